What follows belongs to an exercise in optimizing a design on an open flow for small area; a production flow would make more cautious choices. The RTL was checked by simulation tests, not by an equivalence proof against the original design. The runs stand in the order in which they began. Some may have run side by side, so a run need not build on the results above it, and the first need not be the original design. Some runs may be left out. An edit can pass the tests and still lose a function that they never use. No activity file was given, so power comes from the tool's default toggle rates.

[design/flow/config.mk]
export PLATFORM = sky130hd
export DESIGN_NAME = slave_apb
export DESIGN_NICKNAME = slave_apb
export VERILOG_FILES = /design/flow/design.v
export SDC_FILE = /design/flow/constraint.sdc
export NUM_CORES = 4
export LEC_CHECK = 0
export CAP_MARGIN = 20
export CORE_MARGIN = 2
export CORE_UTILIZATION = 45
export PLACE_DENSITY = 0.6
export SLEW_MARGIN = 20
[design/flow/constraint.sdc]
create_clock -name core_clock -period 10.0 [get_ports {pclk}]
set_input_delay 2.0000 -clock core_clock [delete_from_list [all_inputs] [get_ports {pclk}]]
set_output_delay 2.0000 -clock core_clock [all_outputs]
set_load 0.01 [all_outputs]
[design/flow/design.v]
module slave_apb (
                   output     [ 7 : 0 ]   prdata,
                   output                 pready,
                   output                 pslverr,
                   input                  penable,
                   input                  pwrite,
                   input                  psel,
                   input                  pclk,
                   input                  presetn,
                   input      [ 7 : 0 ]   paddr,
                   input      [ 7 : 0 ]   pwdata
                   );
  reg   [ 3 : 0 ]   cnt16;
  reg   [ 3 : 0 ]   cnt9;
  always @ ( posedge pclk ) begin
    cnt16 <= cnt16 + 4'd1;
    cnt9  <= cnt9[3] ? 4'd0 : cnt9 + 4'd1;
  end
  wire        err  = paddr > 8'd200;
  wire        hi   = paddr[7:4] == 4'd12;
  wire        hit  = hi ? ( paddr[3:0] == cnt9 ) : ( paddr[3:0] == cnt16 );
  assign pslverr = err;
  assign pready  = presetn & ( err | hit );
  wire        wr   = psel & penable & pwrite & presetn & ~err & hit;
  wire  [ 7 : 0 ]   head [ 0 : 12 ];
  genvar r;
  generate
    for ( r = 0; r < 12; r = r + 1 ) begin : g_ring
      reg   [ 127 : 0 ]   ring;
      wire                we = wr & ( paddr[7:4] == r );
      always @ ( posedge pclk )
        ring <= { ( we ? pwdata : ring[7:0] ), ring[127:8] };
      assign head[r] = ring[7:0];
    end
  endgenerate
  reg   [ 71 : 0 ]   ring12;
  always @ ( posedge pclk )
    ring12 <= { ( ( wr & hi ) ? pwdata : ring12[7:0] ), ring12[71:8] };
  assign head[12] = ring12[7:0];
  assign prdata = ( paddr[7:4] > 4'd12 ) ? head[12] : head[paddr[7:4]];
endmodule
[design/flow/run.sh]
#!/bin/bash
# synth_recipe.tcl (not shown) runs the flow's synth.tcl, then flattens the netlist and writes it again
# the make line also repeats each setting of config.mk as NAME=value (left out here)
make -C /OpenROAD-flow-scripts/flow DESIGN_CONFIG=/design/flow/config.mk WORK_HOME=/design/flow/orfs CLKGATE_MAP_FILE= SYNTH_SCRIPT=/design/flow/synth_recipe.tcl finish
==> results of run 1 <==
routing by layer:
| layer | share of wire | vias up |
|---|---|---|
| met4 | 0.045 | 2 |
| li1 | - | 6699 |
| met2 | 0.42 | 334 |
| met3 | 0.044 | 151 |
| met1 | 0.49 | 6483 |
| met5 | 0.00025 | - |
placed cells by master (no fill, tap or decap), types with 3 or more instances in the layout:
cell type                            n
sky130_fd_sc_hd__clkbuf_1           33
sky130_fd_sc_hd__a31oi_1             3
sky130_fd_sc_hd__o2111ai_4           8
sky130_fd_sc_hd__a2111oi_0           3
sky130_fd_sc_hd__nor2b_1            13
sky130_fd_sc_hd__o32ai_1             6
sky130_fd_sc_hd__clkbuf_16         145
sky130_fd_sc_hd__a221oi_1            4
sky130_fd_sc_hd__xnor2_1             5
sky130_fd_sc_hd__o2111ai_2           4
sky130_fd_sc_hd__o21ai_0             8
sky130_fd_sc_hd__clkinv_16           3
sky130_fd_sc_hd__nand3_1             9
sky130_fd_sc_hd__a21oi_1            11
sky130_fd_sc_hd__a22oi_1            14
sky130_fd_sc_hd__clkdlybuf4s50_1    28
sky130_fd_sc_hd__nor2_1             26
sky130_fd_sc_hd__and3b_1             3
sky130_fd_sc_hd__clkinvlp_4          5
sky130_fd_sc_hd__nand2_1            12
sky130_fd_sc_hd__clkinv_8            3
sky130_fd_sc_hd__o22ai_1             5
sky130_fd_sc_hd__inv_6               3
sky130_fd_sc_hd__o211ai_1            3
sky130_fd_sc_hd__o21a_1              4
sky130_fd_sc_hd__clkinv_2           20
sky130_fd_sc_hd__bufinv_16           8
sky130_fd_sc_hd__clkbuf_8           25
sky130_fd_sc_hd__dfxtp_1          1616
sky130_fd_sc_hd__mux2_2            106
sky130_fd_sc_hd__mux2i_1             8
sky130_fd_sc_hd__inv_1              10
sky130_fd_sc_hd__nand2b_1            6
sky130_fd_sc_hd__nor3_1             12
synthesized netlist by cell type (4+ instances only):
| master | count | area, sq um |
|---|---|---|
| sky130_fd_sc_hd__clkbuf_1 | 22 | 82.6 |
| sky130_fd_sc_hd__o32ai_1 | 6 | 52.6 |
| sky130_fd_sc_hd__o2111ai_2 | 4 | 60.1 |
| sky130_fd_sc_hd__mux2_2 | 106 | 1190 |
| sky130_fd_sc_hd__nand2b_1 | 6 | 37.5 |
| sky130_fd_sc_hd__a21oi_1 | 11 | 55.1 |
| sky130_fd_sc_hd__nor3_1 | 12 | 60.1 |
| sky130_fd_sc_hd__nor2b_1 | 13 | 81.3 |
| sky130_fd_sc_hd__nand3_1 | 9 | 45.0 |
| sky130_fd_sc_hd__a221oi_1 | 4 | 35.0 |
| sky130_fd_sc_hd__dfxtp_1 | 1616 | 32400 |
| sky130_fd_sc_hd__o22ai_1 | 5 | 31.3 |
| sky130_fd_sc_hd__nand2_1 | 12 | 45.0 |
| sky130_fd_sc_hd__inv_1 | 10 | 37.5 |
| sky130_fd_sc_hd__o21ai_0 | 8 | 40.0 |
| sky130_fd_sc_hd__o2111ai_4 | 8 | 210 |
| sky130_fd_sc_hd__nor2_1 | 27 | 101 |
| sky130_fd_sc_hd__mux2i_1 | 8 | 80.1 |
| sky130_fd_sc_hd__a22oi_1 | 14 | 105 |
| sky130_fd_sc_hd__xnor2_1 | 5 | 43.8 |
| sky130_fd_sc_hd__o21a_1 | 4 | 30.0 |
area by class of cell:
cell class              count  share of cell area
clock buffers             203              0.0987
flip-flops and latches   1616               0.779
clock inverters            43              0.0136
multi-input cells         315              0.0684
inverters                  10            0.000904
repair buffers             33             0.00763
diodes                      2            0.000121
well taps                1040              0.0313
metrics by stage:
step | utilization | total power [mW] | hold slack [ns] | setup WS (ns)
6_report | 0.535 | 11.8 | 0.299 | 2.72
5_1_grt | 0.535 | 12.2 | 0.314 | 2.61
4_1_cts | 0.535 | 11.9 | 0.307 | 2.72
3_5_place_dp | 0.475 | 6.65 | 0.312 | 2.73
3_3_place_gp | 0.475 | 6.65 | 0.310 | 2.79
2_1_floorplan | - | 6.62 | 0.310 | 4.33
power groups by stage:
stage / registers [mW] / logic (mW) / clock network [mW]
after CTS: 6.44 / 0.0716 / 5.42
final: 6.44 / 0.0727 / 5.29
after detailed placement: 6.58 / 0.0711 / 0
after floorplan: 6.58 / 0.0386 / 0
after global placement: 6.58 / 0.0689 / 0
after global routing: 6.43 / 0.0767 / 5.70
cell families after synthesis:
group           share of synthesized area
flops                               0.915
mux                                0.0379
simple gates                       0.0143
compound gates                     0.0254
buf+inv                           0.00541
xor+xnor                          0.00149
fa+ha+maj                        0.000707
registers in the layout, summed over array words and instances (netlist names):
| name | count |
|---|---|
| cnt9 | 4 |
| ring12 | 72 |
| cnt16 | 4 |
| g_ring.ring | 1536 |
critical path: stages:
cell,delay (ns)
sky130_fd_sc_hd__clkdlybuf4s50_1,0.40
sky130_fd_sc_hd__buf_4,0.25
sky130_fd_sc_hd__nand4bb_4,0.36
sky130_fd_sc_hd__or4_4,0.64
sky130_fd_sc_hd__o21ai_4,0.65
sky130_fd_sc_hd__o21a_1,0.28
sky130_fd_sc_hd__o21a_1,0.13
sky130_fd_sc_hd__clkdlybuf4s50_1,0.53
worst max-delay path by stage:
stage / startpoint / to
2_1_floorplan: paddr[4] / pready
3_3_place_gp: paddr[5] / pready
3_5_place_dp: paddr[5] / pready
4_1_cts: paddr[5] / pready
5_1_grt: paddr[5] / pready
6_report: paddr[5] / pready
==> run notes, run 1 <==
----------------------------------------------------
[Power]
  Clock power frac ... 0.448
  Leak pwr ... 16.5 nW
  Worst vdd rail ir drop ... 152 uV
  Net Sw Frac ... 0.192
  Internal Dissipation ... 9.54 mW
  PD cells ... 284 nW/um^2
  Switching Power ... 2.27 mW
  Logic gate share of total power ... 0.006
  Flop pwr share ... 0.545

[Min path]
  Type of the tightest min-delay check ... reg2reg
  Hold Path Origin ... ring12[32]
  Cells on Worst Hold Path ... 0
  Sink of the worst hold path ... ring12[24]

[Worst setup path]
  Setup crit end kind ... output port
  CP Class ... in2out
  Flop-to-flop setup slack ... 7.00 ns
  Capture point of the worst reg-to-reg path ... g_ring[2].ring[127]
  Worst path arrival time ... 5.28 ns
  Critical path data required time ... 8.00 ns
  Length in cells of the worst reg-to-reg path ... 5
  Setup crit start kind ... primary input
  Largest driver fanout on the critical path ... 35
  FF-to-FF Start ... cnt9[3]

[Clock tree]
  CTS clk-pin slew, worst paths ... 0.07 ns
  CTS hold repair buffers ... 0
  Root Buffer ... sky130_fd_sc_hd__clkbuf_16
  Max Root-Sink Buffers ... 3
  Maximum level of the CTS H-tree ... 4
  Cts bufs inserted ... 142
  Post-cts resize count ... 0
  Total number of clock tree sinks ... 1616
  Skew-Pair Late Insertion Delay ... 0.71 ns
  Setup Fix Bufs, Post-CTS ... 0
  TritonCTS clock tree ... yes

[Timing]
  Tightest Pin Transition ... 1.06 ns
  Final critical path time including I/O delays and setup ... 7.28 ns
  Setup repair after global routing missed its margin ... false
  Hold Fails Final Rpt ... 0
  Worst clock skew on the final layout ... 0.0260 ns
  Headroom to the max-slew limit ... 0.294
  Setup total negative slack ... 0 ns
  Setup-failing EPs final ... 0
  Final number of max-transition violations ... 0
  F_max ... 137 MHz
  Final clock period utilization by the worst path ... 0.728

[Layout]
  Nets ... 2141
  Finished Layout Cells ... 3262
  Layout overhead on the synthesized area ... 17.4%
  Area occupied by multi-input gates ... 2840 sq um
  FILL cells ... 6132
  Seq. cell area ... 32400 sq um
  Fraction of final layout cells sized beyond drive strength 1 ... 0.156
  Finished layout cell area ... 41500 sq um

[Floorplanning]
  Vertical die dimension ... 284 um
  Die Wd ... 284 um
  Core area ... 77600 sq um
  Row count ... 102
  Initial standard-cell utilization of the core ... 0.456
  IO Pins ... 31
  Area of the die ... 80800 sq um

[GRT]
  Busiest metal layer after global routing ... met2
  Global routing usage on met3 ... 0.0357
  Met2 routing resource usage after global routing ... 0.189
  Global-route met1 utilization ... 0.180
  Total global routing overflow ... 0
  First-pass GRT wire length ... 79500 um
  Overall track demand over capacity in global routing ... 0.132
  Maximum number of pins on one net before global-route repair ... 50
  Number of antenna violations at the first check in global routing ... 4
  Number of global-route vias before repair ... 13600

[Synth]
  Ys Warns ... 1
  Post-synthesis cell count ... 1972
  Synthesized area ... 35400 sq um
  Total of flip-flops plus latches after synthesis ... 1616
  Post-synth ARST share ... 0
  Proportion of synthesized chip area in sequential cells ... 0.915
  Dominant register cell in the synthesized netlist ... sky130_fd_sc_hd__dfxtp_1
  Number of enable-type register cells in the synthesized netlist ... 0
  Number of unique standard cell types used by synthesis ... 59
  Mean area per synthesized cell ... 17.9 sq um
  Number of nets in the synthesized netlist ... 1995

[Place]
  Placed inst area ... 36800 sq um
  Routability congestion estimate from global placement ... 0.910
  Number of I/O port buffers ... 30
  Placed Instances ... 3014
  Sum of net half-perimeters after detailed placement ... 31500 um

[Route]
  Count of routing violations after the opening detailed-route iteration ... 740
  DRT Pass-1 Iters ... 5
  Remaining number of nets flagged by the antenna check after routing ... 0
  Post-detailed-route via-to-cell ratio ... 4.19
  Wirelength per Cell ... 16.0 um
  Total vias in the final route ... 13700
  Total Wirelength ... 52100 um
  DRC ... 0

[Job]
  Max-capacitance violation count ... 0

[Run status]
  Status ... timing/DRC/antenna clean

----------------------------------------------------
==> run 2, diff against run 1 <==
--- a/design/flow/config.mk
+++ b/design/flow/config.mk
@@ -7,6 +7,8 @@
 export LEC_CHECK = 0
 export CAP_MARGIN = 20
 export CORE_MARGIN = 2
-export CORE_UTILIZATION = 45
-export PLACE_DENSITY = 0.6
+export CORE_UTILIZATION = 60
+export CTS_BUF_LIST = sky130_fd_sc_hd__clkbuf_4
+export CTS_CLUSTER_SIZE = 30
+export PLACE_DENSITY = 0.75
 export SLEW_MARGIN = 20
==> run 2 against run 1 <==
  * Synthesized cell count is the same
  * Sequential share of layout area grew 1.1 points
  * Die area shrank 25%
  * Final cell count grew 2.7%
  * Synthesized area is the same
  * Via count grew 11%
  * Clock skew grew 0.069 ns
  * Worst hold slack lost 0.039 ns
  * Critical path type unchanged
  * Still clean on timing, DRC and antenna
  * Clock power shrank 9.1%
  * Largest power group unchanged
==> run notes, run 2 <==
----------------------------------------------------
[Timing]
  Final number of max-transition violations ... 0
  Worst clock skew on the final layout ... 0.0948 ns
  Setup repair after global routing missed its margin ... false
  Final critical path time including I/O delays and setup ... 7.24 ns
  Setup-failing EPs final ... 0
  Tightest Pin Transition ... 1.08 ns
  Headroom to the max-slew limit ... 0.277
  Setup total negative slack ... 0 ns
  Hold Fails Final Rpt ... 0
  Final clock period utilization by the worst path ... 0.724
  F_max ... 138 MHz

[Route]
  Count of routing violations after the opening detailed-route iteration ... 882
  Post-detailed-route via-to-cell ratio ... 4.54
  Wirelength per Cell ... 16.4 um
  DRT Pass-1 Iters ... 6
  Total Wirelength ... 55000 um
  Remaining number of nets flagged by the antenna check after routing ... 0
  Total vias in the final route ... 15200
  DRC ... 0

[Worst setup path]
  Worst path arrival time ... 5.24 ns
  Setup crit start kind ... primary input
  Setup crit end kind ... output port
  CP Class ... in2out
  Largest driver fanout on the critical path ... 35
  Critical path data required time ... 8.00 ns

[Place]
  Sum of net half-perimeters after detailed placement ... 31600 um
  Placed inst area ... 36500 sq um
  Placed Instances ... 2738
  Number of I/O port buffers ... 30
  Routability congestion estimate from global placement ... 0.921

[Synth]
  Leading post-synthesis cells by instance count ... sky130_fd_sc_hd__dfxtp_1 (1616), sky130_fd_sc_hd__mux2_2 (106), sky130_fd_sc_hd__nor2_1 (27), sky130_fd_sc_hd__clkbuf_1 (22), sky130_fd_sc_hd__a22oi_1 (14)
  Synthesized area ... 35400 sq um
  Total of flip-flops plus latches after synthesis ... 1616
  Largest cells by area after synthesis ... sky130_fd_sc_hd__dfxtp_1 (91%), sky130_fd_sc_hd__mux2_2 (3.4%), sky130_fd_sc_hd__o2111ai_4 (0.59%)
  Share of Yosys cell area claimed by the top area cell type ... 0.915
  Dominant register cell in the synthesized netlist ... sky130_fd_sc_hd__dfxtp_1
  Proportion of synthesized chip area in sequential cells ... 0.915
  Cell taking the most area after synthesis ... sky130_fd_sc_hd__dfxtp_1
  Post-synthesis cell count ... 1972
  Mean area per synthesized cell ... 17.9 sq um
  Most numerous cell in the Yosys netlist ... sky130_fd_sc_hd__dfxtp_1
  Number of enable-type register cells in the synthesized netlist ... 0
  Number of unique standard cell types used by synthesis ... 59
  Ys Warns ... 1
  Post-synth ARST share ... 0
  Number of nets in the synthesized netlist ... 1995

[Layout]
  Most common cell after layout, fill and taps aside ... sky130_fd_sc_hd__dfxtp_1
  Fraction of final layout cells sized beyond drive strength 1 ... 0.272
  Area occupied by multi-input gates ... 2850 sq um
  Max reg flops ... 1536
  Finished Layout Cells ... 3350
  Finished layout cell area ... 41000 sq um
  Nets ... 2362
  Layout overhead on the synthesized area ... 15.8%
  FILL cells ... 3446
  Most frequent cells in the layout ... sky130_fd_sc_hd__dfxtp_1 (1616), sky130_fd_sc_hd__clkbuf_4 (553), sky130_fd_sc_hd__mux2_2 (106), sky130_fd_sc_hd__clkinv_1 (34), sky130_fd_sc_hd__clkdlybuf4s50_1 (28)
  Regs by FF count ... g_ring.ring x1536, ring12 x72
  Register with the most flip-flops ... g_ring.ring
  Seq. cell area ... 32400 sq um

[Clock tree]
  Maximum level of the CTS H-tree ... 5
  Skew-Pair Late Insertion Delay ... 1.15 ns
  TritonCTS clock tree ... yes
  CTS hold repair buffers ... 0
  Cts bufs inserted ... 363
  CTS clk-pin slew, worst paths ... 0.07 ns
  Root Buffer ... sky130_fd_sc_hd__clkbuf_4
  Max Root-Sink Buffers ... 4
  Post-cts resize count ... 0
  Setup Fix Bufs, Post-CTS ... 0
  Total number of clock tree sinks ... 1616

[Min path]
  Type of the tightest min-delay check ... reg2reg

[Power]
  PD cells ... 276 nW/um^2
  Worst vdd rail ir drop ... 172 uV
  Leak pwr ... 16.9 nW

[GRT]
  Number of antenna violations at the first check in global routing ... 5
  Maximum number of pins on one net before global-route repair ... 50
  Total global routing overflow ... 0
  Overall track demand over capacity in global routing ... 0.187
  Number of global-route vias before repair ... 15900
  First-pass GRT wire length ... 84000 um

[Run status]
  Status ... timing/DRC/antenna clean

[Floorplanning]
  Row count ... 88
  Vertical die dimension ... 247 um
  Area of the die ... 60900 sq um
  IO Pins ... 31
  Die Wd ... 247 um
  Core area ... 58000 sq um
  Initial standard-cell utilization of the core ... 0.609

[Job]
  Max-capacitance violation count ... 0

----------------------------------------------------
run 2: kinds of logic (layout without fill, tap and decap cells):
group	after synthesis	in the layout	synth area share
AO/OA/AOI/OAI	94	94	0.0254
XOR/XNOR	6	6	0.00149
adder cells (fa/ha/maj)	2	2	0.000707
buffers and inverters	41	645	0.00541
flip-flops	1616	1616	0.915
multiplexers	118	118	0.0379
other	0	9	0
AND/OR/NAND/NOR	95	95	0.0143
run 2: area by class of cell:
type	count	area share
well taps	765	0.0234
clock inverters	49	0.00663
clock buffers	553	0.101
diodes	9	0.000550
inverters	10	0.000916
flip-flops and latches	1616	0.790
repair buffers	33	0.00782
multi-input cells	315	0.0695
run 2: routing by layer:
layer	vias up	global-route usage	wire, um
met2	451	0.282	25000
met3	163	0.0612	2920
met5	-	0	13
li1	7369	-	-
met1	7214	0.236	25000
met4	2	0.113	2000
run 2: critical path, stage by stage:
cell and delay [ns]:
sky130_fd_sc_hd__clkdlybuf4s50_1 0.40, sky130_fd_sc_hd__buf_4 0.26, sky130_fd_sc_hd__nand4bb_4 0.36, sky130_fd_sc_hd__or4_4 0.64, sky130_fd_sc_hd__o21ai_4 0.64, sky130_fd_sc_hd__o21a_1 0.26, sky130_fd_sc_hd__o21a_1 0.12, sky130_fd_sc_hd__clkdlybuf4s50_1 0.53
run 2: stage by stage:
step	hold WS, ns	utilization	worst slack, ns	power, mW
2_1_floorplan	0.310	-	4.33	6.62
3_3_place_gp	0.310	0.629	2.85	6.65
3_5_place_dp	0.312	0.629	2.79	6.65
4_1_cts	0.249	0.705	2.77	11.5
5_1_grt	0.258	0.706	2.65	11.8
6_report	0.260	0.706	2.76	11.3
run 2: path summary, 6_finish.rpt:
check                           cells past startpoint             endpoint               start  slack (ns)
worst max-delay path                                8               pready            paddr[5]        2.76
worst min-delay path                                0   g_ring[5].ring[38]  g_ring[5].ring[46]        0.26
worst max register to register                      5  g_ring[1].ring[125]             cnt9[3]        6.84
worst min register to register                      0   g_ring[5].ring[38]  g_ring[5].ring[46]        0.26
run 2: power by group:
part	switching (mW)	internal, mW	total [mW]	leakage [nW]
Clock	2.23	2.58	4.81	2.69
Combinational	0.0464	0.0248	0.0712	1.22
Sequential	0.0000963	6.43	6.43	13.0
Total	2.28	9.04	11.3	16.9
==> run 3, diff against run 2 <==
==> design/flow/config.mk (replaced) <==
export PLATFORM = sky130hd
export DESIGN_NAME = slave_apb
export DESIGN_NICKNAME = slave_apb
export VERILOG_FILES = /design/flow/design.v
export SDC_FILE = /design/flow/constraint.sdc
export NUM_CORES = 4
export LEC_CHECK = 0
export CAP_MARGIN = 20
export CORE_MARGIN = 2
export CORE_UTILIZATION = 45
export CTS_BUF_LIST = sky130_fd_sc_hd__clkbuf_8
export PLACE_DENSITY = 0.6
export SLEW_MARGIN = 20
==> run 3 against run 2 <==
  * Cell area up 0.69%
  * Die area up 33%
  * Synthesized cell count unchanged
  * Flip-flop and latch count unchanged
  * Power down 0.70%
  * Clock power down 2%
  * Sequential power about the same
  * Core utilization down 17 points
  * Routed wire length down 6.5%
  * Global-route usage down 5.7 points
==> run notes, run 3 <==
----------------------------------------------------
[GRT]
  Overall track demand over capacity in global routing ... 0.131
  Total global routing overflow ... 0
  Maximum number of pins on one net before global-route repair ... 50
  First-pass GRT wire length ... 78900 um
  Number of antenna violations at the first check in global routing ... 3
  Number of global-route vias before repair ... 14000

[Place]
  Routability congestion estimate from global placement ... 0.910
  Number of I/O port buffers ... 30
  Worst-case setup slack after placement ... 2.73 ns
  Placed inst area ... 36800 sq um
  Sum of net half-perimeters after detailed placement ... 31500 um

[Min path]
  Type of the tightest min-delay check ... reg2reg

[Layout]
  Register with the most flip-flops ... g_ring.ring
  Most frequent cells in the layout ... sky130_fd_sc_hd__dfxtp_1 (1616), sky130_fd_sc_hd__clkbuf_8 (273), sky130_fd_sc_hd__mux2_2 (106), sky130_fd_sc_hd__inv_1 (86), sky130_fd_sc_hd__clkdlybuf4s50_1 (28)
  Most common cell after layout, fill and taps aside ... sky130_fd_sc_hd__dfxtp_1
  Regs by FF count ... g_ring.ring x1536, ring12 x72
  Finished layout cell area ... 41200 sq um
  Nets ... 2217
  Fraction of final layout cells sized beyond drive strength 1 ... 0.185
  Max reg flops ... 1536
  Layout overhead on the synthesized area ... 16.6%

[Synth]
  Proportion of synthesized chip area in sequential cells ... 0.915
  Dominant register cell in the synthesized netlist ... sky130_fd_sc_hd__dfxtp_1
  Cell taking the most area after synthesis ... sky130_fd_sc_hd__dfxtp_1
  Total of flip-flops plus latches after synthesis ... 1616
  Number of enable-type register cells in the synthesized netlist ... 0
  Number of unique standard cell types used by synthesis ... 59
  Mean area per synthesized cell ... 17.9 sq um
  Most numerous cell in the Yosys netlist ... sky130_fd_sc_hd__dfxtp_1
  Largest cells by area after synthesis ... sky130_fd_sc_hd__dfxtp_1 (91%), sky130_fd_sc_hd__mux2_2 (3.4%), sky130_fd_sc_hd__o2111ai_4 (0.59%)
  Share of Yosys cell area claimed by the top area cell type ... 0.915
  Ys Warns ... 1
  Number of nets in the synthesized netlist ... 1995
  Leading post-synthesis cells by instance count ... sky130_fd_sc_hd__dfxtp_1 (1616), sky130_fd_sc_hd__mux2_2 (106), sky130_fd_sc_hd__nor2_1 (27), sky130_fd_sc_hd__clkbuf_1 (22), sky130_fd_sc_hd__a22oi_1 (14)
  Synthesized area ... 35400 sq um
  Post-synthesis cell count ... 1972
  Post-synth ARST share ... 0

[Timing]
  Headroom to the max-slew limit ... 0.290
  Final number of max-transition violations ... 0
  Tightest Pin Transition ... 1.06 ns
  Final critical path time including I/O delays and setup ... 7.28 ns
  Minimum hold slack ... 0.289 ns
  Final Worst Setup Slack ... 2.72 ns
  Setup repair after global routing missed its margin ... false
  Worst clock skew on the final layout ... 0.0488 ns
  Setup-failing EPs final ... 0
  Final clock period utilization by the worst path ... 0.728
  F_max ... 137 MHz
  Setup total negative slack ... 0 ns
  Hold Fails Final Rpt ... 0

[Route]
  DRC ... 0
  Routed met3 length ... 2360 um
  Wirelength per Cell ... 15.2 um
  Total vias in the final route ... 14000
  Met2 wire length ... 22300 um
  Total Wirelength ... 51400 um
  Remaining number of nets flagged by the antenna check after routing ... 0
  Met1 wire length ... 25300 um
  DRT Pass-1 Iters ... 5
  Count of routing violations after the opening detailed-route iteration ... 602
  Post-detailed-route via-to-cell ratio ... 4.12
  Highest layer used for signal routing ... met5

[Worst setup path]
  Slowest stage cell on the critical path ... sky130_fd_sc_hd__o21ai_4
  Crit-path leading delay family ... buffers and inverters
  Crit path buf inv count ... 3
  Crit path cell chain ... clkdlybuf4s50_1 > buf_4 > nand4bb_4 > or4_4 > o21ai_4 > o21a_1 > o21a_1 > clkdlybuf4s50_1
  Setup crit start kind ... primary input
  CP Class ... in2out
  Worst path arrival time ... 5.28 ns
  Critical path data required time ... 8.00 ns
  Setup crit end kind ... output port
  Largest stage delay, worst path ... 0.65 ns
  Largest driver fanout on the critical path ... 35

[Clock tree]
  Setup Fix Bufs, Post-CTS ... 0
  Max Root-Sink Buffers ... 3
  Maximum level of the CTS H-tree ... 4
  Root Buffer ... sky130_fd_sc_hd__clkbuf_8
  CTS hold repair buffers ... 0
  Post-cts resize count ... 0
  CTS clk-pin slew, worst paths ... 0.06 ns
  Total number of clock tree sinks ... 1616
  TritonCTS clock tree ... yes
  Cts bufs inserted ... 218
  Skew-Pair Late Insertion Delay ... 0.82 ns

[Power]
  Worst vdd rail ir drop ... 115 uV
  Leak pwr ... 16.8 nW
  PD cells ... 272 nW/um^2

[Floorplanning]
  IO Pins ... 31
  Initial standard-cell utilization of the core ... 0.456
  Core area ... 77600 sq um
  Vertical die dimension ... 284 um
  Area of the die ... 80800 sq um
  Row count ... 102
  Die Wd ... 284 um

[Job]
  Max-capacitance violation count ... 0

[Run status]
  Status ... timing/DRC/antenna clean

----------------------------------------------------
-- run 3: cell types whose count changed in the layout (fill, tap and decap cells not counted), sizes merged --
cell      delta
clkinv      -23
buf          -1
clkbuf     -279
clkinvlp     +2
diode        -7
inv         +78
-- run 3: kinds of logic (layout without fill, tap and decap cells) --
group,Yosys count,in the layout,share of synthesized area
AOI/OAI and AO/OA,94,94,0.0254
xor gates and xnor gates,6,6,0.00149
adders and majority gates,2,2,0.000707
buffers and inverters,41,422,0.00541
DFF,1616,1616,0.915
muxes,118,118,0.0379
other,0,2,0
and+or+nand+nor,95,95,0.0143
-- run 3: final cells by class --
class	count	area, sq um
multi-input cells	315	2840
fillers	6226	36400
clock buffers	273	3760
repair buffers	33	317
diodes	2	5.00
inverters	10	37.5
well taps	1040	1300
clock inverters	106	631
flip-flops and latches	1616	32400
-- run 3: layer usage --
| metal | track usage | vias up |
|---|---|---|
| li1 | - | 6890 |
| met1 | 0.175 | 6668 |
| met2 | 0.190 | 332 |
| met3 | 0.0437 | 90 |
| met4 | 0.0621 | 2 |
| met5 | 0 | - |
-- run 3: stage by stage --
step                 util  std cells  power (mW)
floorplan               -       1972        6.62
global placement    0.475       3013        6.65
detailed placement  0.475       3014        6.65
CTS                 0.531       3393        11.4
global route        0.531       3394        11.7
finish              0.531       3395        11.2
-- run 3: final timing paths --
kind | startpoint | end | slack, ns | cells past startpoint
worst max-delay path | paddr[5] | pready | 2.72 | 8
worst min-delay path | g_ring[10].ring[56] | g_ring[10].ring[48] | 0.29 | 0
worst max register to register | cnt9[3] | g_ring[2].ring[127] | 6.96 | 5
worst min register to register | g_ring[10].ring[56] | g_ring[10].ring[48] | 0.29 | 0
-- run 3: power breakdown --
| part | switching [mW] | leakage (nW) | internal [mW] |
|---|---|---|---|
| Combinational | 0.0482 | 1.22 | 0.0244 |
| Sequential | 0.0000920 | 13.0 | 6.44 |
| Clock | 2.18 | 2.54 | 2.54 |
| Total | 2.23 | 16.8 | 9.01 |
==> run 4, diff against run 3 <==
--- a/design/flow/design.v
+++ b/design/flow/design.v
@@ -23,19 +23,21 @@
   assign pready  = presetn & ( err | hit );
   wire        wr   = psel & penable & pwrite & presetn & ~err & hit;
   wire  [ 7 : 0 ]   head [ 0 : 12 ];
+  wire  [ 7 : 0 ]   rd   [ 0 : 12 ];
   genvar r;
   generate
-    for ( r = 0; r < 12; r = r + 1 ) begin : g_ring
-      reg   [ 127 : 0 ]   ring;
-      wire                we = wr & ( paddr[7:4] == r );
+    for ( r = 0; r < 13; r = r + 1 ) begin : g_ring
+      localparam N = ( r < 12 ) ? 16 : 9;           
+      reg   [ 8*N-1 : 0 ]   ring;
+      wire                  sel  = paddr[7:4] == r;
+      wire                  we   = wr & sel;
+      wire                  keep = ~we;
       always @ ( posedge pclk )
-        ring <= { ( we ? pwdata : ring[7:0] ), ring[127:8] };
+        ring <= { ( ( {8{we}} & pwdata ) | ( {8{keep}} & ring[7:0] ) ), ring[8*N-1:8] };
       assign head[r] = ring[7:0];
+      assign rd[r]   = {8{sel}} & ring[7:0];
     end
   endgenerate
-  reg   [ 71 : 0 ]   ring12;
-  always @ ( posedge pclk )
-    ring12 <= { ( ( wr & hi ) ? pwdata : ring12[7:0] ), ring12[71:8] };
-  assign head[12] = ring12[7:0];
-  assign prdata = ( paddr[7:4] > 4'd12 ) ? head[12] : head[paddr[7:4]];
+  assign prdata = rd[0] | rd[1] | rd[2]  | rd[3]  | rd[4]  | rd[5] | rd[6] |
+                  rd[7] | rd[8] | rd[9]  | rd[10] | rd[11] | rd[12];
 endmodule
==> design/flow/flow/run.sh (new file) <==
#!/bin/bash
set -euo pipefail
export CTS_ARGS="-sink_clustering_enable -repair_clock_nets -dont_use_dummy_load -buf_list sky130_fd_sc_hd__clkbuf_8 -sink_clustering_size 20 -sink_clustering_max_diameter 100"
bash standard.sh finish > standard_make.log 2>&1
==> design/flow/standard.sh (new file) <==
#!/bin/bash
# synth_recipe.tcl (not shown) runs the flow's synth.tcl, then flattens the netlist and writes it again
# the make line also repeats each setting of config.mk as NAME=value (left out here)
make -C /OpenROAD-flow-scripts/flow DESIGN_CONFIG=/design/flow/config.mk WORK_HOME=/design/flow/orfs CLKGATE_MAP_FILE= SYNTH_SCRIPT=/design/flow/synth_recipe.tcl "${@:-finish}"
--- a/design/flow/config.mk
+++ b/design/flow/config.mk
@@ -8,6 +8,5 @@
 export CAP_MARGIN = 20
 export CORE_MARGIN = 2
 export CORE_UTILIZATION = 45
-export CTS_BUF_LIST = sky130_fd_sc_hd__clkbuf_8
 export PLACE_DENSITY = 0.6
 export SLEW_MARGIN = 20
removed: design/flow/run.sh
==> run 4 against run 3 <==
  * Worst setup slack worse by 0.44 ns
  * Global-route usage down 0.83 points
  * Flip-flop and latch count unchanged
  * Register-to-register slack improved by 0.09 ns
  * Clock power is 47% lower
  * Critical path depth stayed put
  * Critical path type unchanged
  * Final cell count fell by 11%
  * Largest cell class unchanged
  * Worst hold slack got worse by 0.0093 ns
  * Critical endpoint unchanged
  * Highest routed layer unchanged
  * Via count shrank 10%
==> run notes, run 4 <==
----------------------------------------------------
[Run status]
  Status ... timing/DRC/antenna clean

[Power]
  PD cells ... 238 nW/um^2
  Leak pwr ... 14.7 nW
  Worst vdd rail ir drop ... 126 uV

[Route]
  Total Wirelength ... 47800 um
  Remaining number of nets flagged by the antenna check after routing ... 0
  Post-detailed-route via-to-cell ratio ... 4.16
  DRC ... 0
  DRT Pass-1 Iters ... 7
  Total vias in the final route ... 12600
  Count of routing violations after the opening detailed-route iteration ... 902
  Wirelength per Cell ... 15.8 um

[Timing]
  Final number of max-transition violations ... 0
  Worst clock skew on the final layout ... 0.0691 ns
  Hold Fails Final Rpt ... 0
  Final Worst Setup Slack ... 2.28 ns
  Final critical path time including I/O delays and setup ... 7.72 ns
  Tightest Pin Transition ... 1.16 ns
  Setup total negative slack ... 0 ns
  F_max ... 130 MHz
  Headroom to the max-slew limit ... 0.223
  Final clock period utilization by the worst path ... 0.772
  Setup-failing EPs final ... 0
  Minimum hold slack ... 0.280 ns
  Setup repair after global routing missed its margin ... false

[Floorplanning]
  Core area ... 77100 sq um
  Initial standard-cell utilization of the core ... 0.452
  IO Pins ... 31
  Area of the die ... 79700 sq um
  Row count ... 102
  Vertical die dimension ... 282 um
  Die Wd ... 282 um

[Place]
  Sum of net half-perimeters after detailed placement ... 29100 um
  Number of I/O port buffers ... 30
  Routability congestion estimate from global placement ... 0.775
  Worst-case setup slack after placement ... 2.32 ns
  Placed Instances ... 2934

[Layout]
  Finished Layout Cells ... 3027
  Layout overhead on the synthesized area ... 7.97%
  Most common cell after layout, fill and taps aside ... sky130_fd_sc_hd__dfxtp_1
  Most frequent cells in the layout ... sky130_fd_sc_hd__dfxtp_1 (1616), sky130_fd_sc_hd__mux2_2 (100), sky130_fd_sc_hd__clkbuf_8 (90), sky130_fd_sc_hd__a22oi_1 (40), sky130_fd_sc_hd__clkdlybuf4s50_1 (30)
  Regs by FF count ... g_ring.ring x1608, cnt16 x4, cnt9 x4
  Max reg flops ... 1608
  Fraction of final layout cells sized beyond drive strength 1 ... 0.110
  Register with the most flip-flops ... g_ring.ring
  Nets ... 2010
  FILL cells ... 6407

[Worst setup path]
  Setup crit end kind ... output port
  CP Class ... in2out
  FF-to-FF Start ... cnt16[1]
  Length in cells of the worst reg-to-reg path ... 4
  Setup crit start kind ... primary input
  Largest driver fanout on the critical path ... 14
  Critical path data required time ... 8.00 ns
  Capture point of the worst reg-to-reg path ... g_ring[2].ring[123]
  Flop-to-flop setup slack ... 7.05 ns
  Worst path arrival time ... 5.72 ns

[GRT]
  Maximum number of pins on one net before global-route repair ... 21
  First-pass GRT wire length ... 71800 um
  Number of global-route vias before repair ... 12200
  Total global routing overflow ... 0
  Overall track demand over capacity in global routing ... 0.122
  Number of antenna violations at the first check in global routing ... 8

[Synth]
  Largest cells by area after synthesis ... sky130_fd_sc_hd__dfxtp_1 (93%), sky130_fd_sc_hd__mux2_2 (3.2%), sky130_fd_sc_hd__a22oi_1 (0.86%)
  Number of enable-type register cells in the synthesized netlist ... 0
  Post-synth ARST share ... 0
  Dominant register cell in the synthesized netlist ... sky130_fd_sc_hd__dfxtp_1
  Number of nets in the synthesized netlist ... 1906
  Ys Warns ... 1
  Most numerous cell in the Yosys netlist ... sky130_fd_sc_hd__dfxtp_1
  Cell taking the most area after synthesis ... sky130_fd_sc_hd__dfxtp_1
  Proportion of synthesized chip area in sequential cells ... 0.928
  Synthesized area ... 34900 sq um
  Mean area per synthesized cell ... 18.5 sq um
  Share of Yosys cell area claimed by the top area cell type ... 0.928
  Number of unique standard cell types used by synthesis ... 38
  Leading post-synthesis cells by instance count ... sky130_fd_sc_hd__dfxtp_1 (1616), sky130_fd_sc_hd__mux2_2 (100), sky130_fd_sc_hd__a22oi_1 (40), sky130_fd_sc_hd__clkbuf_1 (13), sky130_fd_sc_hd__nor3_1 (11)
  Total of flip-flops plus latches after synthesis ... 1616
  Post-synthesis cell count ... 1883

[Clock tree]
  Setup Fix Bufs, Post-CTS ... 0
  Maximum level of the CTS H-tree ... 3
  Root Buffer ... sky130_fd_sc_hd__clkbuf_8
  CTS hold repair buffers ... 0
  Total number of clock tree sinks ... 1616
  Post-cts resize count ... 0
  Max Root-Sink Buffers ... 3
  CTS clk-pin slew, worst paths ... 0.11 ns
  Cts bufs inserted ... 90
  Skew-Pair Late Insertion Delay ... 0.73 ns
  TritonCTS clock tree ... yes

[Min path]
  Hold Path Origin ... g_ring[0].ring[75]
  Cells on Worst Hold Path ... 0
  Type of the tightest min-delay check ... reg2reg
  Sink of the worst hold path ... g_ring[0].ring[67]

[Job]
  Max-capacitance violation count ... 0

----------------------------------------------------
-- run 4: cell count changes after synthesis, moves of 8 or more --
cell                        change
sky130_fd_sc_hd__clkbuf_1       -9
sky130_fd_sc_hd__a22oi_1       +26
sky130_fd_sc_hd__nor2b_1        -8
sky130_fd_sc_hd__a222oi_1       +8
sky130_fd_sc_hd__nor2_1        -17
sky130_fd_sc_hd__o21ai_0        -8
sky130_fd_sc_hd__o2111ai_4      -8
sky130_fd_sc_hd__nand2_1        -9
sky130_fd_sc_hd__nand3_1        -8
sky130_fd_sc_hd__nand4_4        +9
sky130_fd_sc_hd__a21oi_1       -11
-- run 4: final cells by class --
type / count / area (sq um) / share of cell area
Sequential cell: 1616 / 32400 / 0.859
Multi-Input combinational cell: 244 / 2410 / 0.0641
Tap cell: 1040 / 1300 / 0.0346
Clock buffer: 90 / 1240 / 0.0329
Timing Repair Buffer: 32 / 319 / 0.00848
Inverter: 3 / 11.3 / 0.000299
Antenna cell: 2 / 5.00 / 0.000133
-- run 4: cell families after synthesis --
group           after synthesis  share of synthesized area
fa+ha+maj                     2                   0.000718
simple gates                 77                     0.0181
compound gates               56                     0.0137
buf+inv                      23                    0.00431
flops                      1616                      0.928
mux                         106                     0.0345
xor+xnor                      3                   0.000754
-- run 4: critical path: stages --
cell and delay, ns:
sky130_fd_sc_hd__clkdlybuf4s50_1 0.78, sky130_fd_sc_hd__nor4bb_4 0.69, sky130_fd_sc_hd__buf_4 0.33, sky130_fd_sc_hd__mux2i_1 0.14
sky130_fd_sc_hd__a22oi_4 0.68, sky130_fd_sc_hd__a31oi_1 0.35, sky130_fd_sc_hd__nor2b_1 0.20, sky130_fd_sc_hd__clkdlybuf4s50_1 0.55
-- run 4: layer usage --
metal,share of wire,vias to the layer above,GRT usage
met3,0.057,134,0.0344
li1,-,6204,-
met1,0.49,5953,0.170
met2,0.41,280,0.175
met5,0.00088,-,0
met4,0.046,8,0.0598
-- run 4: metrics by stage --
stage,power (mW),area [sq um],utilization
finish,8.97,37600,0.488
global placement,6.62,36300,0.471
detailed placement,6.63,36400,0.472
floorplan,6.61,34900,-
global route,9.33,37600,0.488
CTS,9.09,37600,0.488
-- run 4: how the worst max path moves through the flow --
stage | start | to | slack (ns)
floorplan | paddr[5] | pready | 4.50
global placement | paddr[7] | pready | 2.14
detailed placement | paddr[7] | pready | 2.32
CTS | paddr[7] | pready | 2.32
global route | paddr[7] | pready | 2.09
finish | paddr[7] | pready | 2.28
-- run 4: where the power goes --
part           internal (mW)  switching (mW)
combinational         0.0139          0.0304
sequential              6.43        0.000930
clock                  0.815            1.68
total                   7.26            1.71
==> run 5, diff against run 4 <==
==> design/flow/flow/run.sh (replaced) <==
#!/bin/bash
set -euo pipefail
here=$(pwd)
export BUFFER_PORTS_ARGS="-buffer_cell sky130_fd_sc_hd__buf_1"
export POST_FLOORPLAN_TCL="$here/flow/downsize.tcl"
export CTS_ARGS="-sink_clustering_enable -repair_clock_nets -dont_use_dummy_load -buf_list sky130_fd_sc_hd__clkbuf_8 -sink_clustering_size 16 -sink_clustering_max_diameter 100"
bash standard.sh finish > standard_make.log 2>&1
==> design/flow/flow/downsize.tcl (new file) <==
# Swap each combinational cell that synthesis upsized for its smallest drive
# strength of the same function; repair_design and repair_timing, which run
# later in the standard flow, size back up whatever then needs it.
set n_swapped 0
foreach inst [get_cells *] {
  set cell [get_property $inst ref_name]
  if {![regexp {^(sky130_fd_sc_hd__[a-z0-9]+)_([0-9]+)$} $cell -> base size]} { continue }
  if {[regexp {df|dl|sdf|edf|clk|tap|fill|decap|diode|conb} $base]} { continue }
  set best ""
  set best_area 1e9
  foreach s {0 1 2 4} {
    set lc [get_lib_cells -quiet */${base}_$s]
    if {$lc eq ""} { continue }
    if {[get_property $lc dont_use]} { continue }
    set a [get_property $lc area]
    if {$a < $best_area} { set best_area $a; set best ${base}_$s }
  }
  if {$best ne "" && $best ne $cell && $best_area < [get_property [get_lib_cells */$cell] area]} {
    replace_cell $inst $best
    incr n_swapped
  }
}
puts "downsize: swapped $n_swapped cells"
==> run 5 against run 4 <==
  * Largest cell class unchanged
  * Worst hold slack got worse by 0.0028 ns
  * Via count rose by 0.76%
  * Still clean on timing, DRC and antenna
  * Register-to-register slack got worse by 0.22 ns
  * Synthesized cell count did not move
==> run notes, run 5 <==
----------------------------------------------------
[Run status]
  Status ... timing/DRC/antenna clean

[Power]
  Leak pwr ... 14.7 nW
  Internal Dissipation ... 7.43 mW
  Switching Power ... 1.75 mW
  Worst vdd rail ir drop ... 143 uV
  Flop pwr share ... 0.701
  Logic gate share of total power ... 0.004
  Clock power frac ... 0.296
  Net Sw Frac ... 0.191
  PD cells ... 245 nW/um^2

[GRT]
  First-pass GRT wire length ... 72400 um
  Total global routing overflow ... 0
  Number of global-route vias before repair ... 12600
  Maximum number of pins on one net before global-route repair ... 18
  Number of antenna violations at the first check in global routing ... 10
  Overall track demand over capacity in global routing ... 0.122

[Synth]
  Post-synth ARST share ... 0
  Number of enable-type register cells in the synthesized netlist ... 0
  Total of flip-flops plus latches after synthesis ... 1616
  Mean area per synthesized cell ... 18.5 sq um
  Most numerous cell in the Yosys netlist ... sky130_fd_sc_hd__dfxtp_1
  Proportion of synthesized chip area in sequential cells ... 0.928
  Dominant register cell in the synthesized netlist ... sky130_fd_sc_hd__dfxtp_1
  Number of nets in the synthesized netlist ... 1906
  Largest cells by area after synthesis ... sky130_fd_sc_hd__dfxtp_1 (93%), sky130_fd_sc_hd__mux2_2 (3.2%), sky130_fd_sc_hd__a22oi_1 (0.86%)
  Share of Yosys cell area claimed by the top area cell type ... 0.928
  Number of unique standard cell types used by synthesis ... 38
  Leading post-synthesis cells by instance count ... sky130_fd_sc_hd__dfxtp_1 (1616), sky130_fd_sc_hd__mux2_2 (100), sky130_fd_sc_hd__a22oi_1 (40), sky130_fd_sc_hd__clkbuf_1 (13), sky130_fd_sc_hd__nor3_1 (11)
  Synthesized area ... 34900 sq um
  Ys Warns ... 1
  Post-synthesis cell count ... 1883
  Cell taking the most area after synthesis ... sky130_fd_sc_hd__dfxtp_1

[Clock tree]
  Cts bufs inserted ... 111
  Post-cts resize count ... 0
  Root Buffer ... sky130_fd_sc_hd__clkbuf_8
  Setup Fix Bufs, Post-CTS ... 0
  Maximum level of the CTS H-tree ... 3
  CTS clk-pin slew, worst paths ... 0.10 ns
  CTS hold repair buffers ... 0
  TritonCTS clock tree ... yes
  Total number of clock tree sinks ... 1616
  Max Root-Sink Buffers ... 3
  Skew-Pair Late Insertion Delay ... 0.74 ns

[Timing]
  Setup repair after global routing missed its margin ... false
  Final clock period utilization by the worst path ... 0.695
  Worst clock skew on the final layout ... 0.0655 ns
  Final critical path time including I/O delays and setup ... 6.95 ns
  Final number of max-transition violations ... 0
  Tightest Pin Transition ... 1.05 ns
  Setup-failing EPs final ... 0
  Headroom to the max-slew limit ... 0.295
  Setup total negative slack ... 0 ns
  Hold Fails Final Rpt ... 0
  F_max ... 144 MHz

[Worst setup path]
  CP Class ... in2out
  Crit path buf inv count ... 3
  Setup crit start kind ... primary input
  Critical path data required time ... 8.00 ns
  Crit path cell chain ... buf_1 > nor4bb_4 > buf_6 > mux2i_1 > a22oi_1 > a31oi_1 > nor2b_1 > buf_1
  Largest driver fanout on the critical path ... 14
  Crit-path leading delay family ... compound AO/OA/AOI/OAI gates
  Worst path arrival time ... 4.95 ns
  Top cell by count, worst path ... sky130_fd_sc_hd__buf_1
  Setup crit end kind ... output port
  Largest stage delay, worst path ... 0.80 ns
  Slowest stage cell on the critical path ... sky130_fd_sc_hd__a22oi_1

[Floorplanning]
  Initial standard-cell utilization of the core ... 0.452
  Core area ... 77100 sq um
  IO Pins ... 31
  Die Wd ... 282 um
  Area of the die ... 79700 sq um
  Vertical die dimension ... 282 um
  Row count ... 102

[Layout]
  Register with the most flip-flops ... g_ring.ring
  Fraction of final layout cells sized beyond drive strength 1 ... 0.110
  Most frequent cells in the layout ... sky130_fd_sc_hd__dfxtp_1 (1616), sky130_fd_sc_hd__clkbuf_8 (111), sky130_fd_sc_hd__mux2_2 (100), sky130_fd_sc_hd__a22oi_1 (41), sky130_fd_sc_hd__buf_1 (30)
  Regs by FF count ... g_ring.ring x1608, cnt16 x4, cnt9 x4
  Finished layout cell area ... 37500 sq um
  Max reg flops ... 1608
  Nets ... 2030
  Layout overhead on the synthesized area ... 7.66%
  Core occupancy in the finished layout ... 0.487
  Most common cell after layout, fill and taps aside ... sky130_fd_sc_hd__dfxtp_1

[Place]
  Sum of net half-perimeters after detailed placement ... 28800 um
  Placed inst area ... 36000 sq um
  Number of I/O port buffers ... 30
  Routability congestion estimate from global placement ... 0.770

[Route]
  Total vias in the final route ... 12700
  DRT Pass-1 Iters ... 5
  Count of routing violations after the opening detailed-route iteration ... 809
  Remaining number of nets flagged by the antenna check after routing ... 0
  Post-detailed-route via-to-cell ratio ... 4.16
  DRC ... 0
  Wirelength per Cell ... 15.5 um
  Total Wirelength ... 47200 um

[Min path]
  Type of the tightest min-delay check ... reg2reg

[Job]
  Max-capacitance violation count ... 0

----------------------------------------------------
## run 5: cell counts after synthesis
Identical to the previous run, type by type.
## run 5: cell type report
class                      instances  area, sq um
fill                            6451        39600
antenna                            4         10.0
multi-input combinational        244         2200
timing repair buffer              31          124
sequential                      1616        32400
inverter                           3         11.3
clock buffer                     111         1530
tap                             1040         1300
## run 5: logic make-up (layout without fill, tap and decap cells)
kind of cell	Yosys count	count (layout)	synth area share
AOI/OAI and AO/OA	56	56	0.0137
xor gates and xnor gates	3	3	0.000754
adders and majority gates	2	2	0.000718
buffers and inverters	23	145	0.00431
DFF	1616	1616	0.928
muxes	106	106	0.0345
other	0	4	0
and+or+nand+nor	77	77	0.0181
## run 5: metrics by stage
stage,hold WS (ns),instances,worst slack [ns],power (mW)
after global placement,0.309,2933,3.12,6.61
final,0.277,3049,3.05,9.18
after detailed placement,0.312,2933,2.84,6.62
after CTS,0.280,3044,2.80,9.30
after global routing,0.281,3048,2.82,9.56
after floorplan,0.310,1883,4.50,6.61
## run 5: routing by layer
layer  wire length [um]  track usage  part of all wire  up-vias
li1                   -            -                 -     6237
met2              19300        0.172              0.41      277
met1              23800        0.176              0.50     6052
met5                 43            0           0.00091        -
met3               2750       0.0344             0.058      102
met4               1300       0.0525             0.028        6
## run 5: power by group through the flow
stage,Combinational (mW),Clock (mW),Sequential [mW]
CTS,0.0310,2.84,6.43
finish,0.0325,2.72,6.43
global placement,0.0283,0,6.58
global route,0.0347,3.09,6.44
detailed placement,0.0310,0,6.58
floorplan,0.0249,0,6.58
## run 5: final timing paths
check / cells past startpoint / slack (ns) / startpoint / to
max reg2reg: 4 / 6.83 / cnt16[3] / g_ring[3].ring[122]
min reg2reg: 0 / 0.28 / g_ring[2].ring[11] / g_ring[2].ring[3]
max: 8 / 3.05 / paddr[7] / pready
min: 0 / 0.28 / g_ring[2].ring[11] / g_ring[2].ring[3]
==> run 6, diff against run 5 <==
--- a/design/flow/config.mk
+++ b/design/flow/config.mk
@@ -7,6 +7,6 @@
 export LEC_CHECK = 0
 export CAP_MARGIN = 20
 export CORE_MARGIN = 2
-export CORE_UTILIZATION = 45
-export PLACE_DENSITY = 0.6
+export CORE_UTILIZATION = 65
+export PLACE_DENSITY = 0.8
 export SLEW_MARGIN = 20
==> run 6 against run 5 <==
  * Still clean
  * Register-to-register slack improved by 0.05 ns
  * Via count rose by 1.7%
  * Sequential share of layout area rose by 1.1 points
  * Count of clock-buffer cells in the layout fell by 1
  * Synthesized area did not move
  * Clock power barely moved
  * Fmax fell by 0.81%
  * Cell area fell by 1.2%
  * Worst setup slack got worse by 0.057 ns
  * Clock skew fell by 0.021 ns
  * First-iteration DRC count rose by 4.0%
  * Critical path depth did not move
  * Largest cell class unchanged
==> run notes, run 6 <==
----------------------------------------------------
[Clock tree]
  CTS hold repair buffers ... 0
  Max Root-Sink Buffers ... 3
  Setup Fix Bufs, Post-CTS ... 0
  TritonCTS clock tree ... yes
  Post-cts resize count ... 0
  CTS clk-pin slew, worst paths ... 0.09 ns
  Total number of clock tree sinks ... 1616
  Skew-Pair Late Insertion Delay ... 0.71 ns
  Maximum level of the CTS H-tree ... 3
  Cts bufs inserted ... 110
  Root Buffer ... sky130_fd_sc_hd__clkbuf_8

[Layout]
  Fraction of final layout cells sized beyond drive strength 1 ... 0.110
  Nets ... 2031
  Layout overhead on the synthesized area ... 6.34%
  Core occupancy in the finished layout ... 0.703
  Max reg flops ... 1608
  Finished layout cell area ... 37100 sq um
  Most common cell after layout, fill and taps aside ... sky130_fd_sc_hd__dfxtp_1
  Most frequent cells in the layout ... sky130_fd_sc_hd__dfxtp_1 (1616), sky130_fd_sc_hd__clkbuf_8 (110), sky130_fd_sc_hd__mux2_2 (100), sky130_fd_sc_hd__a22oi_1 (41), sky130_fd_sc_hd__buf_1 (30)
  Regs by FF count ... g_ring.ring x1608, cnt16 x4, cnt9 x4
  Register with the most flip-flops ... g_ring.ring
  Finished Layout Cells ... 2696

[Worst setup path]
  Crit path buf inv count ... 3
  Setup crit end kind ... output port
  Worst path arrival time ... 5.01 ns
  Critical path data required time ... 8.00 ns
  Largest driver fanout on the critical path ... 14
  End of the critical path ... pready
  Top cell by count, worst path ... sky130_fd_sc_hd__buf_1
  Crit path cell chain ... buf_1 > nor4bb_4 > buf_6 > mux2i_1 > a22oi_1 > a31oi_1 > nor2b_1 > buf_1
  Slowest stage cell on the critical path ... sky130_fd_sc_hd__a22oi_1
  Largest stage delay, worst path ... 0.84 ns
  Setup crit start kind ... primary input
  CP Class ... in2out
  Flop-to-flop setup slack ... 6.88 ns
  Logic depth of the worst path, buffers included ... 8
  Capture point of the worst reg-to-reg path ... g_ring[3].ring[122]
  Startpoint of the most critical setup path ... paddr[7]
  Crit-path leading delay family ... compound AO/OA/AOI/OAI gates
  FF-to-FF Start ... cnt9[3]
  Length in cells of the worst reg-to-reg path ... 4

[Power]
  Switching Power ... 1.76 mW
  Logic gate share of total power ... 0.004
  Flop pwr share ... 0.700
  Worst vdd rail ir drop ... 133 uV
  Internal Dissipation ... 7.42 mW
  Clock power frac ... 0.296
  Net Sw Frac ... 0.192
  PD cells ... 248 nW/um^2
  Leak pwr ... 14.7 nW

[Timing]
  Worst clock skew on the final layout ... 0.0449 ns
  Setup repair after global routing missed its margin ... false
  Setup total negative slack ... 0 ns
  Setup-failing EPs final ... 0
  Headroom to the max-slew limit ... 0.185
  Final critical path time including I/O delays and setup ... 7.01 ns
  F_max ... 143 MHz
  Final clock period utilization by the worst path ... 0.701
  Hold Fails Final Rpt ... 0
  Tightest Pin Transition ... 1.22 ns
  Final number of max-transition violations ... 0

[Floorplanning]
  Core area ... 52800 sq um
  Row count ... 84
  Area of the die ... 55500 sq um
  IO Pins ... 31
  Vertical die dimension ... 236 um
  Die Wd ... 236 um
  Initial standard-cell utilization of the core ... 0.661

[Route]
  DRC ... 0
  Count of routing violations after the opening detailed-route iteration ... 841
  Remaining number of nets flagged by the antenna check after routing ... 0
  DRT Pass-1 Iters ... 7
  Total vias in the final route ... 12900
  Post-detailed-route via-to-cell ratio ... 4.78
  Wirelength per Cell ... 18.6 um
  Total Wirelength ... 50100 um

[Synth]
  Total of flip-flops plus latches after synthesis ... 1616
  Dominant register cell in the synthesized netlist ... sky130_fd_sc_hd__dfxtp_1
  Multiplexer area fraction after synthesis ... 0.0345
  Largest cells by area after synthesis ... sky130_fd_sc_hd__dfxtp_1 (93%), sky130_fd_sc_hd__mux2_2 (3.2%), sky130_fd_sc_hd__a22oi_1 (0.86%)
  Proportion of synthesized chip area in sequential cells ... 0.928
  Fraction of the mapped netlist area in compound gates ... 0.0137
  Post-synthesis cell count ... 1883
  Cell taking the most area after synthesis ... sky130_fd_sc_hd__dfxtp_1
  Number of unique standard cell types used by synthesis ... 38
  Adder-cell share of the synthesized area ... 0.000718
  Simple-gate share of the synthesized area ... 0.0181
  Most numerous cell in the Yosys netlist ... sky130_fd_sc_hd__dfxtp_1
  Mean area per synthesized cell ... 18.5 sq um
  Post-synth ARST share ... 0
  Number of enable-type register cells in the synthesized netlist ... 0
  Share of Yosys cell area claimed by the top area cell type ... 0.928
  Number of nets in the synthesized netlist ... 1906
  Main combinational cell family by area after synthesis ... multiplexers
  Ys Warns ... 1
  Leading post-synthesis cells by instance count ... sky130_fd_sc_hd__dfxtp_1 (1616), sky130_fd_sc_hd__mux2_2 (100), sky130_fd_sc_hd__a22oi_1 (40), sky130_fd_sc_hd__clkbuf_1 (13), sky130_fd_sc_hd__nor3_1 (11)
  Xor and xnor fraction of the mapped netlist area ... 0.000754
  Synthesized area ... 34900 sq um

[Min path]
  Type of the tightest min-delay check ... reg2reg
  Cells on Worst Hold Path ... 0

[GRT]
  First-pass GRT wire length ... 75900 um
  Maximum number of pins on one net before global-route repair ... 18
  Number of antenna violations at the first check in global routing ... 10
  Total global routing overflow ... 0
  Number of global-route vias before repair ... 13100
  Overall track demand over capacity in global routing ... 0.184

[Place]
  Sum of net half-perimeters after detailed placement ... 30300 um
  Placed Instances ... 2583
  Number of I/O port buffers ... 30
  Routability congestion estimate from global placement ... 0.796
  Placed inst area ... 35500 sq um

[Job]
  Max-capacitance violation count ... 0

[Run status]
  Status ... timing/DRC/antenna clean

----------------------------------------------------
-- run 6: changes by cell type in the layout (fill, tap and decap cells not counted) --
cell,delta
sky130_fd_sc_hd__buf_4,+2
sky130_fd_sc_hd__clkbuf_8,-1
sky130_fd_sc_hd__diode_2,-2
sky130_fd_sc_hd__nor3_1,+1
sky130_fd_sc_hd__nor3_2,-1
sky130_fd_sc_hd__nor4_2,+1
sky130_fd_sc_hd__nor4_4,-1
-- run 6: through the flow --
stage | power (mW) | setup WS (ns) | hold WS [ns]
3_3_place_gp | 6.61 | 3.00 | 0.310
4_1_cts | 9.25 | 2.80 | 0.291
5_1_grt | 9.47 | 2.81 | 0.300
2_1_floorplan | 6.61 | 4.50 | 0.310
3_5_place_dp | 6.62 | 2.79 | 0.312
6_report | 9.18 | 2.99 | 0.295
-- run 6: area by class of cell --
| class | instances | area, sq um |
|---|---|---|
| multi-input cells | 244 | 2190 |
| repair buffers | 33 | 139 |
| flip-flops and latches | 1616 | 32400 |
| fillers | 2992 | 15700 |
| diodes | 2 | 5.00 |
| clock buffers | 110 | 1510 |
| inverters | 3 | 11.3 |
| well taps | 688 | 861 |
-- run 6: layer usage --
layer / vias to the layer above / GRT usage / share of wire
li1: 6229 / - / -
met1: 6144 / 0.260 / 0.47
met2: 376 / 0.273 / 0.43
met3: 130 / 0.0475 / 0.069
met4: 6 / 0.0743 / 0.034
met5: - / 0 / 0.00080
-- run 6: cells by family (layout without fill, tap and decap cells) --
kind of cell / Yosys count / count (layout)
other: 0 / 2
buffers and inverters: 23 / 146
XOR/XNOR: 3 / 3
AO/OA/AOI/OAI: 56 / 56
flip-flops: 1616 / 1616
multiplexers: 106 / 106
AND/OR/NAND/NOR: 77 / 77
adder cells (fa/ha/maj): 2 / 2
-- run 6: power by group through the flow --
stage	Combinational [mW]	Sequential [mW]	Clock, mW
3_5_place_dp	0.0316	6.58	0
6_report	0.0332	6.43	2.72
2_1_floorplan	0.0249	6.58	0
5_1_grt	0.0349	6.44	3.00
4_1_cts	0.0317	6.43	2.79
3_3_place_gp	0.0291	6.58	0
-- run 6: how the worst min path moves through the flow --
stage | slack [ns] | startpoint | to
3_3_place_gp | 0.31 | g_ring[8].ring[105] | g_ring[8].ring[97]
6_report | 0.29 | g_ring[5].ring[61] | g_ring[5].ring[53]
4_1_cts | 0.29 | g_ring[5].ring[61] | g_ring[5].ring[53]
5_1_grt | 0.30 | g_ring[5].ring[61] | g_ring[5].ring[53]
3_5_place_dp | 0.31 | g_ring[11].ring[66] | g_ring[11].ring[58]
2_1_floorplan | 0.31 | g_ring[0].ring[8] | g_ring[0].ring[0]
==> run 7, diff against run 6 <==
--- a/design/flow/design.v
+++ b/design/flow/design.v
@@ -18,10 +18,11 @@
   end
   wire        err  = paddr > 8'd200;
   wire        hi   = paddr[7:4] == 4'd12;
-  wire        hit  = hi ? ( paddr[3:0] == cnt9 ) : ( paddr[3:0] == cnt16 );
+  wire        m16  = paddr[3:0] == cnt16;
+  wire        m9   = paddr[3:0] == cnt9;
+  wire        acc  = psel & penable & pwrite & presetn;
   assign pslverr = err;
-  assign pready  = presetn & ( err | hit );
-  wire        wr   = psel & penable & pwrite & presetn & ~err & hit;
+  assign pready  = presetn & ( err | ( hi ? m9 : m16 ) );
   wire  [ 7 : 0 ]   head [ 0 : 12 ];
   wire  [ 7 : 0 ]   rd   [ 0 : 12 ];
   genvar r;
@@ -30,14 +31,15 @@
       localparam N = ( r < 12 ) ? 16 : 9;           
       reg   [ 8*N-1 : 0 ]   ring;
       wire                  sel  = paddr[7:4] == r;
-      wire                  we   = wr & sel;
-      wire                  keep = ~we;
+      wire                  we   = acc & sel & ( ( r < 12 ) ? m16 : ( m9 & ~err ) );
       always @ ( posedge pclk )
-        ring <= { ( ( {8{we}} & pwdata ) | ( {8{keep}} & ring[7:0] ) ), ring[8*N-1:8] };
+        ring <= { ( we ? pwdata : ring[7:0] ), ring[8*N-1:8] };
       assign head[r] = ring[7:0];
       assign rd[r]   = {8{sel}} & ring[7:0];
     end
   endgenerate
-  assign prdata = rd[0] | rd[1] | rd[2]  | rd[3]  | rd[4]  | rd[5] | rd[6] |
-                  rd[7] | rd[8] | rd[9]  | rd[10] | rd[11] | rd[12];
+  wire  [ 7 : 0 ]   q0 = paddr[5] ? ( paddr[4] ? head[3]  : head[2]  ) : ( paddr[4] ? head[1] : head[0] );
+  wire  [ 7 : 0 ]   q1 = paddr[5] ? ( paddr[4] ? head[7]  : head[6]  ) : ( paddr[4] ? head[5] : head[4] );
+  wire  [ 7 : 0 ]   q2 = paddr[5] ? ( paddr[4] ? head[11] : head[10] ) : ( paddr[4] ? head[9] : head[8] );
+  assign prdata = paddr[7] ? ( paddr[6] ? head[12] : q2 ) : ( paddr[6] ? q1 : q0 );
 endmodule
==> design/flow/flow/run.sh (replaced) <==
#!/bin/bash
set -euo pipefail
here=$(pwd)
export BUFFER_PORTS_ARGS="-buffer_cell sky130_fd_sc_hd__buf_1"
export POST_FLOORPLAN_TCL="$here/flow/post_floorplan.tcl"
export CTS_ARGS="-sink_clustering_enable -repair_clock_nets -dont_use_dummy_load -buf_list sky130_fd_sc_hd__clkbuf_8 -sink_clustering_size 18 -sink_clustering_max_diameter 100"
bash standard.sh finish > standard_make.log 2>&1
==> design/flow/flow/post_floorplan.tcl (new file) <==
source [file join [file dirname [info script]] downsize.tcl]
source [file join [file dirname [info script]] remap.tcl]
==> design/flow/flow/remap.tcl (new file) <==
# Rebuild each 2:1 multiplexer that feeds a flip-flop as an AND-OR gate
# (a22o: X = S&A1 | ~S&A0) with one shared inverter per select net: the same
# function in less area.
set block [ord::get_db_block]
set db [ord::get_db]
set m_a22o [$db findMaster sky130_fd_sc_hd__a22o_1]
set m_inv  [$db findMaster sky130_fd_sc_hd__inv_1]
array set inv_of {}
set n 0
foreach inst [$block getInsts] {
  set mname [[$inst getMaster] getName]
  if {![string match "sky130_fd_sc_hd__mux2_*" $mname]} { continue }
  set x  [[$inst findITerm X] getNet]
  set s  [[$inst findITerm S] getNet]
  set a0 [[$inst findITerm A0] getNet]
  set a1 [[$inst findITerm A1] getNet]
  if {$x eq "NULL" || $s eq "NULL" || $a0 eq "NULL" || $a1 eq "NULL"} { continue }
  # only muxes whose output goes to flip-flop D pins
  set ok 1
  foreach it [$x getITerms] {
    if {[$it getInst] eq $inst} { continue }
    if {![string match "sky130_fd_sc_hd__df*" [[[$it getInst] getMaster] getName]]} { set ok 0 }
  }
  if {!$ok} { continue }
  set sname [$s getName]
  if {![info exists inv_of($sname)]} {
    set sn [odb::dbNet_create $block "${sname}_remap_n"]
    set iv [odb::dbInst_create $block $m_inv "remap_inv_[incr n]"]
    [$iv findITerm A] connect $s
    [$iv findITerm Y] connect $sn
    set inv_of($sname) $sn
  }
  set iname [$inst getName]
  foreach t {X S A0 A1} { [$inst findITerm $t] disconnect }
  odb::dbInst_destroy $inst
  set g [odb::dbInst_create $block $m_a22o $iname]
  [$g findITerm A1] connect $s
  [$g findITerm A2] connect $a1
  [$g findITerm B1] connect $inv_of($sname)
  [$g findITerm B2] connect $a0
  [$g findITerm X]  connect $x
  incr n
}
puts "remap: rebuilt [expr {$n - [array size inv_of]}] multiplexers with [array size inv_of] inverters"
==> run 7 against run 6 <==
  * Still clean on timing, DRC and antenna
  * Die area decreased by 0.28%
  * Count of clock-buffer cells in the layout decreased by 11
  * Register-to-register slack improved by 0.29 ns
  * Final cell count decreased by 1.6%
  * Worst hold slack got worse by 0.0018 ns
  * Critical path depth decreased by 2
  * Synthesized area decreased by 0.29%
  * Routed wire length increased by 1.1%
  * Critical endpoint unchanged
==> run notes, run 7 <==
----------------------------------------------------
[Run status]
  Status ... timing/DRC/antenna clean

[Timing]
  Final critical path time including I/O delays and setup ... 5.79 ns
  Tightest Pin Transition ... 0.995 ns
  Setup-failing EPs final ... 0
  F_max ... 173 MHz
  Hold Fails Final Rpt ... 0
  Worst clock skew on the final layout ... 0.0579 ns
  Final number of max-transition violations ... 0
  Setup repair after global routing missed its margin ... false
  Final clock period utilization by the worst path ... 0.579
  Setup total negative slack ... 0 ns
  Headroom to the max-slew limit ... 0.331

[Layout]
  Layout overhead on the synthesized area ... 5.64%
  Max reg flops ... 1608
  Most common cell after layout, fill and taps aside ... sky130_fd_sc_hd__dfxtp_1
  Nets ... 1988
  Finished layout cell area ... 36700 sq um
  Most frequent cells in the layout ... sky130_fd_sc_hd__dfxtp_1 (1616), sky130_fd_sc_hd__a22o_1 (104), sky130_fd_sc_hd__clkbuf_8 (99), sky130_fd_sc_hd__buf_1 (28), sky130_fd_sc_hd__mux4_2 (24)
  Fraction of final layout cells sized beyond drive strength 1 ... 0.0652
  Register with the most flip-flops ... g_ring.ring
  Regs by FF count ... g_ring.ring x1608, cnt16 x4, cnt9 x4

[Clock tree]
  Max Root-Sink Buffers ... 3
  Skew-Pair Late Insertion Delay ... 0.74 ns
  Total number of clock tree sinks ... 1616
  Maximum level of the CTS H-tree ... 3
  CTS clk-pin slew, worst paths ... 0.10 ns
  Cts bufs inserted ... 99
  TritonCTS clock tree ... yes
  CTS hold repair buffers ... 0
  Setup Fix Bufs, Post-CTS ... 0
  Post-cts resize count ... 0
  Root Buffer ... sky130_fd_sc_hd__clkbuf_8

[GRT]
  Global-route met1 utilization ... 0.260
  Number of global-route vias before repair ... 13000
  Busiest metal layer after global routing ... met2
  Met2 routing resource usage after global routing ... 0.279
  Maximum number of pins on one net before global-route repair ... 34
  Total global routing overflow ... 0
  First-pass GRT wire length ... 75600 um
  Global routing usage on met3 ... 0.0505
  Number of antenna violations at the first check in global routing ... 10
  Overall track demand over capacity in global routing ... 0.186

[Synth]
  Most numerous cell in the Yosys netlist ... sky130_fd_sc_hd__dfxtp_1
  Mean area per synthesized cell ... 18.9 sq um
  Number of enable-type register cells in the synthesized netlist ... 0
  Cell taking the most area after synthesis ... sky130_fd_sc_hd__dfxtp_1
  Number of unique standard cell types used by synthesis ... 31
  Post-synthesis cell count ... 1839
  Dominant register cell in the synthesized netlist ... sky130_fd_sc_hd__dfxtp_1
  Total of flip-flops plus latches after synthesis ... 1616
  Post-synth ARST share ... 0
  Share of Yosys cell area claimed by the top area cell type ... 0.931
  Largest cells by area after synthesis ... sky130_fd_sc_hd__dfxtp_1 (93%), sky130_fd_sc_hd__mux2_2 (3.4%), sky130_fd_sc_hd__mux4_2 (1.6%)
  Leading post-synthesis cells by instance count ... sky130_fd_sc_hd__dfxtp_1 (1616), sky130_fd_sc_hd__mux2_2 (104), sky130_fd_sc_hd__mux4_2 (24), sky130_fd_sc_hd__a22oi_1 (16), sky130_fd_sc_hd__clkbuf_1 (13)
  Proportion of synthesized chip area in sequential cells ... 0.931
  Number of nets in the synthesized netlist ... 1862
  Synthesized area ... 34800 sq um
  Ys Warns ... 1

[Route]
  DRC ... 0
  Total vias in the final route ... 12800
  Post-detailed-route via-to-cell ratio ... 4.82
  Count of routing violations after the opening detailed-route iteration ... 828
  Remaining number of nets flagged by the antenna check after routing ... 0
  Wirelength per Cell ... 19.1 um
  Total Wirelength ... 50700 um
  DRT Pass-1 Iters ... 6

[Worst setup path]
  CP Class ... in2out
  Setup crit start kind ... primary input
  Largest driver fanout on the critical path ... 33
  Setup crit end kind ... output port
  Worst path arrival time ... 3.79 ns
  Critical path data required time ... 8.00 ns

[Floorplanning]
  IO Pins ... 31
  Row count ... 84
  Vertical die dimension ... 235 um
  Initial standard-cell utilization of the core ... 0.659
  Area of the die ... 55300 sq um
  Core area ... 52800 sq um
  Die Wd ... 235 um

[Power]
  Leak pwr ... 14.6 nW
  PD cells ... 247 nW/um^2
  Worst vdd rail ir drop ... 187 uV

[Job]
  Max-capacitance violation count ... 0

[Place]
  Number of I/O port buffers ... 30
  Placed inst area ... 35300 sq um
  Routability congestion estimate from global placement ... 0.876
  Sum of net half-perimeters after detailed placement ... 32900 um

[Min path]
  Type of the tightest min-delay check ... reg2reg

----------------------------------------------------
## run 7: area by class of cell
cell class                 count  area, sq um
multi-input combinational    203         1960
fill                        3128        16000
antenna                        3         7.51
inverter                      14         52.6
clock buffer                  99         1360
timing repair buffer          31          123
sequential                  1616        32400
tap                          688          861
## run 7: through the flow
stage / utilization / setup slack [ns] / total power, mW / cells / hold slack (ns)
after CTS: 0.696 / 4.27 / 9.14 / 2651 / 0.289
final: 0.696 / 4.21 / 9.07 / 2654 / 0.293
after global placement: 0.670 / 4.28 / 6.62 / 2552 / 0.310
after global routing: 0.696 / 4.08 / 9.35 / 2652 / 0.299
after detailed placement: 0.670 / 4.27 / 6.62 / 2552 / 0.312
after floorplan: - / 4.70 / 6.60 / 1839 / 0.310
## run 7: path summary, 6_finish.rpt
| kind | from | end | slack (ns) | cells after the start |
|---|---|---|---|---|
| max | paddr[5] | pready | 4.21 | 6 |
| max reg2reg | cnt16[1] | g_ring[4].ring[124] | 7.17 | 5 |
| min reg2reg | g_ring[11].ring[110] | g_ring[11].ring[102] | 0.29 | 0 |
| min | g_ring[11].ring[110] | g_ring[11].ring[102] | 0.29 | 0 |
## run 7: critical path, cell delays in order
cell,delay (ns)
sky130_fd_sc_hd__clkbuf_2,0.45
sky130_fd_sc_hd__nor2_1,0.49
sky130_fd_sc_hd__nand4_1,0.22
sky130_fd_sc_hd__nor2_1,0.21
sky130_fd_sc_hd__o31a_1,0.23
sky130_fd_sc_hd__buf_1,0.17
## run 7: per-layer routing
metal  routed length (um)  up-vias  part of all wire
li1                     -     6130                 -
met1                23700     6096              0.47
met2                21700      408              0.43
met3                 3220      157             0.063
met4                 2030       12             0.040
met5                   78        -            0.0015
## run 7: kinds of logic (layout without fill, tap and decap cells)
family | Yosys count | after routing | share of synthesized area
flip-flops | 1616 | 1616 | 0.931
AO/OA/AOI/OAI | 20 | 124 | 0.00425
other | 0 | 3 | 0
buffers and inverters | 20 | 144 | 0.00252
adder cells (fa/ha/maj) | 2 | 2 | 0.000720
XOR/XNOR | 11 | 11 | 0.00277
multiplexers | 128 | 24 | 0.0492
AND/OR/NAND/NOR | 42 | 42 | 0.00983
## run 7: where the power goes
group / internal [mW] / switching (mW) / total [mW] / leakage (nW)
registers: 6.43 / 0.00112 / 6.43 / 13.0
clock network: 0.892 / 1.71 / 2.60 / 0.712
logic: 0.00858 / 0.0248 / 0.0334 / 0.846
total: 7.33 / 1.74 / 9.07 / 14.6
==> run 8, diff against run 7 <==
==> design/flow/flow/run.sh (replaced) <==
#!/bin/bash
set -euo pipefail
here=$(pwd)
export BUFFER_PORTS_ARGS="-buffer_cell sky130_fd_sc_hd__buf_1"
export POST_FLOORPLAN_TCL="$here/flow/post_floorplan.tcl"
export CTS_ARGS="-sink_clustering_enable -repair_clock_nets -dont_use_dummy_load -buf_list sky130_fd_sc_hd__clkbuf_8 -sink_clustering_size 20 -sink_clustering_max_diameter 50"
bash standard.sh finish > standard_make.log 2>&1
==> run 8 against run 7 <==
  * Still clean
  * Clock power is 3% lower
  * Synthesized area stayed put
  * Power is 0.82% lower
  * Largest cell class unchanged
  * Largest power group unchanged
==> run notes, run 8 <==
----------------------------------------------------
[Synth]
  Number of enable-type register cells in the synthesized netlist ... 0
  Share of Yosys cell area claimed by the top area cell type ... 0.931
  Fraction of the mapped netlist area in compound gates ... 0.00425
  Number of nets in the synthesized netlist ... 1862
  Dominant register cell in the synthesized netlist ... sky130_fd_sc_hd__dfxtp_1
  Total of flip-flops plus latches after synthesis ... 1616
  Proportion of synthesized chip area in sequential cells ... 0.931
  Cell taking the most area after synthesis ... sky130_fd_sc_hd__dfxtp_1
  Number of unique standard cell types used by synthesis ... 31
  Adder-cell share of the synthesized area ... 0.000720
  Simple-gate share of the synthesized area ... 0.00983
  Leading post-synthesis cells by instance count ... sky130_fd_sc_hd__dfxtp_1 (1616), sky130_fd_sc_hd__mux2_2 (104), sky130_fd_sc_hd__mux4_2 (24), sky130_fd_sc_hd__a22oi_1 (16), sky130_fd_sc_hd__clkbuf_1 (13)
  Post-synth ARST share ... 0
  Xor and xnor fraction of the mapped netlist area ... 0.00277
  Post-synthesis cell count ... 1839
  Multiplexer area fraction after synthesis ... 0.0492
  Mean area per synthesized cell ... 18.9 sq um
  Synthesized area ... 34800 sq um
  Largest cells by area after synthesis ... sky130_fd_sc_hd__dfxtp_1 (93%), sky130_fd_sc_hd__mux2_2 (3.4%), sky130_fd_sc_hd__mux4_2 (1.6%)
  Most numerous cell in the Yosys netlist ... sky130_fd_sc_hd__dfxtp_1
  Main combinational cell family by area after synthesis ... multiplexers
  Ys Warns ... 1

[Worst setup path]
  Length in cells of the worst reg-to-reg path ... 5
  Worst path arrival time ... 3.77 ns
  Capture point of the worst reg-to-reg path ... g_ring[4].ring[120]
  Flop-to-flop setup slack ... 7.17 ns
  Largest driver fanout on the critical path ... 33
  Setup crit end kind ... output port
  End of the critical path ... pready
  Critical path data required time ... 8.00 ns
  Setup crit start kind ... primary input
  Startpoint of the most critical setup path ... paddr[5]
  FF-to-FF Start ... cnt16[0]
  CP Class ... in2out

[Clock tree]
  Setup Fix Bufs, Post-CTS ... 0
  CTS hold repair buffers ... 0
  TritonCTS clock tree ... yes
  Post-cts resize count ... 0
  Maximum level of the CTS H-tree ... 3
  Max Root-Sink Buffers ... 3
  Root Buffer ... sky130_fd_sc_hd__clkbuf_8
  Skew-Pair Late Insertion Delay ... 0.70 ns
  Total number of clock tree sinks ... 1616
  CTS clk-pin slew, worst paths ... 0.10 ns
  Cts bufs inserted ... 93

[Timing]
  Hold Fails Final Rpt ... 0
  Headroom to the max-slew limit ... 0.356
  F_max ... 173 MHz
  Final number of max-transition violations ... 0
  Setup-failing EPs final ... 0
  Minimum hold slack ... 0.284 ns
  Final critical path time including I/O delays and setup ... 5.77 ns
  Final clock period utilization by the worst path ... 0.577
  Setup total negative slack ... 0 ns
  Worst clock skew on the final layout ... 0.0380 ns
  Tightest Pin Transition ... 0.958 ns
  Setup repair after global routing missed its margin ... false

[Power]
  Leak pwr ... 14.5 nW
  PD cells ... 246 nW/um^2
  Internal Dissipation ... 7.28 mW
  Worst vdd rail ir drop ... 192 uV
  Logic gate share of total power ... 0.004
  Net Sw Frac ... 0.190
  Flop pwr share ... 0.715
  Switching Power ... 1.71 mW
  Clock power frac ... 0.281

[Run status]
  Status ... timing/DRC/antenna clean

[Layout]
  Area occupied by multi-input gates ... 1960 sq um
  Regs by FF count ... g_ring.ring x1608, cnt16 x4, cnt9 x4
  Layout overhead on the synthesized area ... 5.40%
  Most common cell after layout, fill and taps aside ... sky130_fd_sc_hd__dfxtp_1
  Most frequent cells in the layout ... sky130_fd_sc_hd__dfxtp_1 (1616), sky130_fd_sc_hd__a22o_1 (104), sky130_fd_sc_hd__clkbuf_8 (93), sky130_fd_sc_hd__buf_1 (28), sky130_fd_sc_hd__mux4_2 (24)
  Fraction of final layout cells sized beyond drive strength 1 ... 0.0623
  Nets ... 1982
  FILL cells ... 3135
  Seq. cell area ... 32400 sq um
  Max reg flops ... 1608
  Finished layout cell area ... 36600 sq um
  Register with the most flip-flops ... g_ring.ring

[Floorplanning]
  Row count ... 84
  IO Pins ... 31
  Core area ... 52800 sq um
  Die Wd ... 235 um
  Initial standard-cell utilization of the core ... 0.659
  Area of the die ... 55300 sq um
  Vertical die dimension ... 235 um

[Route]
  Total Wirelength ... 50100 um
  DRT Pass-1 Iters ... 5
  Count of routing violations after the opening detailed-route iteration ... 845
  Remaining number of nets flagged by the antenna check after routing ... 0
  DRC ... 0
  Wirelength per Cell ... 18.9 um
  Total vias in the final route ... 12700
  Post-detailed-route via-to-cell ratio ... 4.79

[GRT]
  Number of antenna violations at the first check in global routing ... 14
  Total global routing overflow ... 0
  Overall track demand over capacity in global routing ... 0.183
  First-pass GRT wire length ... 74500 um
  Number of global-route vias before repair ... 12900
  Maximum number of pins on one net before global-route repair ... 34

[Place]
  Number of I/O port buffers ... 30
  Routability congestion estimate from global placement ... 0.876
  Placed inst area ... 35300 sq um
  Sum of net half-perimeters after detailed placement ... 32900 um

[Job]
  Max-capacitance violation count ... 0

[Min path]
  Type of the tightest min-delay check ... reg2reg

----------------------------------------------------
-- run 8: cell count changes in the layout (fill, tap and decap cells not counted), sizes merged --
cell,delta
clkbuf,-6
diode,-1
-- run 8: kinds of logic (layout without fill, tap and decap cells) --
| logic type | Yosys count | count (layout) |
|---|---|---|
| other | 0 | 2 |
| adder cells (fa/ha/maj) | 2 | 2 |
| multiplexers | 128 | 24 |
| XOR/XNOR | 11 | 11 |
| AND/OR/NAND/NOR | 42 | 42 |
| buffers and inverters | 20 | 138 |
| flip-flops | 1616 | 1616 |
| AO/OA/AOI/OAI | 20 | 124 |
-- run 8: how the worst min path moves through the flow --
stage	from	to	slack, ns	cells after the start
finish	g_ring[4].ring[53]	g_ring[4].ring[45]	0.28	0
global route	g_ring[5].ring[19]	g_ring[5].ring[11]	0.30	0
CTS	g_ring[4].ring[53]	g_ring[4].ring[45]	0.29	0
detailed placement	g_ring[8].ring[14]	g_ring[8].ring[6]	0.31	0
global placement	g_ring[11].ring[79]	g_ring[11].ring[71]	0.31	0
floorplan	g_ring[0].ring[8]	g_ring[0].ring[0]	0.31	0
-- run 8: power by group through the flow --
stage          combinational [mW]  clock, mW  sequential, mW
6_report                   0.0331       2.53            6.44
3_3_place_gp               0.0311          0            6.58
5_1_grt                    0.0349       2.79            6.44
4_1_cts                    0.0322       2.59            6.44
2_1_floorplan              0.0210          0            6.58
3_5_place_dp               0.0321          0            6.58
-- run 8: metrics by stage --
stage / power, mW / setup slack (ns) / cells / util
4_1_cts: 9.06 / 4.27 / 2645 / 0.694
5_1_grt: 9.27 / 4.09 / 2646 / 0.694
3_3_place_gp: 6.62 / 4.28 / 2552 / 0.670
6_report: 9.00 / 4.23 / 2647 / 0.694
3_5_place_dp: 6.62 / 4.27 / 2552 / 0.670
2_1_floorplan: 6.60 / 4.70 / 1839 / -
-- run 8: final cells by class --
type,count,area share
tap,688,0.0235
clock buffer,93,0.0349
inverter,14,0.00143
antenna,2,0.000137
sequential,1616,0.883
timing repair buffer,31,0.00335
multi-input combinational,203,0.0536
-- run 8: per-layer routing --
layer	global-route usage	part of all wire
met3	0.0475	0.064
met1	0.257	0.47
met4	0.0782	0.039
met5	0	0.0015
met2	0.274	0.43
-- run 8: critical path, stage by stage --
cell and delay [ns]:
sky130_fd_sc_hd__clkbuf_2 0.46, sky130_fd_sc_hd__nor2_1 0.49, sky130_fd_sc_hd__nand4_1 0.24, sky130_fd_sc_hd__nor2_1 0.19, sky130_fd_sc_hd__o31a_1 0.21, sky130_fd_sc_hd__buf_1 0.17
==> run 9, diff against run 8 <==
==> design/flow/flow/run.sh (replaced) <==
#!/bin/bash
set -euo pipefail
here=$(pwd)
python3 flow/filterlib.py "$FLOW_HOME/platforms/sky130hd/lib/sky130_fd_sc_hd__tt_025C_1v80.lib" \
  "$here/rmp.lib" 'lpflow|probe' > filterlib.log 2>&1
export RMP_LIB="$here/rmp.lib"
export RMP_DIR="$here/rmp"
export BUFFER_PORTS_ARGS="-buffer_cell sky130_fd_sc_hd__buf_1"
export POST_FLOORPLAN_TCL="$here/flow/post_floorplan.tcl"
export CTS_ARGS="-sink_clustering_enable -repair_clock_nets -dont_use_dummy_load -buf_list sky130_fd_sc_hd__clkbuf_8 -sink_clustering_size 18 -sink_clustering_max_diameter 100"
bash standard.sh finish > standard_make.log 2>&1
==> design/flow/flow/filterlib.py (new file) <==
import re, sys
# Copy a liberty file without the cells whose names match a pattern.
src, dst, pat = sys.argv[1], sys.argv[2], re.compile(sys.argv[3])
out, skip, depth = [], False, 0
for line in open(src):
    if not skip:
        m = re.match(r'\s*cell\s*\(\s*"?([A-Za-z0-9_]+)"?\s*\)', line)
        if m and pat.search(m.group(1)):
            skip, depth = True, 0
    if skip:
        depth += line.count('{') - line.count('}')
        if depth <= 0 and '}' in line:
            skip = False
        continue
    out.append(line)
open(dst, 'w').writelines(out)
==> design/flow/flow/post_floorplan.tcl (replaced) <==
source [file join [file dirname [info script]] downsize.tcl]
source [file join [file dirname [info script]] remap.tcl]
source [file join [file dirname [info script]] restructure.tcl]
==> design/flow/flow/restructure.tcl (new file) <==
# Re-map the combinational logic for area with OpenROAD's restructure (ABC),
# using a copy of the library without the platform's don't-use cells.
file mkdir $::env(RMP_DIR)
restructure -liberty_file $::env(RMP_LIB) -target area \
  -tielo_port sky130_fd_sc_hd__conb_1/LO -tiehi_port sky130_fd_sc_hd__conb_1/HI \
  -work_dir $::env(RMP_DIR)
==> run 9 against run 8 <==
  * Routed wire length rose by 3.4%
  * Non-clock buffer count shrank 1
  * Worst hold slack lost 0.0026 ns
  * Worst setup slack lost 1.2 ns
  * Fmax decreased by 17%
  * First-iteration DRC count rose by 18%
  * Still clean
  * Register-to-register slack gained 0.28 ns
  * Count of clock-buffer cells in the layout up 6
  * Die area unchanged
  * Final cell count is 1.9% higher
  * Largest cell class unchanged
==> run notes, run 9 <==
----------------------------------------------------
[Run status]
  Status ... timing/DRC/antenna clean

[Synth]
  Most numerous cell in the Yosys netlist ... sky130_fd_sc_hd__dfxtp_1
  Synthesized area ... 34800 sq um
  Number of nets in the synthesized netlist ... 1862
  Post-synth ARST share ... 0
  Dominant register cell in the synthesized netlist ... sky130_fd_sc_hd__dfxtp_1
  Proportion of synthesized chip area in sequential cells ... 0.931
  Leading post-synthesis cells by instance count ... sky130_fd_sc_hd__dfxtp_1 (1616), sky130_fd_sc_hd__mux2_2 (104), sky130_fd_sc_hd__mux4_2 (24), sky130_fd_sc_hd__a22oi_1 (16), sky130_fd_sc_hd__clkbuf_1 (13)
  Ys Warns ... 1
  Main combinational cell family by area after synthesis ... multiplexers
  Cell taking the most area after synthesis ... sky130_fd_sc_hd__dfxtp_1
  Mean area per synthesized cell ... 18.9 sq um
  Post-synthesis cell count ... 1839
  Share of Yosys cell area claimed by the top area cell type ... 0.931
  Adder-cell share of the synthesized area ... 0.000720
  Fraction of the mapped netlist area in compound gates ... 0.00425
  Xor and xnor fraction of the mapped netlist area ... 0.00277
  Number of enable-type register cells in the synthesized netlist ... 0
  Number of unique standard cell types used by synthesis ... 31
  Total of flip-flops plus latches after synthesis ... 1616
  Simple-gate share of the synthesized area ... 0.00983
  Largest cells by area after synthesis ... sky130_fd_sc_hd__dfxtp_1 (93%), sky130_fd_sc_hd__mux2_2 (3.4%), sky130_fd_sc_hd__mux4_2 (1.6%)
  Multiplexer area fraction after synthesis ... 0.0492

[Floorplanning]
  Vertical die dimension ... 235 um
  Core area ... 52800 sq um
  Area of the die ... 55300 sq um
  Die Wd ... 235 um
  Row count ... 84
  IO Pins ... 31
  Initial standard-cell utilization of the core ... 0.659

[GRT]
  Maximum number of pins on one net before global-route repair ... 52
  Number of global-route vias before repair ... 13700
  Overall track demand over capacity in global routing ... 0.190
  Total global routing overflow ... 0
  First-pass GRT wire length ... 78200 um
  Number of antenna violations at the first check in global routing ... 2

[Timing]
  Final number of max-transition violations ... 0
  Final critical path time including I/O delays and setup ... 6.99 ns
  F_max ... 143 MHz
  Setup total negative slack ... 0 ns
  Tightest Pin Transition ... 1.14 ns
  Headroom to the max-slew limit ... 0.238
  Setup-failing EPs final ... 0
  Hold Fails Final Rpt ... 0
  Setup repair after global routing missed its margin ... false
  Worst clock skew on the final layout ... 0.0729 ns
  Final clock period utilization by the worst path ... 0.699

[Worst setup path]
  Setup crit start kind ... primary input
  End of the critical path ... prdata[4]
  Flop-to-flop setup slack ... 7.45 ns
  Largest driver fanout on the critical path ... 51
  Setup crit end kind ... output port
  Length in cells of the worst reg-to-reg path ... 5
  CP Class ... in2out
  FF-to-FF Start ... cnt16[1]
  Capture point of the worst reg-to-reg path ... g_ring[4].ring[120]
  Worst path arrival time ... 4.99 ns
  Critical path data required time ... 8.00 ns
  Startpoint of the most critical setup path ... paddr[5]

[Route]
  DRC ... 0
  Count of routing violations after the opening detailed-route iteration ... 999
  DRT Pass-1 Iters ... 6
  Total Wirelength ... 51800 um
  Wirelength per Cell ... 19.2 um
  Post-detailed-route via-to-cell ratio ... 4.93
  Remaining number of nets flagged by the antenna check after routing ... 0
  Total vias in the final route ... 13300

[Clock tree]
  Maximum level of the CTS H-tree ... 3
  CTS clk-pin slew, worst paths ... 0.10 ns
  Post-cts resize count ... 0
  Cts bufs inserted ... 99
  Max Root-Sink Buffers ... 3
  Root Buffer ... sky130_fd_sc_hd__clkbuf_8
  Total number of clock tree sinks ... 1616
  Skew-Pair Late Insertion Delay ... 0.73 ns
  TritonCTS clock tree ... yes
  Setup Fix Bufs, Post-CTS ... 0
  CTS hold repair buffers ... 0

[Min path]
  Hold Path Origin ... g_ring[2].ring[68]
  Type of the tightest min-delay check ... reg2reg

[Power]
  Worst vdd rail ir drop ... 202 uV
  Switching Power ... 1.77 mW
  PD cells ... 249 nW/um^2
  Internal Dissipation ... 7.34 mW
  Net Sw Frac ... 0.194
  Leak pwr ... 14.1 nW
  Flop pwr share ... 0.706
  Logic gate share of total power ... 0.006
  Clock power frac ... 0.288

[Place]
  Routability congestion estimate from global placement ... 0.888
  Number of I/O port buffers ... 30
  Sum of net half-perimeters after detailed placement ... 32500 um

[Layout]
  Regs by FF count ... g_ring.ring x1608, cnt16 x4, cnt9 x4
  Most frequent cells in the layout ... sky130_fd_sc_hd__dfxtp_1 (1616), sky130_fd_sc_hd__o2bb2ai_1 (105), sky130_fd_sc_hd__clkbuf_8 (99), sky130_fd_sc_hd__o22ai_1 (68), sky130_fd_sc_hd__buf_1 (29)
  N_diodes ... 0
  Max reg flops ... 1608
  Fraction of final layout cells sized beyond drive strength 1 ... 0.0502
  Layout overhead on the synthesized area ... 5.22%
  Nets ... 2033
  Core occupancy in the finished layout ... 0.693
  Most common cell after layout, fill and taps aside ... sky130_fd_sc_hd__dfxtp_1
  Register with the most flip-flops ... g_ring.ring

[Job]
  Max-capacitance violation count ... 0

----------------------------------------------------
==> run 9: cell counts after synthesis <==
Identical to the previous run, type by type.
==> run 9: critical path: stages <==
cell and delay (ns):
sky130_fd_sc_hd__clkbuf_2 0.79, sky130_fd_sc_hd__inv_2 0.65, sky130_fd_sc_hd__o22ai_1 0.41, sky130_fd_sc_hd__o22ai_1 0.16, sky130_fd_sc_hd__a222oi_1 0.42, sky130_fd_sc_hd__o21ai_0 0.29
sky130_fd_sc_hd__buf_1 0.20
==> run 9: worst min-delay path by stage <==
stage,endpoint,slack [ns],cells after the start
6_report,g_ring[2].ring[60],0.28,0
5_1_grt,g_ring[8].ring[38],0.27,0
4_1_cts,g_ring[8].ring[38],0.27,0
3_5_place_dp,g_ring[12].ring[0],0.31,0
3_3_place_gp,g_ring[11].ring[111],0.31,0
2_1_floorplan,g_ring[0].ring[0],0.31,0
==> run 9: kinds of logic after synthesis <==
kind of cell,count (synthesis)
AOI/OAI and AO/OA,20
xor gates and xnor gates,11
adders and majority gates,2
buffers and inverters,20
DFF,1616
muxes,128
and+or+nand+nor,42
==> run 9: power groups by stage <==
stage | registers [mW] | clock network [mW] | logic [mW]
after CTS | 6.43 | 2.68 | 0.0528
after floorplan | 6.58 | 0 | 0.0210
after detailed placement | 6.58 | 0 | 0.0524
final | 6.43 | 2.62 | 0.0547
after global placement | 6.58 | 0 | 0.0486
after global routing | 6.44 | 2.90 | 0.0571
==> run 9: final cells by class <==
type	instances	area [sq um]
clock buffer	99	1360
fill	3072	16200
inverter	25	93.8
multi-input combinational	240	1790
sequential	1616	32400
tap	688	861
timing repair buffer	30	114
==> run 9: per-stage QoR <==
stage          std cells  instance area [sq um]  hold slack, ns  setup WS (ns)  total power, mW
6_report            2698                  36600           0.282           3.01             9.11
5_1_grt             2698                  36600           0.269           2.96             9.39
4_1_cts             2698                  36600           0.274           2.25             9.17
3_5_place_dp        2599                  35200           0.312           2.25             6.63
3_3_place_gp        2599                  35200           0.309           2.72             6.63
2_1_floorplan       1839                  34800           0.310           4.70             6.60
==> run 9: per-layer routing <==
| layer | global-route usage | up-vias | routed length [um] |
|---|---|---|---|
| li1 | - | 6406 | - |
| met1 | 0.272 | 6332 | 24900 |
| met2 | 0.288 | 406 | 22300 |
| met3 | 0.0373 | 153 | 2720 |
| met4 | 0.0793 | 2 | 1860 |
| met5 | 0 | - | 12 |
==> run 10, diff against run 9 <==
==> design/flow/flow/post_floorplan.tcl (replaced) <==
source [file join [file dirname [info script]] downsize.tcl]
source [file join [file dirname [info script]] restructure.tcl]
==> run 10 against run 9 <==
  * Routed wire length increased by 2.5%
  * Core utilization barely moved
  * Via count grew 0.42%
  * Critical path type unchanged
  * Sequential share of layout area barely moved
  * Sequential power about the same
  * Clock power is essentially flat
==> run notes, run 10 <==
----------------------------------------------------
[Clock tree]
  CTS clk-pin slew, worst paths ... 0.10 ns
  Total number of clock tree sinks ... 1616
  Cts bufs inserted ... 99
  Skew-Pair Late Insertion Delay ... 0.72 ns
  Post-cts resize count ... 0
  Maximum level of the CTS H-tree ... 3
  Max Root-Sink Buffers ... 3
  Root Buffer ... sky130_fd_sc_hd__clkbuf_8
  CTS hold repair buffers ... 0
  Setup Fix Bufs, Post-CTS ... 0
  TritonCTS clock tree ... yes

[Worst setup path]
  Setup crit start kind ... primary input
  Top cell by count, worst path ... sky130_fd_sc_hd__o22ai_1
  Worst path arrival time ... 5.15 ns
  Crit path buf inv count ... 3
  Largest stage delay, worst path ... 0.75 ns
  Slowest stage cell on the critical path ... sky130_fd_sc_hd__clkbuf_2
  Critical path data required time ... 8.00 ns
  Crit-path leading delay family ... buffers and inverters
  Largest driver fanout on the critical path ... 51
  CP Class ... in2out
  Setup crit end kind ... output port
  Crit path cell chain ... clkbuf_2 > inv_2 > o22ai_1 > o22ai_1 > a222oi_1 > o21ai_0 > buf_1

[Power]
  Clock power frac ... 0.286
  Logic gate share of total power ... 0.006
  Flop pwr share ... 0.708
  Net Sw Frac ... 0.192
  Worst vdd rail ir drop ... 201 uV
  Switching Power ... 1.75 mW
  Leak pwr ... 14.1 nW
  PnR Total Power ... 9.08 mW
  Internal Dissipation ... 7.34 mW
  PD cells ... 248 nW/um^2

[Timing]
  Setup total negative slack ... 0 ns
  Final number of max-transition violations ... 0
  Setup-failing EPs final ... 0
  Tightest Pin Transition ... 1.05 ns
  Hold Fails Final Rpt ... 0
  Final clock period utilization by the worst path ... 0.715
  Worst clock skew on the final layout ... 0.0783 ns
  Final Worst Setup Slack ... 2.85 ns
  Headroom to the max-slew limit ... 0.298
  Minimum hold slack ... 0.262 ns
  F_max ... 140 MHz
  Final critical path time including I/O delays and setup ... 7.15 ns
  Setup repair after global routing missed its margin ... false

[Run status]
  Status ... timing/DRC/antenna clean

[Synth]
  Largest cells by area after synthesis ... sky130_fd_sc_hd__dfxtp_1 (93%), sky130_fd_sc_hd__mux2_2 (3.4%), sky130_fd_sc_hd__mux4_2 (1.6%)
  Leading post-synthesis cells by instance count ... sky130_fd_sc_hd__dfxtp_1 (1616), sky130_fd_sc_hd__mux2_2 (104), sky130_fd_sc_hd__mux4_2 (24), sky130_fd_sc_hd__a22oi_1 (16), sky130_fd_sc_hd__clkbuf_1 (13)
  Post-synth ARST share ... 0
  Proportion of synthesized chip area in sequential cells ... 0.931
  Number of nets in the synthesized netlist ... 1862
  Post-synthesis cell count ... 1839
  Share of Yosys cell area claimed by the top area cell type ... 0.931
  Cell taking the most area after synthesis ... sky130_fd_sc_hd__dfxtp_1
  Most numerous cell in the Yosys netlist ... sky130_fd_sc_hd__dfxtp_1
  Total of flip-flops plus latches after synthesis ... 1616
  Dominant register cell in the synthesized netlist ... sky130_fd_sc_hd__dfxtp_1
  Number of unique standard cell types used by synthesis ... 31
  Synthesized area ... 34800 sq um
  Mean area per synthesized cell ... 18.9 sq um
  Number of enable-type register cells in the synthesized netlist ... 0
  Ys Warns ... 1

[Layout]
  Most common cell after layout, fill and taps aside ... sky130_fd_sc_hd__dfxtp_1
  Regs by FF count ... g_ring.ring x1608, cnt16 x4, cnt9 x4
  Layout overhead on the synthesized area ... 5.23%
  Fraction of final layout cells sized beyond drive strength 1 ... 0.0502
  Area occupied by multi-input gates ... 1790 sq um
  Finished Layout Cells ... 2700
  Core occupancy in the finished layout ... 0.693
  Max reg flops ... 1608
  Finished layout cell area ... 36600 sq um
  Register with the most flip-flops ... g_ring.ring
  Nets ... 2033
  Seq. cell area ... 32400 sq um
  FILL cells ... 3086
  Most frequent cells in the layout ... sky130_fd_sc_hd__dfxtp_1 (1616), sky130_fd_sc_hd__o2bb2ai_1 (105), sky130_fd_sc_hd__clkbuf_8 (99), sky130_fd_sc_hd__o22ai_1 (68), sky130_fd_sc_hd__buf_1 (29)

[Place]
  Routability congestion estimate from global placement ... 0.814
  Placed inst area ... 35200 sq um
  Sum of net half-perimeters after detailed placement ... 33800 um
  Placed Instances ... 2599
  Number of I/O port buffers ... 30
  Worst-case setup slack after placement ... 2.28 ns

[Route]
  DRT Pass-1 Iters ... 8
  Post-detailed-route via-to-cell ratio ... 4.95
  Remaining number of nets flagged by the antenna check after routing ... 0
  DRC ... 0
  Count of routing violations after the opening detailed-route iteration ... 961
  Wirelength per Cell ... 19.7 um
  Total Wirelength ... 53100 um
  Total vias in the final route ... 13400

[GRT]
  Maximum number of pins on one net before global-route repair ... 52
  Total global routing overflow ... 0
  Number of antenna violations at the first check in global routing ... 0
  Overall track demand over capacity in global routing ... 0.195
  Number of global-route vias before repair ... 13700
  First-pass GRT wire length ... 79600 um

[Job]
  Max-capacitance violation count ... 0

[Floorplanning]
  Initial standard-cell utilization of the core ... 0.659
  Core area ... 52800 sq um
  Vertical die dimension ... 235 um
  IO Pins ... 31
  Die Wd ... 235 um
  Row count ... 84
  Area of the die ... 55300 sq um

[Min path]
  Type of the tightest min-delay check ... reg2reg

----------------------------------------------------
## run 10: cell types whose count changed in the layout (fill, tap and decap cells not counted)
| cell | change |
|---|---|
| sky130_fd_sc_hd__diode_2 | +2 |
## run 10: final timing paths
kind | slack (ns) | endpoint | cells after the start | start
max | 2.85 | prdata[2] | 7 | paddr[5]
max reg2reg | 7.36 | g_ring[5].ring[124] | 6 | cnt16[2]
min reg2reg | 0.26 | g_ring[10].ring[16] | 0 | g_ring[10].ring[24]
min | 0.26 | g_ring[10].ring[16] | 0 | g_ring[10].ring[24]
## run 10: cell type report
cell class | count | area share
sequential | 1616 | 0.884
tap | 688 | 0.0235
antenna | 2 | 0.000137
inverter | 25 | 0.00257
timing repair buffer | 30 | 0.00311
clock buffer | 99 | 0.0372
multi-input combinational | 240 | 0.0490
## run 10: power groups by stage
stage	clock network, mW	registers [mW]	logic [mW]
3_3_place_gp	0	6.58	0.0483
4_1_cts	2.66	6.43	0.0544
5_1_grt	2.87	6.44	0.0591
2_1_floorplan	0	6.58	0.0210
6_report	2.60	6.43	0.0564
3_5_place_dp	0	6.58	0.0532
## run 10: cells by family (layout without fill, tap and decap cells)
logic type / Yosys count / count (layout) / share of synthesized area
AO/OA/AOI/OAI: 20 / 206 / 0.00425
XOR/XNOR: 11 / 0 / 0.00277
adder cells (fa/ha/maj): 2 / 0 / 0.000720
buffers and inverters: 20 / 154 / 0.00252
flip-flops: 1616 / 1616 / 0.931
multiplexers: 128 / 0 / 0.0492
other: 0 / 2 / 0
AND/OR/NAND/NOR: 42 / 34 / 0.00983
## run 10: per-layer routing
| metal | routed length, um | vias up | GRT usage |
|---|---|---|---|
| li1 | - | 6411 | - |
| met1 | 24600 | 6308 | 0.268 |
| met2 | 23300 | 466 | 0.302 |
| met3 | 3170 | 170 | 0.0483 |
| met4 | 1940 | 0 | 0.0784 |
| met5 | 0 | - | 0 |
## run 10: worst register-to-register path, delay by kind of cell (launching register included)
kind	cells	cell delay, ns
AO/OA/AOI/OAI	3	0.76
flip-flops	1	0.42
AND/OR/NAND/NOR	3	1.38
==> run 11, diff against run 10 <==
==> design/flow/flow/run.sh (replaced) <==
#!/bin/bash
set -euo pipefail
here=$(pwd)
python3 flow/filterlib.py "$FLOW_HOME/platforms/sky130hd/lib/sky130_fd_sc_hd__tt_025C_1v80.lib" \
  "$here/rmp.lib" 'lpflow|probe' > filterlib.log 2>&1
export RMP_LIB="$here/rmp.lib"
export RMP_DIR="$here/rmp"
export BUFFER_PORTS_ARGS="-buffer_cell sky130_fd_sc_hd__buf_1"
export POST_FLOORPLAN_TCL="$here/flow/post_floorplan.tcl"
export CTS_ARGS="-sink_clustering_enable -repair_clock_nets -dont_use_dummy_load -buf_list sky130_fd_sc_hd__clkbuf_8 -sink_clustering_size 19 -sink_clustering_max_diameter 100"
bash standard.sh finish > standard_make.log 2>&1
==> run 11 against run 10 <==
  * Via count increased by 0.47%
  * First-iteration DRC count increased by 2.9%
  * Critical path depth unchanged
  * Fmax increased by 6.2%
  * Clock skew decreased by 0.0021 ns
==> run notes, run 11 <==
----------------------------------------------------
[Route]
  Count of routing violations after the opening detailed-route iteration ... 989
  DRC ... 0
  Total Wirelength ... 55000 um
  Remaining number of nets flagged by the antenna check after routing ... 0
  Total vias in the final route ... 13400
  Wirelength per Cell ... 20.4 um
  Post-detailed-route via-to-cell ratio ... 4.98
  DRT Pass-1 Iters ... 9

[Clock tree]
  Total number of clock tree sinks ... 1616
  Max Root-Sink Buffers ... 3
  CTS clk-pin slew, worst paths ... 0.10 ns
  Maximum level of the CTS H-tree ... 3
  Cts bufs inserted ... 95
  CTS hold repair buffers ... 0
  TritonCTS clock tree ... yes
  Root Buffer ... sky130_fd_sc_hd__clkbuf_8
  Skew-Pair Late Insertion Delay ... 0.71 ns
  Setup Fix Bufs, Post-CTS ... 0
  Post-cts resize count ... 0

[GRT]
  Number of global-route vias before repair ... 13700
  Maximum number of pins on one net before global-route repair ... 52
  Overall track demand over capacity in global routing ... 0.201
  First-pass GRT wire length ... 81300 um
  Number of antenna violations at the first check in global routing ... 2
  Total global routing overflow ... 0

[Job]
  Max-capacitance violation count ... 0

[Synth]
  Number of nets in the synthesized netlist ... 1862
  Synthesized area ... 34800 sq um
  Largest cells by area after synthesis ... sky130_fd_sc_hd__dfxtp_1 (93%), sky130_fd_sc_hd__mux2_2 (3.4%), sky130_fd_sc_hd__mux4_2 (1.6%)
  Mean area per synthesized cell ... 18.9 sq um
  Number of enable-type register cells in the synthesized netlist ... 0
  Post-synthesis cell count ... 1839
  Proportion of synthesized chip area in sequential cells ... 0.931
  Dominant register cell in the synthesized netlist ... sky130_fd_sc_hd__dfxtp_1
  Most numerous cell in the Yosys netlist ... sky130_fd_sc_hd__dfxtp_1
  Leading post-synthesis cells by instance count ... sky130_fd_sc_hd__dfxtp_1 (1616), sky130_fd_sc_hd__mux2_2 (104), sky130_fd_sc_hd__mux4_2 (24), sky130_fd_sc_hd__a22oi_1 (16), sky130_fd_sc_hd__clkbuf_1 (13)
  Post-synth ARST share ... 0
  Cell taking the most area after synthesis ... sky130_fd_sc_hd__dfxtp_1
  Share of Yosys cell area claimed by the top area cell type ... 0.931
  Number of unique standard cell types used by synthesis ... 31
  Total of flip-flops plus latches after synthesis ... 1616
  Ys Warns ... 1

[Place]
  Sum of net half-perimeters after detailed placement ... 33800 um
  Routability congestion estimate from global placement ... 0.814
  Placed Instances ... 2599
  Worst-case setup slack after placement ... 2.28 ns
  Number of I/O port buffers ... 30
  Placed inst area ... 35200 sq um

[Layout]
  Seq. cell area ... 32400 sq um
  Max reg flops ... 1608
  Most frequent cells in the layout ... sky130_fd_sc_hd__dfxtp_1 (1616), sky130_fd_sc_hd__o2bb2ai_1 (105), sky130_fd_sc_hd__clkbuf_8 (95), sky130_fd_sc_hd__o22ai_1 (68), sky130_fd_sc_hd__buf_1 (29)
  Most common cell after layout, fill and taps aside ... sky130_fd_sc_hd__dfxtp_1
  Layout overhead on the synthesized area ... 5.11%
  Area occupied by multi-input gates ... 1790 sq um
  N_diodes ... 0
  FILL cells ... 3082
  Finished Layout Cells ... 2695
  Nets ... 2030
  Fraction of final layout cells sized beyond drive strength 1 ... 0.0488
  Regs by FF count ... g_ring.ring x1608, cnt16 x4, cnt9 x4
  Register with the most flip-flops ... g_ring.ring
  Finished layout cell area ... 36500 sq um
  Core occupancy in the finished layout ... 0.693

[Floorplanning]
  Initial standard-cell utilization of the core ... 0.659
  Core area ... 52800 sq um
  Row count ... 84
  Die Wd ... 235 um
  Area of the die ... 55300 sq um
  Vertical die dimension ... 235 um
  IO Pins ... 31

[Min path]
  Type of the tightest min-delay check ... reg2reg

[Timing]
  Final critical path time including I/O delays and setup ... 6.73 ns
  Tightest Pin Transition ... 1.06 ns
  F_max ... 149 MHz
  Headroom to the max-slew limit ... 0.295
  Hold Fails Final Rpt ... 0
  Setup repair after global routing missed its margin ... false
  Setup total negative slack ... 0 ns
  Final number of max-transition violations ... 0
  Final clock period utilization by the worst path ... 0.673
  Worst clock skew on the final layout ... 0.0762 ns
  Minimum hold slack ... 0.251 ns
  Setup-failing EPs final ... 0
  Final Worst Setup Slack ... 3.27 ns

[Worst setup path]
  Setup crit end kind ... output port
  CP Class ... in2out
  Worst path arrival time ... 4.73 ns
  Critical path data required time ... 8.00 ns
  Largest driver fanout on the critical path ... 19
  Setup crit start kind ... primary input

[Power]
  PnR Total Power ... 9.06 mW
  PD cells ... 248 nW/um^2
  Worst vdd rail ir drop ... 209 uV
  Leak pwr ... 14.1 nW

[Run status]
  Status ... timing/DRC/antenna clean

----------------------------------------------------
-- run 11: cell counts after synthesis --
Identical to the previous run, type by type.
-- run 11: worst max-delay path: stages --
cell and delay [ns]:
sky130_fd_sc_hd__buf_1 0.61, sky130_fd_sc_hd__clkinv_1 0.71, sky130_fd_sc_hd__nand2_1 0.44, sky130_fd_sc_hd__nor3_1 0.12, sky130_fd_sc_hd__or3_1 0.37, sky130_fd_sc_hd__a31oi_1 0.27, sky130_fd_sc_hd__buf_1 0.20
-- run 11: area by class of cell --
| type | instances | area share |
|---|---|---|
| inverters | 25 | 0.00257 |
| multi-input cells | 240 | 0.0490 |
| clock buffers | 95 | 0.0358 |
| well taps | 688 | 0.0236 |
| flip-flops and latches | 1616 | 0.885 |
| repair buffers | 31 | 0.00366 |
-- run 11: where the power goes --
group          total, mW  switching [mW]  internal (mW)
Combinational     0.0585          0.0439         0.0147
Clock               2.57            1.71          0.859
Sequential          6.43        0.000580           6.43
Total               9.06            1.76           7.31
-- run 11: cell families after synthesis --
| group | Yosys count | synth area share |
|---|---|---|
| buffers and inverters | 20 | 0.00252 |
| adder cells (fa/ha/maj) | 2 | 0.000720 |
| AND/OR/NAND/NOR | 42 | 0.00983 |
| XOR/XNOR | 11 | 0.00277 |
| flip-flops | 1616 | 0.931 |
| multiplexers | 128 | 0.0492 |
| AO/OA/AOI/OAI | 20 | 0.00425 |
-- run 11: worst paths after layout --
| kind | to | cells after the start | from | slack, ns |
|---|---|---|---|---|
| worst min-delay path | g_ring[6].ring[87] | 0 | g_ring[6].ring[95] | 0.25 |
| worst min register to register | g_ring[6].ring[87] | 0 | g_ring[6].ring[95] | 0.25 |
| worst max-delay path | pready | 7 | paddr[4] | 3.27 |
| worst max register to register | g_ring[5].ring[125] | 6 | cnt16[2] | 7.26 |
-- run 11: routing by layer --
metal / global-route usage / wire length (um)
met3: 0.0455 / 3180
met4: 0.0799 / 2160
met5: 0 / 11
met1: 0.276 / 25100
met2: 0.314 / 24500
==> run 12, diff against run 11 <==
==> design/flow/flow/run.sh (replaced) <==
#!/bin/bash
set -euo pipefail
here=$(pwd)
python3 flow/filterlib.py "$FLOW_HOME/platforms/sky130hd/lib/sky130_fd_sc_hd__tt_025C_1v80.lib" \
  "$here/rmp.lib" 'lpflow|probe' > filterlib.log 2>&1
export RMP_LIB="$here/rmp.lib"
export RMP_DIR="$here/rmp"
export BUFFER_PORTS_ARGS="-buffer_cell sky130_fd_sc_hd__buf_1"
export POST_FLOORPLAN_TCL="$here/flow/post_floorplan.tcl"
export CTS_ARGS="-sink_clustering_enable -repair_clock_nets -dont_use_dummy_load -buf_list sky130_fd_sc_hd__clkbuf_8 -sink_clustering_size 18 -sink_clustering_max_diameter 100"
bash standard.sh finish > standard_make.log 2>&1
--- a/design/flow/config.mk
+++ b/design/flow/config.mk
@@ -7,6 +7,6 @@
 export LEC_CHECK = 0
 export CAP_MARGIN = 20
 export CORE_MARGIN = 2
-export CORE_UTILIZATION = 65
-export PLACE_DENSITY = 0.8
+export CORE_UTILIZATION = 55
+export PLACE_DENSITY = 0.7
 export SLEW_MARGIN = 20
==> run 12 against run 11 <==
  * Still clean
  * First-iteration DRC count down 7.3%
  * Core utilization down 11 points
  * Die area up 18%
  * Synthesized area unchanged
  * Fmax down 10%
  * Flip-flop and latch count unchanged
  * Clock power about the same
  * Sequential power about the same
  * Final cell count up 6.1%
  * Critical path depth up 1
  * Power up 0.11%
  * Worst setup slack worse by 0.78 ns
  * Critical endpoint is now prdata[5]
==> run notes, run 12 <==
----------------------------------------------------
[Layout]
  Core occupancy in the finished layout ... 0.587
  Register with the most flip-flops ... g_ring.ring
  Max reg flops ... 1608
  Most common cell after layout, fill and taps aside ... sky130_fd_sc_hd__dfxtp_1
  Finished Layout Cells ... 2860
  Most frequent cells in the layout ... sky130_fd_sc_hd__dfxtp_1 (1616), sky130_fd_sc_hd__o2bb2ai_1 (105), sky130_fd_sc_hd__clkbuf_8 (99), sky130_fd_sc_hd__o22ai_1 (68), sky130_fd_sc_hd__buf_1 (29)
  Finished layout cell area ... 36800 sq um
  Layout overhead on the synthesized area ... 5.91%
  Fraction of final layout cells sized beyond drive strength 1 ... 0.0512
  Regs by FF count ... g_ring.ring x1608, cnt16 x4, cnt9 x4
  Nets ... 2036

[Timing]
  Setup total negative slack ... 0 ns
  F_max ... 133 MHz
  Hold Fails Final Rpt ... 0
  Final critical path time including I/O delays and setup ... 7.51 ns
  Tightest Pin Transition ... 1.14 ns
  Setup repair after global routing missed its margin ... false
  Headroom to the max-slew limit ... 0.238
  Final number of max-transition violations ... 0
  Final clock period utilization by the worst path ... 0.751
  Setup-failing EPs final ... 0
  Worst clock skew on the final layout ... 0.0619 ns

[Synth]
  Post-synth ARST share ... 0
  Simple-gate share of the synthesized area ... 0.00983
  Most numerous cell in the Yosys netlist ... sky130_fd_sc_hd__dfxtp_1
  Synthesized area ... 34800 sq um
  Number of nets in the synthesized netlist ... 1862
  Fraction of the mapped netlist area in compound gates ... 0.00425
  Cell taking the most area after synthesis ... sky130_fd_sc_hd__dfxtp_1
  Largest cells by area after synthesis ... sky130_fd_sc_hd__dfxtp_1 (93%), sky130_fd_sc_hd__mux2_2 (3.4%), sky130_fd_sc_hd__mux4_2 (1.6%)
  Post-synthesis cell count ... 1839
  Mean area per synthesized cell ... 18.9 sq um
  Main combinational cell family by area after synthesis ... multiplexers
  Xor and xnor fraction of the mapped netlist area ... 0.00277
  Adder-cell share of the synthesized area ... 0.000720
  Number of enable-type register cells in the synthesized netlist ... 0
  Share of Yosys cell area claimed by the top area cell type ... 0.931
  Total of flip-flops plus latches after synthesis ... 1616
  Ys Warns ... 1
  Multiplexer area fraction after synthesis ... 0.0492
  Dominant register cell in the synthesized netlist ... sky130_fd_sc_hd__dfxtp_1
  Proportion of synthesized chip area in sequential cells ... 0.931
  Leading post-synthesis cells by instance count ... sky130_fd_sc_hd__dfxtp_1 (1616), sky130_fd_sc_hd__mux2_2 (104), sky130_fd_sc_hd__mux4_2 (24), sky130_fd_sc_hd__a22oi_1 (16), sky130_fd_sc_hd__clkbuf_1 (13)
  Number of unique standard cell types used by synthesis ... 31

[Worst setup path]
  Capture point of the worst reg-to-reg path ... g_ring[5].ring[120]
  Slowest stage cell on the critical path ... sky130_fd_sc_hd__clkinv_1
  Critical path data required time ... 8.00 ns
  Top cell by count, worst path ... sky130_fd_sc_hd__o22ai_1
  Length in cells of the worst reg-to-reg path ... 6
  Largest stage delay, worst path ... 0.98 ns
  FF-to-FF Start ... cnt16[2]
  Startpoint of the most critical setup path ... paddr[5]
  Logic depth of the worst path, buffers included ... 8
  Largest driver fanout on the critical path ... 50
  Crit path cell chain ... clkbuf_2 > clkinv_1 > buf_16 > o22ai_1 > o22ai_1 > a222oi_1 > o21ai_0 > buf_1
  Crit path buf inv count ... 4
  Setup crit end kind ... output port
  Worst path arrival time ... 5.51 ns
  End of the critical path ... prdata[5]
  CP Class ... in2out
  Crit-path leading delay family ... buffers and inverters
  Setup crit start kind ... primary input
  Flop-to-flop setup slack ... 7.26 ns

[Power]
  Logic gate share of total power ... 0.007
  Flop pwr share ... 0.709
  Leak pwr ... 14.1 nW
  Switching Power ... 1.73 mW
  PD cells ... 246 nW/um^2
  Net Sw Frac ... 0.191
  Worst vdd rail ir drop ... 162 uV
  PnR Total Power ... 9.07 mW
  Internal Dissipation ... 7.34 mW
  Clock power frac ... 0.284

[Clock tree]
  Max Root-Sink Buffers ... 3
  Cts bufs inserted ... 99
  TritonCTS clock tree ... yes
  Post-cts resize count ... 0
  Setup Fix Bufs, Post-CTS ... 0
  Skew-Pair Late Insertion Delay ... 0.72 ns
  Maximum level of the CTS H-tree ... 3
  CTS hold repair buffers ... 0
  Total number of clock tree sinks ... 1616
  CTS clk-pin slew, worst paths ... 0.10 ns
  Root Buffer ... sky130_fd_sc_hd__clkbuf_8

[Min path]
  Cells on Worst Hold Path ... 0
  Type of the tightest min-delay check ... reg2reg

[Route]
  Total vias in the final route ... 13000
  Wirelength per Cell ... 16.6 um
  Post-detailed-route via-to-cell ratio ... 4.55
  DRC ... 0
  Count of routing violations after the opening detailed-route iteration ... 917
  Remaining number of nets flagged by the antenna check after routing ... 0
  DRT Pass-1 Iters ... 7
  Total Wirelength ... 47500 um

[Place]
  Sum of net half-perimeters after detailed placement ... 29700 um
  Routability congestion estimate from global placement ... 0.828
  Placed Instances ... 2760
  Number of I/O port buffers ... 30
  Placed inst area ... 35500 sq um

[GRT]
  Number of global-route vias before repair ... 12700
  Number of antenna violations at the first check in global routing ... 3
  First-pass GRT wire length ... 72000 um
  Total global routing overflow ... 0
  Overall track demand over capacity in global routing ... 0.147
  Maximum number of pins on one net before global-route repair ... 51

[Floorplanning]
  IO Pins ... 31
  Die Wd ... 255 um
  Vertical die dimension ... 255 um
  Area of the die ... 65200 sq um
  Row count ... 92
  Core area ... 62700 sq um
  Initial standard-cell utilization of the core ... 0.554

[Job]
  Max-capacitance violation count ... 0

[Run status]
  Status ... timing/DRC/antenna clean

----------------------------------------------------
## run 12: power groups by stage
| stage | Sequential [mW] | Clock, mW | Combinational [mW] |
|---|---|---|---|
| 6_report | 6.43 | 2.58 | 0.0593 |
| 2_1_floorplan | 6.58 | 0 | 0.0210 |
| 4_1_cts | 6.43 | 2.68 | 0.0571 |
| 3_5_place_dp | 6.58 | 0 | 0.0570 |
| 5_1_grt | 6.44 | 2.91 | 0.0620 |
| 3_3_place_gp | 6.58 | 0 | 0.0537 |
## run 12: kinds of logic (layout without fill, tap and decap cells)
logic type,count (synthesis),in the layout
AOI/OAI and AO/OA,20,206
buffers and inverters,20,157
xor gates and xnor gates,11,0
and+or+nand+nor,42,34
adders and majority gates,2,0
other,0,1
DFF,1616,1616
muxes,128,0
## run 12: how the worst min path moves through the flow
stage,startpoint,end
floorplan,g_ring[0].ring[8],g_ring[0].ring[0]
detailed placement,g_ring[12].ring[59],g_ring[12].ring[51]
finish,g_ring[0].ring[19],g_ring[0].ring[11]
CTS,g_ring[0].ring[115],g_ring[0].ring[107]
global route,g_ring[8].ring[28],g_ring[8].ring[20]
global placement,g_ring[0].ring[70],g_ring[0].ring[62]
## run 12: cell type report
type	instances	area, sq um
flip-flops and latches	1616	32400
fillers	4553	25900
multi-input cells	240	1790
clock buffers	99	1360
well taps	846	1060
repair buffers	33	156
inverters	25	93.8
diodes	1	2.50
## run 12: worst register-to-register path: cells and delay by family (launching register included)
| family | cells | cell delay [ns] |
|---|---|---|
| DFF | 1 | 0.40 |
| AOI/OAI and AO/OA | 3 | 0.84 |
| and+or+nand+nor | 3 | 1.35 |
## run 12: stage by stage
stage | hold slack (ns) | setup WS, ns
global route | 0.271 | 2.35
detailed placement | 0.312 | 2.69
floorplan | 0.310 | 4.70
global placement | 0.309 | 2.53
finish | 0.271 | 2.49
CTS | 0.262 | 2.69
## run 12: per-layer routing
| layer | track usage | share of wire |
|---|---|---|
| met5 | 0 | 0.00044 |
| met4 | 0.0757 | 0.043 |
| met1 | 0.213 | 0.50 |
| met3 | 0.0383 | 0.063 |
| met2 | 0.204 | 0.40 |
==> run 13, diff against run 12 <==
--- a/design/flow/config.mk
+++ b/design/flow/config.mk
@@ -7,6 +7,8 @@
 export LEC_CHECK = 0
 export CAP_MARGIN = 20
 export CORE_MARGIN = 2
-export CORE_UTILIZATION = 55
-export PLACE_DENSITY = 0.7
+export CORE_UTILIZATION = 65
+export GPL_ROUTABILITY_DRIVEN = 0
+export GPL_TIMING_DRIVEN = 0
+export PLACE_DENSITY = 0.8
 export SLEW_MARGIN = 20
==> run 13 against run 12 <==
  * Fmax is 9.3% higher
  * Die area decreased by 15%
  * Cell area decreased by 0.42%
  * Core utilization increased by 11 points
  * Synthesized cell count is the same
  * Still clean
==> run notes, run 13 <==
----------------------------------------------------
[Run status]
  Status ... timing/DRC/antenna clean

[Synth]
  Ys Warns ... 1
  Dominant register cell in the synthesized netlist ... sky130_fd_sc_hd__dfxtp_1
  Number of unique standard cell types used by synthesis ... 31
  Share of Yosys cell area claimed by the top area cell type ... 0.931
  Cell taking the most area after synthesis ... sky130_fd_sc_hd__dfxtp_1
  Mean area per synthesized cell ... 18.9 sq um
  Synthesized area ... 34800 sq um
  Total of flip-flops plus latches after synthesis ... 1616
  Post-synthesis cell count ... 1839
  Post-synth ARST share ... 0
  Largest cells by area after synthesis ... sky130_fd_sc_hd__dfxtp_1 (93%), sky130_fd_sc_hd__mux2_2 (3.4%), sky130_fd_sc_hd__mux4_2 (1.6%)
  Most numerous cell in the Yosys netlist ... sky130_fd_sc_hd__dfxtp_1
  Leading post-synthesis cells by instance count ... sky130_fd_sc_hd__dfxtp_1 (1616), sky130_fd_sc_hd__mux2_2 (104), sky130_fd_sc_hd__mux4_2 (24), sky130_fd_sc_hd__a22oi_1 (16), sky130_fd_sc_hd__clkbuf_1 (13)
  Number of nets in the synthesized netlist ... 1862
  Number of enable-type register cells in the synthesized netlist ... 0
  Proportion of synthesized chip area in sequential cells ... 0.931

[Timing]
  Setup-failing EPs final ... 0
  F_max ... 145 MHz
  Tightest Pin Transition ... 1.15 ns
  Hold Fails Final Rpt ... 0
  Setup repair after global routing missed its margin ... false
  Final critical path time including I/O delays and setup ... 6.87 ns
  Headroom to the max-slew limit ... 0.231
  Setup total negative slack ... 0 ns
  Worst clock skew on the final layout ... 0.0467 ns
  Final number of max-transition violations ... 0
  Final clock period utilization by the worst path ... 0.687
  Final Worst Setup Slack ... 3.13 ns
  Minimum hold slack ... 0.308 ns

[Worst setup path]
  Largest driver fanout on the critical path ... 36
  CP Class ... in2out
  Setup crit start kind ... primary input
  Critical path data required time ... 8.00 ns
  Setup crit end kind ... output port
  Worst path arrival time ... 4.87 ns

[Layout]
  Finished layout cell area ... 36700 sq um
  Finished Layout Cells ... 2702
  Most common cell after layout, fill and taps aside ... sky130_fd_sc_hd__dfxtp_1
  Register with the most flip-flops ... g_ring.ring
  Core occupancy in the finished layout ... 0.695
  Regs by FF count ... g_ring.ring x1608, cnt16 x4, cnt9 x4
  Most frequent cells in the layout ... sky130_fd_sc_hd__dfxtp_1 (1616), sky130_fd_sc_hd__o2bb2ai_1 (105), sky130_fd_sc_hd__clkbuf_8 (99), sky130_fd_sc_hd__o22ai_1 (68), sky130_fd_sc_hd__buf_1 (28)
  Max reg flops ... 1608
  Fraction of final layout cells sized beyond drive strength 1 ... 0.0527
  Nets ... 2036
  FILL cells ... 3090
  Layout overhead on the synthesized area ... 5.46%

[Place]
  Worst-case setup slack after placement ... 2.70 ns
  Sum of net half-perimeters after detailed placement ... 30000 um
  Placed inst area ... 35300 sq um
  Placed Instances ... 2602
  Number of I/O port buffers ... 30

[Clock tree]
  CTS clk-pin slew, worst paths ... 0.09 ns
  Total number of clock tree sinks ... 1616
  Root Buffer ... sky130_fd_sc_hd__clkbuf_8
  CTS hold repair buffers ... 0
  Cts bufs inserted ... 99
  Max Root-Sink Buffers ... 3
  Maximum level of the CTS H-tree ... 3
  Skew-Pair Late Insertion Delay ... 0.71 ns
  Setup Fix Bufs, Post-CTS ... 0
  TritonCTS clock tree ... yes
  Post-cts resize count ... 0

[Route]
  Count of routing violations after the opening detailed-route iteration ... 862
  Post-detailed-route via-to-cell ratio ... 4.84
  Wirelength per Cell ... 18.5 um
  DRC ... 0
  Total Wirelength ... 50000 um
  DRT Pass-1 Iters ... 6
  Total vias in the final route ... 13100
  Remaining number of nets flagged by the antenna check after routing ... 0

[GRT]
  Overall track demand over capacity in global routing ... 0.185
  Number of global-route vias before repair ... 13800
  Number of antenna violations at the first check in global routing ... 1
  Maximum number of pins on one net before global-route repair ... 37
  First-pass GRT wire length ... 77700 um
  Total global routing overflow ... 0

[Floorplanning]
  Area of the die ... 55300 sq um
  Initial standard-cell utilization of the core ... 0.659
  Vertical die dimension ... 235 um
  Die Wd ... 235 um
  IO Pins ... 31
  Row count ... 84
  Core area ... 52800 sq um

[Power]
  Worst vdd rail ir drop ... 187 uV
  Leak pwr ... 14.1 nW
  PD cells ... 248 nW/um^2
  PnR Total Power ... 9.10 mW

[Job]
  Max-capacitance violation count ... 0

[Min path]
  Type of the tightest min-delay check ... reg2reg

----------------------------------------------------
[run 13: cells by family after synthesis]
| family | synth area share |
|---|---|
| DFF | 0.931 |
| muxes | 0.0492 |
| and+or+nand+nor | 0.00983 |
| AOI/OAI and AO/OA | 0.00425 |
| buffers and inverters | 0.00252 |
| xor gates and xnor gates | 0.00277 |
| adders and majority gates | 0.000720 |
[run 13: metal layers]
layer  track usage  vias up  share of wire  routed length (um)
met1         0.255     6266           0.47               23400
met5             0        -              0                   0
met3        0.0355      116          0.047                2330
li1              -     6423              -                   -
met4        0.0772        0          0.029                1460
met2         0.291      283           0.46               22800
[run 13: power by group]
group	leakage, nW	switching [mW]	internal [mW]
registers	13.0	0.000473	6.43
logic	0.390	0.0512	0.0169
clock network	0.712	1.71	0.892
[run 13: worst paths after layout]
kind | startpoint | to | slack (ns) | cells after the start
max | paddr[5] | prdata[2] | 3.13 | 10
min | g_ring[8].ring[100] | g_ring[8].ring[92] | 0.31 | 0
max reg2reg | cnt16[2] | g_ring[5].ring[124] | 7.25 | 6
min reg2reg | g_ring[8].ring[100] | g_ring[8].ring[92] | 0.31 | 0
[run 13: critical path: stages]
cell,delay (ns)
sky130_fd_sc_hd__buf_2,0.38
sky130_fd_sc_hd__buf_16,0.22
sky130_fd_sc_hd__buf_16,0.17
sky130_fd_sc_hd__clkinv_2,0.28
sky130_fd_sc_hd__buf_12,0.29
sky130_fd_sc_hd__o22ai_1,0.23
sky130_fd_sc_hd__o22ai_1,0.17
sky130_fd_sc_hd__a222oi_1,0.57
sky130_fd_sc_hd__o21ai_0,0.33
sky130_fd_sc_hd__buf_1,0.21
[run 13: area by class of cell]
cell class                 count  area [sq um]  area share
tap                          688           861      0.0235
clock buffer                  99          1360      0.0372
timing repair buffer          33           190     0.00519
antenna                        1          2.50   0.0000683
multi-input combinational    240          1800      0.0490
inverter                      25          95.1     0.00259
sequential                  1616         32400       0.882
==> run 14, diff against run 13 <==
==> design/flow/flow/run.sh (replaced) <==
#!/bin/bash
set -euo pipefail
here=$(pwd)
python3 flow/filterlib.py "$FLOW_HOME/platforms/sky130hd/lib/sky130_fd_sc_hd__tt_025C_1v80.lib" \
  "$here/rmp.lib" 'lpflow|probe' > filterlib.log 2>&1
export RMP_LIB="$here/rmp.lib"
export RMP_DIR="$here/rmp"
export BUFFER_PORTS_ARGS="-buffer_cell sky130_fd_sc_hd__buf_1"
export POST_FLOORPLAN_TCL="$here/flow/post_floorplan.tcl"
export CTS_ARGS="-sink_clustering_enable -repair_clock_nets -dont_use_dummy_load -buf_list sky130_fd_sc_hd__clkbuf_8 -sink_clustering_size 20 -sink_clustering_max_diameter 100"
bash standard.sh finish > standard_make.log 2>&1
==> run 14 against run 13 <==
  * Non-clock buffer count did not move
  * Power is 0.99% lower
  * Routed wire length down 1.3%
  * Core utilization down 0.24 points
==> run notes, run 14 <==
----------------------------------------------------
[Run status]
  Status ... timing/DRC/antenna clean

[Timing]
  Tightest Pin Transition ... 1.21 ns
  Minimum hold slack ... 0.308 ns
  Final critical path time including I/O delays and setup ... 7.45 ns
  Final clock period utilization by the worst path ... 0.745
  Final Worst Setup Slack ... 2.55 ns
  Hold Fails Final Rpt ... 0
  Setup repair after global routing missed its margin ... false
  F_max ... 134 MHz
  Setup-failing EPs final ... 0
  Final number of max-transition violations ... 0
  Worst clock skew on the final layout ... 0.0385 ns
  Headroom to the max-slew limit ... 0.195

[GRT]
  Number of antenna violations at the first check in global routing ... 2
  Overall track demand over capacity in global routing ... 0.181
  First-pass GRT wire length ... 76600 um
  Maximum number of pins on one net before global-route repair ... 37
  Number of global-route vias before repair ... 13700
  Total global routing overflow ... 0

[Synth]
  Ys Warns ... 1
  Share of Yosys cell area claimed by the top area cell type ... 0.931
  Synthesized area ... 34800 sq um
  Post-synthesis cell count ... 1839
  Number of enable-type register cells in the synthesized netlist ... 0
  Largest cells by area after synthesis ... sky130_fd_sc_hd__dfxtp_1 (93%), sky130_fd_sc_hd__mux2_2 (3.4%), sky130_fd_sc_hd__mux4_2 (1.6%)
  Post-synth ARST share ... 0
  Leading post-synthesis cells by instance count ... sky130_fd_sc_hd__dfxtp_1 (1616), sky130_fd_sc_hd__mux2_2 (104), sky130_fd_sc_hd__mux4_2 (24), sky130_fd_sc_hd__a22oi_1 (16), sky130_fd_sc_hd__clkbuf_1 (13)
  Dominant register cell in the synthesized netlist ... sky130_fd_sc_hd__dfxtp_1
  Number of nets in the synthesized netlist ... 1862
  Number of unique standard cell types used by synthesis ... 31
  Mean area per synthesized cell ... 18.9 sq um
  Cell taking the most area after synthesis ... sky130_fd_sc_hd__dfxtp_1
  Most numerous cell in the Yosys netlist ... sky130_fd_sc_hd__dfxtp_1
  Total of flip-flops plus latches after synthesis ... 1616
  Proportion of synthesized chip area in sequential cells ... 0.931

[Worst setup path]
  Worst path arrival time ... 5.45 ns
  CP Class ... in2out
  Largest driver fanout on the critical path ... 19
  Setup crit start kind ... primary input
  Critical path data required time ... 8.00 ns
  Setup crit end kind ... output port

[Clock tree]
  CTS hold repair buffers ... 0
  Maximum level of the CTS H-tree ... 3
  Cts bufs inserted ... 90
  TritonCTS clock tree ... yes
  Max Root-Sink Buffers ... 3
  Total number of clock tree sinks ... 1616
  Root Buffer ... sky130_fd_sc_hd__clkbuf_8
  Setup Fix Bufs, Post-CTS ... 0
  Skew-Pair Late Insertion Delay ... 0.70 ns
  Post-cts resize count ... 0
  CTS clk-pin slew, worst paths ... 0.11 ns

[Floorplanning]
  Area of the die ... 55300 sq um
  Row count ... 84
  Core area ... 52800 sq um
  Vertical die dimension ... 235 um
  IO Pins ... 31
  Die Wd ... 235 um
  Initial standard-cell utilization of the core ... 0.659

[Route]
  Met1 wire length ... 23600 um
  Met2 wire length ... 22100 um
  Highest layer used for signal routing ... met5
  DRC ... 0
  DRT Pass-1 Iters ... 5
  Wirelength per Cell ... 18.3 um
  Total vias in the final route ... 13100
  Remaining number of nets flagged by the antenna check after routing ... 0
  Count of routing violations after the opening detailed-route iteration ... 782
  Routed met3 length ... 2220 um
  Post-detailed-route via-to-cell ratio ... 4.86
  Total Wirelength ... 49400 um

[Layout]
  Max reg flops ... 1608
  Layout overhead on the synthesized area ... 5.10%
  FILL cells ... 3109
  N_diodes ... 0
  Most common cell after layout, fill and taps aside ... sky130_fd_sc_hd__dfxtp_1
  Nets ... 2027
  Most frequent cells in the layout ... sky130_fd_sc_hd__dfxtp_1 (1616), sky130_fd_sc_hd__o2bb2ai_1 (105), sky130_fd_sc_hd__clkbuf_8 (90), sky130_fd_sc_hd__o22ai_1 (68), sky130_fd_sc_hd__buf_1 (29)
  Register with the most flip-flops ... g_ring.ring
  Fraction of final layout cells sized beyond drive strength 1 ... 0.0484
  Regs by FF count ... g_ring.ring x1608, cnt16 x4, cnt9 x4

[Power]
  Worst vdd rail ir drop ... 187 uV
  Leak pwr ... 14.0 nW
  PnR Total Power ... 9.01 mW
  PD cells ... 247 nW/um^2

[Job]
  Max-capacitance violation count ... 0

[Place]
  Worst-case setup slack after placement ... 2.70 ns
  Sum of net half-perimeters after detailed placement ... 30000 um
  Number of I/O port buffers ... 30

[Min path]
  Type of the tightest min-delay check ... reg2reg

----------------------------------------------------
==> run 14: cell counts after synthesis <==
No cell type changed its count.
==> run 14: where the power goes <==
group          internal [mW]  leakage [nW]  total [mW]  switching [mW]
clock                  0.816         0.647        2.51            1.69
sequential              6.43          13.0        6.43        0.000466
combinational         0.0169         0.387      0.0685          0.0516
total                   7.27          14.0        9.01            1.74
==> run 14: final timing paths <==
kind | start | endpoint | slack (ns) | depth (start not counted)
max | paddr[4] | pready | 2.55 | 7
min | g_ring[8].ring[73] | g_ring[8].ring[65] | 0.31 | 0
max reg2reg | cnt16[2] | g_ring[5].ring[120] | 7.22 | 6
min reg2reg | g_ring[8].ring[73] | g_ring[8].ring[65] | 0.31 | 0
==> run 14: area by class of cell <==
type | count | area [sq um] | share of cell area
Sequential cell | 1616 | 32400 | 0.885
Multi-Input combinational cell | 240 | 1800 | 0.0493
Clock buffer | 90 | 1240 | 0.0339
Tap cell | 688 | 861 | 0.0236
Timing Repair Buffer | 33 | 189 | 0.00517
Inverter | 25 | 95.1 | 0.00260
==> run 14: cell families after synthesis <==
| kind of cell | after synthesis | share of synthesized area |
|---|---|---|
| buffers and inverters | 20 | 0.00252 |
| xor gates and xnor gates | 11 | 0.00277 |
| muxes | 128 | 0.0492 |
| adders and majority gates | 2 | 0.000720 |
| AOI/OAI and AO/OA | 20 | 0.00425 |
| DFF | 1616 | 0.931 |
| and+or+nand+nor | 42 | 0.00983 |
==> run 14: critical path: stages <==
cell and delay, ns:
sky130_fd_sc_hd__buf_1 0.86, sky130_fd_sc_hd__clkinv_1 1.04, sky130_fd_sc_hd__nand2_1 0.53, sky130_fd_sc_hd__nor3_1 0.14, sky130_fd_sc_hd__or3_1 0.42, sky130_fd_sc_hd__a31oi_1 0.25, sky130_fd_sc_hd__buf_1 0.20
==> run 14: per-layer routing <==
metal,global-route usage,up-vias
met4,0.0793,4
met3,0.0364,109
met1,0.251,6273
li1,-,6407
met5,0,-
met2,0.281,292
==> run 14: stage by stage <==
stage	utilization	area [sq um]	instances	TNS, ns
after detailed placement	0.669	35300	2602	0
after global placement	0.667	35200	2599	-3.09
after global routing	0.692	36500	2692	0
after CTS	0.692	36500	2692	0
final	0.692	36500	2692	0
after floorplan	-	34800	1839	0
==> run 15, diff against run 14 <==
==> design/flow/flow/run.sh (replaced) <==
#!/bin/bash
set -euo pipefail
here=$(pwd)
python3 flow/filterlib.py "$FLOW_HOME/platforms/sky130hd/lib/sky130_fd_sc_hd__tt_025C_1v80.lib" \
  "$here/rmp.lib" 'lpflow|probe' > filterlib.log 2>&1
export RMP_LIB="$here/rmp.lib"
export RMP_DIR="$here/rmp"
export BUFFER_PORTS_ARGS="-buffer_cell sky130_fd_sc_hd__buf_1"
export POST_FLOORPLAN_TCL="$here/flow/post_floorplan.tcl"
export CTS_ARGS="-sink_clustering_enable -repair_clock_nets -dont_use_dummy_load -buf_list sky130_fd_sc_hd__clkbuf_8 -sink_clustering_size 18 -sink_clustering_max_diameter 100"
bash standard.sh finish > standard_make.log 2>&1
--- a/design/flow/config.mk
+++ b/design/flow/config.mk
@@ -8,7 +8,5 @@
 export CAP_MARGIN = 20
 export CORE_MARGIN = 2
 export CORE_UTILIZATION = 65
-export GPL_ROUTABILITY_DRIVEN = 0
-export GPL_TIMING_DRIVEN = 0
 export PLACE_DENSITY = 0.8
 export SLEW_MARGIN = 20
removed: design/flow/flow/remap.tcl
==> run 15 against run 14 <==
  * Critical endpoint is now prdata[2]
  * Clock power grew 4%
  * Routed wire length grew 7.5%
  * Global-route usage rose by 1.4 points
  * Synthesized cell count unchanged
  * Largest cell class unchanged
  * Synthesized area is the same
  * Sequential share of layout area is 0.11 points lower
  * Non-clock buffer count fell by 3
  * Cell area grew 0.12%
==> run notes, run 15 <==
----------------------------------------------------
[Run status]
  Status ... timing/DRC/antenna clean

[Worst setup path]
  Setup crit start kind ... primary input
  Startpoint of the most critical setup path ... paddr[5]
  Crit path buf inv count ... 3
  Logic depth of the worst path, buffers included ... 7
  Largest driver fanout on the critical path ... 51
  Slowest stage cell on the critical path ... sky130_fd_sc_hd__clkbuf_2
  Worst path arrival time ... 5.15 ns
  Critical path data required time ... 8.00 ns
  Setup crit end kind ... output port
  Length in cells of the worst reg-to-reg path ... 6
  Largest stage delay, worst path ... 0.75 ns
  FF-to-FF Start ... cnt16[2]
  Capture point of the worst reg-to-reg path ... g_ring[5].ring[124]
  End of the critical path ... prdata[2]
  Top cell by count, worst path ... sky130_fd_sc_hd__o22ai_1
  Crit-path leading delay family ... buffers and inverters
  Flop-to-flop setup slack ... 7.36 ns
  Crit path cell chain ... clkbuf_2 > inv_2 > o22ai_1 > o22ai_1 > a222oi_1 > o21ai_0 > buf_1
  CP Class ... in2out

[Synth]
  Ys Warns ... 1
  Most numerous cell in the Yosys netlist ... sky130_fd_sc_hd__dfxtp_1
  Post-synth ARST share ... 0
  Largest cells by area after synthesis ... sky130_fd_sc_hd__dfxtp_1 (93%), sky130_fd_sc_hd__mux2_2 (3.4%), sky130_fd_sc_hd__mux4_2 (1.6%)
  Number of nets in the synthesized netlist ... 1862
  Post-synthesis cell count ... 1839
  Number of enable-type register cells in the synthesized netlist ... 0
  Total of flip-flops plus latches after synthesis ... 1616
  Number of unique standard cell types used by synthesis ... 31
  Synthesized area ... 34800 sq um
  Mean area per synthesized cell ... 18.9 sq um
  Dominant register cell in the synthesized netlist ... sky130_fd_sc_hd__dfxtp_1
  Cell taking the most area after synthesis ... sky130_fd_sc_hd__dfxtp_1
  Share of Yosys cell area claimed by the top area cell type ... 0.931
  Proportion of synthesized chip area in sequential cells ... 0.931
  Leading post-synthesis cells by instance count ... sky130_fd_sc_hd__dfxtp_1 (1616), sky130_fd_sc_hd__mux2_2 (104), sky130_fd_sc_hd__mux4_2 (24), sky130_fd_sc_hd__a22oi_1 (16), sky130_fd_sc_hd__clkbuf_1 (13)

[Route]
  DRT Pass-1 Iters ... 8
  Count of routing violations after the opening detailed-route iteration ... 961
  DRC ... 0
  Post-detailed-route via-to-cell ratio ... 4.95
  Total Wirelength ... 53100 um
  Remaining number of nets flagged by the antenna check after routing ... 0
  Total vias in the final route ... 13400
  Wirelength per Cell ... 19.7 um

[Timing]
  Worst clock skew on the final layout ... 0.0783 ns
  Final critical path time including I/O delays and setup ... 7.15 ns
  F_max ... 140 MHz
  Final clock period utilization by the worst path ... 0.715
  Hold Fails Final Rpt ... 0
  Final Worst Setup Slack ... 2.85 ns
  Final number of max-transition violations ... 0
  Setup-failing EPs final ... 0
  Tightest Pin Transition ... 1.05 ns
  Setup total negative slack ... 0 ns
  Setup repair after global routing missed its margin ... false
  Headroom to the max-slew limit ... 0.298

[Clock tree]
  TritonCTS clock tree ... yes
  Max Root-Sink Buffers ... 3
  Cts bufs inserted ... 99
  CTS hold repair buffers ... 0
  Total number of clock tree sinks ... 1616
  Post-cts resize count ... 0
  Skew-Pair Late Insertion Delay ... 0.72 ns
  Root Buffer ... sky130_fd_sc_hd__clkbuf_8
  Maximum level of the CTS H-tree ... 3
  Setup Fix Bufs, Post-CTS ... 0
  CTS clk-pin slew, worst paths ... 0.10 ns

[GRT]
  Overall track demand over capacity in global routing ... 0.195
  First-pass GRT wire length ... 79600 um
  Number of global-route vias before repair ... 13700
  Total global routing overflow ... 0
  Number of antenna violations at the first check in global routing ... 0
  Maximum number of pins on one net before global-route repair ... 52

[Floorplanning]
  Initial standard-cell utilization of the core ... 0.659
  Die Wd ... 235 um
  Row count ... 84
  IO Pins ... 31
  Area of the die ... 55300 sq um
  Vertical die dimension ... 235 um
  Core area ... 52800 sq um

[Layout]
  Layout overhead on the synthesized area ... 5.23%
  Max reg flops ... 1608
  Most frequent cells in the layout ... sky130_fd_sc_hd__dfxtp_1 (1616), sky130_fd_sc_hd__o2bb2ai_1 (105), sky130_fd_sc_hd__clkbuf_8 (99), sky130_fd_sc_hd__o22ai_1 (68), sky130_fd_sc_hd__buf_1 (29)
  Fraction of final layout cells sized beyond drive strength 1 ... 0.0502
  Regs by FF count ... g_ring.ring x1608, cnt16 x4, cnt9 x4
  Register with the most flip-flops ... g_ring.ring
  Most common cell after layout, fill and taps aside ... sky130_fd_sc_hd__dfxtp_1
  Nets ... 2033

[Power]
  Worst vdd rail ir drop ... 201 uV
  Leak pwr ... 14.1 nW
  PD cells ... 248 nW/um^2
  PnR Total Power ... 9.08 mW

[Min path]
  Type of the tightest min-delay check ... reg2reg
  Cells on Worst Hold Path ... 0

[Place]
  Number of I/O port buffers ... 30
  Worst-case setup slack after placement ... 2.28 ns
  Routability congestion estimate from global placement ... 0.814
  Sum of net half-perimeters after detailed placement ... 33800 um

[Job]
  Max-capacitance violation count ... 0

----------------------------------------------------
==> run 15: cell counts after synthesis <==
No cell type changed its count.
==> run 15: metrics by stage <==
| step | util | cells | cell area [sq um] | hold slack (ns) |
|---|---|---|---|---|
| floorplan | - | 1839 | 34800 | 0.310 |
| global placement | 0.667 | 2599 | 35200 | 0.309 |
| detailed placement | 0.667 | 2599 | 35200 | 0.312 |
| CTS | 0.693 | 2698 | 36600 | 0.254 |
| global route | 0.693 | 2698 | 36600 | 0.273 |
| finish | 0.693 | 2700 | 36600 | 0.262 |
==> run 15: layer usage <==
layer / global-route usage / wire length [um] / vias to the layer above
li1: - / - / 6411
met1: 0.268 / 24600 / 6308
met2: 0.302 / 23300 / 466
met3: 0.0483 / 3170 / 170
met4: 0.0784 / 1940 / 0
met5: 0 / 0 / -
==> run 15: layout make-up <==
type,count,area (sq um)
sequential,1616,32400
fill,3086,16200
multi-input combinational,240,1790
inverter,25,93.8
timing repair buffer,30,114
clock buffer,99,1360
antenna,2,5.00
tap,688,861
==> run 15: report_power, final <==
part	leakage (nW)	internal, mW	switching (mW)
clock	0.712	0.892	1.70
combinational	0.352	0.0139	0.0426
sequential	13.0	6.43	0.000567
==> run 15: logic make-up after synthesis <==
| logic type | after synthesis | synth area share |
|---|---|---|
| muxes | 128 | 0.0492 |
| xor gates and xnor gates | 11 | 0.00277 |
| adders and majority gates | 2 | 0.000720 |
| AOI/OAI and AO/OA | 20 | 0.00425 |
| DFF | 1616 | 0.931 |
| buffers and inverters | 20 | 0.00252 |
| and+or+nand+nor | 42 | 0.00983 |
==> run 15: how the worst min path moves through the flow <==
| stage | endpoint | start | slack, ns |
|---|---|---|---|
| finish | g_ring[10].ring[16] | g_ring[10].ring[24] | 0.26 |
| detailed placement | g_ring[0].ring[115] | g_ring[0].ring[123] | 0.31 |
| global placement | g_ring[3].ring[73] | g_ring[3].ring[81] | 0.31 |
| CTS | g_ring[10].ring[16] | g_ring[10].ring[24] | 0.25 |
| floorplan | g_ring[0].ring[0] | g_ring[0].ring[8] | 0.31 |
| global route | g_ring[10].ring[16] | g_ring[10].ring[24] | 0.27 |

==> what the ideal ports hide <==
The flow's constraints put no driver on any port. The routed layouts listed below were extracted and timed again, unchanged, in two steps. Step 1 sets driving cells, clkbuf_16 on the clock port and buf_2 on the other inputs (assumed; they add their load-dependent delay and slew). Step 2 moves the port delays by t, midway between the first and last clock arrival at a register: inputs arrive t later, outputs are due t later. That takes back most of the time a late clock gives input paths. a / b / c = ideal ports / drivers / drivers and shift; a / b = the first two.
| run | t, ns | slack for setup (ns) | worst hold slack (ns) | pins driven straight from the clock port |
|---|---|---|---|---|
| run 1 | 0.762 | 2.719 / 2.693 / 2.693 | 0.299 / 0.299 / 0.299 | 1 |
| run 2 | 1.149 | 2.761 / 2.739 / 2.739 | 0.260 / 0.260 / 0.260 | 1 |
| run 3 | 0.859 | 2.718 / 2.692 / 2.692 | 0.289 / 0.289 / 0.289 | 1 |
| run 4 | 0.756 | 2.281 / 2.210 / 2.210 | 0.280 / 0.280 / 0.280 | 1 |
| run 5 | 0.764 | 3.046 / 2.939 / 2.939 | 0.277 / 0.277 / 0.277 | 1 |
| run 6 | 0.740 | 2.989 / 2.897 / 2.897 | 0.295 / 0.295 / 0.295 | 1 |
| run 7 | 0.762 | 4.210 / 4.152 / 4.152 | 0.293 / 0.293 / 0.293 | 1 |
| run 8 | 0.731 | 4.226 / 4.169 / 4.169 | 0.284 / 0.284 / 0.284 | 1 |
| run 9 | 0.744 | 3.007 / 2.989 / 2.989 | 0.282 / 0.282 / 0.282 | 1 |
| run 10 | 0.738 | 2.852 / 2.831 / 2.831 | 0.262 / 0.262 / 0.262 | 1 |
| run 11 | 0.727 | 3.268 / 3.205 / 3.205 | 0.251 / 0.251 / 0.251 | 1 |
| run 12 | 0.746 | 2.489 / 2.467 / 2.467 | 0.271 / 0.271 / 0.271 | 1 |
| run 13 | 0.735 | 3.126 / 3.080 / 3.080 | 0.308 / 0.308 / 0.308 | 1 |
| run 14 | 0.734 | 2.550 / 2.467 / 2.467 | 0.308 / 0.308 / 0.308 | 1 |
| run 15 | 0.738 | 2.852 / 2.831 / 2.831 | 0.262 / 0.262 / 0.262 | 1 |
After both steps every run listed still meets setup and hold. The setup slack of run 5, which loses most, moves by -0.107 ns with the drivers and by -0.107 ns with both steps.
